This is an optimization exercise on Yosys and OpenROAD, whose aim is a short achievable clock period and few clock cycles per item, not a production implementation.
At most, simulation tests tie the RTL to the original design; equivalence was not proved.
Runs are listed by start time; runs that overlapped did not see each other's results, and the first one shown may already differ from the original design.
Some runs may be left out. An edit can pass the tests and still lose a function that they never use.
The RTL of runs 4 to 10 was laid out without a check of its function.
The clock port is modelled as an ideal driver; clocking choices that lean on that would not hold on a real chip.
Power and IR drop assume default switching activity.

**flow/design.v**
```verilog
`timescale 1ns / 1ps
module cache_source(
clk,
rst,
PRead_request,
PWrite_request,
PRead_ready,
PWrite_done,
PWrite_data,
PRead_data,
PAddress,
MRead_request,
MWrite_request,
MRead_ready,
MWrite_done,
MWrite_data,
MRead_data,
MAddress
);
input clk;
input rst;
input PRead_request;
input PWrite_request;
input [7:0] PWrite_data;
input [7:0] PAddress;
output [7:0] PRead_data;
output PRead_ready;
output PWrite_done;
input MRead_ready;
input MWrite_done;
input [31:0] MRead_data;
output [7:0] MAddress;
output MRead_request;
output MWrite_request;
output [7:0] MWrite_data;
reg [31:0] blocks[7:0];
reg [2:0] tags[7:0];
reg [7:0] valid;
wire [2:0] p_tag = PAddress[7:5];
wire [2:0] p_block_select = PAddress[4:2];
wire [1:0] p_byte_in_block = PAddress[1:0];
wire cache_hit = valid[p_block_select] & (tags[p_block_select] == p_tag);
wire fill = PRead_request & MRead_ready;
wire write_hit = PWrite_request & MWrite_done & cache_hit;
always @(posedge clk) begin
    if (rst)
        valid <= 8'h00;
    else if (fill)
        valid[p_block_select] <= 1'b1;
end
always @(posedge clk) begin
    if (fill) begin
        blocks[p_block_select] <= MRead_data;
        tags[p_block_select] <= p_tag;
    end else if (write_hit) begin
        case (p_byte_in_block)
        2'd0: blocks[p_block_select][7:0]   <= PWrite_data;
        2'd1: blocks[p_block_select][15:8]  <= PWrite_data;
        2'd2: blocks[p_block_select][23:16] <= PWrite_data;
        2'd3: blocks[p_block_select][31:24] <= PWrite_data;
        endcase
    end
end
wire [31:0] line = MRead_ready ? MRead_data : blocks[p_block_select];
assign PRead_ready = PRead_request & (cache_hit | MRead_ready);
assign PWrite_done = PWrite_request & MWrite_done;
assign MRead_request = PRead_request & ~cache_hit;
assign MWrite_request = PWrite_request;
assign MWrite_data = PWrite_data;
assign MAddress = {PAddress[7:2], PAddress[1:0] & {2{PWrite_request}}};
assign PRead_data = (p_byte_in_block == 2'd0) ? line[7:0]:
                    (p_byte_in_block == 2'd1) ? line[15:8]:
                    (p_byte_in_block == 2'd2) ? line[23:16]:
                                                line[31:24];
endmodule
```
**flow/run.sh**
```bash
#!/bin/bash
# synth_recipe.tcl (not shown) runs the flow's synth.tcl, then flattens the netlist and writes it again
# the make line also repeats each setting of config.mk as NAME=value (left out here)
make -C /OpenROAD-flow-scripts/flow DESIGN_CONFIG=/design/flow/config.mk WORK_HOME=/design/flow/orfs CLKGATE_MAP_FILE= SYNTH_SCRIPT=/design/flow/synth_recipe.tcl finish
```
**flow/config.mk**
```make
export PLATFORM = sky130hd
export DESIGN_NAME = cache_source
export DESIGN_NICKNAME = cache_source
export VERILOG_FILES = /design/flow/design.v
export SDC_FILE = /design/flow/constraint.sdc
export NUM_CORES = 4
export LEC_CHECK = 0
export CAP_MARGIN = 20
export CORE_MARGIN = 2
export CORE_UTILIZATION = 40
export SLEW_MARGIN = 20
```
**flow/constraint.sdc**
```tcl
create_clock -name core_clock -period 5.0 [get_ports {clk}]
set_input_delay 1.0000 -clock core_clock [delete_from_list [all_inputs] [get_ports {clk}]]
set_output_delay 1.0000 -clock core_clock [all_outputs]
set_load 0.01 [all_outputs]
```
==> results.py, run 1 <==
metrics = {
    "finish": {
        "layout.nets": 987,
        "most_common_cell_after_layout_fill_and_taps_aside": "edfxtp_1",
        "mostFrequentLayoutCells": "edfxtp_1 (280), nor2_1 (85), clkdlybuf4s50_1 (78)",
        "drive_gt1_frac": 0.200,
        "num_antenna_cells": 0,
        "finish.cell_count_without_fillers": 1348,
        "postLayoutCellArea_sq_um": 14900,
        "layout-area-overhead-vs-synth_pct": 19.6,
    },
    "flow_run": {
        "drv.max_cap_violation_count": 0,
    },
    "setup_path": {
        "critical_path.startpoint_type": "input pin",
        "timing.critical_path.required_ns": 4.00,
        "crit_slowest_cell": "clkdlybuf4s50_1",
        "ff2ff_path_depth": 7,
        "critPathArrivalTime_ns": 3.64,
        "reg2reg_launch_point": "tags[7][2]",
        "crit_fanout": 27,
        "worstPathCellList": "buf_2 -> buf_12 -> mux4_2 -> o21ai_0 -> o2bb2ai_1 -> o32a_1 -> o311ai_0 -> clkdlybuf4s50_1",
        "timing.critical_path.to_type": "primary output",
        "path_class": "in2out",
        "slowest_delay_ns": 0.56,
        "critical_path.reg2reg.endpoint": "blocks[6][28]",
        "critPathLaunch": "PAddress[3]",
        "regToRegSetupSlack_ns": 2.08,
    },
    "sta": {
        "worstMarginPinSlew_ns": 1.07,
        "grt_setup_unrepaired": "false",
        "final_hold_viols": 0,
        "worst_slew_margin_rel": 0.287,
        "timing.final.crit_period_ns": 4.64,
        "final.setup_skew_ns": 0.0197,
        "final-max-slew-violation-count": 0,
        "totalNegativeSetupSlack_ns": 0,
        "finalSetupViolCount": 0,
        "final_cycle_share": 0.927,
        "timing.fmax_ghz": 0.216,
    },
    "drt": {
        "first_pass_iters": 7,
        "wirelength_um": 36200,
        "number_of_vias_in_the_routed_layout": 7925,
        "antenna_left": 0,
        "routedWlPerCell_um": 26.9,
        "total_drc_errors_in_the_routed_layout": 0,
        "viasPerCell": 5.88,
        "drc_marker_count_from_the_first_detailed_route_iteration": 972,
    },
    "clocking": {
        "clk_latency_ns": 0.57,
        "clock-root-buffer": "clkbuf_16",
        "cts_resized": 0,
        "htree_num_levels": 1,
        "post_cts_setup_bufs": 0,
        "cts_hold_repair.buffers": 0,
        "cts.sink_count": 288,
        "path_clk_slew_ns": 0.06,
        "number_of_buffers_added_by_the_clock_tree_synthesis_step": 31,
        "clk_path_buf_depth": 3,
        "cts_tree": "done",
    },
    "synth": {
        "synth_cells": 823,
        "synth_area_per_cell_sq_um": 15.1,
        "synth_cell_types": 59,
        "synth-warning-count": 1,
        "synth-edff-count": 280,
        "synth-seq-area-share": 0.688,
        "yosys_register_bits": 288,
        "synth_area_sq_um": 12400,
        "net_count_of_the_mapped_netlist": 880,
        "ys_dominant_reg_cell": "edfxtp_1",
        "async_flop_share": 0,
    },
    "grt": {
        "grt_max_degree": 34,
        "global_route.usage.total": 0.219,
        "antenna_violations_before_repair": 0,
        "number_of_global_route_vias_before_repair": 7873,
        "global_route.overflow_total": 0,
        "grt_first_pass_wirelength_um": 52800,
    },
    "power_and_ir_drop": {
        "pwr-share-clk": 0.416,
        "power.net_switching_mw": 1.25,
        "power_report.internal_total_mw": 4.23,
        "power.density_nw_per_um2": 368,
        "vdd.ir_drop.worst_v": 0.000224,
        "part_of_the_total_power_dissipated_in_combinational_logic": 0.090,
        "switching_share": 0.228,
        "seq_power_share": 0.494,
        "power_leakage_nw": 4.97,
    },
    "worst_hold_path": {
        "holdCritPathClass": "reg2reg",
        "worstHoldStart": "valid[5]",
        "min_to": "valid[5]",
        "hold_path_depth": 2,
    },
    "placed_design": {
        "dpl.hpwl_um": 25200,
        "count_of_input_and_output_buffers": 81,
        "dp_cells": 1293,
        "rd_place_congestion": 0.878,
        "placed_cell_area_sq_um": 13900,
    },
    "floorplanning": {
        "floorplan.die_area_sq_um": 32600,
        "top_level_ports": 82,
        "dieHeight_um": 180,
        "initial_utilization": 0.407,
        "die-width_um": 180,
        "floorplan.core_area_sq_um": 30600,
        "rows": 64,
    },
    "outcome": {
        "status": "timing/DRC/antenna clean",
    },
}
## kinds of logic (layout without fill, tap and decap cells)
family                     after synthesis  in the layout  share of synthesized area
muxes                                  116            116                      0.114
xor gates and xnor gates                 1              1                   0.000704
adders and majority gates                3              3                    0.00302
DFF                                    288            288                      0.688
and+or+nand+nor                        162            162                     0.0598
buffers and inverters                   75            204                     0.0325
AOI/OAI and AO/OA                      178            178                      0.102
## worst max path at each step
stage                    endpoint  slack [ns]  depth (start not counted)
floorplan           PRead_data[1]        1.20                          7
global placement    PRead_data[0]        0.45                          8
detailed placement  PRead_data[0]        0.44                          8
CTS                   PRead_ready        0.44                          9
global route        PRead_data[1]        0.27                          8
finish              PRead_data[0]        0.36                          8
## layout make-up
class	instances	area (sq um)
Sequential cell	288	8570
Tap cell	396	495
Inverter	6	22.5
Timing Repair Buffer	143	1330
Multi-Input combinational cell	460	3480
Fill cell	2667	15700
Clock buffer	32	779
Clock inverter	23	221
## Yosys cell counts, types with 3 or more instances
cell type	number	area (sq um)
a22o_1	8	70.1
a221oi_1	17	149
o22ai_1	7	43.8
o2bb2ai_1	4	35.0
o21ai_0	24	120
nor2b_1	8	50.1
nor2_1	85	319
inv_1	5	18.8
nor3_1	9	45.0
nand3_1	3	15.0
mux4_2	14	315
buf_6	3	33.8
buf_2	23	115
and2_1	9	56.3
and3_1	3	18.8
dfxtp_1	8	160
or3_1	6	37.5
edfxtp_1	280	8410
nand2_1	24	90.1
o32ai_1	3	26.3
mux2_1	3	33.8
o211ai_1	6	45.0
a22oi_1	14	105
buf_4	19	143
nand2b_1	4	25.0
o2111ai_1	3	26.3
a221o_1	11	110
a211oi_1	5	37.5
a31oi_1	6	37.5
o221ai_1	7	61.3
mux2i_1	40	400
mux2_2	59	664
and4_1	3	26.3
a211o_1	3	26.3
ha_1	3	37.5
clkbuf_1	22	82.6
a21oi_1	45	225
## stage by stage
stage          setup WS (ns)   util  power (mW)  hold WS (ns)
2_1_floorplan           1.20      -        3.01         0.431
3_3_place_gp           0.446  0.454        3.24         0.448
3_5_place_dp           0.441  0.454        3.24         0.455
4_1_cts                0.437  0.487        5.50         0.469
5_1_grt                0.267  0.487        5.62         0.496
6_report               0.364  0.487        5.48         0.472
## routing by layer
| layer | part of all wire | track usage |
|---|---|---|
| met1 | 0.42 | 0.311 |
| met2 | 0.46 | 0.344 |
| met3 | 0.090 | 0.0394 |
| met4 | 0.029 | 0.0671 |
| met5 | 0 | 0 |
## registers in the layout (all words and copies together), names as in the netlist
name and cells:
valid 8, blocks 256, tags 24
## worst max-delay path: cells and delay by family
kind            cells  cell delay, ns
buf+inv             3            1.05
compound gates      4            1.02
mux                 1            0.53
## power groups by stage
stage               Sequential (mW)  Clock, mW  Combinational (mW)
finish                         2.71       2.28               0.493
global route                   2.71       2.39               0.520
CTS                            2.71       2.30               0.488
detailed placement             2.76          0               0.486
global placement               2.76          0               0.483
floorplan                      2.75          0               0.254
Testbench counts, summed over its fixed seeds: cycles 63,741, items 24,000.
==> inputs of run 2 (changes only) <==
--- a/flow/config.mk
+++ b/flow/config.mk
@@ -5,7 +5,11 @@
 export SDC_FILE = /design/flow/constraint.sdc
 export NUM_CORES = 4
 export LEC_CHECK = 0
+export ABC_CLOCK_PERIOD_IN_PS = 1000
 export CAP_MARGIN = 20
 export CORE_MARGIN = 2
-export CORE_UTILIZATION = 40
+export CORE_UTILIZATION = 60
+export PLACE_DENSITY = 0.8
+export SETUP_SLACK_MARGIN = 3
 export SLEW_MARGIN = 20
+export TNS_END_PERCENT = 100
==> run 2 against run 1 <==
Compared with the run above: largest cell class unchanged; worst setup slack better by 0.57 ns; critical path depth is 2 higher; non-clock buffer count is 90 higher; clock power is 2% higher; still clean on timing, DRC and antenna; critical endpoint is now PRead_data[2]; count of clock-buffer cells in the layout stayed put; via count is 21% higher.
==> results.py, run 2 <==
metrics = {
    "placed_design": {
        "dp_cells": 1150,
        "dpl.hpwl_um": 23800,
        "count_of_input_and_output_buffers": 81,
        "placement.setup.worst_slack_ns": 0.349,
        "rd_place_congestion": 0.934,
        "placed_cell_area_sq_um": 14200,
    },
    "synth": {
        "synth_area_per_cell_sq_um": 15.1,
        "synth-warning-count": 1,
        "synth_cells": 823,
        "synth_most_common_cell": "edfxtp_1",
        "synth_area_sq_um": 12400,
        "post_synth_most_frequent_cells": "edfxtp_1 (280), nor2_1 (85), mux2_2 (59)",
        "async_flop_share": 0,
        "yosys_register_bits": 288,
        "synth_cell_types": 59,
        "synth.top_cell.area_share": 0.675,
        "synth-seq-area-share": 0.688,
        "synth-edff-count": 280,
        "net_count_of_the_mapped_netlist": 880,
        "synth_area_leader_cell": "edfxtp_1",
        "ys_dominant_reg_cell": "edfxtp_1",
        "synthTopCellsByArea": "edfxtp_1 (68%), mux2_2 (5.3%), mux2i_1 (3.2%)",
    },
    "setup_path": {
        "slowest_delay_ns": 0.45,
        "critPathTopFamily": "compound AO/OA/AOI/OAI gates",
        "crit_slowest_cell": "a221oi_2",
        "worstPathCellList": "buf_16 -> buf_8 -> and2_4 -> buf_4 -> a221oi_2 -> o22ai_1 -> nand2_1 -> a21oi_1 -> or3_4 -> buf_6",
        "regToRegSetupSlack_ns": 2.32,
        "path_class": "in2out",
        "timing.critical_path.to_type": "primary output",
        "crit_fanout": 12,
        "cp_num_buf_inv": 4,
        "reg2reg_launch_point": "tags[0][2]",
        "timing.critical_path.required_ns": 4.00,
        "critical_path.startpoint_type": "input pin",
        "critPathArrivalTime_ns": 3.07,
        "ff2ff_path_depth": 8,
        "critical_path.reg2reg.endpoint": "blocks[6][25]",
        "cp.depth": 10,
    },
    "sta": {
        "whs_ns": 0.513,
        "final-max-slew-violation-count": 0,
        "timing.final.crit_period_ns": 4.07,
        "final_cycle_share": 0.814,
        "timing.fmax_ghz": 0.246,
        "final_hold_viols": 0,
        "worstMarginPinSlew_ns": 0.754,
        "grt_setup_unrepaired": "true",
        "post-route-worst-setup-slack_ns": 0.932,
        "finalSetupViolCount": 0,
        "worst_slew_margin_rel": 0.496,
        "final.setup_skew_ns": 0.0308,
        "totalNegativeSetupSlack_ns": 0,
    },
    "clocking": {
        "cts_tree": "done",
        "path_clk_slew_ns": 0.07,
        "number_of_buffers_added_by_the_clock_tree_synthesis_step": 29,
        "cts_hold_repair.buffers": 0,
        "clk_latency_ns": 0.57,
        "clock-root-buffer": "clkbuf_16",
        "cts.sink_count": 288,
        "htree_num_levels": 1,
        "clk_path_buf_depth": 3,
    },
    "worst_hold_path": {
        "worstHoldStart": "valid[1]",
        "hold_path_depth": 2,
        "min_to": "valid[1]",
        "holdCritPathClass": "reg2reg",
    },
    "power_and_ir_drop": {
        "power_report.internal_total_mw": 4.40,
        "power.density_nw_per_um2": 333,
        "pwr-share-clk": 0.402,
        "switching_share": 0.240,
        "seq_power_share": 0.468,
        "part_of_the_total_power_dissipated_in_combinational_logic": 0.129,
        "power_leakage_nw": 6.06,
        "totalPowerFinal_mw": 5.79,
        "power.net_switching_mw": 1.39,
        "vdd.ir_drop.worst_v": 0.000458,
    },
    "drt": {
        "drc_marker_count_from_the_first_detailed_route_iteration": 1485,
        "antenna_left": 0,
        "wirelength_um": 46600,
        "first_pass_iters": 5,
        "number_of_vias_in_the_routed_layout": 9564,
        "total_drc_errors_in_the_routed_layout": 0,
        "viasPerCell": 7.29,
        "routedWlPerCell_um": 35.5,
    },
    "floorplanning": {
        "floorplan.core_area_sq_um": 20300,
        "rows": 52,
        "die-width_um": 148,
        "top_level_ports": 82,
        "dieHeight_um": 148,
        "floorplan.die_area_sq_um": 21900,
        "initial_utilization": 0.613,
    },
    "finish": {
        "multi_input_combinational_cell_area_sq_um": 4510,
        "most_common_cell_after_layout_fill_and_taps_aside": "edfxtp_1",
        "regMostFlops": "blocks",
        "layout.nets": 1076,
        "layout_top_registers": "blocks: 256 flops, tags: 24 flops, valid: 8 flops",
        "drive_gt1_frac": 0.449,
        "final_util": 0.857,
        "finish.cell_count_without_fillers": 1312,
        "layout-area-overhead-vs-synth_pct": 39.7,
        "nFillCells": 804,
        "largest_reg_flops": 256,
        "mostFrequentLayoutCells": "edfxtp_1 (280), buf_4 (68), buf_12 (54)",
        "register_area_sq_um": 8570,
        "postLayoutCellArea_sq_um": 17400,
    },
    "grt": {
        "grt_max_degree": 34,
        "global_route.overflow_total": 0,
        "number_of_global_route_vias_before_repair": 9627,
        "antenna_violations_before_repair": 3,
        "grt_first_pass_wirelength_um": 64000,
        "global_route.usage.total": 0.409,
    },
    "flow_run": {
        "drv.max_cap_violation_count": 0,
    },
    "outcome": {
        "status": "timing/DRC/antenna clean",
    },
}
run 2: how the worst max path moves through the flow:
| stage | to | startpoint |
|---|---|---|
| after global routing | PRead_data[2] | PAddress[4] |
| after floorplan | PRead_data[1] | PAddress[2] |
| after detailed placement | PRead_data[1] | PAddress[3] |
| after global placement | PRead_data[1] | PAddress[3] |
| after CTS | PRead_data[2] | PAddress[3] |
| final | PRead_data[2] | PAddress[4] |
run 2: what timing repair did:
action	in CTS	in global routing
setup buffers	95	5
pin swaps	76	48
cloned	7	1
setup endpoints to repair	572	551
resized for setup	391	39
run 2: logic make-up (layout without fill, tap and decap cells):
logic type      count (synthesis)  after routing  synth area share
xor+xnor                        1              1          0.000704
mux                           116            116             0.114
fa+ha+maj                       3              3           0.00302
flops                         288            288             0.688
buf+inv                        75            291            0.0325
compound gates                178            178             0.102
simple gates                  162            163            0.0598
other cells                     0              2                 0
run 2: area by class of cell:
cell class,count,share of cell area
Clock buffer,32,0.0424
Tap cell,270,0.0194
Antenna cell,2,0.000288
Inverter,6,0.00151
Multi-Input combinational cell,461,0.259
Sequential cell,288,0.493
Clock inverter,20,0.0148
Timing Repair Buffer,233,0.170
run 2: routing by layer:
| metal | GRT usage | share of wire | up-vias |
|---|---|---|---|
| met5 | 0 | 0.00028 | - |
| met4 | 0.253 | 0.080 | 2 |
| met3 | 0.128 | 0.15 | 289 |
| met2 | 0.634 | 0.45 | 966 |
| met1 | 0.507 | 0.33 | 4660 |
| li1 | - | - | 3647 |
run 2: power groups by stage:
stage	registers (mW)	clock network, mW	logic (mW)
after floorplan	2.75	0	0.317
after global placement	2.76	0	0.498
after detailed placement	2.76	0	0.512
after CTS	2.71	2.27	0.664
after global routing	2.71	2.40	0.754
final	2.71	2.33	0.747
run 2: worst min-delay path, stage by stage, from the launching register on:
cell     delay [ns]
dfxtp_1        0.35
a21oi_1        0.05
nor2_1         0.08
==> inputs of run 3 (changes only) <==
--- a/flow/config.mk
+++ b/flow/config.mk
@@ -8,8 +8,7 @@
 export ABC_CLOCK_PERIOD_IN_PS = 1000
 export CAP_MARGIN = 20
 export CORE_MARGIN = 2
-export CORE_UTILIZATION = 60
-export PLACE_DENSITY = 0.8
+export CORE_UTILIZATION = 40
 export SETUP_SLACK_MARGIN = 3
 export SLEW_MARGIN = 20
 export TNS_END_PERCENT = 100
==> run 3 against run 2 <==
Compared with the run above: synthesized cell count is the same; die area grew 49%; register-to-register slack gained 0.13 ns; count of clock-buffer cells in the layout grew 4; sequential power is essentially flat; design area grew 1.7%; sequential cell count is the same; sequential share of layout area shrank 0.83 points; combinational power shrank 2%; worst setup slack gained 0.26 ns; clock power shrank 2%; wire length shrank 13%.
==> results.py, run 3 <==
metrics = {
    "sta": {
        "final.setup_skew_ns": 0.0184,
        "grt_setup_unrepaired": "true",
        "final-max-slew-violation-count": 0,
        "final_hold_viols": 0,
        "timing.fmax_ghz": 0.263,
        "timing.final.crit_period_ns": 3.80,
        "worstMarginPinSlew_ns": 0.459,
        "worst_slew_margin_rel": 0.691,
        "totalNegativeSetupSlack_ns": 0,
        "post-route-worst-setup-slack_ns": 1.20,
        "finalSetupViolCount": 0,
        "final_cycle_share": 0.761,
    },
    "synth": {
        "synth_area_per_cell_sq_um": 15.1,
        "synth.top_cell.area_share": 0.675,
        "synth-warning-count": 1,
        "synthTopCellsByArea": "edfxtp_1 (68%), mux2_2 (5.3%), mux2i_1 (3.2%)",
        "ys_dominant_reg_cell": "edfxtp_1",
        "post_synth_most_frequent_cells": "edfxtp_1 (280), nor2_1 (85), mux2_2 (59)",
        "synth-seq-area-share": 0.688,
        "synth_area_sq_um": 12400,
        "synth_area_leader_cell": "edfxtp_1",
        "synth-edff-count": 280,
        "async_flop_share": 0,
        "yosys_register_bits": 288,
        "net_count_of_the_mapped_netlist": 880,
        "synth_cell_types": 59,
        "synth_most_common_cell": "edfxtp_1",
        "synth_cells": 823,
    },
    "floorplanning": {
        "die-width_um": 180,
        "dieHeight_um": 180,
        "top_level_ports": 82,
        "rows": 64,
        "floorplan.die_area_sq_um": 32600,
        "floorplan.core_area_sq_um": 30600,
        "initial_utilization": 0.407,
    },
    "grt": {
        "grt_max_degree": 19,
        "global_route.usage.total": 0.243,
        "number_of_global_route_vias_before_repair": 8487,
        "global_route.overflow_total": 0,
        "grt_first_pass_wirelength_um": 57900,
        "antenna_violations_before_repair": 0,
    },
    "setup_path": {
        "reg2reg_launch_point": "tags[5][2]",
        "critPathArrivalTime_ns": 2.80,
        "ff2ff_path_depth": 9,
        "regToRegSetupSlack_ns": 2.45,
        "timing.critical_path.to_type": "primary output",
        "crit_fanout": 8,
        "critical_path.startpoint_type": "input pin",
        "timing.critical_path.required_ns": 4.00,
        "path_class": "in2out",
        "critical_path.reg2reg.endpoint": "blocks[3][4]",
    },
    "finish": {
        "largest_reg_flops": 256,
        "multi_input_combinational_cell_area_sq_um": 4520,
        "drive_gt1_frac": 0.447,
        "layout-area-overhead-vs-synth_pct": 42.1,
        "num_antenna_cells": 0,
        "most_common_cell_after_layout_fill_and_taps_aside": "edfxtp_1",
        "register_area_sq_um": 8570,
        "nFillCells": 2318,
        "layout.nets": 1090,
        "regMostFlops": "blocks",
        "layout_top_registers": "blocks: 256 flops, tags: 24 flops, valid: 8 flops",
        "mostFrequentLayoutCells": "edfxtp_1 (280), buf_4 (93), buf_12 (51)",
    },
    "drt": {
        "first_pass_iters": 5,
        "topRoutingLayerUsed": "met4",
        "routed-wl-met2_um": 19300,
        "detail_route.wirelength.met1_um": 16600,
        "antenna_left": 0,
        "number_of_vias_in_the_routed_layout": 8613,
        "met3_routed_wl_um": 3090,
        "routedWlPerCell_um": 28.0,
        "total_drc_errors_in_the_routed_layout": 0,
        "viasPerCell": 5.94,
        "drc_marker_count_from_the_first_detailed_route_iteration": 904,
        "wirelength_um": 40600,
    },
    "placed_design": {
        "placement.setup.worst_slack_ns": 0.419,
        "rd_place_congestion": 0.855,
        "count_of_input_and_output_buffers": 81,
        "dpl.hpwl_um": 24900,
    },
    "power_and_ir_drop": {
        "power.density_nw_per_um2": 323,
        "totalPowerFinal_mw": 5.72,
        "vdd.ir_drop.worst_v": 0.000262,
        "power_leakage_nw": 6.17,
    },
    "clocking": {
        "htree_num_levels": 1,
        "cts.sink_count": 288,
        "cts_hold_repair.buffers": 0,
        "number_of_buffers_added_by_the_clock_tree_synthesis_step": 30,
        "path_clk_slew_ns": 0.06,
        "clk_path_buf_depth": 3,
        "clk_latency_ns": 0.56,
        "clock-root-buffer": "clkbuf_16",
        "cts_tree": "done",
    },
    "worst_hold_path": {
        "worstHoldStart": "valid[1]",
        "hold_path_depth": 2,
        "min_to": "valid[1]",
        "holdCritPathClass": "reg2reg",
    },
    "outcome": {
        "status": "timing/DRC/antenna clean",
    },
    "flow_run": {
        "drv.max_cap_violation_count": 0,
    },
}
[run 3: kinds of logic after synthesis]
group | synth area share
buf+inv | 0.0325
fa+ha+maj | 0.00302
compound gates | 0.102
flops | 0.688
simple gates | 0.0598
xor+xnor | 0.000704
mux | 0.114
[run 3: timing repair]
| action | in CTS | in global routing |
|---|---|---|
| setup buffers | 84 | 16 |
| pin swaps | 64 | 36 |
| gates resized for setup | 390 | 36 |
| cloned | 9 | 2 |
| endpoints found under the setup margin | 572 | 548 |
| endpoints found under the hold margin | 0 | 0 |
[run 3: power by group]
part	internal, mW	switching [mW]	leakage [nW]	total (mW)
clock network	1.38	0.900	0.492	2.28
registers	2.70	0.0125	2.59	2.71
logic	0.351	0.380	3.08	0.732
[run 3: worst max-delay path, stage by stage]
cell and delay, ns:
buf_16 0.14, buf_6 0.13, mux4_2 0.51, nor2_2 0.11
nor3_1 0.06, a21oi_2 0.18, o32ai_2 0.12, buf_4 0.17
a211o_1 0.23, buf_2 0.14
[run 3: layer usage]
| metal | GRT usage | vias to the layer above |
|---|---|---|
| met3 | 0.0390 | 96 |
| li1 | - | 3674 |
| met4 | 0.0974 | 0 |
| met2 | 0.386 | 406 |
| met5 | 0 | - |
| met1 | 0.335 | 4437 |
[run 3: final cells by class]
| type | instances | area share |
|---|---|---|
| clock buffer | 36 | 0.0449 |
| clock inverter | 18 | 0.0121 |
| inverter | 6 | 0.00149 |
| multi-input combinational | 460 | 0.255 |
| timing repair buffer | 247 | 0.174 |
| tap | 396 | 0.0280 |
| sequential | 288 | 0.485 |
[run 3: per-stage QoR]
| step | instances | hold slack, ns | utilization | area (sq um) |
|---|---|---|---|---|
| after global routing | 1451 | 0.492 | 0.578 | 17700 |
| after detailed placement | 1286 | 0.458 | 0.471 | 14400 |
| after CTS | 1433 | 0.473 | 0.566 | 17300 |
| final | 1451 | 0.471 | 0.578 | 17700 |
| after global placement | 1286 | 0.450 | 0.471 | 14400 |
| after floorplan | 823 | 0.431 | - | 13300 |
[run 3: how the worst max path moves through the flow]
stage / depth (start not counted) / end / slack (ns) / from
after floorplan: 9 / PRead_data[1] / 1.32 / PAddress[2]
after CTS: 9 / PRead_data[1] / 1.19 / PAddress[2]
final: 10 / PRead_data[6] / 1.20 / PAddress[2]
after global routing: 10 / PRead_data[6] / 1.15 / PAddress[2]
after detailed placement: 9 / PRead_data[5] / 0.42 / PAddress[3]
after global placement: 9 / PRead_data[5] / 0.41 / PAddress[3]
==> inputs of run 4 (changes only) <==
==> flow/design.v (replaced) <==
`timescale 1ns / 1ps
module cache_source(
clk,
rst,
PRead_request,
PWrite_request,
PRead_ready,
PWrite_done,
PWrite_data,
PRead_data,
PAddress,
MRead_request,
MWrite_request,
MRead_ready,
MWrite_done,
MWrite_data,
MRead_data,
MAddress
);
input clk;
input rst;
input PRead_request;
input PWrite_request;
input [7:0] PWrite_data;
input [7:0] PAddress;
output [7:0] PRead_data;
output PRead_ready;
output PWrite_done;
input MRead_ready;
input MWrite_done;
input [31:0] MRead_data;
output [7:0] MAddress;
output MRead_request;
output MWrite_request;
output [7:0] MWrite_data;
reg [31:0] blocks[7:0];
reg [2:0] tags[7:0];
reg [7:0] valid;
reg mrq, mwq, prr, pwd;
reg [7:0] prd, maddr, mwdata;
reg wr_hit;
wire [2:0] p_tag = PAddress[7:5];
wire [2:0] p_block_select = PAddress[4:2];
wire [1:0] p_byte_in_block = PAddress[1:0];
wire cache_hit = valid[p_block_select] & (tags[p_block_select] == p_tag);
wire idle = ~(mrq | mwq | prr | pwd);
wire fill = mrq & MRead_ready;
wire wdone = mwq & MWrite_done;
always @(posedge clk) begin
    if (rst) begin
        valid <= 8'h00;
        mrq <= 1'b0;
        mwq <= 1'b0;
        prr <= 1'b0;
        pwd <= 1'b0;
    end else begin
        if (fill)
            valid[p_block_select] <= 1'b1;
        mrq <= mrq ? ~MRead_ready : idle & PRead_request & ~cache_hit;
        mwq <= mwq ? ~MWrite_done : idle & PWrite_request;
        prr <= fill | (idle & PRead_request & cache_hit);
        pwd <= wdone;
    end
    wr_hit <= PWrite_request & cache_hit;
    maddr <= {PAddress[7:2], PAddress[1:0] & {2{PWrite_request}}};
    mwdata <= PWrite_data;
end
always @(posedge clk) begin
    if (fill) begin
        blocks[p_block_select] <= MRead_data;
        tags[p_block_select] <= p_tag;
    end else if (wdone & wr_hit) begin
        case (p_byte_in_block)
        2'd0: blocks[p_block_select][7:0]   <= PWrite_data;
        2'd1: blocks[p_block_select][15:8]  <= PWrite_data;
        2'd2: blocks[p_block_select][23:16] <= PWrite_data;
        2'd3: blocks[p_block_select][31:24] <= PWrite_data;
        endcase
    end
end
wire [31:0] line = mrq ? MRead_data : blocks[p_block_select];
always @(posedge clk)
    prd <= (p_byte_in_block == 2'd0) ? line[7:0]:
           (p_byte_in_block == 2'd1) ? line[15:8]:
           (p_byte_in_block == 2'd2) ? line[23:16]:
                                       line[31:24];
assign PRead_ready = prr;
assign PWrite_done = pwd;
assign MRead_request = mrq;
assign MWrite_request = mwq;
assign MWrite_data = mwdata;
assign MAddress = maddr;
assign PRead_data = prd;
endmodule
==> run 4 against run 3 <==
Compared with the run above: worst setup slack improved by 1.5 ns; still clean on timing, DRC and antenna; synthesized area increased by 3.2%; sequential cell count up 29; combinational power down 3.8%; wire length up 6.8%; clock power increased by 9.6%; worst hold slack worse by 0.0064 ns.
==> results.py, run 4 <==
metrics = {
    "outcome": {
        "status": "timing/DRC/antenna clean",
    },
    "setup_path": {
        "worstPathCellList": "buf_16 -> buf_16 -> mux4_2 -> mux4_2 -> nand2_2 -> a21oi_2 -> a311o_1",
        "critPathTopFamily": "multiplexers",
        "slowest_delay_ns": 0.56,
        "crit_slowest_cell": "mux4_2",
        "critPathArrivalTime_ns": 2.74,
        "regToRegSetupSlack_ns": 3.01,
        "path_class": "in2reg",
        "timing.critical_path.required_ns": 5.41,
        "timing.critical_path.to_type": "flop",
        "cp_num_buf_inv": 2,
        "critical_path.startpoint_type": "input pin",
        "crit_fanout": 6,
    },
    "synth": {
        "synth_cell_types": 52,
        "synth-edff-count": 280,
        "synth_area_sq_um": 12800,
        "synth-seq-area-share": 0.712,
        "ys_dominant_reg_cell": "edfxtp_1",
        "async_flop_share": 0,
        "synth.top_cell.area_share": 0.655,
        "post_synth_most_frequent_cells": "edfxtp_1 (280), nor2_1 (80), mux2_2 (54)",
        "synth_most_common_cell": "edfxtp_1",
        "synth-warning-count": 1,
        "synth_area_leader_cell": "edfxtp_1",
        "net_count_of_the_mapped_netlist": 875,
        "synth_cells": 818,
        "yosys_register_bits": 317,
        "synthTopCellsByArea": "edfxtp_1 (65%), dfxtp_1 (5.8%), mux2_2 (4.7%)",
        "synth_area_per_cell_sq_um": 15.7,
    },
    "sta": {
        "worst_slew_margin_rel": 0.509,
        "totalNegativeSetupSlack_ns": 0,
        "timing.fmax_ghz": 0.430,
        "final-max-slew-violation-count": 0,
        "grt_setup_unrepaired": "true",
        "timing.final.crit_period_ns": 2.33,
        "final_cycle_share": 0.465,
        "final.setup_skew_ns": 0.0335,
        "finalSetupViolCount": 0,
        "final_hold_viols": 0,
        "worstMarginPinSlew_ns": 0.730,
    },
    "floorplanning": {
        "initial_utilization": 0.407,
        "dieHeight_um": 183,
        "floorplan.core_area_sq_um": 31600,
        "rows": 65,
        "floorplan.die_area_sq_um": 33600,
        "top_level_ports": 82,
        "die-width_um": 183,
    },
    "power_and_ir_drop": {
        "vdd.ir_drop.worst_v": 0.000216,
        "power_leakage_nw": 6.10,
        "power.density_nw_per_um2": 345,
        "totalPowerFinal_mw": 6.14,
    },
    "finish": {
        "regMostFlops": "blocks",
        "postLayoutCellArea_sq_um": 17800,
        "layout-area-overhead-vs-synth_pct": 38.7,
        "register_area_sq_um": 9170,
        "layout.nets": 1070,
        "mostFrequentLayoutCells": "edfxtp_1 (280), buf_4 (69), clkdlybuf4s50_1 (46)",
        "most_common_cell_after_layout_fill_and_taps_aside": "edfxtp_1",
        "num_antenna_cells": 0,
        "drive_gt1_frac": 0.411,
        "multi_input_combinational_cell_area_sq_um": 4450,
        "largest_reg_flops": 256,
        "nFillCells": 2412,
        "layout_top_registers": "blocks: 256 flops, tags: 24 flops",
    },
    "clocking": {
        "path_clk_slew_ns": 0.06,
        "htree_num_levels": 2,
        "number_of_buffers_added_by_the_clock_tree_synthesis_step": 34,
        "cts.sink_count": 317,
        "clk_latency_ns": 0.53,
        "clk_path_buf_depth": 3,
        "clock-root-buffer": "clkbuf_16",
        "cts_tree": "done",
    },
    "placed_design": {
        "count_of_input_and_output_buffers": 81,
        "rd_place_congestion": 0.886,
        "dpl.hpwl_um": 25700,
        "placed_cell_area_sq_um": 14800,
    },
    "flow_run": {
        "drv.max_cap_violation_count": 0,
    },
    "drt": {
        "first_pass_iters": 6,
        "antenna_left": 0,
        "number_of_vias_in_the_routed_layout": 8760,
        "drc_marker_count_from_the_first_detailed_route_iteration": 1024,
        "viasPerCell": 6.08,
        "routedWlPerCell_um": 30.1,
        "total_drc_errors_in_the_routed_layout": 0,
        "wirelength_um": 43300,
    },
    "worst_hold_path": {
        "holdCritPathClass": "reg2reg",
    },
    "grt": {
        "antenna_violations_before_repair": 0,
        "grt_first_pass_wirelength_um": 60800,
        "global_route.usage.total": 0.255,
        "grt_max_degree": 28,
        "number_of_global_route_vias_before_repair": 8537,
        "global_route.overflow_total": 0,
    },
}
-- run 4: cell count changes after synthesis, sizes merged, moves of 10 or more --
cell | before | now
nand2 | 24 | 34
a21oi | 45 | 34
dfxtp | 8 | 37
a221oi | 17 | 35
buf | 47 | 24
mux2i | 40 | 27
-- run 4: metal layers --
layer | part of all wire | GRT usage
met1 | 0.41 | 0.355
met3 | 0.089 | 0.0455
met5 | 0 | 0
met4 | 0.040 | 0.0973
met2 | 0.46 | 0.402
-- run 4: what timing repair did --
| item | 4_1_cts | 5_1_grt |
|---|---|---|
| resized for setup | 213 | 46 |
| endpoints found under the setup margin | 583 | 293 |
| pin swaps | 43 | 27 |
| cloned | 11 | 2 |
| hold buffers | 0 | 0 |
| hold endpoints to repair | 0 | 0 |
| buffers inserted | 78 | 21 |
-- run 4: kinds of logic (layout without fill, tap and decap cells) --
kind of cell / Yosys count / after routing / share of synthesized area
flip-flops: 317 / 317 / 0.712
buffers and inverters: 63 / 282 / 0.0238
adder cells (fa/ha/maj): 3 / 3 / 0.00292
AO/OA/AOI/OAI: 169 / 169 / 0.0961
AND/OR/NAND/NOR: 152 / 153 / 0.0509
multiplexers: 110 / 110 / 0.111
XOR/XNOR: 4 / 4 / 0.00273
-- run 4: metrics by stage --
step / util / instances / worst slack (ns) / hold slack, ns
CTS: 0.548 / 1417 / 2.71 / 0.468
detailed placement: 0.469 / 1267 / 1.40 / 0.454
floorplan: - / 818 / 2.46 / 0.431
global placement: 0.469 / 1267 / 1.43 / 0.444
global route: 0.564 / 1440 / 2.65 / 0.492
finish: 0.564 / 1440 / 2.67 / 0.464
-- run 4: path summary, 6_finish.rpt --
| check | start | endpoint | depth (start not counted) |
|---|---|---|---|
| hold / removal | valid[5] | valid[5] | 2 |
| setup reg to reg | mrq | blocks[1][28] | 6 |
| setup / recovery | PAddress[3] | prd[1] | 7 |
| hold reg to reg | valid[5] | valid[5] | 2 |
-- run 4: area by class of cell --
class | count | area share
sequential | 317 | 0.515
multi-input combinational | 439 | 0.250
tap | 402 | 0.0282
inverter | 12 | 0.00302
timing repair buffer | 209 | 0.143
clock inverter | 14 | 0.00780
clock buffer | 47 | 0.0534
-- run 4: worst reg2reg max path: cells and delay by family (launching register included) --
kind / cells / cell delay, ns
AOI/OAI and AO/OA: 1 / 0.06
and+or+nand+nor: 2 / 0.63
buffers and inverters: 3 / 0.59
DFF: 1 / 0.36
-- run 4: where the power goes --
| part | internal (mW) | switching, mW | leakage [nW] |
|---|---|---|---|
| Sequential | 2.92 | 0.0178 | 2.83 |
| Clock | 1.48 | 1.01 | 0.531 |
| Combinational | 0.310 | 0.394 | 2.74 |
==> inputs of run 5 (changes only) <==
==> flow/design.v (replaced) <==
`timescale 1ns / 1ps
module cache_source(
clk,
rst,
PRead_request,
PWrite_request,
PRead_ready,
PWrite_done,
PWrite_data,
PRead_data,
PAddress,
MRead_request,
MWrite_request,
MRead_ready,
MWrite_done,
MWrite_data,
MRead_data,
MAddress
);
input clk;
input rst;
input PRead_request;
input PWrite_request;
input [7:0] PWrite_data;
input [7:0] PAddress;
output [7:0] PRead_data;
output PRead_ready;
output PWrite_done;
input MRead_ready;
input MWrite_done;
input [31:0] MRead_data;
output [7:0] MAddress;
output MRead_request;
output MWrite_request;
output [7:0] MWrite_data;
reg [31:0] blocks[7:0];
reg [2:0] tags[7:0];
reg [7:0] valid;
reg rd_pend;
reg [1:0] rd_byte;
reg wr_hit;
wire [2:0] p_tag = PAddress[7:5];
wire [2:0] p_block_select = PAddress[4:2];
wire [1:0] p_byte_in_block = PAddress[1:0];
wire cache_hit = valid[p_block_select] & (tags[p_block_select] == p_tag);
wire fill = rd_pend & MRead_ready;
always @(posedge clk) begin
    if (rst) begin
        valid <= 8'h00;
        rd_pend <= 1'b0;
        wr_hit <= 1'b0;
    end else begin
        if (fill)
            valid[p_block_select] <= 1'b1;
        rd_pend <= PRead_request & ~cache_hit & ~fill;
        wr_hit <= PWrite_request & cache_hit & ~MWrite_done;
    end
    rd_byte <= p_byte_in_block;
end
always @(posedge clk) begin
    if (fill) begin
        blocks[p_block_select] <= MRead_data;
        tags[p_block_select] <= p_tag;
    end else if (wr_hit & MWrite_done) begin
        case (p_byte_in_block)
        2'd0: blocks[p_block_select][7:0]   <= PWrite_data;
        2'd1: blocks[p_block_select][15:8]  <= PWrite_data;
        2'd2: blocks[p_block_select][23:16] <= PWrite_data;
        2'd3: blocks[p_block_select][31:24] <= PWrite_data;
        endcase
    end
end
wire [31:0] cline = blocks[p_block_select];
wire [7:0] cbyte = (p_byte_in_block == 2'd0) ? cline[7:0]:
                   (p_byte_in_block == 2'd1) ? cline[15:8]:
                   (p_byte_in_block == 2'd2) ? cline[23:16]:
                                               cline[31:24];
wire [7:0] mbyte = (rd_byte == 2'd0) ? MRead_data[7:0]:
                   (rd_byte == 2'd1) ? MRead_data[15:8]:
                   (rd_byte == 2'd2) ? MRead_data[23:16]:
                                       MRead_data[31:24];
assign PRead_ready = PRead_request & (cache_hit | fill);
assign PWrite_done = PWrite_request & MWrite_done;
assign MRead_request = PRead_request & ~cache_hit;
assign MWrite_request = PWrite_request;
assign MWrite_data = PWrite_data;
assign MAddress = {PAddress[7:2], PAddress[1:0] & {2{PWrite_request}}};
assign PRead_data = rd_pend ? mbyte : cbyte;
endmodule
==> run 5 against run 4 <==
Compared with the run above: clock power down 11%; power fell by 8.5%; worst setup slack got worse by 1.5 ns; die area fell by 3.2%; critical path depth is 4 higher; via count is 2.3% lower; highest routed layer unchanged.
==> results.py, run 5 <==
metrics = {
    "sta": {
        "finalSetupViolCount": 0,
        "final.setup_skew_ns": 0.0115,
        "timing.final.crit_period_ns": 3.87,
        "worst_slew_margin_rel": 0.570,
        "timing.fmax_ghz": 0.259,
        "totalNegativeSetupSlack_ns": 0,
        "post-route-worst-setup-slack_ns": 1.13,
        "final-max-slew-violation-count": 0,
        "worstMarginPinSlew_ns": 0.646,
        "grt_setup_unrepaired": "true",
        "final_cycle_share": 0.773,
        "final_hold_viols": 0,
    },
    "placed_design": {
        "dpl.hpwl_um": 24700,
        "placement.setup.worst_slack_ns": 0.350,
        "dp_cells": 1233,
        "count_of_input_and_output_buffers": 81,
        "rd_place_congestion": 0.880,
    },
    "grt": {
        "global_route.overflow_total": 0,
        "global_route.usage.total": 0.250,
        "grt_max_degree": 27,
        "grt_first_pass_wirelength_um": 59300,
        "antenna_violations_before_repair": 1,
        "number_of_global_route_vias_before_repair": 8764,
    },
    "finish": {
        "layout-area-overhead-vs-synth_pct": 43.7,
        "most_common_cell_after_layout_fill_and_taps_aside": "edfxtp_1",
        "drive_gt1_frac": 0.465,
        "layout_top_registers": "blocks: 256 flops, tags: 24 flops, valid: 8 flops",
        "layout.nets": 1076,
        "regMostFlops": "blocks",
        "mostFrequentLayoutCells": "edfxtp_1 (280), buf_4 (95), buf_12 (57)",
        "finish.cell_count_without_fillers": 1437,
        "largest_reg_flops": 256,
        "nFillCells": 2256,
        "register_area_sq_um": 8650,
        "multi_input_combinational_cell_area_sq_um": 4510,
    },
    "clocking": {
        "clk_latency_ns": 0.56,
        "cts.sink_count": 292,
        "clk_path_buf_depth": 3,
        "clock-root-buffer": "clkbuf_16",
        "htree_num_levels": 1,
        "cts_tree": "done",
        "path_clk_slew_ns": 0.06,
        "cts_hold_repair.buffers": 0,
        "number_of_buffers_added_by_the_clock_tree_synthesis_step": 31,
    },
    "floorplanning": {
        "initial_utilization": 0.406,
        "top_level_ports": 82,
        "dieHeight_um": 180,
        "die-width_um": 180,
        "floorplan.die_area_sq_um": 32500,
        "floorplan.core_area_sq_um": 30600,
        "rows": 64,
    },
    "synth": {
        "ys_dominant_reg_cell": "edfxtp_1",
        "synth.top_cell.area_share": 0.677,
        "synth_area_per_cell_sq_um": 15.8,
        "synth_cell_types": 63,
        "synth_cells": 785,
        "synth-seq-area-share": 0.696,
        "async_flop_share": 0,
        "synth_area_sq_um": 12400,
        "post_synth_most_frequent_cells": "edfxtp_1 (280), nor2_1 (86), mux2_2 (48)",
        "synth_most_common_cell": "edfxtp_1",
        "net_count_of_the_mapped_netlist": 842,
        "synth_area_leader_cell": "edfxtp_1",
        "synth-edff-count": 280,
        "synth-warning-count": 1,
        "synthTopCellsByArea": "edfxtp_1 (68%), mux4_2 (4.5%), mux2_2 (4.4%)",
        "yosys_register_bits": 292,
    },
    "drt": {
        "routedWlPerCell_um": 28.7,
        "antenna_left": 0,
        "first_pass_iters": 5,
        "drc_marker_count_from_the_first_detailed_route_iteration": 962,
        "wirelength_um": 41200,
        "viasPerCell": 5.95,
        "total_drc_errors_in_the_routed_layout": 0,
        "number_of_vias_in_the_routed_layout": 8556,
    },
    "setup_path": {
        "timing.critical_path.to_type": "primary output",
        "ff2ff_path_depth": 9,
        "timing.critical_path.required_ns": 4.00,
        "path_class": "in2out",
        "critPathArrivalTime_ns": 2.87,
        "critical_path.startpoint_type": "input pin",
        "crit_fanout": 5,
    },
    "power_and_ir_drop": {
        "totalPowerFinal_mw": 5.61,
        "power_leakage_nw": 6.17,
        "vdd.ir_drop.worst_v": 0.000211,
        "power.density_nw_per_um2": 315,
    },
    "worst_hold_path": {
        "hold_path_depth": 2,
        "holdCritPathClass": "reg2reg",
    },
    "outcome": {
        "status": "timing/DRC/antenna clean",
    },
    "flow_run": {
        "drv.max_cap_violation_count": 0,
    },
}
## run 5: cell count changes after synthesis, sizes merged, moves of 10 or more
cell    before  now
dfxtp       37   12
mux2i       27   41
buf         24   42
a221oi      35   17
mux2        64   49
clkbuf      27   16
a31oi        5   15
## run 5: report_power, final
group / total [mW] / switching [mW] / internal [mW]
Combinational: 0.687 / 0.363 / 0.324
Clock: 2.22 / 0.931 / 1.29
Sequential: 2.70 / 0.00816 / 2.70
Total: 5.61 / 1.30 / 4.31
## run 5: final timing paths
path	start	end	slack [ns]
max	PAddress[4]	PRead_data[2]	1.13
min	valid[3]	valid[3]	0.47
max reg2reg	tags[0][2]	wr_hit	2.84
min reg2reg	valid[3]	valid[3]	0.47
## run 5: logic make-up after synthesis
logic type / after synthesis / share of synthesized area
flops: 292 / 0.696
simple gates: 159 / 0.0551
compound gates: 144 / 0.0815
mux: 118 / 0.129
buf+inv: 64 / 0.0310
xor+xnor: 5 / 0.00353
fa+ha+maj: 3 / 0.00302
## run 5: final cells by class
class / count / area share
clock inverter: 12 / 0.00806
sequential: 292 / 0.485
antenna: 1 / 0.000140
multi-input combinational: 429 / 0.252
inverter: 6 / 0.00196
tap: 396 / 0.0278
timing repair buffer: 259 / 0.179
clock buffer: 42 / 0.0458
## run 5: metal layers
metal | track usage | part of all wire | up-vias
li1 | - | - | 3575
met1 | 0.336 | 0.39 | 4326
met2 | 0.393 | 0.46 | 535
met3 | 0.0651 | 0.11 | 120
met4 | 0.0948 | 0.042 | 0
met5 | 0 | 0 | -
## run 5: timing repair
item | 4_1_cts | 5_1_grt
pin swaps | 75 | 24
setup buffers | 111 | 29
cloned | 9 | 0
setup endpoints to repair | 564 | 496
resized for setup | 350 | 52
## run 5: critical path, stage by stage
cell and delay (ns):
buf_12 0.12, buf_16 0.14, buf_16 0.10, buf_4 0.19, buf_4 0.15, mux2i_1 0.18
a22oi_1 0.10, a32oi_2 0.23, o22ai_1 0.14, o31a_1 0.34, buf_2 0.18
## run 5: metrics by stage
stage          area [sq um]  utilization  hold slack (ns)
6_report              17800        0.583            0.468
5_1_grt               17800        0.583            0.506
3_3_place_gp          14300        0.468            0.445
2_1_floorplan         13400            -            0.431
3_5_place_dp          14300        0.468            0.457
4_1_cts               17400        0.570            0.471
==> inputs of run 6 (changes only) <==
==> flow/design.v (replaced) <==
`timescale 1ns / 1ps
module cache_source(
clk,
rst,
PRead_request,
PWrite_request,
PRead_ready,
PWrite_done,
PWrite_data,
PRead_data,
PAddress,
MRead_request,
MWrite_request,
MRead_ready,
MWrite_done,
MWrite_data,
MRead_data,
MAddress
);
input clk;
input rst;
input PRead_request;
input PWrite_request;
input [7:0] PWrite_data;
input [7:0] PAddress;
output [7:0] PRead_data;
output PRead_ready;
output PWrite_done;
input MRead_ready;
input MWrite_done;
input [31:0] MRead_data;
output [7:0] MAddress;
output MRead_request;
output MWrite_request;
output [7:0] MWrite_data;
reg [31:0] blocks[7:0];
reg [2:0] tags[7:0];
reg [7:0] valid;
reg mrq, mwq, prr, pwd;
reg [7:0] prd, maddr, mwdata;
reg [7:0] line_q;    
reg [31:0] wbyte_q;  
reg [1:0] byte_q;
wire [2:0] p_tag = PAddress[7:5];
wire [2:0] p_block_select = PAddress[4:2];
wire [1:0] p_byte_in_block = PAddress[1:0];
wire idle = ~(mrq | mwq | prr | pwd);
wire [7:0] line_dec = 8'd1 << p_block_select;
wire [7:0] match;
genvar g;
generate for (g = 0; g < 8; g = g + 1) begin : m
    assign match[g] = valid[g] & (tags[g] == p_tag);
end endgenerate
wire cache_hit = |(match & line_dec);
always @(posedge clk) begin
    if (rst) begin
        valid <= 8'h00;
        mrq <= 1'b0;
        mwq <= 1'b0;
        prr <= 1'b0;
        pwd <= 1'b0;
    end else begin
        if (mrq & MRead_ready)
            valid <= valid | line_q;
        mrq <= mrq ? ~MRead_ready : idle & PRead_request & ~cache_hit;
        mwq <= mwq ? ~MWrite_done : idle & PWrite_request;
        prr <= (mrq & MRead_ready) | (idle & PRead_request & cache_hit);
        pwd <= mwq & MWrite_done;
    end
    line_q <= 8'd1 << p_block_select;
    wbyte_q <= {32{PWrite_request & cache_hit}} & (32'd1 << PAddress[4:0]);
    byte_q <= p_byte_in_block;
    maddr <= {PAddress[7:2], PAddress[1:0] & {2{PWrite_request}}};
    mwdata <= PWrite_data;
end
genvar i, b;
generate for (i = 0; i < 8; i = i + 1) begin : ln
    always @(posedge clk)
        if (mrq & MRead_ready & line_q[i])
            tags[i] <= maddr[7:5];
    for (b = 0; b < 4; b = b + 1) begin : by
        always @(posedge clk)
            if (mrq & MRead_ready & line_q[i])
                blocks[i][8*b+7:8*b] <= MRead_data[8*b+7:8*b];
            else if (mwq & MWrite_done & wbyte_q[4*i+b])
                blocks[i][8*b+7:8*b] <= mwdata;
    end
end endgenerate
wire [7:0] mbyte = MRead_data[8*byte_q +: 8];
wire [31:0] byte_dec = 32'd1 << PAddress[4:0];
reg [7:0] cbyte;
integer k;
always @* begin
    cbyte = 8'h00;
    for (k = 0; k < 32; k = k + 1)
        cbyte = cbyte | ({8{byte_dec[k]}} & blocks[k/4][8*(k%4) +: 8]);
end
always @(posedge clk)
    prd <= mrq ? mbyte : cbyte;
assign PRead_ready = prr;
assign PWrite_done = pwd;
assign MRead_request = mrq;
assign MWrite_request = mwq;
assign MWrite_data = mwdata;
assign MAddress = maddr;
assign PRead_data = prd;
endmodule
==> run 6 against run 5 <==
Compared with the run above: cell count increased by 41%; highest routed layer unchanged; critical endpoint is now wbyte_q[31]; largest cell class unchanged; worst setup slack improved by 1.7 ns; synthesized cell count increased by 68%.
==> results.py, run 6 <==
metrics = {
    "finish": {
        "finish.cell_count_without_fillers": 2026,
        "drive_gt1_frac": 0.292,
        "register_area_sq_um": 10000,
        "layout.nets": 1517,
        "multi_input_combinational_cell_area_sq_um": 6600,
        "num_antenna_cells": 0,
        "largest_reg_flops": 256,
        "layout_top_registers": "blocks: 256 flops, wbyte_q: 32 flops, tags: 24 flops",
        "layout-area-overhead-vs-synth_pct": 30.3,
        "regMostFlops": "blocks",
        "mostFrequentLayoutCells": "edfxtp_1 (280), a21o_1 (256), buf_4 (102)",
        "nFillCells": 3426,
        "most_common_cell_after_layout_fill_and_taps_aside": "edfxtp_1",
    },
    "power_and_ir_drop": {
        "switching_share": 0.245,
        "power_report.internal_total_mw": 5.37,
        "power.density_nw_per_um2": 331,
        "power.net_switching_mw": 1.74,
        "vdd.ir_drop.worst_v": 0.000252,
        "pwr-share-clk": 0.424,
        "seq_power_share": 0.463,
        "power_leakage_nw": 8.69,
        "part_of_the_total_power_dissipated_in_combinational_logic": 0.112,
    },
    "synth": {
        "synth.top_cell.area_share": 0.510,
        "synth_most_common_cell": "a21o_1",
        "main_combinational_cell_family_by_area_after_synthesis": "compound AO/OA/AOI/OAI gates",
        "synth_cells": 1319,
        "async_flop_share": 0,
        "synth-compound-area-share": 0.190,
        "yosys_register_bits": 358,
        "synth_area_per_cell_sq_um": 12.5,
        "net_count_of_the_mapped_netlist": 1373,
        "synth_cell_types": 68,
        "post_synth_mux_area_share": 0.0277,
        "ys_dominant_reg_cell": "edfxtp_1",
        "synth-seq-area-share": 0.604,
        "synthTopCellsByArea": "edfxtp_1 (51%), a21o_1 (13%), dfxtp_1 (9.5%)",
        "synth-edff-count": 280,
        "post_synth_fa_ha_maj_area_fraction": 0,
        "synth-xor-area-share": 0.0127,
        "synth_simple_gate_area_share": 0.126,
        "synth_area_sq_um": 16500,
        "post_synth_most_frequent_cells": "a21o_1 (288), edfxtp_1 (280), dfxtp_1 (78)",
        "synth-warning-count": 3,
        "synth_area_leader_cell": "edfxtp_1",
    },
    "drt": {
        "total_drc_errors_in_the_routed_layout": 0,
        "wirelength_um": 67900,
        "first_pass_iters": 6,
        "routedWlPerCell_um": 33.5,
        "number_of_vias_in_the_routed_layout": 13200,
        "viasPerCell": 6.50,
        "drc_marker_count_from_the_first_detailed_route_iteration": 2129,
        "antenna_left": 0,
    },
    "sta": {
        "worst_slew_margin_rel": 0.360,
        "totalNegativeSetupSlack_ns": 0,
        "final.setup_skew_ns": 0.0237,
        "finalSetupViolCount": 0,
        "final-max-slew-violation-count": 0,
        "timing.fmax_ghz": 0.454,
        "final_cycle_share": 0.441,
        "final_hold_viols": 0,
        "grt_setup_unrepaired": "true",
        "worstMarginPinSlew_ns": 0.959,
        "timing.final.crit_period_ns": 2.20,
    },
    "grt": {
        "global_route.usage.total": 0.306,
        "grt_max_degree": 44,
        "grt_first_pass_wirelength_um": 93800,
        "number_of_global_route_vias_before_repair": 12700,
        "global_route.overflow_total": 0,
        "antenna_violations_before_repair": 1,
    },
    "setup_path": {
        "crit_slowest_cell": "or3b_4",
        "cp.depth": 8,
        "critical_path.startpoint_type": "input pin",
        "worstPathCellList": "buf_16 -> or3b_4 -> buf_12 -> nor4_4 -> a22oi_2 -> buf_4 -> a41o_4 -> nor3_2",
        "crit_fanout": 8,
        "critPathLaunch": "PAddress[3]",
        "critPathTopFamily": "simple AND/OR/NAND/NOR gates",
        "ff2ff_path_depth": 4,
        "timing.critical_path.required_ns": 5.50,
        "path_class": "in2reg",
        "slowest_delay_ns": 0.43,
        "critPathArrivalTime_ns": 2.71,
        "cp_num_buf_inv": 3,
        "reg2reg_launch_point": "mrq",
        "timing.critical_path.to_type": "flop",
    },
    "outcome": {
        "status": "timing/DRC/antenna clean",
    },
    "clocking": {
        "clock-root-buffer": "clkbuf_16",
        "path_clk_slew_ns": 0.06,
        "htree_num_levels": 2,
        "clk_path_buf_depth": 3,
        "number_of_buffers_added_by_the_clock_tree_synthesis_step": 40,
        "cts_tree": "done",
        "clk_latency_ns": 0.59,
        "cts.sink_count": 358,
    },
    "placed_design": {
        "rd_place_congestion": 0.916,
        "count_of_input_and_output_buffers": 81,
        "dp_cells": 1825,
        "dpl.hpwl_um": 39300,
    },
    "floorplanning": {
        "top_level_ports": 82,
        "die-width_um": 207,
        "floorplan.core_area_sq_um": 40700,
        "dieHeight_um": 207,
        "floorplan.die_area_sq_um": 42900,
        "rows": 74,
        "initial_utilization": 0.405,
    },
    "worst_hold_path": {
        "holdCritPathClass": "reg2reg",
        "hold_path_depth": 2,
        "worstHoldStart": "valid[5]",
    },
    "flow_run": {
        "drv.max_cap_violation_count": 0,
    },
}
run 6: cell count changes after synthesis, sizes merged, moves of 32 or more:
cell / before / now
a21o: 0 / 288
nand3: 4 / 76
nor2b: 6 / 73
dfxtp: 12 / 78
buf: 42 / 92
nor2: 87 / 43
mux2: 49 / 13
nor3: 3 / 38
clkbuf: 16 / 48
run 6: final cells by class:
cell class	instances	area share
clock buffer	55	0.0530
clock inverter	18	0.00798
inverter	11	0.00378
multi-input combinational	814	0.307
sequential	358	0.467
tap	532	0.0310
timing repair buffer	238	0.130
run 6: kinds of logic (layout without fill, tap and decap cells):
group,count (synthesis),count (layout)
buffers and inverters,151,322
and+or+nand+nor,340,341
AOI/OAI and AO/OA,412,415
DFF,358,358
muxes,34,34
xor gates and xnor gates,24,24
run 6: path summary, 6_finish.rpt:
kind                        to  slack [ns]
setup / recovery   wbyte_q[31]        2.80
hold / removal        valid[5]        0.47
setup reg to reg  blocks[5][5]        2.92
hold reg to reg       valid[5]        0.47
run 6: routing by layer:
layer,up-vias,part of all wire,global-route usage
li1,5333,-,-
met1,6523,0.37,0.402
met2,1069,0.42,0.445
met3,247,0.14,0.103
met4,0,0.067,0.171
met5,-,0,0
run 6: what timing repair did:
action / CTS / global route
buffers inserted: 75 / 39
pin swaps: 20 / 14
setup endpoints to repair: 612 / 259
hold buffers: 0 / 0
resized for setup: 321 / 55
gates cloned: 8 / 6
endpoints found under the hold margin: 0 / 0
run 6: through the flow:
step                      power (mW)   util  setup slack (ns)  instance area, sq um  hold WS [ns]
final                           7.11  0.528              2.80                 21500         0.475
after global routing            7.26  0.528              2.76                 21500         0.488
after CTS                       7.03  0.511              2.83                 20800         0.474
after detailed placement        3.96  0.441              1.17                 17900         0.460
after global placement          3.96  0.441              1.17                 17900         0.451
after floorplan                 3.71      -              2.51                 17300         0.440
run 6: worst min-delay path: cells and delay by family, from the launching register on:
family           cells  cell delay [ns]
and+or+nand+nor      2             0.12
DFF                  1             0.32
run 6: power by group through the flow:
| stage | logic [mW] | clock network (mW) | registers (mW) |
|---|---|---|---|
| final | 0.799 | 3.02 | 3.29 |
| after global routing | 0.829 | 3.14 | 3.29 |
| after detailed placement | 0.596 | 0 | 3.37 |
| after floorplan | 0.368 | 0 | 3.35 |
| after CTS | 0.721 | 3.02 | 3.29 |
| after global placement | 0.591 | 0 | 3.37 |
==> inputs of run 7 (changes only) <==
--- a/flow/design.v
+++ b/flow/design.v
@@ -45,13 +45,7 @@
 wire [2:0] p_block_select = PAddress[4:2];
 wire [1:0] p_byte_in_block = PAddress[1:0];
 wire idle = ~(mrq | mwq | prr | pwd);
-wire [7:0] line_dec = 8'd1 << p_block_select;
-wire [7:0] match;
-genvar g;
-generate for (g = 0; g < 8; g = g + 1) begin : m
-    assign match[g] = valid[g] & (tags[g] == p_tag);
-end endgenerate
-wire cache_hit = |(match & line_dec);
+wire cache_hit = valid[p_block_select] & (tags[p_block_select] == p_tag);
 always @(posedge clk) begin
     if (rst) begin
         valid <= 8'h00;
@@ -87,14 +81,8 @@
     end
 end endgenerate
 wire [7:0] mbyte = MRead_data[8*byte_q +: 8];
-wire [31:0] byte_dec = 32'd1 << PAddress[4:0];
-reg [7:0] cbyte;
-integer k;
-always @* begin
-    cbyte = 8'h00;
-    for (k = 0; k < 32; k = k + 1)
-        cbyte = cbyte | ({8{byte_dec[k]}} & blocks[k/4][8*(k%4) +: 8]);
-end
+wire [31:0] cline = blocks[p_block_select];
+wire [7:0] cbyte = cline[8*p_byte_in_block +: 8];
 always @(posedge clk)
     prd <= mrq ? mbyte : cbyte;
 assign PRead_ready = prr;
==> run 7 against run 6 <==
Compared with the run above: worst setup slack better by 0.040 ns; count of clock-buffer cells in the layout is 4 lower; first-iteration DRC count is 20% lower; global-route usage is 1.4 points lower; critical path depth stayed put; die area is 1.4% lower; sequential cell count stayed put; largest cell class unchanged; critical path type unchanged; still clean on timing, DRC and antenna; sequential power hardly changed; power is 3.2% lower; design area is 2.5% lower; worst hold slack worse by 0.012 ns.
==> results.py, run 7 <==
metrics = {
    "sta": {
        "final_hold_viols": 0,
        "grt_setup_unrepaired": "true",
        "finalSetupViolCount": 0,
        "whs_ns": 0.463,
        "totalNegativeSetupSlack_ns": 0,
        "post-route-worst-setup-slack_ns": 2.84,
        "worstMarginPinSlew_ns": 0.739,
        "final-max-slew-violation-count": 0,
        "timing.final.crit_period_ns": 2.16,
        "timing.fmax_ghz": 0.462,
        "final.setup_skew_ns": 0.0309,
        "final_cycle_share": 0.433,
        "worst_slew_margin_rel": 0.508,
    },
    "grt": {
        "grt_max_degree": 36,
        "antenna_violations_before_repair": 1,
        "global_route.overflow_total": 0,
        "grt_first_pass_wirelength_um": 86400,
        "global_route.usage.total": 0.292,
        "number_of_global_route_vias_before_repair": 11800,
    },
    "clocking": {
        "cts_hold_repair.buffers": 0,
        "cts.sink_count": 358,
        "clk_path_buf_depth": 3,
        "clock-root-buffer": "clkbuf_16",
        "htree_num_levels": 2,
        "path_clk_slew_ns": 0.06,
        "number_of_buffers_added_by_the_clock_tree_synthesis_step": 38,
        "cts_tree": "done",
        "clk_latency_ns": 0.56,
    },
    "finish": {
        "drive_gt1_frac": 0.297,
        "nFillCells": 3303,
        "regMostFlops": "blocks",
        "layout.nets": 1414,
        "num_antenna_cells": 0,
        "largest_reg_flops": 256,
        "register_area_sq_um": 10000,
        "postLayoutCellArea_sq_um": 21000,
        "multi_input_combinational_cell_area_sq_um": 6530,
        "most_common_cell_after_layout_fill_and_taps_aside": "edfxtp_1",
        "layout-area-overhead-vs-synth_pct": 29.0,
        "layout_top_registers": "blocks: 256 flops, wbyte_q: 32 flops, tags: 24 flops",
        "mostFrequentLayoutCells": "edfxtp_1 (280), a21o_1 (256), buf_4 (72)",
    },
    "power_and_ir_drop": {
        "power.density_nw_per_um2": 328,
        "vdd.ir_drop.worst_v": 0.000258,
        "power_leakage_nw": 8.69,
    },
    "setup_path": {
        "timing.critical_path.to_type": "flop",
        "ff2ff_path_depth": 5,
        "path_class": "in2reg",
        "regToRegSetupSlack_ns": 3.06,
        "critical_path.startpoint_type": "input pin",
        "critical_path.reg2reg.endpoint": "blocks[5][30]",
        "crit_fanout": 17,
        "timing.critical_path.required_ns": 5.45,
        "reg2reg_launch_point": "mrq",
        "critPathArrivalTime_ns": 2.61,
    },
    "placed_design": {
        "rd_place_congestion": 0.913,
        "placed_cell_area_sq_um": 17800,
        "count_of_input_and_output_buffers": 81,
        "placement.setup.worst_slack_ns": 1.35,
        "dpl.hpwl_um": 35800,
    },
    "synth": {
        "synth.top_cell.area_share": 0.517,
        "async_flop_share": 0,
        "synth_most_common_cell": "a21o_1",
        "ys_dominant_reg_cell": "edfxtp_1",
        "synth-warning-count": 3,
        "yosys_register_bits": 358,
        "net_count_of_the_mapped_netlist": 1297,
        "synth_area_per_cell_sq_um": 13.1,
        "synth_area_leader_cell": "edfxtp_1",
        "synth-edff-count": 280,
        "post_synth_most_frequent_cells": "a21o_1 (288), edfxtp_1 (280), dfxtp_1 (78)",
        "synth_cell_types": 60,
        "synthTopCellsByArea": "edfxtp_1 (52%), a21o_1 (13%), dfxtp_1 (9.6%)",
        "synth-seq-area-share": 0.613,
        "synth_area_sq_um": 16300,
        "synth_cells": 1243,
    },
    "floorplanning": {
        "floorplan.die_area_sq_um": 42300,
        "die-width_um": 206,
        "top_level_ports": 82,
        "floorplan.core_area_sq_um": 39900,
        "initial_utilization": 0.407,
        "rows": 73,
        "dieHeight_um": 206,
    },
    "drt": {
        "first_pass_iters": 6,
        "drc_marker_count_from_the_first_detailed_route_iteration": 1694,
        "total_drc_errors_in_the_routed_layout": 0,
        "number_of_vias_in_the_routed_layout": 12100,
        "antenna_left": 0,
        "wirelength_um": 61300,
        "routedWlPerCell_um": 32.0,
        "viasPerCell": 6.34,
    },
    "flow_run": {
        "drv.max_cap_violation_count": 0,
    },
    "outcome": {
        "status": "timing/DRC/antenna clean",
    },
    "worst_hold_path": {
        "hold_path_depth": 2,
        "min_to": "valid[6]",
        "holdCritPathClass": "reg2reg",
        "worstHoldStart": "valid[6]",
    },
}
run 7: cell types whose count changed in the layout (fill, tap and decap cells not counted), sizes merged, moves of 16 or more:
cell and delta:
nor4 -17, xor2 -22, buf -35, mux4 +16, nand3 -60, a32oi -19, o21ai +21, nand2 +19
mux2i +19, nor2 -17
run 7: layout make-up:
cell class	count	area share
tap	525	0.0313
clock inverter	18	0.00758
inverter	14	0.00286
sequential	358	0.478
multi-input combinational	745	0.311
timing repair buffer	203	0.119
clock buffer	51	0.0496
run 7: worst max-delay path by stage:
stage	startpoint	end	slack, ns	cells after the start
6_report	PAddress[2]	wbyte_q[11]	2.84	8
4_1_cts	PAddress[4]	wbyte_q[3]	2.81	9
3_3_place_gp	PAddress[4]	prd[0]	1.42	7
2_1_floorplan	PAddress[2]	wbyte_q[30]	2.54	8
3_5_place_dp	PAddress[2]	mrq	1.35	7
5_1_grt	PAddress[2]	mrq	2.80	9
run 7: routing by layer:
metal	wire (um)	vias up	GRT usage
met3	6790	176	0.0686
li1	-	5031	-
met1	24500	6131	0.402
met5	0	-	0
met4	3120	0	0.138
met2	27000	802	0.435
run 7: kinds of logic (layout without fill, tap and decap cells):
family | after synthesis | in the layout | share of synthesized area
mux | 82 | 82 | 0.0714
xor+xnor | 3 | 3 | 0.00162
buf+inv | 146 | 286 | 0.0392
flops | 358 | 358 | 0.613
compound gates | 444 | 444 | 0.205
simple gates | 210 | 216 | 0.0698
run 7: where the power goes:
| part | switching, mW | total, mW | leakage, nW | internal (mW) |
|---|---|---|---|---|
| Clock | 1.21 | 2.79 | 0.588 | 1.57 |
| Combinational | 0.447 | 0.818 | 4.93 | 0.371 |
| Sequential | 0.0246 | 3.28 | 3.17 | 3.25 |
run 7: stage by stage:
stage	utilization	cells	power, mW
2_1_floorplan	-	1243	3.74
3_3_place_gp	0.446	1747	3.96
3_5_place_dp	0.446	1747	3.97
4_1_cts	0.513	1887	6.83
5_1_grt	0.525	1914	7.03
6_report	0.525	1914	6.88
run 7: worst max-delay path: stages:
cell and delay [ns]:
buf_16 0.13, mux2_4 0.32, a32oi_4 0.24, o31ai_4 0.14
xnor2_4 0.25, nand4_4 0.14, buf_12 0.18, nor3_1 0.20
run 7: repair_timing:
action	4_1_cts	5_1_grt
setup endpoints to repair	619	306
cloned	20	2
pin swaps	46	36
resized for setup	308	46
hold endpoints to repair	0	0
setup buffers	51	25
==> inputs of run 8 (changes only) <==
==> flow/design.v (replaced) <==
`timescale 1ns / 1ps
module cache_source(
clk,
rst,
PRead_request,
PWrite_request,
PRead_ready,
PWrite_done,
PWrite_data,
PRead_data,
PAddress,
MRead_request,
MWrite_request,
MRead_ready,
MWrite_done,
MWrite_data,
MRead_data,
MAddress
);
input clk;
input rst;
input PRead_request;
input PWrite_request;
input [7:0] PWrite_data;
input [7:0] PAddress;
output [7:0] PRead_data;
output PRead_ready;
output PWrite_done;
input MRead_ready;
input MWrite_done;
input [31:0] MRead_data;
output [7:0] MAddress;
output MRead_request;
output MWrite_request;
output [7:0] MWrite_data;
reg [31:0] blocks[7:0];
reg [2:0] tags[7:0];
reg [7:0] valid;
reg mrq, mwq, prr, pwd;
reg [7:0] prd, maddr, mwdata;
reg busy;
reg fill;       
reg wupd;       
reg whit;       
reg [7:0] line_q;    
reg [31:0] byte_q;   
reg [1:0] off_q;     
reg [31:0] mdata;    
wire [2:0] p_tag = PAddress[7:5];
wire [2:0] p_line = PAddress[4:2];
wire [7:0] line_dec = 8'd1 << p_line;
wire [31:0] byte_dec = 32'd1 << PAddress[4:0];
wire [7:0] match;
genvar g;
generate for (g = 0; g < 8; g = g + 1) begin : m
    assign match[g] = valid[g] & (tags[g] == p_tag);
end endgenerate
wire cache_hit = |(match & line_dec);
reg [7:0] cbyte;
integer k;
always @* begin
    cbyte = 8'h00;
    for (k = 0; k < 32; k = k + 1)
        cbyte = cbyte | ({8{byte_dec[k]}} & blocks[k / 4][8 * (k % 4) +: 8]);
end
wire [7:0] mbyte = MRead_data[8 * off_q +: 8];
wire idle = ~busy;
wire rd_answer = mrq & MRead_ready;
wire wr_answer = mwq & MWrite_done;
always @(posedge clk) begin
    if (rst) begin
        busy <= 1'b0;
        mrq <= 1'b0;
        mwq <= 1'b0;
        prr <= 1'b0;
        pwd <= 1'b0;
        fill <= 1'b0;
        wupd <= 1'b0;
    end else begin
        busy <= idle ? (PRead_request | PWrite_request) : ~(prr | pwd);
        mrq <= mrq ? ~MRead_ready : idle & PRead_request & ~cache_hit;
        mwq <= mwq ? ~MWrite_done : idle & PWrite_request;
        prr <= rd_answer | (idle & PRead_request & cache_hit);
        pwd <= wr_answer;
        fill <= rd_answer;
        wupd <= wr_answer & whit;
    end
    whit <= cache_hit;
    line_q <= line_dec;
    byte_q <= byte_dec;
    off_q <= PAddress[1:0];
    mdata <= MRead_data;
    maddr <= {PAddress[7:2], PAddress[1:0] & {2{PWrite_request}}};
    mwdata <= PWrite_data;
    prd <= busy ? mbyte : cbyte;
end
always @(posedge clk) begin
    if (rst)
        valid <= 8'h00;
    else if (fill)
        valid <= valid | line_q;
end
genvar i, b;
generate for (i = 0; i < 8; i = i + 1) begin : ln
    always @(posedge clk)
        if (fill & line_q[i])
            tags[i] <= maddr[7:5];
    for (b = 0; b < 4; b = b + 1) begin : by
        always @(posedge clk)
            if (fill & line_q[i])
                blocks[i][8 * b +: 8] <= mdata[8 * b +: 8];
            else if (wupd & byte_q[4 * i + b])
                blocks[i][8 * b +: 8] <= mwdata;
    end
end endgenerate
assign PRead_ready = prr;
assign PWrite_done = pwd;
assign MRead_request = mrq;
assign MWrite_request = mwq;
assign MWrite_data = mwdata;
assign MAddress = maddr;
assign PRead_data = prd;
endmodule
==> run 8 against run 7 <==
Compared with the run above: cell count grew 19%; combinational power shrank 28%; global-route usage grew 3.4 points; sequential cell count grew 36; utilization shrank 1.2 points; power grew 9.6%; first-iteration DRC count grew 29%; synthesized cell count grew 29%; sequential power grew 11%; largest power group unchanged; largest cell class unchanged; wire length grew 16%; worst hold slack lost 0.026 ns.
==> results.py, run 8 <==
metrics = {
    "drt": {
        "viasPerCell": 6.07,
        "total_drc_errors_in_the_routed_layout": 0,
        "routedWlPerCell_um": 31.3,
        "antenna_left": 0,
        "first_pass_iters": 6,
        "drc_marker_count_from_the_first_detailed_route_iteration": 2185,
        "wirelength_um": 71300,
        "number_of_vias_in_the_routed_layout": 13800,
    },
    "power_and_ir_drop": {
        "totalPowerFinal_mw": 7.55,
        "power_leakage_nw": 8.14,
        "vdd.ir_drop.worst_v": 0.000306,
        "power.density_nw_per_um2": 359,
    },
    "sta": {
        "timing.final.crit_period_ns": 2.45,
        "worstMarginPinSlew_ns": 0.929,
        "totalNegativeSetupSlack_ns": 0,
        "whs_ns": 0.437,
        "post-route-worst-setup-slack_ns": 2.55,
        "final_cycle_share": 0.490,
        "worst_slew_margin_rel": 0.375,
        "final-max-slew-violation-count": 0,
        "final.setup_skew_ns": 0.0165,
        "timing.fmax_ghz": 0.408,
        "finalSetupViolCount": 0,
        "grt_setup_unrepaired": "true",
        "final_hold_viols": 0,
    },
    "synth": {
        "synth-seq-area-share": 0.641,
        "async_flop_share": 0,
        "post_synth_fa_ha_maj_area_fraction": 0,
        "post_synth_most_frequent_cells": "nand2_1 (663), edfxtp_1 (280), dfxtp_1 (114)",
        "net_count_of_the_mapped_netlist": 1655,
        "synth-warning-count": 3,
        "synth_cells": 1601,
        "yosys_register_bits": 394,
        "synth-compound-area-share": 0.0584,
        "ys_dominant_reg_cell": "edfxtp_1",
        "synthTopCellsByArea": "edfxtp_1 (50%), nand2_1 (15%), dfxtp_1 (14%)",
        "synth.top_cell.area_share": 0.505,
        "synth-edff-count": 280,
        "synth-xor-area-share": 0.0126,
        "synth_area_per_cell_sq_um": 10.4,
        "synth_simple_gate_area_share": 0.220,
        "synth_area_sq_um": 16700,
        "main_combinational_cell_family_by_area_after_synthesis": "simple AND/OR/NAND/NOR gates",
        "synth_most_common_cell": "nand2_1",
        "synth_area_leader_cell": "edfxtp_1",
        "synth_cell_types": 65,
        "post_synth_mux_area_share": 0.0276,
    },
    "flow_run": {
        "drv.max_cap_violation_count": 0,
    },
    "floorplanning": {
        "dieHeight_um": 208,
        "floorplan.die_area_sq_um": 43300,
        "die-width_um": 208,
        "rows": 74,
        "initial_utilization": 0.406,
        "floorplan.core_area_sq_um": 41000,
        "top_level_ports": 82,
    },
    "clocking": {
        "path_clk_slew_ns": 0.06,
        "number_of_buffers_added_by_the_clock_tree_synthesis_step": 43,
        "clock-root-buffer": "clkbuf_16",
        "cts_hold_repair.buffers": 0,
        "htree_num_levels": 2,
        "clk_path_buf_depth": 3,
        "clk_latency_ns": 0.56,
        "cts.sink_count": 394,
        "cts_tree": "done",
    },
    "worst_hold_path": {
        "min_to": "wupd",
        "holdCritPathClass": "reg2reg",
        "worstHoldStart": "whit",
        "hold_path_depth": 1,
    },
    "setup_path": {
        "critPathArrivalTime_ns": 2.89,
        "critPathTopFamily": "compound AO/OA/AOI/OAI gates",
        "worstPathCellList": "buf_16 -> buf_16 -> mux2_4 -> a32o_2 -> a221o_1 -> or4_4 -> o32a_1",
        "crit_slowest_cell": "or4_4",
        "reg2reg_launch_point": "busy",
        "critical_path.reg2reg.endpoint": "prd[6]",
        "crit_fanout": 5,
        "timing.critical_path.required_ns": 5.44,
        "cell_occurring_most_often_along_the_worst_timing_path": "buf_16",
        "critical_path.startpoint_type": "input pin",
        "path_class": "in2reg",
        "ff2ff_path_depth": 6,
        "cp_num_buf_inv": 2,
        "timing.critical_path.to_type": "flop",
        "slowest_delay_ns": 0.42,
        "regToRegSetupSlack_ns": 2.84,
    },
    "finish": {
        "most_common_cell_after_layout_fill_and_taps_aside": "nand2_1",
        "largest_reg_flops": 256,
        "mostFrequentLayoutCells": "nand2_1 (650), edfxtp_1 (280), dfxtp_1 (88)",
        "finish.cell_count_without_fillers": 2278,
        "drive_gt1_frac": 0.211,
        "layout-area-overhead-vs-synth_pct": 26.2,
        "nFillCells": 3640,
        "num_antenna_cells": 0,
        "layout.nets": 1767,
        "regMostFlops": "blocks",
        "layout_top_registers": "blocks: 256 flops, byte_q: 32 flops, mdata: 32 flops",
    },
    "grt": {
        "antenna_violations_before_repair": 1,
        "number_of_global_route_vias_before_repair": 12700,
        "global_route.overflow_total": 0,
        "grt_first_pass_wirelength_um": 98400,
        "global_route.usage.total": 0.326,
        "grt_max_degree": 38,
    },
    "placed_design": {
        "count_of_input_and_output_buffers": 81,
        "dp_cells": 2122,
        "placement.setup.worst_slack_ns": 1.04,
        "rd_place_congestion": 1.04,
        "dpl.hpwl_um": 47700,
    },
    "outcome": {
        "status": "timing/DRC/antenna clean",
    },
}
[run 8: metrics by stage]
| step | utilization | area (sq um) |
|---|---|---|
| floorplan | - | 16800 |
| global placement | 0.435 | 17800 |
| detailed placement | 0.435 | 17900 |
| CTS | 0.505 | 20700 |
| global route | 0.513 | 21000 |
| finish | 0.513 | 21000 |
[run 8: area by class of cell]
| type | count | area, sq um | share of cell area |
|---|---|---|---|
| multi-input combinational | 1064 | 5960 | 0.283 |
| clock buffer | 67 | 1320 | 0.0629 |
| clock inverter | 11 | 133 | 0.00630 |
| inverter | 21 | 139 | 0.00660 |
| tap | 532 | 666 | 0.0316 |
| timing repair buffer | 189 | 2060 | 0.0981 |
| sequential | 394 | 10800 | 0.511 |
[run 8: cell families (layout without fill, tap and decap cells)]
logic type / Yosys count / after routing
AOI/OAI and AO/OA: 127 / 127
xor gates and xnor gates: 24 / 24
buffers and inverters: 143 / 288
DFF: 394 / 394
muxes: 32 / 32
and+or+nand+nor: 881 / 881
[run 8: how the worst max path moves through the flow]
stage | from | to | slack (ns) | cells past startpoint
5_1_grt | PAddress[0] | prd[4] | 2.55 | 7
3_5_place_dp | PAddress[3] | prd[1] | 1.04 | 8
2_1_floorplan | PAddress[0] | prd[4] | 2.29 | 6
3_3_place_gp | PAddress[3] | prd[3] | 1.07 | 8
4_1_cts | PAddress[0] | prd[4] | 2.58 | 7
6_report | PAddress[0] | prd[4] | 2.55 | 7
[run 8: power breakdown]
| group | internal, mW | leakage (nW) | total (mW) | switching [mW] |
|---|---|---|---|---|
| sequential | 3.54 | 3.47 | 3.64 | 0.0978 |
| clock | 1.97 | 0.721 | 3.31 | 1.34 |
| combinational | 0.255 | 3.95 | 0.590 | 0.335 |
[run 8: layer usage]
layer | track usage | routed length, um | vias up
li1 | - | - | 5730
met5 | 0 | 12 | -
met1 | 0.466 | 27900 | 6728
met4 | 0.142 | 3720 | 2
met3 | 0.0868 | 9920 | 223
met2 | 0.466 | 29700 | 1147
[run 8: what timing repair did]
| action | CTS | global route |
|---|---|---|
| setup endpoints to repair | 611 | 85 |
| endpoints found under the hold margin | 0 | 0 |
| gates resized for setup | 359 | 41 |
| setup buffers | 57 | 15 |
| cloned | 6 | 0 |
| pin swaps | 28 | 37 |
==> inputs of run 9 (changes only) <==
--- a/flow/config.mk
+++ b/flow/config.mk
@@ -5,10 +5,10 @@
 export SDC_FILE = /design/flow/constraint.sdc
 export NUM_CORES = 4
 export LEC_CHECK = 0
-export ABC_CLOCK_PERIOD_IN_PS = 1000
+export ABC_CLOCK_PERIOD_IN_PS = 500
 export CAP_MARGIN = 20
 export CORE_MARGIN = 2
 export CORE_UTILIZATION = 40
-export SETUP_SLACK_MARGIN = 3
+export SETUP_SLACK_MARGIN = 2.5
 export SLEW_MARGIN = 20
 export TNS_END_PERCENT = 100
==> run 9 against run 8 <==
Compared with the run above: global-route usage shrank 3.6 points; non-clock buffer count shrank 72; via count shrank 6.1%; utilization shrank 3.6 points; critical path type unchanged; largest power group unchanged.
==> results.py, run 9 <==
metrics = {
    "clocking": {
        "htree_num_levels": 2,
        "cts_tree": "done",
        "clk_path_buf_depth": 3,
        "cts.sink_count": 394,
        "cts_hold_repair.buffers": 0,
        "number_of_buffers_added_by_the_clock_tree_synthesis_step": 43,
        "clk_latency_ns": 0.58,
        "path_clk_slew_ns": 0.07,
        "clock-root-buffer": "clkbuf_16",
    },
    "setup_path": {
        "path_class": "in2reg",
        "critical_path.reg2reg.endpoint": "blocks[0][15]",
        "crit_fanout": 18,
        "ff2ff_path_depth": 2,
        "regToRegSetupSlack_ns": 2.59,
        "reg2reg_launch_point": "fill",
        "timing.critical_path.required_ns": 5.46,
        "critical_path.startpoint_type": "input pin",
        "critPathArrivalTime_ns": 2.98,
        "timing.critical_path.to_type": "flop",
    },
    "sta": {
        "final_hold_viols": 0,
        "timing.final.crit_period_ns": 2.52,
        "grt_setup_unrepaired": "false",
        "finalSetupViolCount": 0,
        "timing.fmax_ghz": 0.397,
        "final_cycle_share": 0.503,
        "worst_slew_margin_rel": 0.410,
        "final-max-slew-violation-count": 0,
        "post-route-worst-setup-slack_ns": 2.48,
        "worstMarginPinSlew_ns": 0.883,
        "totalNegativeSetupSlack_ns": 0,
        "final.setup_skew_ns": 0.0361,
    },
    "synth": {
        "synth_cells": 1601,
        "synth_cell_types": 65,
        "synth-seq-area-share": 0.641,
        "synth_most_common_cell": "nand2_1",
        "synth-edff-count": 280,
        "post_synth_most_frequent_cells": "nand2_1 (663), edfxtp_1 (280), dfxtp_1 (114)",
        "net_count_of_the_mapped_netlist": 1655,
        "async_flop_share": 0,
        "synth-warning-count": 3,
        "synth_area_leader_cell": "edfxtp_1",
        "synth.top_cell.area_share": 0.505,
        "ys_dominant_reg_cell": "edfxtp_1",
        "synthTopCellsByArea": "edfxtp_1 (50%), nand2_1 (15%), dfxtp_1 (14%)",
        "yosys_register_bits": 394,
        "synth_area_sq_um": 16700,
        "synth_area_per_cell_sq_um": 10.4,
    },
    "finish": {
        "mostFrequentLayoutCells": "nand2_1 (661), edfxtp_1 (280), dfxtp_1 (101)",
        "largest_reg_flops": 256,
        "layout-area-overhead-vs-synth_pct": 17.4,
        "drive_gt1_frac": 0.107,
        "nFillCells": 3688,
        "layout.nets": 1695,
        "finish.cell_count_without_fillers": 2207,
        "layout_top_registers": "blocks: 256 flops, byte_q: 32 flops, mdata: 32 flops",
        "num_antenna_cells": 0,
        "most_common_cell_after_layout_fill_and_taps_aside": "nand2_1",
        "regMostFlops": "blocks",
    },
    "worst_hold_path": {
        "min_to": "wupd",
        "hold_path_depth": 1,
        "worstHoldStart": "whit",
        "holdCritPathClass": "reg2reg",
    },
    "floorplanning": {
        "top_level_ports": 82,
        "floorplan.core_area_sq_um": 41000,
        "floorplan.die_area_sq_um": 43300,
        "dieHeight_um": 208,
        "die-width_um": 208,
        "initial_utilization": 0.406,
        "rows": 74,
    },
    "drt": {
        "first_pass_iters": 6,
        "number_of_vias_in_the_routed_layout": 13000,
        "viasPerCell": 5.88,
        "total_drc_errors_in_the_routed_layout": 0,
        "antenna_left": 0,
        "wirelength_um": 62800,
        "drc_marker_count_from_the_first_detailed_route_iteration": 1943,
        "routedWlPerCell_um": 28.5,
    },
    "power_and_ir_drop": {
        "totalPowerFinal_mw": 7.47,
        "power.density_nw_per_um2": 382,
        "power.net_switching_mw": 1.72,
        "seq_power_share": 0.487,
        "vdd.ir_drop.worst_v": 0.000279,
        "part_of_the_total_power_dissipated_in_combinational_logic": 0.060,
        "pwr-share-clk": 0.453,
        "power_leakage_nw": 7.49,
        "switching_share": 0.230,
        "power_report.internal_total_mw": 5.75,
    },
    "grt": {
        "global_route.overflow_total": 0,
        "number_of_global_route_vias_before_repair": 12000,
        "grt_max_degree": 37,
        "antenna_violations_before_repair": 1,
        "global_route.usage.total": 0.290,
        "grt_first_pass_wirelength_um": 89000,
    },
    "placed_design": {
        "dpl.hpwl_um": 44800,
        "count_of_input_and_output_buffers": 81,
        "placement.setup.worst_slack_ns": 0.810,
        "rd_place_congestion": 1.00,
        "dp_cells": 2112,
    },
    "outcome": {
        "status": "timing/DRC/antenna clean",
    },
    "flow_run": {
        "drv.max_cap_violation_count": 0,
    },
}
[run 9: power groups by stage]
stage	Combinational (mW)	Sequential [mW]	Clock, mW
4_1_cts	0.435	3.63	3.40
2_1_floorplan	0.258	3.64	0
3_5_place_dp	0.411	3.72	0
3_3_place_gp	0.402	3.72	0
5_1_grt	0.475	3.64	3.53
6_report	0.448	3.64	3.39
[run 9: how the worst max path moves through the flow]
| stage | start | end | slack, ns | cells past startpoint |
|---|---|---|---|---|
| after global routing | mwq | MWrite_request | 2.50 | 1 |
| after global placement | PAddress[3] | prd[1] | 0.88 | 8 |
| after floorplan | PAddress[0] | prd[4] | 2.29 | 6 |
| after CTS | prd[4] | PRead_data[4] | 2.50 | 1 |
| after detailed placement | PAddress[3] | prd[5] | 0.81 | 7 |
| final | PAddress[0] | prd[6] | 2.48 | 6 |
[run 9: metal layers]
metal	wire length [um]	up-vias	GRT usage
met5	0	-	0
met1	25700	6303	0.424
met2	26900	956	0.424
li1	-	5588	-
met3	8330	140	0.0761
met4	1930	0	0.0811
[run 9: logic make-up after synthesis]
logic type,after synthesis,share of synthesized area
simple gates,881,0.220
xor+xnor,24,0.0126
mux,32,0.0276
buf+inv,143,0.0397
compound gates,127,0.0584
flops,394,0.641
[run 9: what timing repair did]
item	4_1_cts	5_1_grt
setup buffers	16	0
setup endpoints to repair	275	10
resized for setup	80	13
[run 9: area by class of cell]
type | count | area (sq um) | area share
Timing Repair Buffer | 117 | 1160 | 0.0593
Clock inverter | 20 | 250 | 0.0128
Multi-Input combinational cell | 1064 | 5400 | 0.276
Clock buffer | 59 | 1260 | 0.0644
Sequential cell | 394 | 10700 | 0.549
Tap cell | 532 | 666 | 0.0340
Inverter | 21 | 103 | 0.00524
[run 9: worst max-delay path, cell delays in order]
cell and delay (ns):
buf_12 0.15, buf_4 0.25, mux4_2 0.60, a221oi_1 0.37, nand4_1 0.14, o41a_1 0.43
[run 9: through the flow]
stage               hold slack [ns]  utilization  instance area [sq um]
detailed placement            0.421        0.433                  17800
global route                  0.443        0.477                  19600
global placement              0.422        0.432                  17700
CTS                           0.428        0.476                  19500
floorplan                     0.406            -                  16700
finish                        0.423        0.477                  19600
==> inputs of run 10 (changes only) <==
--- a/flow/design.v
+++ b/flow/design.v
@@ -46,27 +46,39 @@
 reg [31:0] byte_q;   
 reg [1:0] off_q;     
 reg [31:0] mdata;    
-wire [2:0] p_tag = PAddress[7:5];
-wire [2:0] p_line = PAddress[4:2];
-wire [7:0] line_dec = 8'd1 << p_line;
-wire [31:0] byte_dec = 32'd1 << PAddress[4:0];
-wire [7:0] match;
-genvar g;
-generate for (g = 0; g < 8; g = g + 1) begin : m
-    assign match[g] = valid[g] & (tags[g] == p_tag);
-end endgenerate
-wire cache_hit = |(match & line_dec);
-reg [7:0] cbyte;
-integer k;
-always @* begin
-    cbyte = 8'h00;
-    for (k = 0; k < 32; k = k + 1)
-        cbyte = cbyte | ({8{byte_dec[k]}} & blocks[k / 4][8 * (k % 4) +: 8]);
-end
-wire [7:0] mbyte = MRead_data[8 * off_q +: 8];
 wire idle = ~busy;
 wire rd_answer = mrq & MRead_ready;
 wire wr_answer = mwq & MWrite_done;
+wire [3:0] lo_n;
+wire [7:0] hi_n;
+cs_pdec u_pdec(.a(PAddress[4:0]), .en(idle), .lo_n(lo_n), .hi_n(hi_n));
+wire [23:0] tag_flat;
+genvar g;
+generate for (g = 0; g < 8; g = g + 1) begin : tf
+    assign tag_flat[3 * g +: 3] = tags[g];
+end endgenerate
+wire [7:0] m_n;
+cs_tageq u_tageq(.tags(tag_flat), .valid(valid), .t(PAddress[7:5]), .m_n(m_n));
+wire hit;
+cs_hit u_hit(.hi_n(hi_n), .m_n(m_n), .hit(hit));
+wire [31:0] s;
+cs_sel u_sel(.lo_n(lo_n), .hi_n(hi_n), .s(s));
+wire [255:0] d;
+genvar kk, bb;
+generate for (bb = 0; bb < 8; bb = bb + 1) begin : db
+    for (kk = 0; kk < 32; kk = kk + 1) begin : dk
+        assign d[32 * bb + kk] = blocks[kk / 4][8 * (kk % 4) + bb];
+    end
+end endgenerate
+wire [127:0] y_n;
+cs_aoi u_aoi(.s(s), .d(d), .y_n(y_n));
+wire [31:0] z;
+cs_nand4 u_nand4(.y_n(y_n), .z(z));
+wire [15:0] w_n;
+cs_nor2 u_nor2(.z(z), .w_n(w_n));
+wire [7:0] mbyte = MRead_data[8 * off_q +: 8];
+wire [7:0] prd_next;
+cs_out u_out(.w_n(w_n), .busy(busy), .mbyte(mbyte), .y(prd_next));
 always @(posedge clk) begin
     if (rst) begin
         busy <= 1'b0;
@@ -78,21 +90,22 @@
         wupd <= 1'b0;
     end else begin
         busy <= idle ? (PRead_request | PWrite_request) : ~(prr | pwd);
-        mrq <= mrq ? ~MRead_ready : idle & PRead_request & ~cache_hit;
+        mrq <= mrq ? ~MRead_ready : idle & PRead_request & ~hit;
         mwq <= mwq ? ~MWrite_done : idle & PWrite_request;
-        prr <= rd_answer | (idle & PRead_request & cache_hit);
+        prr <= rd_answer | (PRead_request & hit);
         pwd <= wr_answer;
         fill <= rd_answer;
         wupd <= wr_answer & whit;
     end
-    whit <= cache_hit;
-    line_q <= line_dec;
-    byte_q <= byte_dec;
+    if (idle)
+        whit <= hit;
+    line_q <= 8'd1 << PAddress[4:2];
+    byte_q <= 32'd1 << PAddress[4:0];
     off_q <= PAddress[1:0];
     mdata <= MRead_data;
     maddr <= {PAddress[7:2], PAddress[1:0] & {2{PWrite_request}}};
     mwdata <= PWrite_data;
-    prd <= busy ? mbyte : cbyte;
+    prd <= prd_next;
 end
 always @(posedge clk) begin
     if (rst)
@@ -121,3 +134,53 @@
 assign MAddress = maddr;
 assign PRead_data = prd;
 endmodule
+module cs_pdec(input [4:0] a, input en, output [3:0] lo_n, output [7:0] hi_n);
+genvar i;
+generate for (i = 0; i < 4; i = i + 1) begin : l
+    assign lo_n[i] = ~(a[1:0] == i);
+end
+for (i = 0; i < 8; i = i + 1) begin : h
+    assign hi_n[i] = ~(en & (a[4:2] == i));
+end endgenerate
+endmodule
+module cs_tageq(input [23:0] tags, input [7:0] valid, input [2:0] t, output [7:0] m_n);
+genvar j;
+generate for (j = 0; j < 8; j = j + 1) begin : e
+    assign m_n[j] = ~(valid[j] & (tags[3 * j +: 3] == t));
+end endgenerate
+endmodule
+module cs_hit(input [7:0] hi_n, input [7:0] m_n, output hit);
+assign hit = |(~hi_n & ~m_n);
+endmodule
+module cs_sel(input [3:0] lo_n, input [7:0] hi_n, output [31:0] s);
+genvar k;
+generate for (k = 0; k < 32; k = k + 1) begin : g
+    assign s[k] = ~(lo_n[k % 4] | hi_n[k / 4]);
+end endgenerate
+endmodule
+module cs_aoi(input [31:0] s, input [255:0] d, output [127:0] y_n);
+genvar b, p;
+generate for (b = 0; b < 8; b = b + 1) begin : gb
+    for (p = 0; p < 16; p = p + 1) begin : gp
+        assign y_n[16 * b + p] = ~((s[2 * p] & d[32 * b + 2 * p]) | (s[2 * p + 1] & d[32 * b + 2 * p + 1]));
+    end
+end endgenerate
+endmodule
+module cs_nand4(input [127:0] y_n, output [31:0] z);
+genvar q;
+generate for (q = 0; q < 32; q = q + 1) begin : g
+    assign z[q] = ~&y_n[4 * q +: 4];
+end endgenerate
+endmodule
+module cs_nor2(input [31:0] z, output [15:0] w_n);
+genvar r;
+generate for (r = 0; r < 16; r = r + 1) begin : g
+    assign w_n[r] = ~(z[2 * r] | z[2 * r + 1]);
+end endgenerate
+endmodule
+module cs_out(input [15:0] w_n, input busy, input [7:0] mbyte, output [7:0] y);
+genvar b;
+generate for (b = 0; b < 8; b = b + 1) begin : g
+    assign y[b] = ~(w_n[2 * b] & w_n[2 * b + 1] & ~(busy & mbyte[b]));
+end endgenerate
+endmodule
--- a/flow/config.mk
+++ b/flow/config.mk
@@ -5,10 +5,12 @@
 export SDC_FILE = /design/flow/constraint.sdc
 export NUM_CORES = 4
 export LEC_CHECK = 0
-export ABC_CLOCK_PERIOD_IN_PS = 500
+export ABC_CLOCK_PERIOD_IN_PS = 1000
 export CAP_MARGIN = 20
 export CORE_MARGIN = 2
 export CORE_UTILIZATION = 40
-export SETUP_SLACK_MARGIN = 2.5
+export SETUP_SLACK_MARGIN = 3
 export SLEW_MARGIN = 20
+export SYNTH_HIERARCHICAL = 1
+export SYNTH_MINIMUM_KEEP_SIZE = 0
 export TNS_END_PERCENT = 100
==> run 10 against run 9 <==
Compared with the run above: die area grew 1.7%; sequential power grew 1%; largest power group unchanged; worst setup slack gained 0.26 ns; wire length shrank 11%; worst hold slack gained 0.045 ns; sequential cell count is the same; critical endpoint is now mrq; synthesized area grew 1.8%; still clean.
==> results.py, run 10 <==
metrics = {
    "outcome": {
        "status": "timing/DRC/antenna clean",
    },
    "sta": {
        "whs_ns": 0.467,
        "worstMarginPinSlew_ns": 0.955,
        "finalSetupViolCount": 0,
        "grt_setup_unrepaired": "true",
        "worst_slew_margin_rel": 0.362,
        "final_hold_viols": 0,
        "final-max-slew-violation-count": 0,
        "totalNegativeSetupSlack_ns": 0,
        "timing.final.crit_period_ns": 2.25,
        "final_cycle_share": 0.451,
        "final.setup_skew_ns": 0.0329,
        "post-route-worst-setup-slack_ns": 2.75,
        "timing.fmax_ghz": 0.444,
    },
    "drt": {
        "viasPerCell": 6.14,
        "first_pass_iters": 5,
        "antenna_left": 0,
        "total_drc_errors_in_the_routed_layout": 0,
        "wirelength_um": 56100,
        "drc_marker_count_from_the_first_detailed_route_iteration": 1460,
        "routedWlPerCell_um": 29.8,
        "number_of_vias_in_the_routed_layout": 11600,
    },
    "synth": {
        "synth_area_leader_cell": "edfxtp_1",
        "net_count_of_the_mapped_netlist": 1309,
        "synth_simple_gate_area_share": 0.0617,
        "synth_most_common_cell": "a21o_1",
        "post_synth_fa_ha_maj_area_fraction": 0,
        "synth_cells": 1255,
        "yosys_register_bits": 394,
        "synth_cell_types": 39,
        "post_synth_mux_area_share": 0.0106,
        "synth_area_sq_um": 17000,
        "synth-edff-count": 281,
        "synth-seq-area-share": 0.631,
        "synth-compound-area-share": 0.222,
        "synth_area_per_cell_sq_um": 13.5,
        "post_synth_most_frequent_cells": "a21o_1 (288), edfxtp_1 (281), dfxtp_1 (113)",
        "async_flop_share": 0,
        "synth.top_cell.area_share": 0.497,
        "synth-xor-area-share": 0.0124,
        "ys_dominant_reg_cell": "edfxtp_1",
        "synth-warning-count": 9,
        "synthTopCellsByArea": "edfxtp_1 (50%), dfxtp_1 (13%), a21o_1 (13%)",
        "main_combinational_cell_family_by_area_after_synthesis": "compound AO/OA/AOI/OAI gates",
    },
    "setup_path": {
        "timing.critical_path.required_ns": 5.48,
        "worstPathCellList": "buf_6 -> xnor2_1 -> nand4_1 -> o22ai_1 -> or4_4 -> or4b_1 -> a21oi_1",
        "crit_slowest_cell": "or4_4",
        "timing.critical_path.to_type": "flop",
        "crit_fanout": 9,
        "path_class": "in2reg",
        "slowest_delay_ns": 0.56,
        "critPathArrivalTime_ns": 2.74,
        "critical_path.startpoint_type": "input pin",
    },
    "clocking": {
        "clock-root-buffer": "clkbuf_16",
        "path_clk_slew_ns": 0.06,
        "number_of_buffers_added_by_the_clock_tree_synthesis_step": 43,
        "cts_tree": "done",
        "cts.sink_count": 394,
        "htree_num_levels": 2,
        "clk_path_buf_depth": 3,
        "clk_latency_ns": 0.59,
    },
    "grt": {
        "grt_first_pass_wirelength_um": 79300,
        "global_route.usage.total": 0.254,
        "number_of_global_route_vias_before_repair": 11000,
        "antenna_violations_before_repair": 0,
        "global_route.overflow_total": 0,
        "grt_max_degree": 40,
    },
    "floorplanning": {
        "floorplan.core_area_sq_um": 41900,
        "top_level_ports": 82,
        "die-width_um": 210,
        "rows": 75,
        "initial_utilization": 0.404,
        "floorplan.die_area_sq_um": 44100,
        "dieHeight_um": 210,
    },
    "finish": {
        "layout.nets": 1360,
        "layout_top_registers": "blocks: 256 flops, byte_q: 32 flops, mdata: 32 flops",
        "layout-area-overhead-vs-synth_pct": 16.5,
        "mostFrequentLayoutCells": "a21o_1 (288), edfxtp_1 (281), a22oi_1 (92)",
        "regMostFlops": "blocks",
        "most_common_cell_after_layout_fill_and_taps_aside": "a21o_1",
        "num_antenna_cells": 0,
        "largest_reg_flops": 256,
        "postLayoutCellArea_sq_um": 19800,
        "drive_gt1_frac": 0.215,
        "nFillCells": 3643,
    },
    "power_and_ir_drop": {
        "totalPowerFinal_mw": 7.31,
        "vdd.ir_drop.worst_v": 0.000230,
        "power_leakage_nw": 7.96,
        "power.density_nw_per_um2": 370,
    },
    "placed_design": {
        "count_of_input_and_output_buffers": 81,
        "rd_place_congestion": 0.891,
        "dpl.hpwl_um": 35100,
        "placement.setup.worst_slack_ns": 1.11,
        "placed_cell_area_sq_um": 17500,
    },
    "worst_hold_path": {
        "holdCritPathClass": "reg2reg",
    },
    "flow_run": {
        "drv.max_cap_violation_count": 0,
    },
}
==> run 10: cell types whose count changed in the layout (fill, tap and decap cells not counted), moves of 19 or more <==
cell,previous run,this run
nand2_1,661,13
a21o_1,2,288
a22oi_1,30,92
nand3_1,53,8
a21boi_1,0,36
a22oi_2,1,36
buf_6,5,35
a21boi_0,0,28
xnor2_1,0,24
xor2_1,24,0
nand4_1,19,41
clkdlybuf4s50_1,64,45
dfxtp_1,101,82
==> run 10: what timing repair did <==
action,CTS,global route
pin swaps,34,28
buffers inserted,30,6
resized for setup,291,37
cloned,6,3
endpoints found under the setup margin,285,109
hold buffers,0,0
endpoints found under the hold margin,0,0
==> run 10: final timing paths <==
path                     from  endpoint  slack [ns]  cells after the start
setup / recovery  PAddress[7]       mrq        2.75                      7
hold / removal       valid[0]  valid[0]        0.47                      2
setup reg to reg         busy       mrq        2.83                      7
hold reg to reg      valid[0]  valid[0]        0.47                      2
==> run 10: cell families (layout without fill, tap and decap cells) <==
| family | count (synthesis) | after routing |
|---|---|---|
| XOR/XNOR | 24 | 24 |
| AND/OR/NAND/NOR | 200 | 207 |
| flip-flops | 394 | 394 |
| multiplexers | 8 | 8 |
| buffers and inverters | 133 | 212 |
| AO/OA/AOI/OAI | 496 | 496 |
==> run 10: through the flow <==
step | util | cells
after global routing | 0.471 | 1880
after floorplan | - | 1255
after CTS | 0.466 | 1871
after detailed placement | 0.417 | 1755
final | 0.471 | 1880
after global placement | 0.417 | 1755
==> run 10: critical path, delay by kind of cell <==
kind            cells  cell delay [ns]
buf+inv             1             0.14
xor+xnor            1             0.14
simple gates        3             1.22
compound gates      2             0.23
==> run 10: where the power goes <==
part | total, mW | switching [mW] | internal, mW
clock | 3.15 | 1.32 | 1.83
sequential | 3.69 | 0.137 | 3.55
combinational | 0.467 | 0.239 | 0.228
==> run 10: per-layer routing <==
| layer | track usage | part of all wire |
|---|---|---|
| met1 | 0.382 | 0.43 |
| met2 | 0.358 | 0.41 |
| met3 | 0.0608 | 0.12 |
| met4 | 0.0873 | 0.035 |
| met5 | 0 | 0 |
==> run 10: area by class of cell <==
type / instances / area (sq um) / share of cell area
Sequential cell: 394 / 10800 / 0.545
Multi-Input combinational cell: 735 / 5600 / 0.283
Timing Repair Buffer: 131 / 1310 / 0.0664
Clock buffer: 65 / 1280 / 0.0650
Tap cell: 539 / 674 / 0.0341
Clock inverter: 15 / 110 / 0.00557
Inverter: 1 / 7.51 / 0.000380
==> run 10: modules after synthesis (local to each module, per instance) <==
module | times used | cells inside | flops+latches | cell area [sq um]
cs_nand4 | 1 | 32 | 0 | 200
cs_sel | 1 | 36 | 0 | 165
cs_out | 1 | 17 | 0 | 75.1
cs_tageq | 1 | 35 | 0 | 294
cs_aoi | 1 | 160 | 0 | 1340
cs_hit | 1 | 5 | 0 | 32.5
cs_nor2 | 1 | 16 | 0 | 60.1
cs_pdec | 1 | 12 | 0 | 98.8
cache_source | 1 | 942 | 394 | 14700
==> inputs of run 11 (changes only) <==
--- a/flow/design.v
+++ b/flow/design.v
@@ -46,12 +46,16 @@
 reg [31:0] byte_q;   
 reg [1:0] off_q;     
 reg [31:0] mdata;    
+reg [2:0] tag_q;
+reg [7:0] wdata_q;
 wire idle = ~busy;
 wire rd_answer = mrq & MRead_ready;
 wire wr_answer = mwq & MWrite_done;
 wire [3:0] lo_n;
 wire [7:0] hi_n;
-cs_pdec u_pdec(.a(PAddress[4:0]), .en(idle), .lo_n(lo_n), .hi_n(hi_n));
+wire [4:0] a_n;
+cs_inv5 u_inv(.a(PAddress[4:0]), .y(a_n));
+cs_pdec u_pdec(.a(PAddress[4:0]), .a_n(a_n), .en(idle), .lo_n(lo_n), .hi_n(hi_n));
 wire [23:0] tag_flat;
 genvar g;
 generate for (g = 0; g < 8; g = g + 1) begin : tf
@@ -59,8 +63,11 @@
 end endgenerate
 wire [7:0] m_n;
 cs_tageq u_tageq(.tags(tag_flat), .valid(valid), .t(PAddress[7:5]), .m_n(m_n));
-wire hit;
-cs_hit u_hit(.hi_n(hi_n), .m_n(m_n), .hit(hit));
+wire hit, hit_n;
+cs_hit u_hit(.hi_n(hi_n), .m_n(m_n), .hit(hit), .hit_n(hit_n));
+wire mrq_d, prr_d;
+cs_ctl u_ctl(.keep_r(~rst & mrq & ~MRead_ready), .new_r(~rst & idle & PRead_request), .hit_n(hit_n), .y(mrq_d));
+cs_ctl u_ctl2(.keep_r(~rst & rd_answer), .new_r(~rst & PRead_request), .hit_n(hit), .y(prr_d));
 wire [31:0] s;
 cs_sel u_sel(.lo_n(lo_n), .hi_n(hi_n), .s(s));
 wire [255:0] d;
@@ -82,23 +89,24 @@
 always @(posedge clk) begin
     if (rst) begin
         busy <= 1'b0;
-        mrq <= 1'b0;
         mwq <= 1'b0;
-        prr <= 1'b0;
         pwd <= 1'b0;
         fill <= 1'b0;
         wupd <= 1'b0;
     end else begin
         busy <= idle ? (PRead_request | PWrite_request) : ~(prr | pwd);
-        mrq <= mrq ? ~MRead_ready : idle & PRead_request & ~hit;
         mwq <= mwq ? ~MWrite_done : idle & PWrite_request;
-        prr <= rd_answer | (PRead_request & hit);
         pwd <= wr_answer;
         fill <= rd_answer;
         wupd <= wr_answer & whit;
     end
-    if (idle)
-        whit <= hit;
+    mrq <= mrq_d;
+    prr <= prr_d;
+    whit <= hit | (whit & busy);
+    if (idle) begin
+        tag_q <= PAddress[7:5];
+        wdata_q <= PWrite_data;
+    end
     line_q <= 8'd1 << PAddress[4:2];
     byte_q <= 32'd1 << PAddress[4:0];
     off_q <= PAddress[1:0];
@@ -117,13 +125,13 @@
 generate for (i = 0; i < 8; i = i + 1) begin : ln
     always @(posedge clk)
         if (fill & line_q[i])
-            tags[i] <= maddr[7:5];
+            tags[i] <= tag_q;
     for (b = 0; b < 4; b = b + 1) begin : by
         always @(posedge clk)
             if (fill & line_q[i])
                 blocks[i][8 * b +: 8] <= mdata[8 * b +: 8];
             else if (wupd & byte_q[4 * i + b])
-                blocks[i][8 * b +: 8] <= mwdata;
+                blocks[i][8 * b +: 8] <= wdata_q;
     end
 end endgenerate
 assign PRead_ready = prr;
@@ -134,13 +142,16 @@
 assign MAddress = maddr;
 assign PRead_data = prd;
 endmodule
-module cs_pdec(input [4:0] a, input en, output [3:0] lo_n, output [7:0] hi_n);
+module cs_inv5(input [4:0] a, output [4:0] y);
+assign y = ~a;
+endmodule
+module cs_pdec(input [4:0] a, input [4:0] a_n, input en, output [3:0] lo_n, output [7:0] hi_n);
 genvar i;
 generate for (i = 0; i < 4; i = i + 1) begin : l
-    assign lo_n[i] = ~(a[1:0] == i);
+    assign lo_n[i] = ~((i & 2 ? a[1] : a_n[1]) & (i & 1 ? a[0] : a_n[0]));
 end
 for (i = 0; i < 8; i = i + 1) begin : h
-    assign hi_n[i] = ~(en & (a[4:2] == i));
+    assign hi_n[i] = ~(en & (i & 4 ? a[4] : a_n[4]) & (i & 2 ? a[3] : a_n[3]) & (i & 1 ? a[2] : a_n[2]));
 end endgenerate
 endmodule
 module cs_tageq(input [23:0] tags, input [7:0] valid, input [2:0] t, output [7:0] m_n);
@@ -149,8 +160,26 @@
     assign m_n[j] = ~(valid[j] & (tags[3 * j +: 3] == t));
 end endgenerate
 endmodule
-module cs_hit(input [7:0] hi_n, input [7:0] m_n, output hit);
-assign hit = |(~hi_n & ~m_n);
+module cs_hit(input [7:0] hi_n, input [7:0] m_n, output hit, output hit_n);
+wire [3:0] u;
+cs_o22ai u_o(.a(hi_n), .b(m_n), .y(u));
+wire [1:0] v_n;
+cs_nor2x2 u_n(.a(u), .y(v_n));
+assign hit = ~&v_n;
+assign hit_n = &v_n;
+endmodule
+module cs_o22ai(input [7:0] a, input [7:0] b, output [3:0] y);
+genvar p;
+generate for (p = 0; p < 4; p = p + 1) begin : g
+    assign y[p] = ~((a[2 * p] | b[2 * p]) & (a[2 * p + 1] | b[2 * p + 1]));
+end endgenerate
+endmodule
+module cs_nor2x2(input [3:0] a, output [1:0] y);
+assign y[0] = ~(a[0] | a[1]);
+assign y[1] = ~(a[2] | a[3]);
+endmodule
+module cs_ctl(input keep_r, input new_r, input hit_n, output y);
+assign y = keep_r | (new_r & hit_n);
 endmodule
 module cs_sel(input [3:0] lo_n, input [7:0] hi_n, output [31:0] s);
 genvar k;
==> flow/flow/run.sh (new file) <==
#!/bin/bash
# The standard layout, with two hooks: port buffers made strong after the
# resize step, and after CTS the clock root buffer dropped and timing repaired
# again (see the .tcl files beside this script).
HERE=$(pwd)
export POST_RESIZE_TCL=$HERE/flow/post_resize.tcl
export POST_CTS_TCL=$HERE/flow/post_cts.tcl
bash standard.sh > standard.log 2>&1
status=$?
tail -n 20 standard.log
exit $status
==> flow/flow/post_cts.tcl (new file) <==
set block [ord::get_db_block]
set clknet [[$block findBTerm clk] getNet]
set loads [$clknet getITerms]
if {[llength $loads] == 1} {
  set root [[lindex $loads 0] getInst]
  set onet [[$root findITerm X] getNet]
  set sinks {}
  foreach it [$onet getITerms] { if {[$it getInst] != $root} { lappend sinks $it } }
  if {[llength $sinks] <= 4} {
    puts "Removing clock root [$root getName] with [llength $sinks] loads"
    foreach it $sinks { $it disconnect; $it connect $clknet }
    odb::dbInst_destroy $root
    odb::dbNet_destroy $onet
  }
}
# More setup repair passes than the flow's one.
estimate_parasitics -placement
for {set i 0} {$i < 3} {incr i} {
  repair_timing -setup -setup_margin $::env(SETUP_SLACK_MARGIN) -repair_tns 100 -verbose
  estimate_parasitics -placement
}
detailed_placement
estimate_parasitics -placement
report_worst_slack -max
==> flow/flow/post_resize.tcl (new file) <==
# Port buffers: strong cells (the resizer leaves some as delay cells).
foreach inst [get_cells -quiet {input* output*}] {
  set m [get_property [get_lib_cells -of_objects $inst] name]
  if {![string match "sky130_fd_sc_hd__*buf*" $m] && ![string match "sky130_fd_sc_hd__dly*" $m]} { continue }
  set want [expr {[string match "input*" [get_name $inst]] ? "sky130_fd_sc_hd__buf_12" : "sky130_fd_sc_hd__buf_6"}]
  if {$m ne $want} { replace_cell $inst $want }
}
==> flow/standard.sh (new file) <==
#!/bin/bash
# synth_recipe.tcl (not shown) runs the flow's synth.tcl, then flattens the netlist and writes it again
# the make line also repeats each setting of config.mk as NAME=value (left out here)
make -C /OpenROAD-flow-scripts/flow DESIGN_CONFIG=/design/flow/config.mk WORK_HOME=/design/flow/orfs CLKGATE_MAP_FILE= SYNTH_SCRIPT=/design/flow/synth_recipe.tcl "${@:-finish}"
removed: flow/run.sh
==> run 11 against run 10 <==
Compared with the run above: design area up 4.9%; synthesized cell count grew 1.7%; wire length decreased by 0.64%; clock power grew 4%; sequential power increased by 4%; largest power group unchanged; clock skew is 0.0083 ns lower; synthesized area rose by 2.1%; still clean on timing, DRC and antenna; critical endpoint is now prd[0]; register-to-register slack improved by 0.22 ns; maximum frequency grew 4.0%; power rose by 4.5%; highest routed layer unchanged.
==> results.py, run 11 <==
metrics = {
    "clocking": {
        "cts.sink_count": 405,
        "cts_tree": "done",
        "path_clk_slew_ns": 0.06,
        "clk_latency_ns": 0.39,
    },
    "grt": {
        "grt_util_met2": 0.359,
        "groute.layer.met1.usage": 0.372,
        "grt_first_pass_wirelength_um": 80100,
        "gr-max-usage-layer": "met1",
        "global_route.usage.total": 0.250,
        "grt_max_degree": 45,
        "antenna_violations_before_repair": 1,
        "number_of_global_route_vias_before_repair": 11400,
        "global_route.overflow_total": 0,
        "grt.met3_usage": 0.0610,
    },
    "floorplanning": {
        "top_level_ports": 82,
        "floorplan.core_area_sq_um": 42900,
        "floorplan.die_area_sq_um": 45000,
        "rows": 76,
        "dieHeight_um": 212,
        "initial_utilization": 0.404,
        "die-width_um": 212,
    },
    "synth": {
        "synthTopCellsByArea": "edfxtp_1 (50%), dfxtp_1 (13%), a21o_1 (13%)",
        "synth.top_cell.area_share": 0.505,
        "synth_area_per_cell_sq_um": 13.6,
        "synth_area_sq_um": 17300,
        "synth_cell_types": 35,
        "yosys_register_bits": 405,
        "post_synth_most_frequent_cells": "a21o_1 (291), edfxtp_1 (291), dfxtp_1 (114)",
        "ys_dominant_reg_cell": "edfxtp_1",
        "synth-seq-area-share": 0.637,
        "net_count_of_the_mapped_netlist": 1330,
        "synth_cells": 1276,
        "async_flop_share": 0,
        "synth_area_leader_cell": "edfxtp_1",
        "synth-edff-count": 291,
        "synth-warning-count": 9,
    },
    "sta": {
        "final-max-slew-violation-count": 0,
        "finalSetupViolCount": 0,
        "final_cycle_share": 0.433,
        "worstMarginPinSlew_ns": 0.879,
        "grt_setup_unrepaired": "true",
        "totalNegativeSetupSlack_ns": 0,
        "final.setup_skew_ns": 0.0246,
        "timing.final.crit_period_ns": 2.17,
        "final_hold_viols": 0,
        "timing.fmax_ghz": 0.461,
        "worst_slew_margin_rel": 0.413,
    },
    "finish": {
        "layout.nets": 1365,
        "most_common_cell_after_layout_fill_and_taps_aside": "edfxtp_1",
        "layout_top_registers": "blocks: 256 flops, byte_q: 32 flops, mdata: 32 flops",
        "regMostFlops": "blocks",
        "drive_gt1_frac": 0.250,
        "final_util": 0.483,
        "largest_reg_flops": 256,
        "mostFrequentLayoutCells": "edfxtp_1 (291), a21o_1 (277), a22oi_1 (97)",
        "finish.cell_count_without_fillers": 1932,
        "layout-area-overhead-vs-synth_pct": 19.8,
    },
    "placed_design": {
        "dp_cells": 1816,
        "count_of_input_and_output_buffers": 81,
        "dpl.hpwl_um": 35300,
        "rd_place_congestion": 0.862,
    },
    "setup_path": {
        "slowest_delay_ns": 0.24,
        "crit_slowest_cell": "nor2_4",
        "regToRegSetupSlack_ns": 3.05,
        "timing.critical_path.required_ns": 5.26,
        "critical_path.reg2reg.endpoint": "blocks[7][0]",
        "crit_fanout": 8,
        "worstPathCellList": "buf_12 -> clkinvlp_4 -> nand2_8 -> buf_4 -> nor2_4 -> a22oi_2 -> nand4_1 -> nor2_4 -> nand3_1",
        "critPathArrivalTime_ns": 2.43,
        "cell_occurring_most_often_along_the_worst_timing_path": "nor2_4",
        "reg2reg_launch_point": "line_q[7]",
        "timing.critical_path.to_type": "flop",
        "ff2ff_path_depth": 2,
        "path_class": "in2reg",
        "critical_path.startpoint_type": "input pin",
    },
    "drt": {
        "wirelength_um": 55800,
        "antenna_left": 0,
        "first_pass_iters": 5,
        "number_of_vias_in_the_routed_layout": 11800,
        "drc_marker_count_from_the_first_detailed_route_iteration": 1606,
        "viasPerCell": 6.09,
        "total_drc_errors_in_the_routed_layout": 0,
        "routedWlPerCell_um": 28.9,
    },
    "power_and_ir_drop": {
        "power.density_nw_per_um2": 368,
        "power.net_switching_mw": 1.70,
        "seq_power_share": 0.501,
        "power_report.internal_total_mw": 5.94,
        "power_leakage_nw": 8.30,
        "pwr-share-clk": 0.429,
        "part_of_the_total_power_dissipated_in_combinational_logic": 0.070,
        "switching_share": 0.222,
        "vdd.ir_drop.worst_v": 0.000219,
    },
    "flow_run": {
        "drv.max_cap_violation_count": 0,
    },
    "worst_hold_path": {
        "worstHoldStart": "whit",
        "holdCritPathClass": "reg2reg",
        "min_to": "whit",
        "hold_path_depth": 1,
    },
    "outcome": {
        "status": "timing/DRC/antenna clean",
    },
}
-- run 11: cell types whose count changed in the layout (fill, tap and decap cells not counted), sizes merged, moves of 4 or more --
cell and delta:
buf +30, clkdlybuf4s50 -45, inv +4, nand4 +7, edfxtp +10
-- run 11: cells by family after synthesis --
family / Yosys count / synth area share
flip-flops: 405 / 0.637
AND/OR/NAND/NOR: 203 / 0.0596
AO/OA/AOI/OAI: 497 / 0.219
XOR/XNOR: 24 / 0.0121
multiplexers: 8 / 0.0104
buffers and inverters: 139 / 0.0626
-- run 11: critical path: cells and delay by family --
family,cells,cell delay [ns]
compound gates,1,0.23
simple gates,5,0.78
buf+inv,3,0.39
-- run 11: how the worst max path moves through the flow --
stage,from,endpoint,slack [ns],cells past startpoint
2_1_floorplan,PAddress[6],mrq,3.02,7
3_3_place_gp,PAddress[4],prd[0],1.42,8
3_5_place_dp,busy,prd[3],1.85,7
5_1_grt,PAddress[0],prd[0],2.79,11
6_report,PAddress[0],prd[0],2.83,9
-- run 11: cell type report --
class                   instances  area (sq um)
clock buffers                  64          1340
repair inverters                1          5.00
flip-flops and latches        405         11100
repair buffers                115          1720
diodes                          1          2.50
multi-input cells             739          5680
clock inverters                16           149
well taps                     585           732
inverters                       6          30.0
fillers                      3695         22200
-- run 11: per-module statistics from Yosys, one instance, submodules excluded --
| module | cells inside | flops+latches | area, sq um | copies in the design |
|---|---|---|---|---|
| cs_aoi | 160 | 0 | 1340 | 1 |
| cs_inv5 | 5 | 0 | 18.8 | 1 |
| cs_nand4 | 32 | 0 | 200 | 1 |
| cs_out | 17 | 0 | 75.1 | 1 |
| cs_pdec | 13 | 0 | 76.3 | 1 |
| cs_nor2 | 16 | 0 | 60.1 | 1 |
| cs_sel | 36 | 0 | 165 | 1 |
| cs_o22ai | 4 | 0 | 25.0 | 1 |
| cs_tageq | 35 | 0 | 294 | 1 |
| cs_nor2x2 | 2 | 0 | 7.51 | 1 |
| cs_hit | 2 | 0 | 10.0 | 1 |
| cache_source | 952 | 405 | 15000 | 1 |
| cs_ctl | 1 | 0 | 7.51 | 2 |
-- run 11: stage by stage --
stage / power (mW) / setup slack [ns] / instance area (sq um) / hold slack, ns
final: 7.64 / 2.83 / 20700 / 0.452
after global routing: 7.83 / 2.79 / 20700 / 0.479
after detailed placement: 4.36 / 1.85 / 18400 / 0.445
after global placement: 4.30 / 1.42 / 17800 / 0.431
after floorplan: 4.07 / 3.02 / 17300 / 0.422
-- run 11: power by group through the flow --
stage	Sequential (mW)	Clock, mW	Combinational, mW
floorplan	3.77	0	0.298
global route	3.83	3.44	0.573
global placement	3.89	0	0.415
finish	3.83	3.28	0.533
detailed placement	3.89	0	0.473
-- run 11: per-layer routing --
metal / vias to the layer above / wire (um)
met2: 825 / 23600
met1: 5907 / 23200
met5: - / 0
met3: 92 / 7350
li1: 4934 / -
met4: 0 / 1630
Testbench counts for the RTL of run 11, summed over its fixed seeds: cycles 103,715, items 24,000.
==> inputs of run 12 (changes only) <==
==> flow/run.sh (new file) <==
#!/bin/bash
# synth_recipe.tcl (not shown) runs the flow's synth.tcl, then flattens the netlist and writes it again
# the make line also repeats each setting of config.mk as NAME=value (left out here)
make -C /OpenROAD-flow-scripts/flow DESIGN_CONFIG=/design/flow/config.mk WORK_HOME=/design/flow/orfs CLKGATE_MAP_FILE= SYNTH_SCRIPT=/design/flow/synth_recipe.tcl finish
removed: flow/flow/run.sh
removed: flow/flow/post_cts.tcl
removed: flow/flow/post_resize.tcl
removed: flow/standard.sh
==> run 12 against run 11 <==
Compared with the run above: still clean; maximum frequency grew 6.3%; via count is 0.61% lower; register-to-register slack worse by 0.06 ns; clock power about the same; count of clock-buffer cells in the layout shrank 7; global-route usage about the same; sequential power barely moved; synthesized area unchanged; design area fell by 2.9%; largest cell class unchanged.
==> results.py, run 12 <==
metrics = {
    "outcome": {
        "status": "timing/DRC/antenna clean",
    },
    "sta": {
        "grt_setup_unrepaired": "true",
        "timing.final.crit_period_ns": 2.04,
        "final-max-slew-violation-count": 0,
        "timing.fmax_ghz": 0.490,
        "worstMarginPinSlew_ns": 0.894,
        "final_hold_viols": 0,
        "finalSetupViolCount": 0,
        "worst_slew_margin_rel": 0.403,
        "whs_ns": 0.450,
        "totalNegativeSetupSlack_ns": 0,
        "final.setup_skew_ns": 0.00947,
        "final_cycle_share": 0.408,
    },
    "grt": {
        "global_route.usage.total": 0.250,
        "antenna_violations_before_repair": 1,
        "grt_first_pass_wirelength_um": 79500,
        "grt_max_degree": 45,
        "number_of_global_route_vias_before_repair": 11300,
        "global_route.overflow_total": 0,
    },
    "floorplanning": {
        "dieHeight_um": 212,
        "floorplan.die_area_sq_um": 45000,
        "top_level_ports": 82,
        "die-width_um": 212,
        "rows": 76,
        "initial_utilization": 0.404,
        "floorplan.core_area_sq_um": 42900,
    },
    "synth": {
        "synth_cell_types": 35,
        "yosys_register_bits": 405,
        "synthTopCellsByArea": "edfxtp_1 (50%), dfxtp_1 (13%), a21o_1 (13%)",
        "synth_area_leader_cell": "edfxtp_1",
        "synth_cells": 1276,
        "synth-warning-count": 9,
        "async_flop_share": 0,
        "synth_area_sq_um": 17300,
        "post_synth_most_frequent_cells": "a21o_1 (291), edfxtp_1 (291), dfxtp_1 (114)",
        "synth-seq-area-share": 0.637,
        "synth.top_cell.area_share": 0.505,
        "synth-edff-count": 291,
        "net_count_of_the_mapped_netlist": 1330,
        "synth_area_per_cell_sq_um": 13.6,
        "ys_dominant_reg_cell": "edfxtp_1",
    },
    "power_and_ir_drop": {
        "power.density_nw_per_um2": 378,
        "power_leakage_nw": 8.00,
        "vdd.ir_drop.worst_v": 0.000227,
    },
    "setup_path": {
        "critPathArrivalTime_ns": 1.04,
        "crit_slowest_cell": "dfxtp_4",
        "timing.critical_path.to_type": "primary output",
        "timing.critical_path.required_ns": 4.00,
        "crit_fanout": 1,
        "critical_path.startpoint_type": "flop",
        "worstPathCellList": "buf_6",
        "slowest_delay_ns": 0.36,
        "path_class": "reg2out",
        "critPathTopFamily": "flip-flops",
        "cp_num_buf_inv": 1,
    },
    "clocking": {
        "number_of_buffers_added_by_the_clock_tree_synthesis_step": 44,
        "cts_hold_repair.buffers": 0,
        "clock-root-buffer": "clkbuf_16",
        "clk_latency_ns": 0.56,
        "clk_path_buf_depth": 3,
        "path_clk_slew_ns": 0.06,
        "cts_tree": "done",
        "cts.sink_count": 405,
        "htree_num_levels": 2,
    },
    "finish": {
        "mostFrequentLayoutCells": "edfxtp_1 (291), a21o_1 (277), a22oi_1 (98)",
        "multi_input_combinational_cell_area_sq_um": 5680,
        "regMostFlops": "blocks",
        "largest_reg_flops": 256,
        "num_antenna_cells": 0,
        "register_area_sq_um": 11100,
        "finish.cell_count_without_fillers": 1930,
        "most_common_cell_after_layout_fill_and_taps_aside": "edfxtp_1",
        "drive_gt1_frac": 0.213,
        "layout.nets": 1367,
        "nFillCells": 3772,
        "layout_top_registers": "blocks: 256 flops, byte_q: 32 flops, mdata: 32 flops",
        "layout-area-overhead-vs-synth_pct": 16.3,
    },
    "placed_design": {
        "dp_cells": 1816,
        "count_of_input_and_output_buffers": 81,
        "rd_place_congestion": 0.862,
        "dpl.hpwl_um": 35000,
    },
    "drt": {
        "drc_marker_count_from_the_first_detailed_route_iteration": 1528,
        "number_of_vias_in_the_routed_layout": 11700,
        "total_drc_errors_in_the_routed_layout": 0,
        "wirelength_um": 55900,
        "viasPerCell": 6.05,
        "antenna_left": 0,
        "routedWlPerCell_um": 29.0,
        "first_pass_iters": 5,
    },
    "worst_hold_path": {
        "holdCritPathClass": "reg2reg",
    },
    "flow_run": {
        "drv.max_cap_violation_count": 0,
    },
}
-- run 12: cell counts after synthesis --
No cell type changed its count.
-- run 12: layer usage --
metal  track usage  routed length [um]  share of wire  vias up
met5             0                   0              0        -
met3        0.0594                6770           0.12      100
met4        0.0896                1970          0.035        0
met2         0.346               23000           0.41      780
li1              -                   -              -     4920
met1         0.378               24100           0.43     5886
-- run 12: modules after synthesis (local to each module, per instance) --
module / cell area (sq um) / flops+latches / copies in the design
cs_nor2: 60.1 / 0 / 1
cs_aoi: 1340 / 0 / 1
cs_tageq: 294 / 0 / 1
cache_source: 15000 / 405 / 1
cs_hit: 10.0 / 0 / 1
cs_pdec: 76.3 / 0 / 1
cs_o22ai: 25.0 / 0 / 1
cs_nor2x2: 7.51 / 0 / 1
cs_nand4: 200 / 0 / 1
cs_inv5: 18.8 / 0 / 1
cs_out: 75.1 / 0 / 1
cs_ctl: 7.51 / 0 / 2
cs_sel: 165 / 0 / 1
-- run 12: metrics by stage --
| step | total power, mW | utilization | area, sq um | worst slack, ns |
|---|---|---|---|---|
| after global routing | 7.82 | 0.469 | 20100 | 2.93 |
| after global placement | 4.30 | 0.416 | 17800 | 1.42 |
| after floorplan | 4.07 | - | 17300 | 3.02 |
| after detailed placement | 4.31 | 0.416 | 17800 | 1.40 |
| after CTS | 7.61 | 0.466 | 20000 | 2.94 |
| final | 7.61 | 0.469 | 20100 | 2.96 |
-- run 12: final cells by class --
class | count | area share
clock inverter | 21 | 0.00864
timing repair inverter | 2 | 0.000622
multi-input combinational | 739 | 0.282
inverter | 6 | 0.00186
sequential | 405 | 0.549
timing repair buffer | 115 | 0.0568
clock buffer | 57 | 0.0644
tap | 585 | 0.0364
-- run 12: cells by family (layout without fill, tap and decap cells) --
group	Yosys count	in the layout	synth area share
buf+inv	139	201	0.0626
simple gates	203	210	0.0596
compound gates	497	497	0.219
flops	405	405	0.637
mux	8	8	0.0104
xor+xnor	24	24	0.0121
-- run 12: power breakdown --
part | leakage, nW | total (mW) | switching [mW] | internal (mW)
clock network | 0.724 | 3.29 | 1.36 | 1.94
logic | 3.70 | 0.487 | 0.247 | 0.240
registers | 3.58 | 3.83 | 0.159 | 3.67
total | 8.00 | 7.61 | 1.76 | 5.85
-- run 12: worst paths after layout --
| check | startpoint | to | slack (ns) | cells after the start |
|---|---|---|---|---|
| hold / removal | whit | whit | 0.45 | 1 |
| setup reg to reg | line_q[6] | blocks[6][5] | 2.99 | 2 |
| hold reg to reg | whit | whit | 0.45 | 1 |
| setup / recovery | prd[0] | PRead_data[0] | 2.96 | 1 |
-- run 12: repair_timing --
action / CTS / global route
gates resized for setup: 293 / 38
endpoints found under the hold margin: 0 / 0
cloned: 9 / 0
setup endpoints to repair: 279 / 190
pin swaps: 28 / 19
buffers inserted: 23 / 4
==> inputs of run 13 (changes only) <==
--- a/flow/design.v
+++ b/flow/design.v
@@ -47,7 +47,25 @@
 reg [1:0] off_q;     
 reg [31:0] mdata;    
 reg [2:0] tag_q;
+reg [7:0] fill_ln;
+reg [31:0] wupd_b;
 reg [7:0] wdata_q;
+function [1023:0] sel_even(input [2047:0] v, input integer n);
+    integer i;
+    begin
+        sel_even = 0;
+        for (i = 0; i < n; i = i + 1)
+            sel_even[8 * i +: 8] = v[16 * i +: 8];
+    end
+endfunction
+function [1023:0] sel_odd(input [2047:0] v, input integer n);
+    integer i;
+    begin
+        sel_odd = 0;
+        for (i = 0; i < n; i = i + 1)
+            sel_odd[8 * i +: 8] = v[16 * i + 8 +: 8];
+    end
+endfunction
 wire idle = ~busy;
 wire rd_answer = mrq & MRead_ready;
 wire wr_answer = mwq & MWrite_done;
@@ -68,36 +86,42 @@
 wire mrq_d, prr_d;
 cs_ctl u_ctl(.keep_r(~rst & mrq & ~MRead_ready), .new_r(~rst & idle & PRead_request), .hit_n(hit_n), .y(mrq_d));
 cs_ctl u_ctl2(.keep_r(~rst & rd_answer), .new_r(~rst & PRead_request), .hit_n(hit), .y(prr_d));
-wire [31:0] s;
-cs_sel u_sel(.lo_n(lo_n), .hi_n(hi_n), .s(s));
 wire [255:0] d;
 genvar kk, bb;
-generate for (bb = 0; bb < 8; bb = bb + 1) begin : db
-    for (kk = 0; kk < 32; kk = kk + 1) begin : dk
-        assign d[32 * bb + kk] = blocks[kk / 4][8 * (kk % 4) + bb];
-    end
-end endgenerate
-wire [127:0] y_n;
-cs_aoi u_aoi(.s(s), .d(d), .y_n(y_n));
-wire [31:0] z;
-cs_nand4 u_nand4(.y_n(y_n), .z(z));
-wire [15:0] w_n;
-cs_nor2 u_nor2(.z(z), .w_n(w_n));
+generate for (kk = 0; kk < 32; kk = kk + 1) begin : dk
+    for (bb = 0; bb < 8; bb = bb + 1) begin : db
+        assign d[8 * kk + bb] = blocks[kk / 4][8 * (kk % 4) + bb];
+    end
+end endgenerate
+wire [127:0] l1;
+wire [63:0] l2;
+wire [31:0] l3;
+wire [15:0] l4;
+wire [7:0] cbyte_n;
+cs_mux2i #(.N(128)) u_l1(.a(sel_even(d, 32)), .b(sel_odd(d, 32)), .s(PAddress[0]), .y(l1));
+cs_mux2i #(.N(64)) u_l2(.a(sel_even(l1, 16)), .b(sel_odd(l1, 16)), .s(PAddress[1]), .y(l2));
+cs_mux2i #(.N(32)) u_l3(.a(sel_even(l2, 8)), .b(sel_odd(l2, 8)), .s(PAddress[2]), .y(l3));
+cs_mux2i #(.N(16)) u_l4(.a(sel_even(l3, 4)), .b(sel_odd(l3, 4)), .s(PAddress[3]), .y(l4));
+cs_mux2i #(.N(8)) u_l5(.a(l4[7:0]), .b(l4[15:8]), .s(PAddress[4]), .y(cbyte_n));
 wire [7:0] mbyte = MRead_data[8 * off_q +: 8];
 wire [7:0] prd_next;
-cs_out u_out(.w_n(w_n), .busy(busy), .mbyte(mbyte), .y(prd_next));
+cs_mux2i #(.N(8)) u_out(.a(cbyte_n), .b(~mbyte), .s(busy), .y(prd_next));
 always @(posedge clk) begin
     if (rst) begin
         busy <= 1'b0;
         mwq <= 1'b0;
         pwd <= 1'b0;
         fill <= 1'b0;
+        fill_ln <= 8'h00;
+        wupd_b <= 32'h0;
         wupd <= 1'b0;
     end else begin
         busy <= idle ? (PRead_request | PWrite_request) : ~(prr | pwd);
         mwq <= mwq ? ~MWrite_done : idle & PWrite_request;
         pwd <= wr_answer;
         fill <= rd_answer;
+        fill_ln <= {8{rd_answer}} & line_q;
+        wupd_b <= {32{wr_answer & whit}} & byte_q;
         wupd <= wr_answer & whit;
     end
     mrq <= mrq_d;
@@ -124,13 +148,13 @@
 genvar i, b;
 generate for (i = 0; i < 8; i = i + 1) begin : ln
     always @(posedge clk)
-        if (fill & line_q[i])
+        if (fill_ln[i])
             tags[i] <= tag_q;
     for (b = 0; b < 4; b = b + 1) begin : by
         always @(posedge clk)
-            if (fill & line_q[i])
+            if (fill_ln[i])
                 blocks[i][8 * b +: 8] <= mdata[8 * b +: 8];
-            else if (wupd & byte_q[4 * i + b])
+            else if (wupd_b[4 * i + b])
                 blocks[i][8 * b +: 8] <= wdata_q;
     end
 end endgenerate
@@ -181,35 +205,6 @@
 module cs_ctl(input keep_r, input new_r, input hit_n, output y);
 assign y = keep_r | (new_r & hit_n);
 endmodule
-module cs_sel(input [3:0] lo_n, input [7:0] hi_n, output [31:0] s);
-genvar k;
-generate for (k = 0; k < 32; k = k + 1) begin : g
-    assign s[k] = ~(lo_n[k % 4] | hi_n[k / 4]);
-end endgenerate
-endmodule
-module cs_aoi(input [31:0] s, input [255:0] d, output [127:0] y_n);
-genvar b, p;
-generate for (b = 0; b < 8; b = b + 1) begin : gb
-    for (p = 0; p < 16; p = p + 1) begin : gp
-        assign y_n[16 * b + p] = ~((s[2 * p] & d[32 * b + 2 * p]) | (s[2 * p + 1] & d[32 * b + 2 * p + 1]));
-    end
-end endgenerate
-endmodule
-module cs_nand4(input [127:0] y_n, output [31:0] z);
-genvar q;
-generate for (q = 0; q < 32; q = q + 1) begin : g
-    assign z[q] = ~&y_n[4 * q +: 4];
-end endgenerate
-endmodule
-module cs_nor2(input [31:0] z, output [15:0] w_n);
-genvar r;
-generate for (r = 0; r < 16; r = r + 1) begin : g
-    assign w_n[r] = ~(z[2 * r] | z[2 * r + 1]);
-end endgenerate
-endmodule
-module cs_out(input [15:0] w_n, input busy, input [7:0] mbyte, output [7:0] y);
-genvar b;
-generate for (b = 0; b < 8; b = b + 1) begin : g
-    assign y[b] = ~(w_n[2 * b] & w_n[2 * b + 1] & ~(busy & mbyte[b]));
-end endgenerate
-endmodule
+module cs_mux2i #(parameter N = 8) (input [N-1:0] a, input [N-1:0] b, input s, output [N-1:0] y);
+assign y = ~(s ? b : a);
+endmodule
==> flow/flow/run.sh (new file) <==
#!/bin/bash
# The standard layout, with two hooks: port buffers made strong after the
# resize step, and after CTS timing repaired
# again (see the .tcl files beside this script).
HERE=$(pwd)
export POST_RESIZE_TCL=$HERE/flow/post_resize.tcl
export POST_CTS_TCL=$HERE/flow/post_cts.tcl
bash standard.sh > standard.log 2>&1
status=$?
tail -n 20 standard.log
exit $status
==> flow/flow/post_cts.tcl (new file) <==
# More setup repair passes than the flow's one.
estimate_parasitics -placement
for {set i 0} {$i < 3} {incr i} {
  repair_timing -setup -setup_margin $::env(SETUP_SLACK_MARGIN) -repair_tns 100 -verbose
  estimate_parasitics -placement
}
detailed_placement
estimate_parasitics -placement
report_worst_slack -max
==> flow/flow/post_resize.tcl (new file) <==
# Port buffers: strong cells (the resizer leaves some as delay cells).
foreach inst [get_cells -quiet {input* output*}] {
  set m [get_property [get_lib_cells -of_objects $inst] name]
  if {![string match "sky130_fd_sc_hd__*buf*" $m] && ![string match "sky130_fd_sc_hd__dly*" $m]} { continue }
  set want [expr {[string match "input*" [get_name $inst]] ? "sky130_fd_sc_hd__buf_12" : "sky130_fd_sc_hd__buf_6"}]
  if {$m ne $want} { replace_cell $inst $want }
}
==> flow/standard.sh (new file) <==
#!/bin/bash
# synth_recipe.tcl (not shown) runs the flow's synth.tcl, then flattens the netlist and writes it again
# the make line also repeats each setting of config.mk as NAME=value (left out here)
make -C /OpenROAD-flow-scripts/flow DESIGN_CONFIG=/design/flow/config.mk WORK_HOME=/design/flow/orfs CLKGATE_MAP_FILE= SYNTH_SCRIPT=/design/flow/synth_recipe.tcl "${@:-finish}"
removed: flow/run.sh
==> run 13 against run 12 <==
Compared with the run above: still clean; first-iteration DRC count shrank 15%; critical path depth is the same; global-route usage shrank 3.0 points; largest cell class unchanged; largest power group unchanged.
==> results.py, run 13 <==
metrics = {
    "outcome": {
        "status": "timing/DRC/antenna clean",
    },
    "sta": {
        "grt_setup_unrepaired": "true",
        "worst_slew_margin_rel": 0.332,
        "worstMarginPinSlew_ns": 1.00,
        "final_hold_viols": 0,
        "post-route-worst-setup-slack_ns": 2.95,
        "final_cycle_share": 0.409,
        "totalNegativeSetupSlack_ns": 0,
        "finalSetupViolCount": 0,
        "final.setup_skew_ns": 0.0162,
        "final-max-slew-violation-count": 0,
        "timing.final.crit_period_ns": 2.05,
        "timing.fmax_ghz": 0.489,
    },
    "setup_path": {
        "crit_fanout": 1,
        "critPathTopFamily": "flip-flops",
        "crit_slowest_cell": "dfxtp_4",
        "slowest_delay_ns": 0.36,
        "cp_num_buf_inv": 1,
        "critical_path.startpoint_type": "flop",
        "timing.critical_path.to_type": "primary output",
        "timing.critical_path.required_ns": 4.00,
        "path_class": "reg2out",
        "worstPathCellList": "buf_6",
        "critPathArrivalTime_ns": 1.05,
    },
    "synth": {
        "synth_area_sq_um": 19100,
        "synth_area_per_cell_sq_um": 11.8,
        "net_count_of_the_mapped_netlist": 1669,
        "synth_cells": 1615,
        "synth-warning-count": 17,
    },
    "power_and_ir_drop": {
        "pwr-share-clk": 0.412,
        "power.density_nw_per_um2": 358,
        "seq_power_share": 0.514,
        "power_leakage_nw": 9.12,
        "part_of_the_total_power_dissipated_in_combinational_logic": 0.074,
        "switching_share": 0.230,
        "power_report.internal_total_mw": 6.19,
        "power.net_switching_mw": 1.85,
        "vdd.ir_drop.worst_v": 0.000279,
    },
    "grt": {
        "antenna_violations_before_repair": 0,
        "global_route.overflow_total": 0,
        "grt_max_degree": 48,
        "global_route.usage.total": 0.220,
        "number_of_global_route_vias_before_repair": 11400,
        "grt_first_pass_wirelength_um": 77900,
    },
    "placed_design": {
        "count_of_input_and_output_buffers": 81,
        "rd_place_congestion": 0.790,
        "dpl.hpwl_um": 34400,
        "placement.setup.worst_slack_ns": 1.99,
    },
    "floorplanning": {
        "die-width_um": 223,
        "floorplan.die_area_sq_um": 49500,
        "top_level_ports": 82,
        "rows": 80,
        "initial_utilization": 0.403,
        "floorplan.core_area_sq_um": 47400,
        "dieHeight_um": 223,
    },
    "finish": {
        "nFillCells": 4225,
        "mostFrequentLayoutCells": "nand2_1 (516), edfxtp_1 (291), mux2i_1 (251)",
        "multi_input_combinational_cell_area_sq_um": 6350,
        "register_area_sq_um": 11800,
        "drive_gt1_frac": 0.157,
        "layout.nets": 1729,
        "largest_reg_flops": 256,
        "layout-area-overhead-vs-synth_pct": 17.6,
        "num_antenna_cells": 0,
        "regMostFlops": "blocks",
        "most_common_cell_after_layout_fill_and_taps_aside": "nand2_1",
    },
    "drt": {
        "wirelength_um": 55300,
        "routedWlPerCell_um": 23.8,
        "antenna_left": 0,
        "total_drc_errors_in_the_routed_layout": 0,
        "first_pass_iters": 5,
        "drc_marker_count_from_the_first_detailed_route_iteration": 1302,
        "viasPerCell": 5.28,
        "number_of_vias_in_the_routed_layout": 12300,
    },
    "clocking": {
        "cts_tree": "done",
        "path_clk_slew_ns": 0.06,
        "clk_latency_ns": 0.56,
        "cts.sink_count": 444,
    },
    "flow_run": {
        "drv.max_cap_violation_count": 0,
    },
    "worst_hold_path": {
        "holdCritPathClass": "reg2reg",
    },
}
run 13: path summary, 6_finish.rpt:
check | end | from | slack, ns | cells after the start
max | PRead_data[3] | prd[3] | 2.95 | 1
min | wupd_b[20] | byte_q[20] | 0.42 | 1
max reg2reg | prd[1] | off_q[0] | 3.17 | 3
min reg2reg | wupd_b[20] | byte_q[20] | 0.42 | 1
run 13: area by class of cell:
| class | instances | area share |
|---|---|---|
| Sequential cell | 444 | 0.527 |
| Multi-Input combinational cell | 1048 | 0.282 |
| Timing Repair Buffer | 124 | 0.0881 |
| Clock buffer | 68 | 0.0613 |
| Tap cell | 615 | 0.0343 |
| Clock inverter | 15 | 0.00440 |
| Inverter | 12 | 0.00201 |
run 13: stage by stage:
stage / std cells / hold WS, ns / power (mW) / instance area, sq um / utilization
2_1_floorplan: 1615 / 0.406 / 4.45 / 19100 / -
3_3_place_gp: 2222 / 0.409 / 4.68 / 19900 / 0.420
3_5_place_dp: 2222 / 0.411 / 4.74 / 20500 / 0.432
5_1_grt: 2326 / 0.434 / 8.26 / 22500 / 0.473
6_report: 2326 / 0.421 / 8.04 / 22500 / 0.473
run 13: power by group through the flow:
stage	Clock, mW	Sequential [mW]	Combinational [mW]
global placement	0	4.19	0.484
global route	3.50	4.13	0.638
floorplan	0	4.09	0.361
finish	3.31	4.13	0.594
detailed placement	0	4.20	0.542
run 13: layer usage:
metal	vias to the layer above	GRT usage	part of all wire
li1	5581	-	-
met2	644	0.327	0.43
met5	-	0	0
met3	101	0.0345	0.10
met4	0	0.0769	0.034
met1	5946	0.326	0.44
Testbench counts for the RTL of run 13, summed over its fixed seeds: cycles 103,715, items 24,000.
==> inputs of run 14 (changes only) <==
==> flow/run.sh (new file) <==
#!/bin/bash
# synth_recipe.tcl (not shown) runs the flow's synth.tcl, then flattens the netlist and writes it again
# the make line also repeats each setting of config.mk as NAME=value (left out here)
make -C /OpenROAD-flow-scripts/flow DESIGN_CONFIG=/design/flow/config.mk WORK_HOME=/design/flow/orfs CLKGATE_MAP_FILE= SYNTH_SCRIPT=/design/flow/synth_recipe.tcl finish
removed: flow/flow/run.sh
removed: flow/flow/post_cts.tcl
removed: flow/flow/post_resize.tcl
removed: flow/standard.sh
==> run 14 against run 13 <==
Compared with the run above: cell count decreased by 0.43%; maximum frequency decreased by 0.56%; sequential power about the same; synthesized cell count unchanged; register-to-register slack about the same; clock skew increased by 0.0033 ns; critical path type unchanged; sequential cell count unchanged.
==> results.py, run 14 <==
metrics = {
    "outcome": {
        "status": "timing/DRC/antenna clean",
    },
    "setup_path": {
        "worstPathCellList": "buf_6",
        "crit_fanout": 1,
        "timing.critical_path.to_type": "primary output",
        "critPathTopFamily": "flip-flops",
        "critical_path.startpoint_type": "flop",
        "critPathArrivalTime_ns": 1.06,
        "slowest_delay_ns": 0.36,
        "path_class": "reg2out",
        "crit_slowest_cell": "dfxtp_4",
        "cp_num_buf_inv": 1,
        "timing.critical_path.required_ns": 4.00,
    },
    "finish": {
        "layout.nets": 1720,
        "layout-area-overhead-vs-synth_pct": 14.2,
        "mostFrequentLayoutCells": "nand2_1 (516), edfxtp_1 (291), mux2i_1 (250)",
        "regMostFlops": "blocks",
        "largest_reg_flops": 256,
        "num_antenna_cells": 0,
        "drive_gt1_frac": 0.117,
        "finish.cell_count_without_fillers": 2316,
        "most_common_cell_after_layout_fill_and_taps_aside": "nand2_1",
    },
    "floorplanning": {
        "floorplan.core_area_sq_um": 47400,
        "top_level_ports": 82,
        "rows": 80,
        "initial_utilization": 0.403,
        "dieHeight_um": 223,
        "die-width_um": 223,
        "floorplan.die_area_sq_um": 49500,
    },
    "sta": {
        "final_cycle_share": 0.411,
        "timing.final.crit_period_ns": 2.06,
        "worst_slew_margin_rel": 0.414,
        "final_hold_viols": 0,
        "totalNegativeSetupSlack_ns": 0,
        "grt_setup_unrepaired": "true",
        "finalSetupViolCount": 0,
        "post-route-worst-setup-slack_ns": 2.94,
        "final-max-slew-violation-count": 0,
        "whs_ns": 0.420,
        "worstMarginPinSlew_ns": 0.878,
        "final.setup_skew_ns": 0.0194,
        "timing.fmax_ghz": 0.486,
    },
    "synth": {
        "synth-warning-count": 17,
        "net_count_of_the_mapped_netlist": 1669,
        "synth_cells": 1615,
        "synth_area_sq_um": 19100,
        "synth_area_per_cell_sq_um": 11.8,
    },
    "drt": {
        "routedWlPerCell_um": 23.7,
        "drc_marker_count_from_the_first_detailed_route_iteration": 1326,
        "total_drc_errors_in_the_routed_layout": 0,
        "first_pass_iters": 5,
        "wirelength_um": 54900,
        "antenna_left": 0,
        "viasPerCell": 5.22,
        "number_of_vias_in_the_routed_layout": 12100,
    },
    "grt": {
        "grt_first_pass_wirelength_um": 77800,
        "global_route.usage.total": 0.221,
        "antenna_violations_before_repair": 0,
        "number_of_global_route_vias_before_repair": 11400,
        "grt_max_degree": 48,
        "global_route.overflow_total": 0,
    },
    "power_and_ir_drop": {
        "power_leakage_nw": 8.79,
        "vdd.ir_drop.worst_v": 0.000294,
        "power.density_nw_per_um2": 370,
    },
    "placed_design": {
        "placement.setup.worst_slack_ns": 1.74,
        "dpl.hpwl_um": 34000,
        "dp_cells": 2222,
        "rd_place_congestion": 0.790,
        "count_of_input_and_output_buffers": 81,
    },
    "clocking": {
        "cts_tree": "done",
        "number_of_buffers_added_by_the_clock_tree_synthesis_step": 45,
        "clk_latency_ns": 0.57,
        "clock-root-buffer": "clkbuf_16",
        "path_clk_slew_ns": 0.07,
        "cts.sink_count": 444,
        "clk_path_buf_depth": 3,
        "htree_num_levels": 2,
    },
    "flow_run": {
        "drv.max_cap_violation_count": 0,
    },
    "worst_hold_path": {
        "holdCritPathClass": "reg2reg",
    },
}
## run 14: path summary, 6_finish.rpt
check	start	end	slack (ns)	cells after the start
worst max register to register	off_q[0]	prd[1]	3.18	3
worst max-delay path	prd[3]	PRead_data[3]	2.94	1
worst min register to register	byte_q[20]	wupd_b[20]	0.42	1
worst min-delay path	byte_q[20]	wupd_b[20]	0.42	1
## run 14: area by class of cell
cell class / instances / area, sq um
Multi-Input combinational cell: 1049 / 6370
Clock inverter: 18 / 194
Clock buffer: 64 / 1310
Fill cell: 4346 / 25600
Timing Repair Buffer: 114 / 1300
Sequential cell: 444 / 11800
Tap cell: 615 / 769
Inverter: 12 / 45.0
## run 14: stage by stage
step / cell area (sq um) / util / power [mW]
after global placement: 19900 / 0.420 / 4.68
after detailed placement: 19900 / 0.420 / 4.69
after CTS: 21700 / 0.457 / 8.09
after floorplan: 19100 / - / 4.45
after global routing: 21800 / 0.460 / 8.31
final: 21800 / 0.460 / 8.08
## run 14: power breakdown
group	internal, mW	switching [mW]	total, mW	leakage (nW)
sequential	3.98	0.147	4.13	3.89
combinational	0.242	0.296	0.539	4.16
clock	2.03	1.38	3.41	0.741
total	6.25	1.82	8.08	8.79
## run 14: what timing repair did
item	in CTS	in global routing
gates resized for setup	179	22
gates cloned	5	2
hold buffers	0	0
setup endpoints to repair	99	36
buffers inserted	2	3
## run 14: layer usage
layer	up-vias	global-route usage	share of wire
met3	94	0.0487	0.10
met5	-	0	0
met4	0	0.0738	0.032
li1	5578	-	-
met2	578	0.327	0.43
met1	5828	0.320	0.44
==> inputs of run 15 (changes only) <==
==> flow/flow/run.sh (new file) <==
#!/bin/bash
# The standard layout, with two hooks: port buffers made strong after the
# resize step, and after CTS the clock root buffer dropped and timing repaired
# again (see the .tcl files beside this script).
HERE=$(pwd)
export POST_RESIZE_TCL=$HERE/flow/post_resize.tcl
export POST_CTS_TCL=$HERE/flow/post_cts.tcl
bash standard.sh > standard.log 2>&1
status=$?
tail -n 20 standard.log
exit $status
==> flow/flow/post_cts.tcl (new file) <==
set block [ord::get_db_block]
set clknet [[$block findBTerm clk] getNet]
set loads [$clknet getITerms]
if {[llength $loads] == 1} {
  set root [[lindex $loads 0] getInst]
  set onet [[$root findITerm X] getNet]
  set sinks {}
  foreach it [$onet getITerms] { if {[$it getInst] != $root} { lappend sinks $it } }
  if {[llength $sinks] <= 4} {
    puts "Removing clock root [$root getName] with [llength $sinks] loads"
    foreach it $sinks { $it disconnect; $it connect $clknet }
    odb::dbInst_destroy $root
    odb::dbNet_destroy $onet
  }
}
# More setup repair passes than the flow's one.
estimate_parasitics -placement
for {set i 0} {$i < 3} {incr i} {
  repair_timing -setup -setup_margin $::env(SETUP_SLACK_MARGIN) -repair_tns 100 -verbose
  estimate_parasitics -placement
}
detailed_placement
estimate_parasitics -placement
report_worst_slack -max
==> flow/flow/post_resize.tcl (new file) <==
# Port buffers: strong cells (the resizer leaves some as delay cells).
foreach inst [get_cells -quiet {input* output*}] {
  set m [get_property [get_lib_cells -of_objects $inst] name]
  if {![string match "sky130_fd_sc_hd__*buf*" $m] && ![string match "sky130_fd_sc_hd__dly*" $m]} { continue }
  set want [expr {[string match "input*" [get_name $inst]] ? "sky130_fd_sc_hd__buf_12" : "sky130_fd_sc_hd__buf_6"}]
  if {$m ne $want} { replace_cell $inst $want }
}
==> flow/standard.sh (new file) <==
#!/bin/bash
# synth_recipe.tcl (not shown) runs the flow's synth.tcl, then flattens the netlist and writes it again
# the make line also repeats each setting of config.mk as NAME=value (left out here)
make -C /OpenROAD-flow-scripts/flow DESIGN_CONFIG=/design/flow/config.mk WORK_HOME=/design/flow/orfs CLKGATE_MAP_FILE= SYNTH_SCRIPT=/design/flow/synth_recipe.tcl "${@:-finish}"
--- a/flow/config.mk
+++ b/flow/config.mk
@@ -9,7 +9,7 @@
 export CAP_MARGIN = 20
 export CORE_MARGIN = 2
 export CORE_UTILIZATION = 40
-export SETUP_SLACK_MARGIN = 3
+export SETUP_SLACK_MARGIN = 4.5
 export SLEW_MARGIN = 20
 export SYNTH_HIERARCHICAL = 1
 export SYNTH_MINIMUM_KEEP_SIZE = 0
removed: flow/run.sh
==> run 15 against run 14 <==
Compared with the run above: still clean on timing, DRC and antenna; sequential power barely moved; utilization rose by 13 points; worst setup slack got worse by 0.061 ns; critical path depth rose by 8; power rose by 3.0%; maximum frequency fell by 2.9%; wire length rose by 31%; critical endpoint is now prd[1].
==> results.py, run 15 <==
metrics = {
    "sta": {
        "final.setup_skew_ns": 0.0257,
        "final_hold_viols": 0,
        "final-max-slew-violation-count": 0,
        "totalNegativeSetupSlack_ns": 0,
        "post-route-worst-setup-slack_ns": 2.88,
        "worst_slew_margin_rel": 0.472,
        "worstMarginPinSlew_ns": 0.790,
        "finalSetupViolCount": 0,
        "grt_setup_unrepaired": "true",
        "timing.fmax_ghz": 0.472,
        "final_cycle_share": 0.424,
        "timing.final.crit_period_ns": 2.12,
    },
    "power_and_ir_drop": {
        "power_report.internal_total_mw": 6.37,
        "switching_share": 0.234,
        "seq_power_share": 0.493,
        "part_of_the_total_power_dissipated_in_combinational_logic": 0.107,
        "totalPowerFinal_mw": 8.31,
        "power.net_switching_mw": 1.94,
        "pwr-share-clk": 0.400,
        "power_leakage_nw": 11.5,
        "vdd.ir_drop.worst_v": 0.000241,
        "power.density_nw_per_um2": 297,
    },
    "clocking": {
        "clk_latency_ns": 0.39,
        "path_clk_slew_ns": 0.07,
        "cts.sink_count": 444,
        "cts_tree": "done",
    },
    "setup_path": {
        "critical_path.reg2reg.endpoint": "prd[4]",
        "critPathTopFamily": "multiplexers",
        "critPathArrivalTime_ns": 2.41,
        "ff2ff_path_depth": 3,
        "cp_num_buf_inv": 3,
        "path_class": "in2reg",
        "crit_slowest_cell": "mux2i_2",
        "timing.critical_path.to_type": "flop",
        "cell_occurring_most_often_along_the_worst_timing_path": "mux2i_1",
        "worstPathCellList": "buf_16 -> buf_12 -> buf_16 -> mux2i_1 -> mux2i_1 -> mux2i_1 -> mux2i_2 -> mux2i_1 -> mux2i_1",
        "crit_fanout": 8,
        "slowest_delay_ns": 0.29,
        "reg2reg_launch_point": "off_q[0]",
        "critical_path.startpoint_type": "input pin",
        "timing.critical_path.required_ns": 5.29,
        "regToRegSetupSlack_ns": 3.16,
    },
    "floorplanning": {
        "floorplan.core_area_sq_um": 47400,
        "dieHeight_um": 223,
        "floorplan.die_area_sq_um": 49500,
        "initial_utilization": 0.403,
        "top_level_ports": 82,
        "die-width_um": 223,
        "rows": 80,
    },
    "placed_design": {
        "rd_place_congestion": 0.809,
        "placement.setup.worst_slack_ns": 2.10,
        "count_of_input_and_output_buffers": 81,
        "placed_cell_area_sq_um": 20800,
        "dpl.hpwl_um": 33700,
    },
    "drt": {
        "total_drc_errors_in_the_routed_layout": 0,
        "routedWlPerCell_um": 28.8,
        "first_pass_iters": 5,
        "antenna_left": 0,
        "drc_marker_count_from_the_first_detailed_route_iteration": 1226,
        "viasPerCell": 5.70,
        "wirelength_um": 71600,
        "number_of_vias_in_the_routed_layout": 14200,
    },
    "outcome": {
        "status": "timing/DRC/antenna clean",
    },
    "grt": {
        "grt_max_degree": 20,
        "antenna_violations_before_repair": 2,
        "global_route.overflow_total": 0,
        "grt_first_pass_wirelength_um": 100000,
        "number_of_global_route_vias_before_repair": 14300,
        "global_route.usage.total": 0.285,
    },
    "synth": {
        "synth-warning-count": 17,
        "net_count_of_the_mapped_netlist": 1669,
        "synth_cells": 1615,
        "synth_area_sq_um": 19100,
        "synth_area_per_cell_sq_um": 11.8,
    },
    "finish": {
        "layout.nets": 1885,
        "largest_reg_flops": 256,
        "regMostFlops": "blocks",
        "num_antenna_cells": 0,
        "nFillCells": 3523,
        "most_common_cell_after_layout_fill_and_taps_aside": "edfxtp_1",
        "layout-area-overhead-vs-synth_pct": 46.3,
        "drive_gt1_frac": 0.502,
        "postLayoutCellArea_sq_um": 27900,
        "mostFrequentLayoutCells": "edfxtp_1 (291), nand2_2 (260), mux2i_1 (251)",
    },
    "flow_run": {
        "drv.max_cap_violation_count": 0,
    },
    "worst_hold_path": {
        "holdCritPathClass": "reg2reg",
        "hold_path_depth": 1,
        "worstHoldStart": "byte_q[19]",
        "min_to": "wupd_b[19]",
    },
}
==> run 15: cell count changes in the layout (fill, tap and decap cells not counted), moves of 50 or more <==
cell      change
dfxtp_1      -50
nand2b_4     +65
buf_12      +104
nand2b_1     -65
buf_6        +57
nand2_4      +85
nand2_1     -346
nand2_2     +260
buf_16       +58
==> run 15: worst max-delay path by stage <==
stage                start      to  slack, ns  cells after the start
2_1_floorplan  PAddress[0]  prd[0]       2.97                      8
3_3_place_gp   PAddress[0]  prd[5]       1.81                      8
3_5_place_dp   PAddress[0]  prd[5]       2.10                      8
5_1_grt        PAddress[0]  prd[1]       2.81                      9
6_report       PAddress[0]  prd[1]       2.88                      9
==> run 15: metal layers <==
layer | vias to the layer above | global-route usage | part of all wire
li1 | 5967 | - | -
met1 | 6991 | 0.357 | 0.37
met2 | 918 | 0.461 | 0.46
met3 | 274 | 0.0751 | 0.11
met4 | 2 | 0.132 | 0.060
met5 | - | 0 | 0.00017
==> run 15: power by group through the flow <==
stage                     sequential [mW]  clock, mW  combinational (mW)
after global routing                 4.10       3.48               0.924
final                                4.10       3.33               0.886
after global placement               4.17          0               0.489
after floorplan                      4.09          0               0.385
after detailed placement             4.18          0               0.546
==> run 15: final cells by class <==
| class | count | area, sq um | share of cell area |
|---|---|---|---|
| clock buffer | 68 | 1360 | 0.0486 |
| clock inverter | 16 | 108 | 0.00385 |
| inverter | 12 | 60.1 | 0.00215 |
| multi-input combinational | 1052 | 8620 | 0.308 |
| sequential | 444 | 11900 | 0.426 |
| tap | 615 | 769 | 0.0275 |
| timing repair buffer | 274 | 5090 | 0.182 |
| timing repair inverter | 2 | 27.5 | 0.000985 |
==> run 15: through the flow <==
step | cells | utilization | hold WS, ns
after global placement | 2213 | 0.426 | 0.415
after floorplan | 1615 | - | 0.412
after detailed placement | 2213 | 0.438 | 0.417
final | 2483 | 0.589 | 0.417
after global routing | 2483 | 0.589 | 0.432
==> inputs of run 16 (changes only) <==
==> flow/flow/run.sh (replaced) <==
#!/bin/bash
# The standard layout, with two hooks: port buffers made strong after the
# resize step, and after CTS timing repaired
# again (see the .tcl files beside this script).
HERE=$(pwd)
export POST_RESIZE_TCL=$HERE/flow/post_resize.tcl
export POST_CTS_TCL=$HERE/flow/post_cts.tcl
bash standard.sh > standard.log 2>&1
status=$?
tail -n 20 standard.log
exit $status
==> flow/flow/post_cts.tcl (replaced) <==
# More setup repair passes than the flow's one.
estimate_parasitics -placement
for {set i 0} {$i < 3} {incr i} {
  repair_timing -setup -setup_margin $::env(SETUP_SLACK_MARGIN) -repair_tns 100 -verbose
  estimate_parasitics -placement
}
detailed_placement
estimate_parasitics -placement
report_worst_slack -max
==> run 16 against run 15 <==
Compared with the run above: still clean; count of clock-buffer cells in the layout is 1 higher; largest power group unchanged; first-iteration DRC count fell by 4.4%; synthesized cell count stayed put; wire length rose by 1.1%; register-to-register slack better by 0.31 ns; synthesized area stayed put; power grew 1.4%; utilization is 0.24 points higher.
==> results.py, run 16 <==
metrics = {
    "sta": {
        "finalSetupViolCount": 0,
        "grt_setup_unrepaired": "true",
        "worstMarginPinSlew_ns": 0.669,
        "timing.fmax_ghz": 0.484,
        "final.setup_skew_ns": 0.0344,
        "worst_slew_margin_rel": 0.553,
        "totalNegativeSetupSlack_ns": 0,
        "final-max-slew-violation-count": 0,
        "final_cycle_share": 0.413,
        "final_hold_viols": 0,
        "timing.final.crit_period_ns": 2.07,
    },
    "floorplanning": {
        "initial_utilization": 0.403,
        "dieHeight_um": 223,
        "top_level_ports": 82,
        "floorplan.core_area_sq_um": 47400,
        "floorplan.die_area_sq_um": 49500,
        "die-width_um": 223,
        "rows": 80,
    },
    "setup_path": {
        "slowest_delay_ns": 0.38,
        "crit_fanout": 4,
        "critical_path.startpoint_type": "flop",
        "critPathTopFamily": "flip-flops",
        "regToRegSetupSlack_ns": 3.47,
        "timing.critical_path.to_type": "primary output",
        "crit_slowest_cell": "dfxtp_4",
        "cp_num_buf_inv": 1,
        "critPathArrivalTime_ns": 1.07,
        "worstPathCellList": "buf_6",
        "path_class": "reg2out",
        "timing.critical_path.required_ns": 4.00,
    },
    "placed_design": {
        "dpl.hpwl_um": 33700,
        "placed_cell_area_sq_um": 20800,
        "rd_place_congestion": 0.809,
        "count_of_input_and_output_buffers": 81,
    },
    "drt": {
        "first_pass_iters": 5,
        "viasPerCell": 5.73,
        "number_of_vias_in_the_routed_layout": 14200,
        "routedWlPerCell_um": 29.1,
        "total_drc_errors_in_the_routed_layout": 0,
        "antenna_left": 0,
        "wirelength_um": 72400,
        "drc_marker_count_from_the_first_detailed_route_iteration": 1172,
    },
    "finish": {
        "most_common_cell_after_layout_fill_and_taps_aside": "edfxtp_1",
        "regMostFlops": "blocks",
        "mostFrequentLayoutCells": "edfxtp_1 (291), nand2_2 (257), mux2i_1 (248)",
        "num_antenna_cells": 0,
        "drive_gt1_frac": 0.506,
        "layout-area-overhead-vs-synth_pct": 46.9,
        "largest_reg_flops": 256,
        "postLayoutCellArea_sq_um": 28100,
        "layout.nets": 1888,
    },
    "grt": {
        "global_route.overflow_total": 0,
        "grt.met3_usage": 0.0657,
        "groute.layer.met1.usage": 0.364,
        "grt_util_met2": 0.453,
        "gr-max-usage-layer": "met2",
        "global_route.usage.total": 0.286,
        "grt_first_pass_wirelength_um": 100000,
        "grt_max_degree": 20,
        "antenna_violations_before_repair": 2,
        "number_of_global_route_vias_before_repair": 14300,
    },
    "synth": {
        "synth_area_sq_um": 19100,
        "net_count_of_the_mapped_netlist": 1669,
        "synth-warning-count": 17,
        "synth_area_per_cell_sq_um": 11.8,
        "synth_cells": 1615,
    },
    "clocking": {
        "path_clk_slew_ns": 0.07,
        "cts.sink_count": 444,
        "cts_tree": "done",
        "clk_latency_ns": 0.60,
    },
    "outcome": {
        "status": "timing/DRC/antenna clean",
    },
    "power_and_ir_drop": {
        "power_leakage_nw": 11.5,
        "power.density_nw_per_um2": 300,
        "vdd.ir_drop.worst_v": 0.000238,
    },
    "worst_hold_path": {
        "holdCritPathClass": "reg2reg",
    },
    "flow_run": {
        "drv.max_cap_violation_count": 0,
    },
}
## run 16: stage by stage
| step | power, mW | worst slack [ns] | cells | utilization | hold WS, ns |
|---|---|---|---|---|---|
| 3_5_place_dp | 4.72 | 2.10 | 2213 | 0.438 | 0.417 |
| 6_report | 8.43 | 2.93 | 2486 | 0.591 | 0.413 |
| 3_3_place_gp | 4.66 | 1.81 | 2213 | 0.426 | 0.415 |
| 5_1_grt | 8.61 | 2.92 | 2486 | 0.591 | 0.421 |
| 2_1_floorplan | 4.47 | 2.97 | 1615 | - | 0.412 |
## run 16: final cells by class
class                           instances  area [sq um]
Multi-Input combinational cell       1051          8630
Fill cell                            3509         19400
Timing Repair inverter                  2          27.5
Sequential cell                       444         11900
Tap cell                              615           769
Timing Repair Buffer                  277          5160
Clock inverter                         16           108
Clock buffer                           69          1380
Inverter                               12          60.1
## run 16: report_power, final
group / leakage, nW / switching [mW] / total, mW / internal, mW
clock network: 0.737 / 1.47 / 3.43 / 1.96
logic: 6.91 / 0.427 / 0.894 / 0.467
registers: 3.90 / 0.123 / 4.10 / 3.98
total: 11.5 / 2.02 / 8.43 / 6.41
## run 16: per-layer routing
metal  vias up  share of wire
met3       297           0.11
met2       959           0.46
met1      7007           0.37
li1       5969              -
met4         2          0.065
met5         -        0.00021
## run 16: final timing paths
| check | start | end | cells after the start |
|---|---|---|---|
| worst max-delay path | mrq | MRead_request | 1 |
| worst min-delay path | byte_q[19] | wupd_b[19] | 1 |
| worst max register to register | off_q[1] | prd[4] | 3 |
| worst min register to register | byte_q[19] | wupd_b[19] | 1 |
==> inputs of run 17 (changes only) <==
--- a/flow/design.v
+++ b/flow/design.v
@@ -46,7 +46,7 @@
 reg [31:0] byte_q;   
 reg [1:0] off_q;     
 reg [31:0] mdata;    
-reg [2:0] tag_q;
+reg [7:0] addr_q;   
 reg [7:0] fill_ln;
 reg [31:0] wupd_b;
 reg [7:0] wdata_q;
@@ -128,12 +128,12 @@
     prr <= prr_d;
     whit <= hit | (whit & busy);
     if (idle) begin
-        tag_q <= PAddress[7:5];
+        addr_q <= PAddress;
         wdata_q <= PWrite_data;
     end
-    line_q <= 8'd1 << PAddress[4:2];
-    byte_q <= 32'd1 << PAddress[4:0];
-    off_q <= PAddress[1:0];
+    line_q <= 8'd1 << addr_q[4:2];
+    byte_q <= 32'd1 << addr_q[4:0];
+    off_q <= addr_q[1:0];
     mdata <= MRead_data;
     maddr <= {PAddress[7:2], PAddress[1:0] & {2{PWrite_request}}};
     mwdata <= PWrite_data;
@@ -149,7 +149,7 @@
 generate for (i = 0; i < 8; i = i + 1) begin : ln
     always @(posedge clk)
         if (fill_ln[i])
-            tags[i] <= tag_q;
+            tags[i] <= addr_q[7:5];
     for (b = 0; b < 4; b = b + 1) begin : by
         always @(posedge clk)
             if (fill_ln[i])
==> flow/run.sh (new file) <==
#!/bin/bash
# synth_recipe.tcl (not shown) runs the flow's synth.tcl, then flattens the netlist and writes it again
# the make line also repeats each setting of config.mk as NAME=value (left out here)
make -C /OpenROAD-flow-scripts/flow DESIGN_CONFIG=/design/flow/config.mk WORK_HOME=/design/flow/orfs CLKGATE_MAP_FILE= SYNTH_SCRIPT=/design/flow/synth_recipe.tcl finish
--- a/flow/config.mk
+++ b/flow/config.mk
@@ -9,7 +9,7 @@
 export CAP_MARGIN = 20
 export CORE_MARGIN = 2
 export CORE_UTILIZATION = 40
-export SETUP_SLACK_MARGIN = 4.5
+export SETUP_SLACK_MARGIN = 3
 export SLEW_MARGIN = 20
 export SYNTH_HIERARCHICAL = 1
 export SYNTH_MINIMUM_KEEP_SIZE = 0
removed: flow/flow/run.sh
removed: flow/flow/post_cts.tcl
removed: flow/flow/post_resize.tcl
removed: flow/standard.sh
==> run 17 against run 16 <==
Compared with the run above: still clean on timing, DRC and antenna; maximum frequency up 0.17%; die area up 0.74%; first-iteration DRC count down 18%; clock power up about 10%; largest cell class unchanged; largest power group unchanged; highest routed layer is now met4.
==> results.py, run 17 <==
metrics = {
    "grt": {
        "global_route.usage.total": 0.214,
        "antenna_violations_before_repair": 0,
        "number_of_global_route_vias_before_repair": 11600,
        "global_route.overflow_total": 0,
        "grt_first_pass_wirelength_um": 76800,
        "grt_max_degree": 48,
    },
    "setup_path": {
        "reg2reg_launch_point": "fill_ln[7]",
        "path_class": "reg2out",
        "regToRegSetupSlack_ns": 3.17,
        "timing.critical_path.required_ns": 4.00,
        "timing.critical_path.to_type": "primary output",
        "critPathLaunch": "prd[7]",
        "ff2ff_path_depth": 2,
        "slowest_delay_ns": 0.36,
        "crit_fanout": 1,
        "critical_path.startpoint_type": "flop",
        "critPathTopFamily": "flip-flops",
        "worstPathCellList": "buf_6",
        "critPathArrivalTime_ns": 1.06,
        "critical_path.reg2reg.endpoint": "blocks[7][26]",
        "crit_slowest_cell": "dfxtp_4",
        "cp_num_buf_inv": 1,
    },
    "placed_design": {
        "rd_place_congestion": 0.801,
        "dpl.hpwl_um": 34100,
        "count_of_input_and_output_buffers": 81,
    },
    "drt": {
        "viasPerCell": 5.22,
        "first_pass_iters": 5,
        "number_of_vias_in_the_routed_layout": 12100,
        "routedWlPerCell_um": 23.0,
        "drc_marker_count_from_the_first_detailed_route_iteration": 957,
        "total_drc_errors_in_the_routed_layout": 0,
        "wirelength_um": 53300,
        "antenna_left": 0,
    },
    "clocking": {
        "cts.sink_count": 449,
        "clk_latency_ns": 0.59,
        "cts_tree": "done",
        "clk_path_buf_depth": 3,
        "htree_num_levels": 2,
        "number_of_buffers_added_by_the_clock_tree_synthesis_step": 47,
        "path_clk_slew_ns": 0.07,
        "clock-root-buffer": "clkbuf_16",
    },
    "sta": {
        "grt_setup_unrepaired": "true",
        "timing.final.crit_period_ns": 2.06,
        "final.setup_skew_ns": 0.0163,
        "final_cycle_share": 0.413,
        "final_hold_viols": 0,
        "worstMarginPinSlew_ns": 0.824,
        "timing.fmax_ghz": 0.485,
        "worst_slew_margin_rel": 0.450,
        "whs_ns": 0.426,
        "final-max-slew-violation-count": 0,
        "totalNegativeSetupSlack_ns": 0,
        "finalSetupViolCount": 0,
    },
    "finish": {
        "layout.nets": 1723,
        "mostFrequentLayoutCells": "nand2_1 (515), edfxtp_1 (296), mux2i_1 (254)",
        "most_common_cell_after_layout_fill_and_taps_aside": "nand2_1",
        "drive_gt1_frac": 0.126,
        "num_antenna_cells": 0,
        "layout-area-overhead-vs-synth_pct": 14.5,
        "final_util": 0.463,
        "largest_reg_flops": 256,
        "regMostFlops": "blocks",
    },
    "worst_hold_path": {
        "min_to": "wupd_b[13]",
        "holdCritPathClass": "reg2reg",
        "hold_path_depth": 1,
        "worstHoldStart": "byte_q[13]",
    },
    "floorplanning": {
        "top_level_ports": 82,
        "dieHeight_um": 223,
        "initial_utilization": 0.404,
        "floorplan.core_area_sq_um": 47600,
        "die-width_um": 223,
        "rows": 80,
        "floorplan.die_area_sq_um": 49900,
    },
    "power_and_ir_drop": {
        "power_leakage_nw": 8.89,
        "power.density_nw_per_um2": 384,
        "vdd.ir_drop.worst_v": 0.000263,
        "totalPowerFinal_mw": 8.47,
    },
    "synth": {
        "synth_cells": 1618,
        "synth-warning-count": 17,
        "synth_area_sq_um": 19300,
        "synth_area_per_cell_sq_um": 11.9,
        "net_count_of_the_mapped_netlist": 1672,
    },
    "outcome": {
        "status": "timing/DRC/antenna clean",
    },
    "flow_run": {
        "drv.max_cap_violation_count": 0,
    },
}
[run 17: worst max path at each step]
stage | to | slack [ns] | depth (start not counted)
after global routing | PRead_data[7] | 2.91 | 1
final | PRead_data[7] | 2.94 | 1
after floorplan | prd[0] | 2.97 | 8
after detailed placement | prd[4] | 1.83 | 8
after global placement | prd[4] | 1.88 | 8
after CTS | PRead_data[4] | 2.74 | 1
[run 17: layout make-up]
cell class	count	area (sq um)
well taps	615	769
clock buffers	66	1490
fillers	4282	25600
inverters	13	48.8
clock inverters	22	228
multi-input cells	1048	6340
repair buffers	110	1180
flip-flops and latches	449	12000
[run 17: repair_timing]
item,4_1_cts,5_1_grt
setup buffers,2,3
pin swaps,0,1
setup endpoints to repair,99,39
hold buffers,0,0
gates resized for setup,166,26
cloned,3,2
[run 17: power by group]
part / internal, mW / switching [mW] / leakage [nW]
Clock: 2.26 / 1.52 / 0.854
Combinational: 0.236 / 0.290 / 4.09
Sequential: 4.04 / 0.123 / 3.94
[run 17: layer usage]
layer / share of wire / vias to the layer above / track usage / wire length [um]
met5: 0 / - / 0 / 0
met4: 0.026 / 0 / 0.0662 / 1400
met3: 0.076 / 81 / 0.0344 / 4050
met2: 0.45 / 504 / 0.335 / 23900
met1: 0.45 / 5971 / 0.305 / 24000
li1: - / 5581 / - / -
[run 17: per-stage QoR]
stage	instances	instance area (sq um)	setup WS, ns
after floorplan	1618	19300	2.97
after global placement	2225	20000	1.88
after detailed placement	2225	20000	1.83
after CTS	2318	21900	2.74
after global routing	2323	22000	2.91
final	2323	22000	2.94
Testbench counts for the RTL of run 17, summed over its fixed seeds: cycles 103,715, items 24,000.
==> inputs of run 18 (changes only) <==
==> flow/flow/run.sh (new file) <==
#!/bin/bash
# The standard layout, with two hooks: port buffers made strong after the
# resize step, and after CTS timing repaired
# again (see the .tcl files beside this script).
HERE=$(pwd)
export POST_RESIZE_TCL=$HERE/flow/post_resize.tcl
export POST_CTS_TCL=$HERE/flow/post_cts.tcl
bash standard.sh > standard.log 2>&1
status=$?
tail -n 20 standard.log
exit $status
==> flow/flow/post_cts.tcl (new file) <==
# More setup repair passes than the flow's one.
estimate_parasitics -placement
for {set i 0} {$i < 3} {incr i} {
  repair_timing -setup -setup_margin $::env(SETUP_SLACK_MARGIN) -repair_tns 100 -verbose
  estimate_parasitics -placement
}
detailed_placement
estimate_parasitics -placement
report_worst_slack -max
==> flow/flow/post_resize.tcl (new file) <==
# Port buffers: strong cells (the resizer leaves some as delay cells).
foreach inst [get_cells -quiet {input* output*}] {
  set m [get_property [get_lib_cells -of_objects $inst] name]
  if {![string match "sky130_fd_sc_hd__*buf*" $m] && ![string match "sky130_fd_sc_hd__dly*" $m]} { continue }
  set want [expr {[string match "input*" [get_name $inst]] ? "sky130_fd_sc_hd__buf_12" : "sky130_fd_sc_hd__buf_6"}]
  if {$m ne $want} { replace_cell $inst $want }
}
==> flow/standard.sh (new file) <==
#!/bin/bash
# synth_recipe.tcl (not shown) runs the flow's synth.tcl, then flattens the netlist and writes it again
# the make line also repeats each setting of config.mk as NAME=value (left out here)
make -C /OpenROAD-flow-scripts/flow DESIGN_CONFIG=/design/flow/config.mk WORK_HOME=/design/flow/orfs CLKGATE_MAP_FILE= SYNTH_SCRIPT=/design/flow/synth_recipe.tcl "${@:-finish}"
removed: flow/run.sh
==> run 18 against run 17 <==
Compared with the run above: still clean; clock power decreased by 6.3%; non-clock buffer count fell by 1; cell count hardly changed; sequential power is essentially flat; register-to-register slack about the same; die area did not move; power down 2.3%; count of clock-buffer cells in the layout increased by 5; via count fell by 0.49%; sequential cell count is the same; critical path type unchanged; highest routed layer is now met5.
==> results.py, run 18 <==
metrics = {
    "finish": {
        "layout-area-overhead-vs-synth_pct": 16.7,
        "mostFrequentLayoutCells": "nand2_1 (515), edfxtp_1 (296), mux2i_1 (254)",
        "nFillCells": 4243,
        "drive_gt1_frac": 0.155,
        "regMostFlops": "blocks",
        "largest_reg_flops": 256,
        "most_common_cell_after_layout_fill_and_taps_aside": "nand2_1",
        "num_antenna_cells": 0,
        "layout.nets": 1721,
    },
    "synth": {
        "synth_cells": 1618,
        "synth-warning-count": 17,
        "synth_area_per_cell_sq_um": 11.9,
        "net_count_of_the_mapped_netlist": 1672,
        "synth_area_sq_um": 19300,
    },
    "outcome": {
        "status": "timing/DRC/antenna clean",
    },
    "drt": {
        "total_drc_errors_in_the_routed_layout": 0,
        "routedWlPerCell_um": 22.8,
        "wirelength_um": 53000,
        "drc_marker_count_from_the_first_detailed_route_iteration": 1004,
        "antenna_left": 0,
        "first_pass_iters": 5,
        "number_of_vias_in_the_routed_layout": 12100,
        "viasPerCell": 5.20,
    },
    "power_and_ir_drop": {
        "power_report.internal_total_mw": 6.41,
        "power.net_switching_mw": 1.86,
        "seq_power_share": 0.503,
        "power.density_nw_per_um2": 368,
        "vdd.ir_drop.worst_v": 0.000246,
        "switching_share": 0.225,
        "pwr-share-clk": 0.428,
        "totalPowerFinal_mw": 8.28,
        "power_leakage_nw": 9.10,
        "part_of_the_total_power_dissipated_in_combinational_logic": 0.069,
    },
    "sta": {
        "final.setup_skew_ns": 0.0236,
        "post-route-worst-setup-slack_ns": 2.93,
        "final-max-slew-violation-count": 0,
        "totalNegativeSetupSlack_ns": 0,
        "grt_setup_unrepaired": "true",
        "timing.fmax_ghz": 0.484,
        "worstMarginPinSlew_ns": 0.846,
        "finalSetupViolCount": 0,
        "timing.final.crit_period_ns": 2.07,
        "worst_slew_margin_rel": 0.435,
        "final_hold_viols": 0,
        "final_cycle_share": 0.413,
    },
    "setup_path": {
        "crit_fanout": 1,
        "cp.depth": 1,
        "slowest_delay_ns": 0.36,
        "reg2reg_launch_point": "fill_ln[7]",
        "ff2ff_path_depth": 2,
        "crit_slowest_cell": "dfxtp_4",
        "path_class": "reg2out",
        "critPathLaunch": "prd[7]",
        "regToRegSetupSlack_ns": 3.17,
        "timing.critical_path.to_type": "primary output",
        "timing.critical_path.required_ns": 4.00,
        "worstPathCellList": "buf_6",
        "cp_num_buf_inv": 1,
        "critPathTopFamily": "flip-flops",
        "critPathArrivalTime_ns": 1.07,
        "critical_path.startpoint_type": "flop",
        "critical_path.reg2reg.endpoint": "blocks[7][30]",
        "worst_setup_path_endpoint": "PRead_data[7]",
    },
    "grt": {
        "global_route.usage.total": 0.213,
        "grt_max_degree": 48,
        "antenna_violations_before_repair": 1,
        "global_route.overflow_total": 0,
        "grt_first_pass_wirelength_um": 76600,
        "number_of_global_route_vias_before_repair": 11800,
    },
    "floorplanning": {
        "die-width_um": 223,
        "floorplan.die_area_sq_um": 49900,
        "rows": 80,
        "top_level_ports": 82,
        "initial_utilization": 0.404,
        "floorplan.core_area_sq_um": 47600,
        "dieHeight_um": 223,
    },
    "placed_design": {
        "dpl.hpwl_um": 34400,
        "rd_place_congestion": 0.801,
        "count_of_input_and_output_buffers": 81,
        "placement.setup.worst_slack_ns": 2.03,
    },
    "worst_hold_path": {
        "holdCritPathClass": "reg2reg",
    },
    "clocking": {
        "clk_latency_ns": 0.59,
        "cts.sink_count": 449,
        "cts_tree": "done",
        "path_clk_slew_ns": 0.06,
    },
    "flow_run": {
        "drv.max_cap_violation_count": 0,
    },
}
## run 18: cell count changes in the layout (fill, tap and decap cells not counted), moves of 2 or more
cell             previous run  this run
clkbuf_16                  58        51
clkbuf_1                    5         9
clkinv_4                    2         0
clkdlybuf4s50_1            45         0
clkbuf_8                    5        13
buf_12                      1        51
dfxtp_1                   133       123
buf_6                      21        31
clkdlybuf4s15_2             3         0
dfxtp_2                    17        28
buf_2                      10         0
## run 18: routing by layer
metal | up-vias | track usage | routed length (um)
li1 | 5563 | - | -
met2 | 537 | 0.342 | 24000
met3 | 88 | 0.0510 | 4560
met1 | 5888 | 0.291 | 23100
met5 | - | 0 | 11
met4 | 2 | 0.0585 | 1330
## run 18: worst min path at each step
stage	cells after the start	endpoint	from
2_1_floorplan	1	wupd_b[10]	byte_q[10]
3_3_place_gp	1	wupd_b[12]	byte_q[12]
3_5_place_dp	1	wupd_b[14]	byte_q[14]
5_1_grt	1	wupd_b[27]	byte_q[27]
6_report	1	wupd_b[14]	byte_q[14]
## run 18: power by group through the flow
stage	sequential (mW)	combinational (mW)	clock, mW
6_report	4.16	0.571	3.54
5_1_grt	4.16	0.616	3.73
3_5_place_dp	4.23	0.547	0
3_3_place_gp	4.23	0.487	0
2_1_floorplan	4.15	0.370	0
## run 18: metrics by stage
| step | cells | area, sq um | hold WS [ns] | util |
|---|---|---|---|---|
| after floorplan | 1618 | 19300 | 0.406 | - |
| after global placement | 2225 | 20000 | 0.410 | 0.421 |
| after detailed placement | 2225 | 20600 | 0.412 | 0.433 |
| after global routing | 2321 | 22500 | 0.434 | 0.471 |
| final | 2321 | 22500 | 0.425 | 0.471 |
## run 18: final cells by class
| type | count | area [sq um] | area share |
|---|---|---|---|
| inverter | 13 | 48.8 | 0.00217 |
| multi-input combinational | 1047 | 6320 | 0.281 |
| timing repair buffer | 109 | 1730 | 0.0772 |
| sequential | 449 | 12000 | 0.534 |
| clock inverter | 17 | 154 | 0.00685 |
| clock buffer | 71 | 1440 | 0.0641 |
| tap | 615 | 769 | 0.0343 |
==> inputs of run 19 (changes only) <==
==> flow/flow/run.sh (replaced) <==
#!/bin/bash
# The standard layout, with three hooks (the .tcl files beside this script):
# registers that drive outputs moved next to their output buffers after
# detailed placement, port buffers made strong after the resize step, and
# timing repaired again after CTS.
HERE=$(pwd)
export POST_DETAIL_PLACE_TCL=$HERE/flow/post_dp.tcl
export POST_RESIZE_TCL=$HERE/flow/post_resize.tcl
export POST_CTS_TCL=$HERE/flow/post_cts.tcl
bash standard.sh > standard.log 2>&1
status=$?
tail -n 20 standard.log
exit $status
==> flow/flow/post_dp.tcl (new file) <==
# Move each register that drives an output buffer next to that buffer, then
# legalize.
set block [ord::get_db_block]
set moved 0
foreach bt [$block getBTerms] {
  if {[$bt getIoType] ne "OUTPUT"} continue
  set net [$bt getNet]
  foreach it [$net getITerms] {
    if {![$it isOutputSignal]} continue
    set buf [$it getInst]
    set in [$buf findITerm A]
    if {$in eq "NULL" || $in eq ""} continue
    set dnet [$in getNet]
    foreach dit [$dnet getITerms] {
      if {![$dit isOutputSignal]} continue
      set ff [$dit getInst]
      if {![string match "*df*" [[$ff getMaster] getName]]} continue
      set loc [$buf getLocation]
      $ff setLocation [lindex $loc 0] [lindex $loc 1]
      incr moved
    }
  }
}
puts "post_dp: moved $moved registers next to their output buffers"
detailed_placement
==> run 19 against run 18 <==
Compared with the run above: still clean on timing, DRC and antenna; critical path depth is the same; first-iteration DRC count rose by 23%; cell count is 0.99% higher; sequential power about the same; register-to-register slack worse by 0.06 ns; worst hold slack worse by 0.0040 ns; design area is 1.7% higher; clock power rose by 1%; power up 1.1%; critical endpoint is now PWrite_done; highest routed layer is now met4.
==> results.py, run 19 <==
metrics = {
    "outcome": {
        "status": "timing/DRC/antenna clean",
    },
    "setup_path": {
        "timing.critical_path.required_ns": 4.00,
        "crit_slowest_cell": "dfxtp_2",
        "critPathArrivalTime_ns": 1.04,
        "worstPathCellList": "buf_6",
        "critPathTopFamily": "flip-flops",
        "timing.critical_path.to_type": "primary output",
        "path_class": "reg2out",
        "cp_num_buf_inv": 1,
        "crit_fanout": 2,
        "critical_path.startpoint_type": "flop",
        "slowest_delay_ns": 0.33,
    },
    "sta": {
        "worstMarginPinSlew_ns": 0.851,
        "timing.final.crit_period_ns": 2.04,
        "final-max-slew-violation-count": 0,
        "totalNegativeSetupSlack_ns": 0,
        "finalSetupViolCount": 0,
        "worst_slew_margin_rel": 0.432,
        "grt_setup_unrepaired": "true",
        "final.setup_skew_ns": 0.0179,
        "final_hold_viols": 0,
        "final_cycle_share": 0.407,
        "timing.fmax_ghz": 0.491,
    },
    "drt": {
        "number_of_vias_in_the_routed_layout": 12200,
        "wirelength_um": 54800,
        "drc_marker_count_from_the_first_detailed_route_iteration": 1233,
        "viasPerCell": 5.22,
        "routedWlPerCell_um": 23.4,
        "total_drc_errors_in_the_routed_layout": 0,
        "antenna_left": 0,
        "first_pass_iters": 6,
    },
    "placed_design": {
        "rd_place_congestion": 0.801,
        "dpl.hpwl_um": 34400,
        "count_of_input_and_output_buffers": 81,
    },
    "finish": {
        "layout-area-overhead-vs-synth_pct": 18.6,
        "register_area_sq_um": 12000,
        "layout.nets": 1743,
        "largest_reg_flops": 256,
        "drive_gt1_frac": 0.169,
        "final_util": 0.479,
        "regMostFlops": "blocks",
        "multi_input_combinational_cell_area_sq_um": 6350,
        "nFillCells": 4213,
        "most_common_cell_after_layout_fill_and_taps_aside": "nand2_1",
        "mostFrequentLayoutCells": "nand2_1 (515), edfxtp_1 (296), mux2i_1 (246)",
        "num_antenna_cells": 0,
    },
    "synth": {
        "synth_cells": 1618,
        "synth-warning-count": 17,
        "synth_area_sq_um": 19300,
        "net_count_of_the_mapped_netlist": 1672,
        "synth_area_per_cell_sq_um": 11.9,
    },
    "clocking": {
        "path_clk_slew_ns": 0.06,
        "cts.sink_count": 449,
        "cts_tree": "done",
        "clk_latency_ns": 0.60,
    },
    "grt": {
        "grt_max_degree": 48,
        "grt_first_pass_wirelength_um": 79100,
        "antenna_violations_before_repair": 1,
        "global_route.usage.total": 0.220,
        "number_of_global_route_vias_before_repair": 11900,
        "global_route.overflow_total": 0,
    },
    "power_and_ir_drop": {
        "power_leakage_nw": 9.28,
        "power.density_nw_per_um2": 366,
        "vdd.ir_drop.worst_v": 0.000242,
    },
    "floorplanning": {
        "initial_utilization": 0.404,
        "rows": 80,
        "floorplan.die_area_sq_um": 49900,
        "floorplan.core_area_sq_um": 47600,
        "die-width_um": 223,
        "top_level_ports": 82,
        "dieHeight_um": 223,
    },
    "flow_run": {
        "drv.max_cap_violation_count": 0,
    },
    "worst_hold_path": {
        "holdCritPathClass": "reg2reg",
    },
}
-- run 19: final cells by class --
class | instances | area share
inverters | 13 | 0.00214
flip-flops and latches | 449 | 0.525
multi-input cells | 1047 | 0.278
clock buffers | 73 | 0.0644
repair buffers | 130 | 0.0904
well taps | 615 | 0.0337
clock inverters | 17 | 0.00630
-- run 19: worst paths after layout --
kind / slack [ns] / endpoint / depth (start not counted) / start
max reg2reg: 3.11 / prd[3] / 3 / off_q[1]
min reg2reg: 0.42 / wupd_b[14] / 1 / byte_q[14]
max: 2.96 / PWrite_done / 1 / pwd
min: 0.42 / wupd_b[14] / 1 / byte_q[14]
-- run 19: stage by stage --
step	worst slack, ns	total power [mW]	cell area, sq um	std cells	hold slack, ns
3_3_place_gp	1.88	4.72	20000	2225	0.410
5_1_grt	2.93	8.61	22800	2344	0.434
6_report	2.96	8.36	22800	2344	0.421
3_5_place_dp	2.03	4.78	20600	2225	0.412
2_1_floorplan	2.97	4.52	19300	1618	0.406
-- run 19: power breakdown --
part           internal (mW)  switching (mW)
clock network           2.09            1.49
logic                  0.312           0.312
registers               4.04           0.116
-- run 19: metal layers --
layer,part of all wire,routed length (um),up-vias,global-route usage
met3,0.089,4870,87,0.0415
met1,0.44,24100,5976,0.309
met2,0.45,24500,538,0.349
met5,0,0,-,0
met4,0.024,1340,0,0.0609
li1,-,-,5625,-
==> inputs of run 20 (changes only) <==
--- a/flow/config.mk
+++ b/flow/config.mk
@@ -8,7 +8,8 @@
 export ABC_CLOCK_PERIOD_IN_PS = 1000
 export CAP_MARGIN = 20
 export CORE_MARGIN = 2
-export CORE_UTILIZATION = 40
+export CORE_UTILIZATION = 65
+export PLACE_DENSITY = 0.75
 export SETUP_SLACK_MARGIN = 3
 export SLEW_MARGIN = 20
 export SYNTH_HIERARCHICAL = 1
==> run 20 against run 19 <==
Compared with the run above: power shrank 4.4%; synthesized area did not move; utilization increased by 28 points; clock power shrank 11%; sequential power increased by 1%; die area decreased by 38%; clock skew grew 0.0028 ns; via count rose by 3.0%; maximum frequency increased by 0.48%; critical endpoint is now prr; highest routed layer unchanged.
==> results.py, run 20 <==
metrics = {
    "worst_hold_path": {
        "worstHoldStart": "byte_q[16]",
        "hold_path_depth": 1,
        "min_to": "wupd_b[16]",
        "holdCritPathClass": "reg2reg",
    },
    "finish": {
        "most_common_cell_after_layout_fill_and_taps_aside": "nand2_1",
        "regMostFlops": "blocks",
        "mostFrequentLayoutCells": "nand2_1 (515), edfxtp_1 (296), mux2i_1 (250)",
        "largest_reg_flops": 256,
        "drive_gt1_frac": 0.157,
        "num_antenna_cells": 0,
        "layout-area-overhead-vs-synth_pct": 15.3,
        "final_util": 0.755,
        "finish.cell_count_without_fillers": 2102,
        "layout.nets": 1729,
        "postLayoutCellArea_sq_um": 22200,
        "nFillCells": 1805,
    },
    "setup_path": {
        "critPathTopFamily": "buffers and inverters",
        "cp_num_buf_inv": 3,
        "timing.critical_path.required_ns": 5.44,
        "ff2ff_path_depth": 7,
        "crit_slowest_cell": "buf_6",
        "regToRegSetupSlack_ns": 3.05,
        "critical_path.reg2reg.endpoint": "prr",
        "slowest_delay_ns": 0.32,
        "reg2reg_launch_point": "busy",
        "critical_path.startpoint_type": "input pin",
        "critPathArrivalTime_ns": 2.47,
        "path_class": "in2reg",
        "crit_fanout": 20,
        "worstPathCellList": "buf_12 -> buf_6 -> inv_1 -> nand4_1 -> o22ai_1 -> nor2_1 -> nand2_1 -> a21o_1",
        "timing.critical_path.to_type": "flop",
    },
    "floorplanning": {
        "top_level_ports": 82,
        "dieHeight_um": 176,
        "die-width_um": 176,
        "floorplan.die_area_sq_um": 31000,
        "initial_utilization": 0.655,
        "floorplan.core_area_sq_um": 29400,
        "rows": 63,
    },
    "synth": {
        "net_count_of_the_mapped_netlist": 1672,
        "synth_cells": 1618,
        "synth-warning-count": 17,
        "synth_area_sq_um": 19300,
        "synth_area_per_cell_sq_um": 11.9,
    },
    "placed_design": {
        "dpl.hpwl_um": 33200,
        "dp_cells": 1997,
        "count_of_input_and_output_buffers": 81,
        "rd_place_congestion": 0.843,
        "placement.setup.worst_slack_ns": 1.92,
        "placed_cell_area_sq_um": 20300,
    },
    "clocking": {
        "cts.sink_count": 449,
        "cts_tree": "done",
        "path_clk_slew_ns": 0.06,
        "clk_latency_ns": 0.56,
    },
    "drt": {
        "antenna_left": 0,
        "number_of_vias_in_the_routed_layout": 12600,
        "wirelength_um": 55100,
        "routedWlPerCell_um": 26.2,
        "drc_marker_count_from_the_first_detailed_route_iteration": 1384,
        "total_drc_errors_in_the_routed_layout": 0,
        "first_pass_iters": 6,
        "viasPerCell": 5.99,
    },
    "sta": {
        "grt_setup_unrepaired": "true",
        "worst_slew_margin_rel": 0.361,
        "timing.final.crit_period_ns": 2.03,
        "timing.fmax_ghz": 0.494,
        "final_cycle_share": 0.405,
        "final.setup_skew_ns": 0.0207,
        "whs_ns": 0.425,
        "post-route-worst-setup-slack_ns": 2.97,
        "finalSetupViolCount": 0,
        "final-max-slew-violation-count": 0,
        "worstMarginPinSlew_ns": 0.957,
        "totalNegativeSetupSlack_ns": 0,
        "final_hold_viols": 0,
    },
    "grt": {
        "grt_util_met2": 0.564,
        "number_of_global_route_vias_before_repair": 12500,
        "grt.met3_usage": 0.0874,
        "grt_max_degree": 48,
        "groute.layer.met1.usage": 0.478,
        "global_route.usage.total": 0.364,
        "gr-max-usage-layer": "met2",
        "antenna_violations_before_repair": 0,
        "grt_first_pass_wirelength_um": 79700,
        "global_route.overflow_total": 0,
    },
    "outcome": {
        "status": "timing/DRC/antenna clean",
    },
    "power_and_ir_drop": {
        "part_of_the_total_power_dissipated_in_combinational_logic": 0.076,
        "seq_power_share": 0.524,
        "pwr-share-clk": 0.400,
        "totalPowerFinal_mw": 7.99,
        "power.density_nw_per_um2": 360,
        "power.net_switching_mw": 1.87,
        "power_report.internal_total_mw": 6.12,
        "switching_share": 0.234,
        "vdd.ir_drop.worst_v": 0.000311,
        "power_leakage_nw": 9.11,
    },
    "flow_run": {
        "drv.max_cap_violation_count": 0,
    },
}
[run 20: final cells by class]
type / instances / area (sq um) / share of cell area
Clock buffer: 61 / 1230 / 0.0552
Multi-Input combinational cell: 1047 / 6330 / 0.285
Timing Repair Buffer: 119 / 1930 / 0.0870
Sequential cell: 449 / 12000 / 0.540
Clock inverter: 23 / 174 / 0.00784
Inverter: 13 / 48.8 / 0.00220
Tap cell: 390 / 488 / 0.0220
[run 20: routing by layer]
metal / vias up / part of all wire
li1: 5582 / -
met1: 5951 / 0.36
met2: 862 / 0.45
met3: 203 / 0.12
met4: 0 / 0.064
met5: - / 0
[run 20: power groups by stage]
stage / sequential [mW] / clock (mW) / combinational, mW
floorplan: 4.15 / 0 / 0.370
global placement: 4.25 / 0 / 0.479
detailed placement: 4.26 / 0 / 0.541
global route: 4.18 / 3.36 / 0.645
finish: 4.19 / 3.20 / 0.607
[run 20: worst register-to-register path: stages, from the launching register on]
cell     delay (ns)
dfxtp_4        0.54
inv_1          0.09
buf_4          0.25
nand4_1        0.20
o22ai_1        0.13
nor2_1         0.22
nand2_1        0.20
a21o_1         0.21
[run 20: worst max path at each step]
stage / start / end / slack, ns / cells past startpoint
floorplan: PAddress[0] / prd[0] / 2.97 / 8
global placement: PAddress[0] / prd[0] / 1.76 / 9
detailed placement: PAddress[0] / prd[3] / 1.92 / 9
global route: mwdata[2] / MWrite_data[2] / 2.97 / 1
finish: PAddress[3] / prr / 2.97 / 8
==> inputs of run 21 (changes only) <==
==> flow/flow/run.sh (replaced) <==
#!/bin/bash
# The standard layout, with two hooks: port buffers made strong after the
# resize step, and after CTS timing repaired
# again (see the .tcl files beside this script).
HERE=$(pwd)
export POST_RESIZE_TCL=$HERE/flow/post_resize.tcl
export POST_CTS_TCL=$HERE/flow/post_cts.tcl
bash standard.sh > standard.log 2>&1
status=$?
tail -n 20 standard.log
exit $status
removed: flow/flow/post_dp.tcl
==> run 21 against run 20 <==
Compared with the run above: still clean on timing, DRC and antenna; critical path depth shrank 1; sequential power is essentially flat; design area grew 0.15%; critical endpoint is now mrq; highest routed layer unchanged.
==> results.py, run 21 <==
metrics = {
    "outcome": {
        "status": "timing/DRC/antenna clean",
    },
    "power_and_ir_drop": {
        "vdd.ir_drop.worst_v": 0.000417,
        "totalPowerFinal_mw": 8.13,
        "power.density_nw_per_um2": 366,
        "power_leakage_nw": 9.14,
    },
    "floorplanning": {
        "top_level_ports": 82,
        "dieHeight_um": 176,
        "floorplan.die_area_sq_um": 31000,
        "initial_utilization": 0.655,
        "floorplan.core_area_sq_um": 29400,
        "die-width_um": 176,
        "rows": 63,
    },
    "grt": {
        "global_route.usage.total": 0.361,
        "antenna_violations_before_repair": 0,
        "global_route.overflow_total": 0,
        "grt_max_degree": 48,
        "number_of_global_route_vias_before_repair": 12300,
        "grt_first_pass_wirelength_um": 79200,
    },
    "placed_design": {
        "count_of_input_and_output_buffers": 81,
        "rd_place_congestion": 0.843,
        "placed_cell_area_sq_um": 20300,
        "dp_cells": 1997,
        "dpl.hpwl_um": 33200,
    },
    "drt": {
        "viasPerCell": 6.05,
        "antenna_left": 0,
        "total_drc_errors_in_the_routed_layout": 0,
        "drc_marker_count_from_the_first_detailed_route_iteration": 1452,
        "wirelength_um": 56100,
        "routedWlPerCell_um": 26.7,
        "first_pass_iters": 5,
        "number_of_vias_in_the_routed_layout": 12700,
    },
    "sta": {
        "timing.final.crit_period_ns": 2.04,
        "whs_ns": 0.424,
        "final-max-slew-violation-count": 0,
        "worst_slew_margin_rel": 0.327,
        "grt_setup_unrepaired": "true",
        "finalSetupViolCount": 0,
        "totalNegativeSetupSlack_ns": 0,
        "timing.fmax_ghz": 0.491,
        "final_hold_viols": 0,
        "final.setup_skew_ns": 0.0218,
        "final_cycle_share": 0.408,
        "worstMarginPinSlew_ns": 1.01,
    },
    "finish": {
        "most_common_cell_after_layout_fill_and_taps_aside": "nand2_1",
        "drive_gt1_frac": 0.153,
        "finish.cell_count_without_fillers": 2099,
        "postLayoutCellArea_sq_um": 22200,
        "regMostFlops": "blocks",
        "nFillCells": 1823,
        "layout.nets": 1728,
        "mostFrequentLayoutCells": "nand2_1 (515), edfxtp_1 (296), mux2i_1 (255)",
        "largest_reg_flops": 256,
        "layout-area-overhead-vs-synth_pct": 15.5,
        "num_antenna_cells": 0,
    },
    "clocking": {
        "cts_tree": "done",
        "clk_latency_ns": 0.56,
        "cts.sink_count": 449,
        "path_clk_slew_ns": 0.06,
    },
    "setup_path": {
        "worstPathCellList": "inv_1 -> buf_4 -> nand4_1 -> o22ai_1 -> nor2_1 -> and2_1 -> a21o_1",
        "critPathArrivalTime_ns": 2.49,
        "cp_num_buf_inv": 2,
        "critical_path.startpoint_type": "flop",
        "timing.critical_path.required_ns": 5.45,
        "timing.critical_path.to_type": "flop",
        "crit_slowest_cell": "dfxtp_4",
        "slowest_delay_ns": 0.44,
        "crit_fanout": 25,
        "critPathTopFamily": "simple AND/OR/NAND/NOR gates",
        "path_class": "reg2reg",
    },
    "synth": {
        "synth_area_per_cell_sq_um": 11.9,
        "synth_area_sq_um": 19300,
        "synth_cells": 1618,
        "synth-warning-count": 17,
        "net_count_of_the_mapped_netlist": 1672,
    },
    "worst_hold_path": {
        "holdCritPathClass": "reg2reg",
    },
    "flow_run": {
        "drv.max_cap_violation_count": 0,
    },
}
[run 21: cell count changes in the layout (fill, tap and decap cells not counted), sizes merged]
cell | before | now
clkbuf | 64 | 76
clkinv | 18 | 9
inv | 17 | 14
buf | 114 | 113
bufbuf | 2 | 1
bufinv | 1 | 0
[run 21: report_power, final]
group	leakage [nW]	switching, mW	internal, mW
registers	3.94	0.155	4.03
clock network	0.736	1.40	1.94
logic	4.47	0.309	0.296
total	9.14	1.87	6.27
[run 21: layer usage]
layer	vias to the layer above	wire (um)	global-route usage
met4	0	3120	0.170
met3	171	6680	0.0644
met5	-	0	0.00801
li1	5576	-	-
met2	921	25800	0.577
met1	6039	20500	0.485
[run 21: final timing paths]
check             start         end  slack [ns]  depth (start not counted)
max reg2reg        busy         mrq        2.96                          7
min reg2reg  byte_q[16]  wupd_b[16]        0.42                          1
min          byte_q[16]  wupd_b[16]        0.42                          1
max                busy         mrq        2.96                          7
[run 21: final cells by class]
class / instances / area, sq um / area share
flip-flops and latches: 449 / 12000 / 0.539
multi-input cells: 1047 / 6320 / 0.284
repair buffers: 119 / 1920 / 0.0862
clock buffers: 71 / 1410 / 0.0634
well taps: 390 / 488 / 0.0220
clock inverters: 10 / 62.6 / 0.00281
inverters: 13 / 48.8 / 0.00220
[run 21: through the flow]
stage           util  worst slack (ns)
2_1_floorplan      -              2.97
3_3_place_gp   0.672              1.76
3_5_place_dp   0.691              1.92
5_1_grt        0.756              2.97
6_report       0.756              2.96

==> separate check: timing with driven ports <==
In the flow no input, the clock included, has a driving cell. The finished layouts below were timed again as built, in two steps. Step 1 sets driving cells, clkbuf_16 on the clock port and buf_2 on the other inputs (assumed; they add their load-dependent delay and slew). Step 2 moves the port delays by t, midway between the first and last clock arrival at a register: inputs arrive t later, outputs are due t later. That takes back most of the time a late clock gives input paths. Slacks: no drivers / after step 1 / after step 2; pairs: no drivers / after step 1.
| run | shift t [ns] | setup slack, ns | worst data-port slew with drivers (ns) |
|---|---|---|---|
| run 1 | 0.610 | 0.364 / 0.342 / 0.342 | 0.05 |
| run 2 | 0.602 | 0.932 / 0.790 / 0.790 | 0.27 |
| run 3 | 0.601 | 1.195 / 0.996 / 0.996 | 0.27 |
| run 4 | 0.561 | 2.674 / 2.524 / 1.963 | 0.21 |
| run 5 | 0.603 | 1.134 / 1.065 / 1.065 | 0.07 |
| run 6 | 0.625 | 2.796 / 2.668 / 2.043 | 0.24 |
| run 7 | 0.599 | 2.836 / 2.491 / 1.892 | 0.45 |
| run 8 | 0.614 | 2.549 / 2.390 / 1.776 | 0.26 |
| run 9 | 0.609 | 2.483 / 2.457 / 1.848 | 0.09 |
| run 10 | 0.621 | 2.745 / 2.764 / 2.143 | 0.05 |
| run 11 | 0.491 | 2.833 / 2.888 / 2.397 | 0.08 |
| run 12 | 0.613 | 2.961 / 2.906 / 2.360 | 0.06 |
| run 13 | 0.605 | 2.954 / 2.719 / 2.114 | 0.37 |
| run 14 | 0.616 | 2.943 / 2.826 / 2.210 | 0.26 |
| run 15 | 0.500 | 2.882 / 2.661 / 2.161 | 0.43 |
| run 16 | 0.640 | 2.933 / 2.775 / 2.135 | 0.46 |
| run 17 | 0.641 | 2.936 / 2.875 / 2.264 | 0.25 |
| run 18 | 0.633 | 2.934 / 2.858 / 2.224 | 0.27 |
| run 19 | 0.643 | 2.964 / 2.723 / 2.080 | 0.37 |
| run 20 | 0.607 | 2.974 / 2.770 / 2.163 | 0.31 |
| run 21 | 0.601 | 2.962 / 2.771 / 2.169 | 0.32 |
After both steps setup and hold are still met in every run listed. The setup slack of run 7, which loses most, moves by -0.345 ns with the drivers and by -0.944 ns with both steps.
